This is an optimization exercise on Yosys and OpenROAD, whose aim is small area, a short achievable clock period and few clock cycles, not a production implementation. At most, simulation tests tie the RTL to the original design; equivalence was not proved. The runs stand in the order in which they began. Some may have run side by side, so a run need not build on the results above it, and the first need not be the original design. Some runs may be left out. An edit can pass the tests and still lose a function that they never use. For runs 2 to 4 and 10, only the layout was checked, not whether the RTL still works. Power figures rest on the tool's default switching activity, not on a simulated workload.

## flow/design.v

```verilog
module half_addr(
    input a,
    input b,
    output sum,
    output carry  
);
assign sum = a ^ b;
assign carry = a & b;
endmodule
module full_addr(
    input a,
    input b,
    input cin,  
    output sum,
    output carry  
);
assign sum = a ^ b ^ cin;
assign carry = (a & b) | (cin & (a ^ b));
endmodule
module i4_addr(
    input  [3:0] a,           
    input  [3:0] b,           
    input        cin,         
    input        valid_in,    
    output [3:0] sum,         
    output       group_g,     
    output       group_p,     
    output       ready_out    
);
wire [3:0] g, p;
assign g = a & b;           
assign p = a | b;           
wire c1, c2, c3;
assign c1 = g[0] | (p[0] & cin);
assign c2 = g[1] | (p[1] & g[0]) | (p[1] & p[0] & cin);
assign c3 = g[2] | (p[2] & g[1]) | (p[2] & p[1] & g[0]) | (p[2] & p[1] & p[0] & cin);
assign group_g = g[3] | (p[3] & g[2]) | (p[3] & p[2] & g[1]) | (p[3] & p[2] & p[1] & g[0]);
assign group_p = p[3] & p[2] & p[1] & p[0];
assign sum[0] = a[0] ^ b[0] ^ cin;
assign sum[1] = a[1] ^ b[1] ^ c1;
assign sum[2] = a[2] ^ b[2] ^ c2;
assign sum[3] = a[3] ^ b[3] ^ c3;
reg ready_out_reg;
always @(*) begin
    if (valid_in) begin
        ready_out_reg = 1'b1;
    end else begin
        ready_out_reg = 1'b0;
    end
end
assign ready_out = ready_out_reg;
endmodule
module i8_addr(
    input  [7:0] a,           
    input  [7:0] b,           
    input        cin,         
    input        valid_in,    
    output [7:0] sum,         
    output       group_g,     
    output       group_p,     
    output       ready_out    
);
wire [3:0] a_low  = a[3:0];
wire [3:0] a_high = a[7:4];
wire [3:0] b_low  = b[3:0];
wire [3:0] b_high = b[7:4];
wire c4;                
wire g_low, p_low;      
wire g_high, p_high;    
wire ready_low, ready_high;
i4_addr cla_low(
    .a(a_low), .b(b_low), .cin(cin), .valid_in(valid_in),
    .sum(sum[3:0]), .group_g(g_low), .group_p(p_low), .ready_out(ready_low)
);
i4_addr cla_high(
    .a(a_high), .b(b_high), .cin(c4), .valid_in(valid_in),
    .sum(sum[7:4]), .group_g(g_high), .group_p(p_high), .ready_out(ready_high)
);
assign c4 = g_low | (p_low & cin);
assign group_g = g_high | (p_high & g_low);
assign group_p = p_high & p_low;
assign ready_out = ready_low & ready_high;
endmodule
module i16_add(
    input  [15:0] a,          
    input  [15:0] b,          
    input        valid_in,    
    output [15:0] sum,        
    output       carry_out,   
    output       ready_out    
);
wire [7:0] a_low  = a[7:0];   
wire [7:0] a_high = a[15:8];  
wire [7:0] b_low  = b[7:0];
wire [7:0] b_high = b[15:8];
wire c0, c8;                
wire g_low, p_low;          
wire g_high, p_high;        
wire ready_low, ready_high; 
assign c0 = 1'b0;           
i8_addr cla_low_8bit(
    .a(a_low), .b(b_low), .cin(c0), .valid_in(valid_in),
    .sum(sum[7:0]), .group_g(g_low), .group_p(p_low), .ready_out(ready_low)
);
i8_addr cla_high_8bit(
    .a(a_high), .b(b_high), .cin(c8), .valid_in(valid_in),
    .sum(sum[15:8]), .group_g(g_high), .group_p(p_high), .ready_out(ready_high)
);
assign c8 = g_low | (p_low & c0);                   
assign carry_out = g_high | (p_high & g_low) | (p_high & p_low & c0);  
assign ready_out = ready_low & ready_high;
endmodule
module i16_sub(
    input  [15:0] a,          
    input  [15:0] b,          
    input        valid_in,    
    output [15:0] diff,       
    output       borrow_out,  
    output       ready_out    
);
wire [15:0] b_neg = ~b;  
wire [7:0] a_low  = a[7:0];
wire [7:0] a_high = a[15:8];
wire [7:0] b_low  = b_neg[7:0];
wire [7:0] b_high = b_neg[15:8];
wire c0, c8;               
wire g_low, p_low;         
wire g_high, p_high;       
wire ready_low, ready_high;
wire carry_result;
assign c0 = 1'b1;           
i8_addr cla_low_8bit(
    .a(a_low), .b(b_low), .cin(c0), .valid_in(valid_in),
    .sum(diff[7:0]), .group_g(g_low), .group_p(p_low), .ready_out(ready_low)
);
i8_addr cla_high_8bit(
    .a(a_high), .b(b_high), .cin(c8), .valid_in(valid_in),
    .sum(diff[15:8]), .group_g(g_high), .group_p(p_high), .ready_out(ready_high)
);
assign c8 = g_low | (p_low & c0);
assign carry_result = g_high | (p_high & g_low) | (p_high & p_low & c0);
assign borrow_out = ~carry_result;
assign ready_out = ready_low & ready_high;
endmodule
module i16_mul(
    input signed [15:0] a,    
    input signed [15:0] b,    
    input        valid_in,
    output signed [15:0] prod,  
    output       ready_out
);
wire sign_a = a[15];
wire sign_b = b[15];
wire sign_res = sign_a ^ sign_b;
wire [15:0] abs_a = sign_a ? (~a + 1'b1) : a;
wire [15:0] abs_b = sign_b ? (~b + 1'b1) : b;
reg [15:0] abs_prod;
integer i;
always @(*) begin
    abs_prod = 16'd0;
    for(i = 0; i < 16; i = i + 1) begin
        if(abs_b[i]) begin
            abs_prod = abs_prod + (abs_a << i);
        end
    end
end
assign prod = sign_res ? (~abs_prod + 1'b1) : abs_prod;
assign ready_out = valid_in;
endmodule
module i16_div(
    input signed [15:0] a,    
    input signed [15:0] b,    
    input        valid_in,
    output signed [15:0] quot,  
    output       ready_out
);
wire sign_a = a[15];
wire sign_b = b[15];
wire sign_res = sign_a ^ sign_b;
wire [15:0] abs_a = sign_a ? (~a + 1'b1) : a;
wire [15:0] abs_b = sign_b ? (~b + 1'b1) : b;
reg [15:0] abs_quot;
reg [31:0] temp_r;  
integer i;
always @(*) begin
    temp_r = 32'd0;
    if (abs_b == 0) begin
        abs_quot = 16'hFFFF;  
    end else begin
        abs_quot = 16'd0;
        temp_r = 32'd0;
        for(i = 15; i >= 0; i = i - 1) begin
            temp_r = temp_r << 1;
            temp_r[0] = abs_a[i];  
            if(temp_r >= {16'd0, abs_b}) begin
                temp_r = temp_r - {16'd0, abs_b};
                abs_quot[i] = 1'b1;
            end
        end
    end
end
assign quot = sign_res ? (~abs_quot + 1'b1) : abs_quot;
assign ready_out = valid_in;
endmodule
module calc(
    input clk,  
    input rst_n,  
    input [7:0] num,
    input [2:0] op,
    input start,
    output reg [15:0] result,
    output reg [15:0] display_val,  
    output [2:0] led_op,  
    output reg stop
);
reg [15:0] local_result;
reg local_stop;
localparam ADD = 3'd6;
localparam SUB = 3'd5;
localparam MUL = 3'd4;
localparam DIV = 3'd1;
localparam ENT = 3'd2;
localparam CLR = 3'd3;
reg [15:0] a, b;
reg [2:0] local_op;
assign led_op = local_op;  
wire [15:0] res_add, res_sub, res_mul, res_div;
i16_add u_add(.a(a), .b(b), .valid_in(1'b1), .sum(res_add), .carry_out(), .ready_out());
i16_sub u_sub(.a(a), .b(b), .valid_in(1'b1), .diff(res_sub), .borrow_out(), .ready_out());
i16_mul u_mul(.a(a), .b(b), .valid_in(1'b1), .prod(res_mul), .ready_out());
i16_div u_div(.a(a), .b(b), .valid_in(1'b1), .quot(res_div), .ready_out());
localparam S_INPUT_A = 2'b00;
localparam S_INPUT_B = 2'b01;
reg [2:0] state;
always @(posedge clk) begin
	if (~rst_n) begin
    	local_stop <= 0;
        a <= 0;
        b <= 0;
        local_result <= 0;
        display_val <= 0;
        local_op <= 0;
        state <= S_INPUT_A;
    end else begin
        if (~start&local_stop) begin
        local_stop <= 0;
        end else if (start&~local_stop) begin
            case (state)
            S_INPUT_A: begin
                if (op == CLR) begin
                    a <= 0; b <= 0; display_val <= 0; local_result <= 0; local_op <= 0;
                end else if (op == ADD || op == SUB || op == MUL || op == DIV) begin
                    local_op <= op;
                    b <= 0;
                    state <= S_INPUT_B;
                end else if (op == 0) begin
                    a <= a * 16'd10 + {8'd0, num};
                    display_val <= a * 16'd10 + {8'd0, num};
                end
            end
            S_INPUT_B: begin
                if (op == CLR) begin
                    a <= 0; b <= 0; display_val <= 0; local_result <= 0; local_op <= 0;
                    state <= S_INPUT_A;
                end else if (op == ENT) begin
                    case (local_op)
                    ADD: begin local_result <= res_add; display_val <= res_add; end
                    SUB: begin local_result <= res_sub; display_val <= res_sub; end
                    DIV: begin local_result <= res_div; display_val <= res_div; end
                    MUL: begin local_result <= res_mul; display_val <= res_mul; end
                    endcase
                    a <= 0;
                    local_op <= 0;  
                    state <= S_INPUT_A;
                end else if (op == 0) begin
                    b <= b * 16'd10 + {8'd0, num};
                    display_val <= b * 16'd10 + {8'd0, num};
                end
            end
            endcase
            local_stop <= 1;
        end
    end
end
always @(posedge clk) begin
    result <= local_result;
    stop <= local_stop;
end
endmodule
```

## flow/constraint.sdc

```tcl
create_clock -name core_clock -period 55.0 [get_ports {clk}]
set_input_delay 11.0000 -clock core_clock [delete_from_list [all_inputs] [get_ports {clk}]]
set_output_delay 11.0000 -clock core_clock [all_outputs]
set_load 0.01 [all_outputs]
```

## flow/run.sh

```bash
#!/bin/bash
# synth_recipe.tcl (not shown) runs the flow's synth.tcl, then flattens the netlist and writes it again
# the make line also repeats each setting of config.mk as NAME=value (left out here)
make -C /OpenROAD-flow-scripts/flow DESIGN_CONFIG=/design/flow/config.mk WORK_HOME=/design/flow/orfs CLKGATE_MAP_FILE= SYNTH_SCRIPT=/design/flow/synth_recipe.tcl finish
```

## flow/config.mk

```make
export PLATFORM = sky130hd
export DESIGN_NAME = calc
export DESIGN_NICKNAME = calc
export VERILOG_FILES = /design/flow/design.v
export SDC_FILE = /design/flow/constraint.sdc
export NUM_CORES = 4
export LEC_CHECK = 0
export CAP_MARGIN = 20
export CORE_MARGIN = 2
export CORE_UTILIZATION = 40
export PLACE_DENSITY = 0.6
export SLEW_MARGIN = 20
```

==> impl_results.md, run 1 <==
* Layout Skew at 0.0119 ns
* Placer Congestion at 0.992
* # diodes at 0
* Post-synthesis register bit count at 86
* Post-route ant nets at 0
* Top cell type's share of synthesized area at 18.6%
* Cell variety after synth at 126
* Clock slew at reported path FFs at 0.07 ns
* Final hold slack at 0.341 ns
* Total GRT Usage at 27.1%
* Final min period at 52.22 ns
* Pre-antenna DRT Iters at 6
* Synth Net Count at 5115
* Die width at 290 um
* GRT overflow at 0
* Cells after synthesis at 4579
* Hold WC Path Type: flop to flop
* Register area share after synthesis at 5.28%
* Worst skew pair latency at 0.36 ns
* Port Buf Inserts at 49
* CP Data Required Time at 55.31 ns
* CP peak stage delay at 0.65 ns
* TritonCTS Buffers at 9
* 1st-iter DRT viols at 3076
* H-tree depth at 3
* Post-synth ARST share at 0%
* Area contributors post-synth: ha_1 19%, xnor2_1 7.8%, a21oi_1 6.6%
* Worst reg2reg path depth at 303
* Final period utilization at 94.9%
* Routed wire per std cell at 20.2 um
* CTS tree: yes
* R2r setup slk at 2.78 ns
* Setup CP Type: flop to flop
* CTS root buffer: clkbuf_16
* Chip Height at 290 um
* CP most frequent cell: a21o_1
* Top cells by count, synth: 484 x ha_1, 431 x a21oi_1, 408 x nor2_1, 371 x nand2_1, 293 x o21ai_0
* HPWL Detailed at 95300 um
* EDFF count, synth at 0
* Netlist Area Pre-Place at 32600 um2
* Final wirelength at 119000 um
* Setup crit end kind: flop
* CP arrival at 52.53 ns
* Final setup vio count at 0
* Hold_buf cts at 0
* Initial antenna violation count at 0
* Most common cell in the netlist: ha_1
* Synth area leader: ha_1
* Final Hold Fails at 0
* Max clock buf depth at 2
* Peak Freq at 19.1 MHz
* Worst-Margin Slew at 1.19 ns
* Std-Cell Rows at 104
* Final core utilization at 47.2%
* Synth-to-Final Area Change at 16.7%
* Fin nets at 5373
* Die area at 83800 um2
* Clock Sinks at 86
* Core Box Area at 80700 um2
* Slowest CP cell: or4b_4
* Slew Viols, Final at 0
* Predominant post-synthesis flop cell: dfxtp_1
* First-pass GRT wire length at 183000 um
* Initial cell density of the core at 40.4%
* Via count of the routed design at 35200
* Vias in the first global route at 32200
* MaxCap Viol Count at 0
* Slew HR at 20.5%
* Min-Delay Path Depth at 0
* Crit Path Max Fanout at 27
* I/O pins at 50
* Number of vias per cell at 5.97
* Synthesized area per cell at 7.12 um2
* Drt drc at 0
* Share of layout cells above drive strength 1 at 15.5%
* Largest net degree at the start of global routing at 64
* Status: no timing/DRC/antenna violations
* Yosys warns at 4
* CP Launch Type: flop
timing repair:
item	CTS	global route
buffers inserted	7	99
hold endpoints to repair	0	0
setup endpoints to repair	27	32
pin swaps	3	135
gates cloned	0	3
gates resized for setup	6	238
area by class of cell:
type | instances | area, um2
clock inverters | 7 | 73.8
multi-input cells | 4068 | 30500
flip-flops and latches | 86 | 1730
repair buffers | 386 | 3120
clock buffers | 9 | 225
inverters | 286 | 1070
fillers | 8156 | 42600
well taps | 1060 | 1330
critical path: cells and delay by family (launching register included):
kind	cells	cell delay (ns)
compound gates	158	25.20
xor+xnor	1	0.19
fa+ha+maj	17	4.85
mux	8	2.19
buf+inv	16	2.26
flops	1	0.32
simple gates	103	17.01
state kept, by name, indices dropped and copies added (netlist names):
register,count
stop,1
local_stop,1
local_result,16
b,16
a,16
result,16
state,1
local_op,3
display_val,16
placed cells by master, fill, tap and decap left out, types with 55 or more instances in the layout:
cell type  instances
o21bai_1          86
nor2b_1           70
ha_1             475
nor2_1           388
nand3_1          124
buf_4            322
nand4_1           65
dfxtp_1           85
o21ai_0          236
a21o_1           156
nand2_1          365
nand2b_1         109
o21ai_1           64
a21oi_1          392
inv_1            279
xor2_1           125
mux2_2            55
nor3_1            84
xnor2_1          281
kinds of logic (layout without fill, tap and decap cells):
logic type,count (synthesis),count (layout),synth area share (%)
and+or+nand+nor,1566,1567,24.8
AOI/OAI and AO/OA,1454,1454,29.2
adders and majority gates,522,522,20.9
buffers and inverters,426,688,5.11
xor gates and xnor gates,417,417,11.2
muxes,108,108,3.55
DFF,86,86,5.28
final timing paths:
kind,from,end
hold reg to reg,local_result[12],result[12]
hold / removal,local_result[12],result[12]
setup / recovery,b[1],display_val[4]
setup reg to reg,b[1],display_val[4]
layer usage:
metal | global-route usage [%] | part of all wire (%) | up-vias
met4 | 7.13 | 2.8 | 0
met3 | 2.17 | 6.0 | 163
li1 | - | - | 17200
met1 | 38.9 | 47 | 16600
met2 | 43.5 | 44 | 1223
met5 | 0 | 0 | -
stage by stage:
step	area (um2)	cells	TNS, ns	setup WS, ns
after floorplan	33000	4579	0	0.000771
after global placement	35900	5777	-0.760	-0.146
after detailed placement	35900	5777	-12.89	-1.11
after CTS	36300	5800	0	0.0138
after global routing	38100	5902	-4.37	-0.439
final	38100	5902	0	2.78
Testbench counts, summed over its fixed seeds: cycles 45,608.
Power of run 1 is not shown: default switching activity piles up to over one toggle a cycle in this logic, so the estimate is an artifact.
==> run 2: changes to the inputs <==
==> flow/design.v (replaced) <==
module calc(
    input clk,
    input rst_n,
    input [7:0] num,
    input [2:0] op,
    input start,
    output [15:0] result,
    output [15:0] display_val,
    output [2:0] led_op,
    output stop
);
localparam ADD = 3'd6;
localparam SUB = 3'd5;
localparam MUL = 3'd4;
localparam DIV = 3'd1;
localparam ENT = 3'd2;
localparam CLR = 3'd3;
reg [15:0] a, b, r;
reg [2:0]  o;           
reg        stp;         
reg        busy;        
reg        show_b, show_r;
reg [3:0]  cnt;         
reg        fin;         
reg        sg;          
wire ph = |o;
assign result = r;
assign display_val = show_b ? b : (show_r ? r : a);
assign led_op = o;
assign stop = stp;
wire is_mul = (o == MUL);
wire is_div = (o == DIV);
wire is_sub = (o == SUB);
reg [16:0] x, y;
reg        cin;
always @(*) begin
    x = 17'd0; y = 17'd0; cin = 1'b0;
    if (is_div) begin
        if (busy & ~fin) begin
            x = {r, a[15]};
            y = {~r[15], b ^ {16{~r[15] ^ b[15]}}};
            cin = ~r[15] ^ b[15];
        end else begin
            x = {1'b0, a ^ {16{busy ? sg : a[15]}}};
            cin = busy ? sg : a[15];
        end
    end else if (is_mul) begin
        x = busy ? {1'b0, r} : 17'd0;
        y = a[0] ? {1'b0, b} : 17'd0;
    end else begin
        x = {1'b0, a};
        y = {1'b0, b ^ {16{is_sub}}};
        cin = is_sub;
    end
end
wire [16:0] s;
rca #(17) u_add(.x(x), .y(y), .ci(cin), .s(s));
wire [15:0] cur = ph ? b : a;
wire [15:0] dg;
wire [15:0] t0 = {cur[12:0], 3'd0};
wire [15:0] t1 = {cur[14:0], 1'b0};
wire [15:0] t2 = {8'd0, num};
wire [15:0] cs_s = t0 ^ t1 ^ t2;
wire [15:0] cs_c = (t0 & t1) | (t0 & t2) | (t1 & t2);
rca #(16) u_dig(.x(cs_s), .y({cs_c[14:0], 1'b0}), .ci(1'b0), .s(dg));
wire req = start & ~stp & ~busy;
wire mul_last = (a[15:1] == 15'd0);
always @(posedge clk) begin
    if (~rst_n) begin
        a <= 0; b <= 0; r <= 0; o <= 0;
        stp <= 0; busy <= 0; show_b <= 0; show_r <= 0;
        cnt <= 0; fin <= 0; sg <= 0;
    end else if (busy) begin
        if (is_mul) begin
            r <= s[15:0];
            a <= {1'b0, a[15:1]};
            b <= {b[14:0], 1'b0};
            if (mul_last) begin
                busy <= 0; stp <= 1; o <= 0;
            end
        end else if (~fin) begin
            r <= s[15:0];
            a <= {a[14:0], ~s[16]};
            cnt <= cnt + 4'd1;
            if (cnt == 4'd15) fin <= 1;
        end else begin
            r <= s[15:0];
            a <= 0;
            busy <= 0; stp <= 1; o <= 0;
        end
    end else if (stp) begin
        if (~start) stp <= 0;
    end else if (start) begin
        stp <= 1;
        case (op)
        3'd0: begin
            if (ph) begin b <= dg; show_b <= 1; show_r <= 0; end
            else    begin a <= dg; show_b <= 0; show_r <= 0; end
        end
        ADD, SUB, MUL, DIV: begin
            if (~ph) begin o <= op; b <= 0; end
        end
        CLR: begin
            a <= 0; b <= 0; r <= 0; o <= 0; show_b <= 0; show_r <= 1;
        end
        ENT: begin
            if (ph) begin
                show_b <= 0; show_r <= 1;
                if (is_mul) begin
                    r <= s[15:0];
                    a <= {1'b0, a[15:1]};
                    b <= {b[14:0], 1'b0};
                    if (mul_last) o <= 0;
                    else begin busy <= 1; stp <= 0; end
                end else if (is_div) begin
                    a <= s[15:0];
                    r <= 0;
                    sg <= a[15] ^ b[15];
                    cnt <= 0; fin <= 0;
                    busy <= 1; stp <= 0;
                end else begin
                    r <= s[15:0];
                    a <= 0;
                    o <= 0;
                end
            end
        end
        default: ;
        endcase
    end
end
endmodule
module rca #(parameter W = 16) (
    input  [W-1:0] x,
    input  [W-1:0] y,
    input          ci,
    output [W-1:0] s
);
wire [W:0] c;
assign c[0] = ci;
genvar i;
generate
    for (i = 0; i < W; i = i + 1) begin : g
        assign s[i] = x[i] ^ y[i] ^ c[i];
        assign c[i+1] = (x[i] & y[i]) | (c[i] & (x[i] ^ y[i]));
    end
endgenerate
endmodule
==> impl_results.md, run 2 <==
* Port Buf Inserts at 49 (unchanged)
* Drt drc at 0 (unchanged)
* Cell variety after synth at 66 (-48%)
* Slew HR at 27.0% (+6.5 points)
* # resized after CTS at 0 (-6)
* Final hold slack at 0.492 ns (+0.150 ns)
* CTS root buffer: clkbuf_16
* Final wirelength at 19700 um (-84%)
* Final min period at 16.69 ns (-35.53 ns)
* Register area share after synthesis at 22.3% (+17 points)
* Layout fillers at 1307 (-84%)
* # diodes at 0 (unchanged)
* Min-delay src: cnt[0]
* Final Cell Area at 6320 um2 (-83%)
* Biggest registers after layout: a x16, b x16, r x16
* Final period utilization at 30.3% (-65 points)
* Clock Sinks at 61 (-29%)
* Top cell type's share of synthesized area at 22.3% (+3.8 points)
* Share of layout cells above drive strength 1 at 7.36% (-8.1 points)
* Area contributors post-synth: dfxtp_1 22%, fa_1 12%, nand2_1 6.4%
* Routed wire per std cell at 23.1 um (+14%)
* I/O pins at 50 (unchanged)
* Setup crit end kind: flop
* Pre-antenna DRT Iters at 6 (unchanged)
* RSZ-0062 raised after global routing: no
* Crit Path Max Fanout at 3 (-89%)
* Post-synthesis mux area share at 5.77% (+2.2 points)
* Max clock buf depth at 2 (unchanged)
* Post-synthesis register bit count at 61 (-29%)
* Slew Viols, Final at 0 (unchanged)
* CP delay by family, top: adder cells
* Commonest non-fill, non-tap cell in the layout: nand2_1
* Synth Area in XOR/XNOR at 4.00% (-7.2 points)
* GRT overflow at 0 (unchanged)
* TritonCTS Buffers at 9 (unchanged)
* Clock slew at reported path FFs at 0.05 ns (-0.02 ns)
* Chip Height at 121 um (-58%)
* Number of vias per cell at 6.58 (+10%)
* RR Startpoint: busy
* Via count of the routed design at 5623 (-84%)
* Total setup buffers inserted after CTS at 0 (-7)
* CP arrival at 16.94 ns (-35.59 ns)
* Leakage at 2.22 nW
* Total GRT Usage at 28.1% (+0.93 points)
* Std-Cell Rows at 42 (-60%)
* H-tree depth at 3 (unchanged)
* 1st-iter DRT viols at 827 (-73%)
* Synthesized area per cell at 8.11 um2 (+14%)
* Fin nets at 734 (-86%)
* First-pass GRT wire length at 31600 um (-83%)
* Most common cell in the netlist: nand2_1
* Layout Skew at 0.00728 ns (-0.00462 ns)
* Cells after synthesis at 674 (-85%)
* Synth Area in Simple Gates at 18.1% (-6.6 points)
* CP Launch Type: input port
* Hold EP: cnt[0]
* FF-to-FF End: a[0]
* EDFF count, synth at 0 (unchanged)
* Final setup vio count at 0 (unchanged)
* Placed cell areas at 6030 um2 (-83%)
* Core Box Area at 13300 um2 (-84%)
* Top cells by count, synth: 93 x nand2_1, 66 x clkbuf_1, 61 x dfxtp_1, 36 x o21ai_0, 35 x nor2_1
* CTS tree: yes
* Hold WC Path Type: flop to flop
* Most frequent cells in the layout: 93 x nand2_1, 59 x dfxtp_1, 49 x clkdlybuf4s50_1
* Worst skew pair latency at 0.34 ns (-0.02 ns)
* HPWL Detailed at 13500 um (-86%)
* Setup CP Type: input port to flop
* Placer Congestion at 0.883 (-11%)
* VDD IR max at 0.0168 mV
* Netlist Area Pre-Place at 5470 um2 (-83%)
* Die width at 121 um (-58%)
* Pwr/cell area at 22.2 nW/um2
* Crit path buf inv count at 2 (-14)
* Yosys warns at 1 (-3)
* Setup_tns at 0 ns (unchanged)
* Final Hold Fails at 0 (unchanged)
* Predominant post-synthesis flop cell: dfxtp_1
* Die area at 14600 um2 (-83%)
* CP most frequent cell: fa_1
* CP peak stage delay at 0.56 ns (-0.09 ns)
* Post-synth ARST share at 0% (unchanged)
* Hold_buf cts at 0 (unchanged)
* Largest family of logic cells by synthesized area: compound AO/OA/AOI/OAI gates
* MaxCap Viol Count at 0 (unchanged)
* Crit-path cells: clkdlybuf4s50_1 > fa_1 > fa_1 > fa_1 > fa_1 > fa_1 > fa_1 > fa_1 > inv_1 > fa_1 > fa_1 > fa_1 > fa_1 > fa_1 > fa_1 > xnor2_1 > and3_1 > mux2i_1 > a311oi_1
* Synth Net Count at 732 (-86%)
* Slowest CP cell: fa_1
* Min-Delay Path Depth at 1 (+1)
* Synth area leader: dfxtp_1
* Initial antenna violation count at 0 (unchanged)
* Initial cell density of the core at 41.1% (+0.71 points)
* Adder-cell share of the synthesized area at 14.6% (-6.3 points)
* Status: no timing/DRC/antenna violations
* Worst reg2reg path depth at 24 (-92%)
* Peak Freq at 59.9 MHz (+210%)
* Largest net degree at the start of global routing at 49 (-23%)
* Compound-Gate Fraction of Synth Area at 27.8% (-1.4 points)
* Worst-Margin Slew at 1.09 ns (-0.0948 ns)
* Vias in the first global route at 5515 (-83%)
* Synth-to-Final Area Change at 15.5%
* R2r setup slk at 44.88 ns (+42.10 ns)
* Post-route ant nets at 0 (unchanged)
* CP Data Required Time at 55.25 ns (-0.06 ns)
run 2: changes by cell type after synthesis, sizes merged, moves of 125 or more:
cell	before	now
a21oi	434	20
o21ai	319	36
nand2	373	93
nor2	415	35
a21o	157	2
xnor2	292	24
inv	285	27
ha	484	11
nand3	135	10
run 2: report_power, final:
| part | internal [W] | leakage [nW] | switching [W] | total [W] |
|---|---|---|---|---|
| registers | 0.0000453 | 0.494 | 0.00000313 | 0.0000484 |
| clock network | 0.0000357 | 0.139 | 0.0000210 | 0.0000567 |
| logic | 0.0000141 | 1.59 | 0.0000212 | 0.0000353 |
| total | 0.0000951 | 2.22 | 0.0000454 | 0.000140 |
run 2: layer usage:
metal	global-route usage (%)	vias to the layer above	routed length [um]
met5	0	-	0
met4	14.0	0	932
met3	5.50	69	1680
met2	43.1	343	8800
met1	37.6	2715	8310
li1	-	2496	-
run 2: area by class of cell:
type | count | area (um2) | share of cell area, %
sequential | 61 | 1220 | 19.4
tap | 176 | 220 | 3.49
inverter | 28 | 105 | 1.66
clock inverter | 2 | 35.0 | 0.555
multi-input combinational | 511 | 3880 | 61.4
timing repair buffer | 65 | 611 | 9.67
clock buffer | 12 | 246 | 3.90
run 2: metrics by stage:
| step | util [%] | total power (W) | setup WS (ns) | instances |
|---|---|---|---|---|
| detailed placement | 45.4 | 0.0000839 | 37.96 | 841 |
| global route | 47.5 | 0.000147 | 38.05 | 855 |
| global placement | 45.4 | 0.0000832 | 38.03 | 841 |
| floorplan | - | 0.0000715 | 38.77 | 674 |
| CTS | 47.5 | 0.000141 | 38.29 | 855 |
| finish | 47.5 | 0.000140 | 38.31 | 855 |
run 2: worst register-to-register path, cell delays in order (launching register included):
cell and delay (ns):
dfxtp_2 0.46, buf_4 0.53, mux2i_2 0.28, buf_4 0.33
nor2_1 0.08, o21a_1 0.20, fa_1 0.46, fa_1 0.46
fa_1 0.46, fa_1 0.47, fa_1 0.47, fa_1 0.47
fa_1 0.48, fa_1 0.48, fa_1 0.48, fa_1 0.47
fa_1 0.47, fa_1 0.47, fa_1 0.47, fa_1 0.46
fa_1 0.46, fa_1 0.49, xnor2_1 0.17, a222oi_1 0.27
a21oi_1 0.11
run 2: logic make-up (layout without fill, tap and decap cells):
logic type | after synthesis | after routing
buffers and inverters | 102 | 107
AND/OR/NAND/NOR | 206 | 206
adder cells (fa/ha/maj) | 44 | 44
AO/OA/AOI/OAI | 205 | 205
flip-flops | 61 | 61
multiplexers | 31 | 31
XOR/XNOR | 25 | 25
run 2: how the worst max path moves through the flow:
stage | slack, ns | from | cells past startpoint | to
floorplan | 38.77 | num[3] | 18 | a[15]
global placement | 38.03 | num[3] | 19 | a[15]
global route | 38.05 | num[3] | 19 | a[15]
CTS | 38.29 | num[3] | 19 | a[15]
finish | 38.31 | num[3] | 19 | a[15]
detailed placement | 37.96 | num[3] | 19 | a[15]
==> run 3: changes to the inputs <==
==> flow/design.v (replaced) <==
module calc(
    input clk,
    input rst_n,
    input [7:0] num,
    input [2:0] op,
    input start,
    output [15:0] result,
    output [15:0] display_val,
    output [2:0] led_op,
    output stop
);
localparam ADD = 3'd6;
localparam SUB = 3'd5;
localparam MUL = 3'd4;
localparam DIV = 3'd1;
localparam ENT = 3'd2;
localparam CLR = 3'd3;
reg [15:0] a, b, r;
reg [2:0]  o;           
reg        stp;         
reg        busy;        
reg        show_b, show_r;
reg [3:0]  cnt;         
reg        algn;        
reg        fix;         
reg        sg;          
reg        bneg;        
wire ph = |o;
assign result = r;
assign display_val = show_b ? b : (show_r ? r : a);
assign led_op = o;
assign stop = stp;
wire is_add = (o == ADD);
wire is_sub = (o == SUB);
wire is_mul = (o == MUL);
wire is_div = (o == DIV);
wire div_run = busy & is_div & ~fix;
wire sel_a = (~busy & (is_add | is_sub | is_div)) | div_run;
wire inv_a = ~busy & is_div & a[15];
wire sel_r = busy & (is_mul | fix);
wire y_en  = is_add | is_sub | (is_mul & a[0]) | div_run;
wire y_inv = (~busy & is_sub) | (div_run & ~bneg);
wire ci    = y_inv | inv_a | (busy & fix);
wire [15:0] x = sel_a ? (a ^ {16{inv_a}}) : (sel_r ? r : 16'd0);
wire [15:0] y = (b & {16{y_en}}) ^ {16{y_inv}};
wire [15:0] s;
wire        co;
rca #(16) u_add(.x(x), .y(y), .ci(ci), .s(s), .co(co));
wire [15:0] cur = ph ? b : a;
wire [15:0] c10;
rca #(13) u_x10(.x(cur[12:0]), .y(cur[14:2]), .ci(1'b0), .s(c10[15:3]), .co());
assign c10[2:0] = {cur[1:0], 1'b0};
wire [7:0] hi1 = c10[15:8] + 8'd1;
wire [7:0] lo;
wire       c8;
cla8 u_lo(.x(c10[7:0]), .y(num), .s(lo), .co(c8));
wire [15:0] dg = {c8 ? hi1 : c10[15:8], lo};
wire [15:0] pm;         
assign pm[15] = a[15];
genvar gi;
generate
    for (gi = 14; gi >= 0; gi = gi - 1) begin : g_pm
        assign pm[gi] = pm[gi+1] | a[gi];
    end
endgenerate
wire fits = y[15] & (y[14] | ~bneg) & ~|(~y[14:0] & ~pm[15:1]) & ~&cnt;
wire req    = start & ~stp & ~busy;
wire q_dig  = req & (op == 3'd0);
wire q_clr  = req & (op == CLR);
wire q_ent  = req & (op == ENT) & ph;
wire q_opk  = req & (op == ADD || op == SUB || op == MUL || op == DIV) & ~ph;
wire mul_last = ~|a[15:1];
wire b_mul   = busy & is_mul;
wire b_fix   = busy & is_div & fix;
wire b_shift = div_run & algn & fits;
wire b_step  = div_run & ~(algn & fits);
wire last    = b_step & (cnt == 4'd0);
wire done    = (b_mul & mul_last) | b_fix | (last & ~sg);
wire e_mul = q_ent & is_mul;
wire e_div = q_ent & is_div;
wire e_as  = q_ent & (is_add | is_sub);
wire a_dg  = q_dig & ~ph;
wire a_s   = e_div | (b_step & co & ~last);
wire a_sh  = e_mul | b_mul;
wire a_clr = q_clr | e_as | last;
wire a_hld = ~(a_dg | a_s | a_sh | a_clr);
wire b_dg  = q_dig & ph;
wire b_shl = e_mul | b_mul | b_shift;
wire b_shr = b_step;
wire b_clr = q_clr | q_opk;
wire b_hld = ~(b_dg | b_shl | b_shr | b_clr);
wire r_s   = e_as | e_mul | b_mul | b_fix;
wire r_sh  = b_step;
wire r_ini = e_div;
wire r_clr = q_clr;
wire r_hld = ~(r_s | r_sh | r_ini | r_clr);
wire sgn = a[15] ^ b[15];
always @(posedge clk) begin
    if (~rst_n) begin
        a <= 0; b <= 0; r <= 0;
    end else begin
        a <= ({16{a_dg}} & dg) | ({16{a_s}} & s) |
             ({16{a_sh}} & {1'b0, a[15:1]}) | ({16{a_hld}} & a);
        b <= ({16{b_dg}} & dg) | ({16{b_shl}} & {b[14:0], 1'b0}) |
             ({16{b_shr}} & {bneg, b[15:1]}) | ({16{b_hld}} & b);
        r <= ({16{r_s}} & s) | ({16{r_sh}} & {r[14:0], co ^ sg}) |
             {16{r_ini & sgn}} | ({16{r_hld}} & r);
    end
end
always @(posedge clk) begin
    if (~rst_n) begin
        o <= 0; stp <= 0; busy <= 0; show_b <= 0; show_r <= 0;
        cnt <= 0; algn <= 0; fix <= 0; sg <= 0; bneg <= 0;
    end else begin
        if (stp & ~start) stp <= 0;
        if (req | done) stp <= 1;
        if ((e_mul & ~mul_last) | e_div) begin busy <= 1; stp <= 0; end
        if (done) busy <= 0;
        if (q_opk) o <= op;
        if (q_clr | e_as | (e_mul & mul_last) | done) o <= 0;
        if (q_dig) begin show_b <= ph; show_r <= 0; end
        if (q_clr | q_ent) begin show_b <= 0; show_r <= 1; end
        if (e_div) begin
            sg <= sgn; bneg <= b[15];
            cnt <= 0; algn <= 1; fix <= 0;
        end
        if (b_shift) cnt <= cnt + 4'd1;
        if (b_step) begin
            algn <= 0;
            cnt <= cnt - 4'd1;
            if (cnt == 4'd0 && sg) fix <= 1;
        end
        if (b_fix) fix <= 0;
    end
end
endmodule
module rca #(parameter W = 16) (
    input  [W-1:0] x,
    input  [W-1:0] y,
    input          ci,
    output [W-1:0] s,
    output         co
);
wire [W:0] c;
assign c[0] = ci;
assign co = c[W];
genvar i;
generate
    for (i = 0; i < W; i = i + 1) begin : g
        assign s[i] = x[i] ^ y[i] ^ c[i];
        assign c[i+1] = (x[i] & y[i]) | (c[i] & (x[i] ^ y[i]));
    end
endgenerate
endmodule
module cla8 (
    input  [7:0] x,
    input  [7:0] y,
    output [7:0] s,
    output       co
);
wire [7:0] g0 = x & y;
wire [7:0] p0 = x ^ y;
wire [7:0] g1, p1, g2, p2, g3;
assign g1[0] = g0[0];                 assign p1[0] = p0[0];
genvar i;
generate
    for (i = 1; i < 8; i = i + 1) begin : l1
        assign g1[i] = g0[i] | (p0[i] & g0[i-1]);
        assign p1[i] = p0[i] & p0[i-1];
    end
    for (i = 0; i < 2; i = i + 1) begin : l2a
        assign g2[i] = g1[i]; assign p2[i] = p1[i];
    end
    for (i = 2; i < 8; i = i + 1) begin : l2
        assign g2[i] = g1[i] | (p1[i] & g1[i-2]);
        assign p2[i] = p1[i] & p1[i-2];
    end
    for (i = 0; i < 4; i = i + 1) begin : l3a
        assign g3[i] = g2[i];
    end
    for (i = 4; i < 8; i = i + 1) begin : l3
        assign g3[i] = g2[i] | (p2[i] & g2[i-4]);
    end
endgenerate
assign s = p0 ^ {g3[6:0], 1'b0};
assign co = g3[7];
endmodule
==> impl_results.md, run 3 <==
* Status: no timing/DRC/antenna violations
* CTS tree: yes
* Hold_buf cts at 0 (unchanged)
* Drt drc at 0 (unchanged)
* Commonest non-fill, non-tap cell in the layout: nand2_1
* Setup_tns at 0 ns (unchanged)
* Clock Sinks at 63 (+3.3%)
* Initial cell density of the core at 40.4% (-0.70 points)
* Fin worst setup slack at 41.48 ns (+3.18 ns)
* Layout Skew at 0.00785 ns (+0.000573 ns)
* Core Box Area at 14400 um2 (+8.1%)
* Fin nets at 789 (+7.5%)
* Hold WC Path Type: flop to flop
* EDFF count, synth at 0 (unchanged)
* Grt met1 use at 35.3% (-2.3 points)
* TritonCTS Buffers at 9 (unchanged)
* Post-route ant nets at 0 (unchanged)
* Final wirelength at 20800 um (+5.5%)
* Chip Height at 125 um (+3.0%)
* Netlist Area Pre-Place at 5810 um2 (+6.2%)
* CTS root buffer: clkbuf_16
* Number of vias per cell at 6.48 (-1.5%)
* RSZ-0062 raised after global routing: no
* Cells after synthesis at 727 (+7.9%)
* Crit Path Max Fanout at 18 (+15)
* Synth-to-Final Area Change at 15.1%
* HPWL Detailed at 14500 um (+8.0%)
* # diodes at 0 (unchanged)
* VDD IR max at 0.0126 mV (-25%)
* Synthesized area per cell at 7.99 um2 (-1.5%)
* Routing usage on met3 at 5.24% (-0.26 points)
* Placer Congestion at 0.897 (+1.7%)
* Slew HR at 21.2% (-5.8 points)
* Std-Cell Rows at 44 (+4.8%)
* Worst-Margin Slew at 1.18 ns (+0.0847 ns)
* Place WS at 40.86 ns (+2.91 ns)
* Peak Freq at 74.0 MHz (+23%)
* Largest net degree at the start of global routing at 46 (-6.1%)
* Via count of the routed design at 5981 (+6.4%)
* RR Startpoint: o[2]
* Layout fillers at 1426 (+9.1%)
* Port Buf Inserts at 49 (unchanged)
* Routed wire per std cell at 22.5 um (-2.2%)
* Pwr/cell area at 18.6 nW/um2 (-17%)
* Initial antenna violation count at 0 (unchanged)
* Slew Viols, Final at 0 (unchanged)
* H-tree depth at 3 (unchanged)
* Die width at 125 um (+3.0%)
* Tot Pwr at 0.000124 W (-12%)
* # resized after CTS at 0 (unchanged)
* Yosys warns at 1 (unchanged)
* Synth Net Count at 781 (+6.7%)
* Placed cell areas at 6340 um2 (+5.1%)
* CP peak stage delay at 0.69 ns (+0.13 ns)
* CP arrival at 13.72 ns (-3.22 ns)
* Biggest registers after layout: a x16, b x16, r x16
* Seq pwr share at 38.0% (+3.5 points)
* Met2 usage at 43.1% (about the same)
* First-pass GRT wire length at 32800 um (+3.9%)
* Crit path buf inv count at 2 (unchanged)
* Setup crit end kind: flop
* Top cell type's share of synthesized area at 21.7% (-0.62 points)
* I/O pins at 50 (unchanged)
* R2r setup slk at 43.10 ns (-1.78 ns)
* Top cells by count, synth: 82 x nand2_1, 65 x o21ai_0, 63 x dfxtp_1, 52 x a21oi_1, 44 x clkbuf_1
* Clock slew at reported path FFs at 0.06 ns (about the same)
* Combinational share of power at 9.5% (-16 points)
* Final Cell Area at 6690 um2 (+5.9%)
* Total setup buffers inserted after CTS at 0 (unchanged)
* P_int at 0.0000934 W (-1.8%)
* Area contributors post-synth: dfxtp_1 22%, fa_1 9.6%, o21ai_0 5.6%
* Final Hold Fails at 0 (unchanged)
* Min-delay src: r[3]
* Final period utilization at 24.6% (-5.8 points)
* CP Launch Type: input port
* CP Data Required Time at 55.20 ns (-0.05 ns)
* MaxCap Viol Count at 0 (unchanged)
* Predominant post-synthesis flop cell: dfxtp_1
* NetSw at 0.0000307 W (-32%)
* Setup CP Type: input port to flop
* Post-synth ARST share at 0% (unchanged)
* Clock network power share at 52.5% (+12 points)
* Finished Layout Cells at 923 (+8.0%)
* Most frequent cells in the layout: 82 x nand2_1, 65 x o21ai_0, 61 x dfxtp_1
* Total GRT Usage at 26.7% (-1.4 points)
* CP delay by family, top: compound AO/OA/AOI/OAI gates
* Crit-path cells: clkdlybuf4s50_1 > nor4b_1 > and2_1 > nand2_1 > a21boi_2 > nor4b_2 > buf_4 > a222oi_1 > a21oi_1
* 1st-iter DRT viols at 722 (-13%)
* Critical Path Start: start
* Slowest CP cell: a21boi_2
* Post-synthesis register bit count at 63 (+3.3%)
* GRT overflow at 0 (unchanged)
* Most common cell in the netlist: nand2_1
* Share of layout cells above drive strength 1 at 6.50% (-0.87 points)
* Worst skew pair latency at 0.35 ns (about the same)
* Max clock buf depth at 2 (unchanged)
* Final setup vio count at 0 (unchanged)
* Die area at 15500 um2 (+6.0%)
* Final min period at 13.52 ns (-3.18 ns)
* GRT Max-Usage Layer: met2
* Dpl cells at 907 (+7.8%)
* Leakage at 2.29 nW (+3.4%)
* Synth area leader: dfxtp_1
* Cell variety after synth at 74 (+12%)
* Pre-antenna DRT Iters at 7 (+1)
* Vias in the first global route at 5783 (+4.9%)
* Register area share after synthesis at 21.7% (-0.62 points)
* Sw frac at 24.7% (-7.6 points)
-- run 3: cell families (layout without fill, tap and decap cells) --
group                      count (synthesis)  in the layout  synth area share [%]
adders and majority gates                 40             40                  12.2
xor gates and xnor gates                  43             43                  6.48
buffers and inverters                     92            104                  6.70
muxes                                     31             31                  5.40
DFF                                       63             63                  21.7
and+or+nand+nor                          219            219                  18.4
AOI/OAI and AO/OA                        239            239                  29.1
-- run 3: cell type report --
cell class	instances	area (um2)	area share (%)
Clock buffer	12	267	3.98
Clock inverter	3	65.1	0.973
Inverter	28	105	1.57
Multi-Input combinational cell	572	4170	62.4
Sequential cell	63	1260	18.9
Tap cell	184	230	3.44
Timing Repair Buffer	61	584	8.74
-- run 3: routing by layer --
metal / routed length [um] / part of all wire, %
met5: 0 / 0
met4: 609 / 2.9
met2: 9810 / 47
met1: 8860 / 43
met3: 1530 / 7.4
-- run 3: path summary, 6_finish.rpt --
kind | to | cells after the start
max | b[6] | 9
min | r[3] | 2
max reg2reg | a[5] | 24
min reg2reg | r[3] | 2
-- run 3: power groups by stage --
stage           clock, W  combinational [W]  sequential (W)
2_1_floorplan          0         0.00000825       0.0000472
3_3_place_gp           0          0.0000113       0.0000481
3_5_place_dp           0          0.0000114       0.0000481
4_1_cts        0.0000656          0.0000115       0.0000471
5_1_grt        0.0000674          0.0000127       0.0000472
6_report       0.0000652          0.0000118       0.0000472
-- run 3: tightest hold or removal path: stages (launching register included) --
cell and delay, ns:
dfxtp_1 0.35, nand3_1 0.08, a21oi_1 0.06
-- run 3: through the flow --
stage                     hold slack, ns  util [%]
after floorplan                    0.478         -
after global placement             0.509      44.1
after detailed placement           0.512      44.1
after CTS                          0.522      46.4
after global routing               0.551      46.6
final                              0.526      46.6
==> run 4: changes to the inputs <==
==> flow/flow/run.sh (new file) <==
#!/bin/bash
# Layout flow: the standard flow, unchanged (keeps copies of the standard flow's scripts for reference).
cp standard.sh standard_sh.log
cp synth_recipe.tcl synth_recipe_tcl.log
cp config.mk config_mk.log
bash standard.sh > standard.log 2>&1
==> flow/standard.sh (new file) <==
#!/bin/bash
# synth_recipe.tcl (not shown) runs the flow's synth.tcl, then flattens the netlist and writes it again
# the make line also repeats each setting of config.mk as NAME=value (left out here)
make -C /OpenROAD-flow-scripts/flow DESIGN_CONFIG=/design/flow/config.mk WORK_HOME=/design/flow/orfs CLKGATE_MAP_FILE= SYNTH_SCRIPT=/design/flow/synth_recipe.tcl "${@:-finish}"
removed: flow/run.sh
==> impl_results.md, run 4 <==
* Port Buf Inserts at 49 (unchanged)
* Register area share after synthesis at 21.7% (unchanged)
* Max clock buf depth at 2 (unchanged)
* Biggest registers after layout: a x16, b x16, r x16
* Vias in the first global route at 5783 (unchanged)
* GRT overflow at 0 (unchanged)
* Clock slew at reported path FFs at 0.06 ns (about the same)
* Routed wire per std cell at 22.5 um (unchanged)
* Post-synth ARST share at 0% (unchanged)
* # diodes at 0 (unchanged)
* Most frequent cells in the layout: 82 x nand2_1, 65 x o21ai_0, 61 x dfxtp_1
* Total GRT Usage at 26.7% (unchanged)
* RSZ-0062 raised after global routing: no
* Most common cell in the netlist: nand2_1
* Pre-antenna DRT Iters at 7 (unchanged)
* Netlist Area Pre-Place at 5810 um2 (unchanged)
* Via count of the routed design at 5981 (unchanged)
* Clock Sinks at 63 (unchanged)
* First-pass GRT wire length at 32800 um (unchanged)
* # resized after CTS at 0 (unchanged)
* Setup CP Type: input port to flop
* Final min period at 13.52 ns (unchanged)
* Std-Cell Rows at 44 (unchanged)
* Grt met1 use at 35.3% (unchanged)
* EDFF count, synth at 0 (unchanged)
* Die width at 125 um (unchanged)
* Status: no timing/DRC/antenna violations
* Setup crit end kind: flop
* Worst-Margin Slew at 1.18 ns (unchanged)
* Yosys warns at 1 (unchanged)
* Synth area leader: dfxtp_1
* Finished Layout Cells at 923 (unchanged)
* Number of vias per cell at 6.48 (unchanged)
* Worst reg2reg path depth at 24 (unchanged)
* Placed cell areas at 6340 um2 (unchanged)
* Post-synthesis register bit count at 63 (unchanged)
* Initial antenna violation count at 0 (unchanged)
* HPWL Detailed at 14500 um (unchanged)
* Crit Path Max Fanout at 18 (unchanged)
* Leakage at 2.29 nW (unchanged)
* Slew Viols, Final at 0 (unchanged)
* Peak Freq at 74.0 MHz (unchanged)
* CP Data Required Time at 55.20 ns (about the same)
* VDD IR max at 0.0126 mV (unchanged)
* R2r setup slk at 43.10 ns (about the same)
* Post-route ant nets at 0 (unchanged)
* CTS root buffer: clkbuf_16
* Synth-to-Final Area Change at 15.1% (unchanged)
* Drt drc at 0 (unchanged)
* Initial cell density of the core at 40.4% (unchanged)
* CTS tree: yes
* Largest net degree at the start of global routing at 46 (unchanged)
* Final hold slack at 0.526 ns (unchanged)
* Final wirelength at 20800 um (unchanged)
* Pwr/cell area at 18.6 nW/um2 (unchanged)
* CP Launch Type: input port
* Commonest non-fill, non-tap cell in the layout: nand2_1
* Predominant post-synthesis flop cell: dfxtp_1
* I/O pins at 50 (unchanged)
* Met2 usage at 43.1% (unchanged)
* Setup_tns at 0 ns (unchanged)
* Final Hold Fails at 0 (unchanged)
* Synthesized area per cell at 7.99 um2 (unchanged)
* 1st-iter DRT viols at 722 (unchanged)
* Fin worst setup slack at 41.48 ns (unchanged)
* Fin nets at 789 (unchanged)
* Area contributors post-synth: dfxtp_1 22%, fa_1 9.6%, o21ai_0 5.6%
* Routing usage on met3 at 5.24% (unchanged)
* Share of layout cells above drive strength 1 at 6.50% (unchanged)
* Top cells by count, synth: 82 x nand2_1, 65 x o21ai_0, 63 x dfxtp_1, 52 x a21oi_1, 44 x clkbuf_1
* Cell variety after synth at 74 (unchanged)
* Final period utilization at 24.6% (unchanged)
* Place WS at 40.86 ns (unchanged)
* Cells after synthesis at 727 (unchanged)
* Placer Congestion at 0.897 (unchanged)
* Slew HR at 21.2% (unchanged)
* H-tree depth at 3 (unchanged)
* Chip Height at 125 um (unchanged)
* Hold_buf cts at 0 (unchanged)
* Dpl cells at 907 (unchanged)
* MaxCap Viol Count at 0 (unchanged)
* Core Box Area at 14400 um2 (unchanged)
* Hold WC Path Type: flop to flop
* Layout Skew at 0.00785 ns (unchanged)
* Final Cell Area at 6690 um2 (unchanged)
* Synth Net Count at 781 (unchanged)
* GRT Max-Usage Layer: met2
* Total setup buffers inserted after CTS at 0 (unchanged)
* Top cell type's share of synthesized area at 21.7% (unchanged)
* Final setup vio count at 0 (unchanged)
* Min-Delay Path Depth at 2 (unchanged)
* Worst skew pair latency at 0.35 ns (about the same)
* Die area at 15500 um2 (unchanged)
* CP arrival at 13.72 ns (about the same)
* TritonCTS Buffers at 9 (unchanged)
run 4: cell counts in the layout (fill, tap and decap cells not counted):
Identical to the previous run, type by type.
run 4: final cells by class:
cell class | count | area, um2
clock buffers | 12 | 267
clock inverters | 3 | 65.1
fillers | 1426 | 7680
inverters | 28 | 105
multi-input cells | 572 | 4170
flip-flops and latches | 63 | 1260
well taps | 184 | 230
repair buffers | 61 | 584
run 4: kinds of logic (layout without fill, tap and decap cells):
logic type,after synthesis,count (layout),synth area share [%]
AO/OA/AOI/OAI,239,239,29.1
multiplexers,31,31,5.40
flip-flops,63,63,21.7
AND/OR/NAND/NOR,219,219,18.4
adder cells (fa/ha/maj),40,40,12.2
buffers and inverters,92,104,6.70
XOR/XNOR,43,43,6.48
run 4: worst paths after layout:
kind          end  start
min          r[3]   r[3]
max          b[6]  start
min reg2reg  r[3]   r[3]
max reg2reg  a[5]   o[2]
run 4: critical path, stage by stage:
cell and delay, ns:
clkdlybuf4s50_1 0.49, nor4b_1 0.47, and2_1 0.24, nand2_1 0.13
a21boi_2 0.69, nor4b_2 0.10, buf_4 0.23, a222oi_1 0.25
a21oi_1 0.11
run 4: stage by stage:
stage | power (W) | util, %
finish | 0.000124 | 46.6
global route | 0.000127 | 46.6
CTS | 0.000124 | 46.4
detailed placement | 0.0000596 | 44.1
global placement | 0.0000594 | 44.1
floorplan | 0.0000555 | -
run 4: routing by layer:
layer | wire length, um | up-vias | share of wire, %
met5 | 0 | - | 0
met4 | 609 | 0 | 2.9
met3 | 1530 | 52 | 7.4
met2 | 9810 | 311 | 47
met1 | 8860 | 2910 | 43
li1 | - | 2708 | -
run 4: power breakdown:
group | internal, W | switching [W]
sequential | 0.0000460 | 0.00000123
combinational | 0.00000440 | 0.00000737
clock | 0.0000431 | 0.0000221
total | 0.0000934 | 0.0000307
==> run 5: changes to the inputs <==
--- a/flow/design.v
+++ b/flow/design.v
@@ -37,7 +37,7 @@
 wire div_run = busy & is_div & ~fix;
-wire sel_a = (~busy & (is_add | is_sub | is_div)) | div_run;
-wire inv_a = ~busy & is_div & a[15];
+wire sel_a = (~busy & (is_add | is_sub)) | div_run;
+wire inv_a = ~busy & is_sub;
 wire sel_r = busy & (is_mul | fix);
-wire y_en  = is_add | is_sub | (is_mul & a[0]) | div_run;
-wire y_inv = (~busy & is_sub) | (div_run & ~bneg);
+wire y_en  = is_add | is_sub | (is_mul & a[0]) | is_div & ~fix;
+wire y_inv = (~busy & is_div & b[15]) | (div_run & ~bneg);
 wire ci    = y_inv | inv_a | (busy & fix);
@@ -48,3 +48,3 @@
 rca #(16) u_add(.x(x), .y(y), .ci(ci), .s(s), .co(co));
-wire [15:0] cur = ph ? b : a;
+wire [15:0] cur = a;
 wire [15:0] c10;
@@ -81,12 +81,11 @@
 wire e_as  = q_ent & (is_add | is_sub);
-wire a_dg  = q_dig & ~ph;
+wire a_dg  = q_dig;
 wire a_s   = e_div | (b_step & co & ~last);
 wire a_sh  = e_mul | b_mul;
-wire a_clr = q_clr | e_as | last;
+wire a_clr = q_clr | q_opk | e_as | last;
 wire a_hld = ~(a_dg | a_s | a_sh | a_clr);
-wire b_dg  = q_dig & ph;
+wire b_a   = q_opk | e_div;
 wire b_shl = e_mul | b_mul | b_shift;
 wire b_shr = b_step;
-wire b_clr = q_clr | q_opk;
-wire b_hld = ~(b_dg | b_shl | b_shr | b_clr);
+wire b_hld = ~(b_a | b_shl | b_shr);
 wire r_s   = e_as | e_mul | b_mul | b_fix;
@@ -99,3 +98,3 @@
     if (~rst_n) begin
-        a <= 0; b <= 0; r <= 0;
+        a <= 0; r <= 0;
     end else begin
@@ -103,4 +102,2 @@
              ({16{a_sh}} & {1'b0, a[15:1]}) | ({16{a_hld}} & a);
-        b <= ({16{b_dg}} & dg) | ({16{b_shl}} & {b[14:0], 1'b0}) |
-             ({16{b_shr}} & {bneg, b[15:1]}) | ({16{b_hld}} & b);
         r <= ({16{r_s}} & s) | ({16{r_sh}} & {r[14:0], co ^ sg}) |
@@ -108,2 +105,6 @@
     end
+end
+always @(posedge clk) begin
+    b <= ({16{b_a}} & a) | ({16{b_shl}} & {b[14:0], 1'b0}) |
+         ({16{b_shr}} & {bneg, b[15:1]}) | ({16{b_hld}} & b);
 end
@@ -120,6 +121,7 @@
         if (q_clr | e_as | (e_mul & mul_last) | done) o <= 0;
-        if (q_dig) begin show_b <= ph; show_r <= 0; end
+        if (q_dig) begin show_b <= 0; show_r <= 0; end
+        if (q_opk & ~show_r) show_b <= 1;
         if (q_clr | q_ent) begin show_b <= 0; show_r <= 1; end
         if (e_div) begin
-            sg <= sgn; bneg <= b[15];
+            sg <= sgn; bneg <= a[15];
             cnt <= 0; algn <= 1; fix <= 0;
==> flow/run.sh (new file) <==
#!/bin/bash
# synth_recipe.tcl (not shown) runs the flow's synth.tcl, then flattens the netlist and writes it again
# the make line also repeats each setting of config.mk as NAME=value (left out here)
make -C /OpenROAD-flow-scripts/flow DESIGN_CONFIG=/design/flow/config.mk WORK_HOME=/design/flow/orfs CLKGATE_MAP_FILE= SYNTH_SCRIPT=/design/flow/synth_recipe.tcl finish
--- a/flow/config.mk
+++ b/flow/config.mk
@@ -9,4 +9,4 @@
 export CORE_MARGIN = 2
-export CORE_UTILIZATION = 40
-export PLACE_DENSITY = 0.6
+export CORE_UTILIZATION = 70
+export PLACE_DENSITY = 0.8
 export SLEW_MARGIN = 20
removed: flow/flow/run.sh
removed: flow/standard.sh
==> impl_results.md, run 5 <==
* Status: no timing/DRC/antenna violations
* Initial cell density of the core at 72.9% (+32 points)
* Placer Congestion at 0.983 (+9.5%)
* Cell variety after synth at 69 (-6.8%)
* Slew HR at 22.1% (+0.90 points)
* Clock slew at reported path FFs at 0.07 ns (about the same)
* Vias in the first global route at 4995 (-14%)
* Setup crit end kind: flop
* CTS tree: yes
* GRT overflow at 0 (unchanged)
* Peak Freq at 72.1 MHz (-2.6%)
* FF-to-FF End: a[5]
* Hold_buf cts at 0 (unchanged)
* Via count of the routed design at 5399 (-9.7%)
* Crit Path Max Fanout at 18 (unchanged)
* Chip Height at 91.1 um (-27%)
* R2r setup slk at 43.86 ns (+0.76 ns)
* Setup_tns at 0 ns (unchanged)
* HPWL Detailed at 11000 um (-24%)
* Max clock buf depth at 2 (unchanged)
* TritonCTS Buffers at 9 (unchanged)
* Total GRT Usage at 38.9% (+12 points)
* Fin nets at 699 (-11%)
* Area contributors post-synth: dfxtp_1 24%, fa_1 11%, xnor2_1 6.9%
* CP arrival at 14.09 ns (+0.37 ns)
* Synthesized area per cell at 8.42 um2 (+5.4%)
* Seq pwr share at 46.3% (+8.3 points)
* CP Data Required Time at 55.22 ns (+0.02 ns)
* Dpl cells at 733 (-19%)
* H-tree depth at 3 (unchanged)
* Final setup vio count at 0 (unchanged)
* Biggest registers after layout: a x16, b x16, r x16
* Worst skew pair latency at 0.35 ns (about the same)
* Die width at 91.1 um (-27%)
* Min-delay src: b[0]
* Largest net degree at the start of global routing at 41 (-11%)
* Register area share after synthesis at 23.7% (+2.0 points)
* Min-Delay Path Depth at 2 (unchanged)
* Clock network power share at 43.6% (-8.9 points)
* Final min period at 13.88 ns (+0.360 ns)
* Predominant post-synthesis flop cell: dfxtp_1
* Core Box Area at 7290 um2 (-49%)
* Slowest CP cell: a2111oi_0
* Finished Layout Cells at 748 (-19%)
* Number of vias per cell at 7.22 (+11%)
* Hold EP: b[1]
* Initial antenna violation count at 0 (unchanged)
* VDD IR max at 0.0136 mV (+8.1%)
* Worst reg2reg path depth at 24 (unchanged)
* Final wirelength at 16000 um (-23%)
* I/O pins at 50 (unchanged)
* Register Area at 1260 um2 (-0.20%)
* Setup CP Type: input port to flop
* Synth Net Count at 685 (-12%)
* Sw frac at 26.3% (+1.5 points)
* Final period utilization at 25.2% (+0.66 points)
* Std-Cell Rows at 31 (-30%)
* CP Launch Type: input port
* Layout Skew at 0.0115 ns (+0.00361 ns)
* Final Cell Area at 6000 um2 (-10%)
* Post-route ant nets at 0 (unchanged)
* Combinational share of power at 10.1% (+0.6 points)
* Pre-antenna DRT Iters at 11 (+4)
* # resized after CTS at 0 (unchanged)
* CTS root buffer: clkbuf_8
* CP peak stage delay at 0.87 ns (+0.18 ns)
* Share of layout cells above drive strength 1 at 6.32% (-0.18 points)
* Placed cell areas at 5790 um2 (-8.7%)
* Top cell type's share of synthesized area at 23.7% (+2.0 points)
* NetSw at 0.0000274 W (-11%)
* Netlist Area Pre-Place at 5310 um2 (-8.5%)
* Yosys warns at 1 (unchanged)
* Synth area leader: dfxtp_1
* Pwr/cell area at 17.4 nW/um2 (-6.4%)
* # diodes at 0 (unchanged)
* Post-synthesis register bit count at 63 (unchanged)
* CP delay by family, top: simple AND/OR/NAND/NOR gates
* Crit path buf inv count at 2 (unchanged)
* Area of the multi-input gates at 3730 um2 (-11%)
* 1st-iter DRT viols at 778 (+7.8%)
* EDFF count, synth at 0 (unchanged)
* MaxCap Viol Count at 0 (unchanged)
* Final Hold Fails at 0 (unchanged)
* Post-synth ARST share at 0% (unchanged)
* Leakage at 2.12 nW (-7.4%)
* Layout fillers at 477 (-67%)
* Clock Sinks at 63 (unchanged)
* Most common cell in the netlist: nand2_1
* Cells after synthesis at 631 (-13%)
* RR Startpoint: o[2]
* Die area at 8300 um2 (-46%)
* P_int at 0.0000769 W (-18%)
* Port Buf Inserts at 49 (unchanged)
* First-pass GRT wire length at 26000 um (-21%)
* Total setup buffers inserted after CTS at 0 (unchanged)
* Drt drc at 0 (unchanged)
* Routed wire per std cell at 21.4 um (-4.9%)
* Slew Viols, Final at 0 (unchanged)
* Commonest non-fill, non-tap cell in the layout: nand2_1
* Synth-to-Final Area Change at 13.0%
* Worst-Margin Slew at 1.16 ns (-0.0190 ns)
* Top cells by count, synth: 90 x nand2_1, 63 x dfxtp_1, 42 x o21ai_0, 42 x xnor2_1, 38 x clkbuf_1
* Most frequent cells in the layout: 90 x nand2_1, 63 x dfxtp_1, 49 x clkdlybuf4s50_1
* Crit-path cells: clkdlybuf4s50_1 > nor2_1 > a2111oi_0 > inv_1 > nand2_1 > nor4_1 > and2_1 > o2bb2ai_1
* RSZ-0062 raised after global routing: no
* Hold WC Path Type: flop to flop
[run 5: final cells by class]
| class | instances | area share [%] |
|---|---|---|
| inverters | 31 | 1.94 |
| clock inverters | 4 | 1.17 |
| flip-flops and latches | 63 | 21.0 |
| well taps | 99 | 2.06 |
| clock buffers | 11 | 2.35 |
| multi-input cells | 481 | 62.1 |
| repair buffers | 59 | 9.42 |
[run 5: power groups by stage]
stage / registers (W) / clock network (W) / logic [W]
final: 0.0000483 / 0.0000455 / 0.0000106
after global routing: 0.0000485 / 0.0000469 / 0.0000114
after CTS: 0.0000482 / 0.0000448 / 0.0000103
after detailed placement: 0.0000493 / 0 / 0.0000102
after global placement: 0.0000492 / 0 / 0.00000975
after floorplan: 0.0000478 / 0 / 0.00000782
[run 5: how the worst max path moves through the flow]
stage	from	endpoint	cells after the start
final	op[0]	a[10]	8
after global placement	op[0]	a[0]	8
after CTS	op[0]	a[10]	8
after detailed placement	op[0]	a[10]	8
after floorplan	num[2]	a[9]	10
after global routing	op[0]	a[11]	8
[run 5: per-layer routing]
| metal | global-route usage (%) | share of wire (%) | vias up |
|---|---|---|---|
| met5 | 0 | 0 | - |
| met4 | 16.2 | 4.1 | 0 |
| met3 | 8.55 | 11 | 83 |
| met2 | 61.2 | 45 | 413 |
| met1 | 52.0 | 40 | 2551 |
| li1 | - | - | 2352 |
[run 5: cells by family after synthesis]
logic type / Yosys count / share of synthesized area (%)
adder cells (fa/ha/maj): 40 / 13.4
AO/OA/AOI/OAI: 192 / 27.9
multiplexers: 21 / 4.00
flip-flops: 63 / 23.7
AND/OR/NAND/NOR: 177 / 16.0
buffers and inverters: 87 / 6.66
XOR/XNOR: 51 / 8.41
[run 5: metrics by stage]
step                hold slack, ns  power (W)  util [%]  setup WS, ns
global route                 0.541   0.000107      82.3         40.87
floorplan                    0.448  0.0000556         -         42.13
detailed placement           0.489  0.0000595      79.4         40.86
global placement             0.486  0.0000590      79.4         41.11
finish                       0.506   0.000104      82.3         41.12
CTS                          0.499   0.000103      82.3         41.20
[run 5: tightest hold or removal path: stages, from the launching register on]
cell	delay [ns]
dfxtp_1	0.35
nand2_1	0.07
nand2_1	0.04
Testbench counts for the RTL of run 5, summed over its fixed seeds: cycles 28,086.
==> run 6: changes to the inputs <==
==> flow/flow/run.sh (new file) <==
#!/bin/bash
# Layout flow: the standard flow with small port buffers and a clock
# tree of small buffers without dummy loads. Each tool's output is in standard.log.
bash standard.sh \
  "BUFFER_PORTS_ARGS=-buffer_cell sky130_fd_sc_hd__buf_2" \
  "CTS_ARGS=-sink_clustering_enable -repair_clock_nets -dont_use_dummy_load -buf_list sky130_fd_sc_hd__clkbuf_4" \
  finish > standard.log 2>&1
==> flow/standard.sh (new file) <==
#!/bin/bash
# synth_recipe.tcl (not shown) runs the flow's synth.tcl, then flattens the netlist and writes it again
# the make line also repeats each setting of config.mk as NAME=value (left out here)
make -C /OpenROAD-flow-scripts/flow DESIGN_CONFIG=/design/flow/config.mk WORK_HOME=/design/flow/orfs CLKGATE_MAP_FILE= SYNTH_SCRIPT=/design/flow/synth_recipe.tcl "${@:-finish}"
--- a/flow/config.mk
+++ b/flow/config.mk
@@ -11,2 +11,2 @@
 export PLACE_DENSITY = 0.8
-export SLEW_MARGIN = 20
+export SLEW_MARGIN = 80
removed: flow/run.sh
==> impl_results.md, run 6 <==
* Combinational share of power at 15.6% (+5.5 points)
* P_int at 0.0000589 W (-23%)
* Initial antenna violation count at 0 (unchanged)
* CP arrival at 15.14 ns (+1.05 ns)
* Seq pwr share at 56.8% (+10 points)
* Pwr/cell area at 13.6 nW/um2 (-22%)
* Via count of the routed design at 5612 (+3.9%)
* NetSw at 0.0000255 W (-7.1%)
* Layout fillers at 463 (-2.9%)
* Final hold slack at 0.529 ns (+0.0231 ns)
* Top cells by count, synth: 90 x nand2_1, 63 x dfxtp_1, 42 x o21ai_0, 42 x xnor2_1, 38 x clkbuf_1
* Largest net degree at the start of global routing at 38 (-7.3%)
* HPWL Detailed at 11900 um (+8.0%)
* Hold WC Path Type: flop to flop
* Pre-antenna DRT Iters at 10 (-1)
* Critical Path Start: op[0]
* Final wirelength at 17000 um (+6.2%)
* Slew HR at 77.0% (+55 points)
* Final period utilization at 27.0% (+1.7 points)
* Max clock buf depth at 2 (unchanged)
* Commonest non-fill, non-tap cell in the layout: nand2_1
* Clock slew at reported path FFs at 0.11 ns (+0.04 ns)
* Post-synth ARST share at 0% (unchanged)
* H-tree depth at 3 (unchanged)
* Synthesized area per cell at 8.42 um2 (unchanged)
* Crit path depth at 14 (+6)
* Setup CP Type: input port to flop
* I/O pins at 50 (unchanged)
* Crit path buf inv count at 8 (+6)
* R2r setup slk at 44.37 ns (+0.51 ns)
* 1st-iter DRT viols at 974 (+25%)
* Post-synthesis register bit count at 63 (unchanged)
* Die area at 8300 um2 (unchanged)
* Register area share after synthesis at 23.7% (unchanged)
* Yosys warns at 1 (unchanged)
* Total setup buffers inserted after CTS at 0 (unchanged)
* CP peak stage delay at 0.58 ns (-0.29 ns)
* Final setup vio count at 0 (unchanged)
* Port Buf Inserts at 49 (unchanged)
* Synth-to-Final Area Change at 16.5%
* Setup crit end: b[3]
* Clock Sinks at 63 (unchanged)
* Share of layout cells above drive strength 1 at 23.7% (+17 points)
* CTS tree: yes
* Number of vias per cell at 7.24 (+0.32%)
* CP Data Required Time at 55.30 ns (+0.08 ns)
* Synth area leader: dfxtp_1
* Peak Freq at 67.4 MHz (-6.5%)
* Setup_tns at 0 ns (unchanged)
* Worst reg2reg path depth at 26 (+8.3%)
* Top cell type's share of synthesized area at 23.7% (unchanged)
* Chip Height at 91.1 um (unchanged)
* Netlist Area Pre-Place at 5310 um2 (unchanged)
* Fin nets at 732 (+4.7%)
* Cells after synthesis at 631 (unchanged)
* Drt drc at 0 (unchanged)
* First-pass GRT wire length at 27700 um (+6.3%)
* Final core utilization at 84.9% (+2.6 points)
* Most common cell in the netlist: nand2_1
* RSZ-0062 raised after global routing: no
* Slowest CP cell: clkdlybuf4s50_1
* Std-Cell Rows at 31 (unchanged)
* Register Area at 1310 um2 (+3.6%)
* FF-to-FF End: a[11]
* Predominant post-synthesis flop cell: dfxtp_1
* Clock network power share at 27.5% (-16 points)
* Post-route ant nets at 0 (unchanged)
* Hold_buf cts at 0 (unchanged)
* Synth Net Count at 685 (unchanged)
* Crit-path cells: buf_2 > nor2_2 > a2111oi_4 > clkdlybuf4s50_1 > clkdlybuf4s50_1 > clkdlybuf4s50_1 > clkdlybuf4s50_1 > clkdlybuf4s50_1 > inv_1 > nand2_4 > nor3b_2 > buf_4 > a222oi_1 > nand2_1
* Crit Path Max Fanout at 18 (unchanged)
* Dpl cells at 762 (+4.0%)
* CTS root buffer: clkbuf_4
* Slew Viols, Final at 0 (unchanged)
* Initial cell density of the core at 72.9% (unchanged)
* Core Box Area at 7290 um2 (unchanged)
* Placer Congestion at 0.941 (-4.3%)
* Setup crit end kind: flop
* Status: no timing/DRC/antenna violations
* Worst skew pair latency at 0.43 ns (+0.08 ns)
* RR Startpoint: o[0]
* Biggest registers after layout: a x16, b x16, r x16
* VDD IR max at 0.0144 mV (+5.5%)
* Cell variety after synth at 69 (unchanged)
* Routed wire per std cell at 22.0 um (+2.5%)
* Area contributors post-synth: dfxtp_1 24%, fa_1 11%, xnor2_1 6.9%
* GRT overflow at 0 (unchanged)
* MaxCap Viol Count at 0 (unchanged)
* Sw frac at 30.2% (+3.9 points)
* # resized after CTS at 0 (unchanged)
* Tot Pwr at 0.0000844 W (-19%)
* TritonCTS Buffers at 9 (unchanged)
* CP most frequent cell: clkdlybuf4s50_1
* Die width at 91.1 um (unchanged)
* Total GRT Usage at 41.5% (+2.6 points)
* CP delay by family, top: buffers and inverters
* Most frequent cells in the layout: 86 x nand2_1, 56 x buf_2, 40 x xnor2_1
* Area of the multi-input gates at 4010 um2 (+7.7%)
* EDFF count, synth at 0 (unchanged)
* Vias in the first global route at 5456 (+9.2%)
* Leakage at 2.33 nW (+9.9%)
* Layout Skew at 0.0337 ns (+0.0223 ns)
* Final Hold Fails at 0 (unchanged)
* Worst-Margin Slew at 0.344 ns (-0.815 ns)
* Finished Layout Cells at 775 (+3.6%)
* Final min period at 14.84 ns (+0.961 ns)
* # diodes at 0 (unchanged)
* CP Launch Type: input port
run 6: cell types whose count changed in the layout (fill, tap and decap cells not counted), moves of 14 or more:
| cell | delta |
|---|---|
| dfxtp_1 | -26 |
| o21ai_1 | +14 |
| buf_2 | +56 |
| clkdlybuf4s50_1 | -39 |
| dfxtp_2 | +21 |
| o21ai_0 | -16 |
run 6: final cells by class:
type | count | area share [%]
multi-input cells | 481 | 64.8
flip-flops and latches | 63 | 21.1
repair buffers | 92 | 9.11
well taps | 99 | 2.00
inverters | 31 | 1.88
clock buffers | 9 | 1.09
run 6: kinds of logic (layout without fill, tap and decap cells):
kind of cell	after synthesis	in the layout	synth area share (%)
AOI/OAI and AO/OA	192	192	27.9
buffers and inverters	87	132	6.66
muxes	21	21	4.00
adders and majority gates	40	40	13.4
and+or+nand+nor	177	177	16.0
xor gates and xnor gates	51	51	8.41
DFF	63	63	23.7
run 6: how the worst min path moves through the flow:
stage                      from    end  slack (ns)  cells after the start
after detailed placement   b[0]   b[1]        0.49                      2
after floorplan            b[0]   b[1]        0.45                      2
after global placement     b[0]   b[1]        0.48                      2
after CTS                  b[0]   b[1]        0.51                      2
final                      b[0]   b[1]        0.53                      2
after global routing      r[10]  r[10]        0.54                      1
run 6: stage by stage:
step / area [um2] / setup slack [ns]
after floorplan: 5310 / 42.13
after global placement: 5530 / 41.56
after detailed placement: 5980 / 39.80
after CTS: 6040 / 40.19
after global routing: 6190 / 40.06
final: 6190 / 40.16
run 6: power by group through the flow:
stage          combinational (W)  sequential, W  clock [W]
6_report               0.0000132      0.0000480  0.0000232
5_1_grt                0.0000141      0.0000481  0.0000250
2_1_floorplan         0.00000782      0.0000478          0
3_5_place_dp           0.0000121      0.0000489          0
4_1_cts                0.0000122      0.0000479  0.0000228
3_3_place_gp          0.00000891      0.0000492          0
run 6: per-layer routing:
metal  global-route usage [%]  vias up  part of all wire [%]
li1                         -     2419                     -
met1                     56.9     2617                    38
met2                     64.8      489                    45
met3                     5.98       87                    13
met4                     19.7        0                   4.3
met5                        0        -                     0
run 6: worst reg2reg max path: cells and delay by family, from the launching register on:
family	cells	cell delay, ns
adders and majority gates	16	7.53
DFF	1	0.49
and+or+nand+nor	2	0.47
AOI/OAI and AO/OA	4	0.81
xor gates and xnor gates	1	0.18
buffers and inverters	3	1.05
==> run 7: changes to the inputs <==
--- a/flow/config.mk
+++ b/flow/config.mk
@@ -11,2 +11,2 @@
 export PLACE_DENSITY = 0.8
-export SLEW_MARGIN = 80
+export SLEW_MARGIN = 20
==> impl_results.md, run 7 <==
* Total GRT Usage at 38.4% (-3.1 points)
* Area of the multi-input gates at 3730 um2 (-7.1%)
* Finished Layout Cells at 741 (-4.4%)
* Area contributors post-synth: dfxtp_1 24%, fa_1 11%, xnor2_1 6.9%
* Synth Net Count at 685 (unchanged)
* Yosys warns at 1 (unchanged)
* Die width at 91.1 um (unchanged)
* Layout fillers at 575 (+24%)
* Worst-Margin Slew at 1.12 ns (+0.773 ns)
* Synth-to-Final Area Change at 5.58%
* Tot Pwr at 0.0000818 W (-3.1%)
* Number of vias per cell at 7.06 (-2.5%)
* Place WS at 41.31 ns (+1.51 ns)
* Pre-antenna DRT Iters at 6 (-4)
* Post-synth ARST share at 0% (unchanged)
* Largest net degree at the start of global routing at 38 (unchanged)
* Initial cell density of the core at 72.9% (unchanged)
* CP Launch Type: input port
* Status: no timing/DRC/antenna violations
* Port Buf Inserts at 49 (unchanged)
* First-pass GRT wire length at 25700 um (-7.1%)
* Top cells by count, synth: 90 x nand2_1, 63 x dfxtp_1, 42 x o21ai_0, 42 x xnor2_1, 38 x clkbuf_1
* Netlist Area Pre-Place at 5310 um2 (unchanged)
* Register area share after synthesis at 23.7% (unchanged)
* Final period utilization at 24.3% (-2.6 points)
* Leakage at 2.13 nW (-8.8%)
* CP Data Required Time at 55.29 ns (about the same)
* CTS root buffer: clkbuf_4
* 1st-iter DRT viols at 657 (-33%)
* Final wirelength at 15600 um (-8.5%)
* Min-Delay Path Depth at 2 (unchanged)
* Die area at 8300 um2 (unchanged)
* # resized after CTS at 0 (unchanged)
* Core Box Area at 7290 um2 (unchanged)
* Cells after synthesis at 631 (unchanged)
* CTS tree: yes
* Synth area leader: dfxtp_1
* FF-to-FF End: a[2]
* Predominant post-synthesis flop cell: dfxtp_1
* Layout Skew at 0.0285 ns (-0.00523 ns)
* Register Area at 1260 um2 (-3.3%)
* Dpl cells at 732 (-3.9%)
* CP arrival at 13.68 ns (-1.46 ns)
* Setup CP Type: input port to flop
* Synthesized area per cell at 8.42 um2 (unchanged)
* Commonest non-fill, non-tap cell in the layout: nand2_1
* Clock Sinks at 63 (unchanged)
* Fin worst setup slack at 41.61 ns (+1.45 ns)
* Worst skew pair latency at 0.42 ns (about the same)
* HPWL Detailed at 10900 um (-8.1%)
* Setup crit end kind: flop
* Worst reg2reg path depth at 24 (-7.7%)
* Final min period at 13.39 ns (-1.45 ns)
* Setup_tns at 0 ns (unchanged)
* Vias in the first global route at 5088 (-6.7%)
* Post-synthesis register bit count at 63 (unchanged)
* TritonCTS Buffers at 9 (unchanged)
* VDD IR max at 0.0119 mV (-17%)
* GRT overflow at 0 (unchanged)
* Clock slew at reported path FFs at 0.09 ns (-0.02 ns)
* MaxCap Viol Count at 0 (unchanged)
* # diodes at 0 (unchanged)
* Peak Freq at 74.7 MHz (+11%)
* Hold WC Path Type: flop to flop
* H-tree depth at 3 (unchanged)
* Final setup vio count at 0 (unchanged)
* Hold_buf cts at 0 (unchanged)
* RSZ-0062 raised after global routing: no
* Std-Cell Rows at 31 (unchanged)
* RR Startpoint: o[2]
* Fin nets at 698 (-4.6%)
* Chip Height at 91.1 um (unchanged)
* Crit Path Max Fanout at 18 (unchanged)
* Most frequent cells in the layout: 90 x nand2_1, 61 x dfxtp_1, 49 x buf_2
* Total setup buffers inserted after CTS at 0 (unchanged)
* Cell variety after synth at 69 (unchanged)
* R2r setup slk at 43.85 ns (-0.52 ns)
* Hold EP: b[1]
* Drt drc at 0 (unchanged)
* Slew Viols, Final at 0 (unchanged)
* Max clock buf depth at 2 (unchanged)
* Share of layout cells above drive strength 1 at 13.4% (-10 points)
* Via count of the routed design at 5231 (-6.8%)
* Placer Congestion at 0.941 (unchanged)
* Initial antenna violation count at 0 (unchanged)
* Post-route ant nets at 0 (unchanged)
* Slew HR at 25.0% (-52 points)
* Most common cell in the netlist: nand2_1
* EDFF count, synth at 0 (unchanged)
* Pwr/cell area at 14.6 nW/um2 (+6.9%)
* Routed wire per std cell at 21.0 um (-4.3%)
* I/O pins at 50 (unchanged)
* Final Hold Fails at 0 (unchanged)
* Top cell type's share of synthesized area at 23.7% (unchanged)
* Final core utilization at 76.9% (-8.0 points)
* Biggest registers after layout: a x16, b x16, r x16
* Min-delay src: b[0]
run 7: cell counts after synthesis:
Identical to the previous run, type by type.
run 7: worst max-delay path: stages:
cell	delay, ns
buf_2	0.16
nor2_1	0.07
a2111oi_0	0.88
inv_1	0.17
nand2_1	0.52
nor3b_1	0.26
buf_4	0.25
a222oi_1	0.27
nand2_1	0.08
run 7: worst max path at each step:
stage                     startpoint  endpoint  depth (start not counted)
after floorplan               num[2]      a[9]                         10
after global placement         op[0]      b[9]                          9
after detailed placement       op[0]      b[2]                          9
after CTS                      op[0]      b[2]                          9
after global routing           op[0]      b[2]                          9
final                          op[0]      b[2]                          9
run 7: cell type report:
cell class	count	area share, %
multi-input combinational	481	66.4
sequential	63	22.5
timing repair buffer	58	5.58
tap	99	2.21
inverter	31	2.07
clock buffer	9	1.20
run 7: kinds of logic (layout without fill, tap and decap cells):
kind of cell	Yosys count	count (layout)	synth area share, %
AOI/OAI and AO/OA	192	192	27.9
xor gates and xnor gates	51	51	8.41
adders and majority gates	40	40	13.4
buffers and inverters	87	98	6.66
DFF	63	63	23.7
muxes	21	21	4.00
and+or+nand+nor	177	177	16.0
run 7: power by group:
part | leakage, nW | total (W) | internal, W | switching [W]
registers | 0.509 | 0.0000484 | 0.0000462 | 0.00000219
clock network | 0.0414 | 0.0000238 | 0.00000761 | 0.0000162
logic | 1.58 | 0.00000961 | 0.00000358 | 0.00000602
run 7: layer usage:
layer | vias up | part of all wire (%) | GRT usage [%]
met4 | 0 | 3.4 | 17.6
met2 | 384 | 46 | 60.1
met1 | 2435 | 40 | 52.2
met5 | - | 0 | 0
met3 | 63 | 11 | 6.39
li1 | 2349 | - | -
run 7: through the flow:
stage          hold WS (ns)  instance area [um2]
2_1_floorplan         0.448                 5310
3_3_place_gp          0.483                 5530
3_5_place_dp          0.492                 5530
4_1_cts               0.503                 5600
5_1_grt               0.518                 5610
6_report              0.510                 5610
==> run 8: changes to the inputs <==
==> flow/flow/run.sh (replaced) <==
#!/bin/bash
# Layout flow: the standard flow with small port buffers, a clock tree of
# small buffers without dummy loads, and timing repair that aims for slack
# well above zero. Each tool's output is in standard.log.
bash standard.sh \
  "BUFFER_PORTS_ARGS=-buffer_cell sky130_fd_sc_hd__buf_2" \
  "CTS_ARGS=-sink_clustering_enable -repair_clock_nets -dont_use_dummy_load -buf_list sky130_fd_sc_hd__clkbuf_4" \
  "SETUP_SLACK_MARGIN=42.5" \
  finish > standard.log 2>&1
==> impl_results.md, run 8 <==
* Fin nets at 708 (+1.4%)
* Final Hold Fails at 0 (unchanged)
* # diodes at 0 (unchanged)
* VDD IR max at 0.0135 mV (+13%)
* Hold WC Path Type: flop to flop
* EDFF count, synth at 0 (unchanged)
* Cell variety after synth at 69 (unchanged)
* Netlist Area Pre-Place at 5310 um2 (unchanged)
* I/O pins at 50 (unchanged)
* CP arrival at 12.81 ns (-0.87 ns)
* Synthesized area per cell at 8.42 um2 (unchanged)
* Initial antenna violation count at 0 (unchanged)
* Die area at 8300 um2 (unchanged)
* Slew Viols, Final at 0 (unchanged)
* Worst skew pair latency at 0.44 ns (+0.02 ns)
* Commonest non-fill, non-tap cell in the layout: nand2_1
* Synth Net Count at 685 (unchanged)
* Share of layout cells above drive strength 1 at 20.1% (+6.7 points)
* Largest net degree at the start of global routing at 35 (-7.9%)
* Final period utilization at 22.8% (-1.6 points)
* Yosys warns at 1 (unchanged)
* Via count of the routed design at 5364 (+2.5%)
* Status: no timing/DRC/antenna violations
* Drt drc at 0 (unchanged)
* Worst-Margin Slew at 1.14 ns (+0.0261 ns)
* Biggest registers after layout: a x16, b x16, r x16
* Hold_buf cts at 0 (unchanged)
* Slowest CP cell: mux2_4
* Final setup vio count at 0 (unchanged)
* Placer Congestion at 1.02 (+8.3%)
* CP Launch Type: input port
* Clock Sinks at 63 (unchanged)
* Setup CP Type: input port to flop
* Slew HR at 23.5% (-1.5 points)
* Std-Cell Rows at 31 (unchanged)
* Synth-to-Final Area Change at 11.5%
* Post-synth ARST share at 0% (unchanged)
* CTS root buffer: clkbuf_4
* Most common cell in the netlist: nand2_1
* Total GRT Usage at 39.9% (+1.5 points)
* Routed wire per std cell at 22.0 um (+4.5%)
* Top cell type's share of synthesized area at 23.7% (unchanged)
* Final wirelength at 16500 um (+5.9%)
* Max clock buf depth at 2 (unchanged)
* Setup_tns at 0 ns (unchanged)
* Vias in the first global route at 5210 (+2.4%)
* Register area share after synthesis at 23.7% (unchanged)
* Initial cell density of the core at 72.9% (unchanged)
* MaxCap Viol Count at 0 (unchanged)
* Core Box Area at 7290 um2 (unchanged)
* HPWL Detailed at 11100 um (+1.8%)
* Pwr/cell area at 14.1 nW/um2 (-3.2%)
* GRT overflow at 0 (unchanged)
* Crit Path Max Fanout at 8 (-10)
* CP peak stage delay at 0.33 ns (-0.55 ns)
* Final min period at 12.52 ns (-0.870 ns)
* Layout Skew at 0.0361 ns (+0.00756 ns)
* Port Buf Inserts at 49 (unchanged)
* Synth area leader: dfxtp_1
* CP delay by family, top: compound AO/OA/AOI/OAI gates
* CTS tree: yes
* Chip Height at 91.1 um (unchanged)
* Peak Freq at 79.9 MHz (+6.9%)
* First-pass GRT wire length at 26600 um (+3.4%)
* TritonCTS Buffers at 9 (unchanged)
* Area of the multi-input gates at 3910 um2 (+5.0%)
* Crit path buf inv count at 1 (-2)
* CP Data Required Time at 55.29 ns (about the same)
* Cells after synthesis at 631 (unchanged)
* H-tree depth at 3 (unchanged)
* Die width at 91.1 um (unchanged)
* Post-synthesis register bit count at 63 (unchanged)
* Top cells by count, synth: 90 x nand2_1, 63 x dfxtp_1, 42 x o21ai_0, 42 x xnor2_1, 38 x clkbuf_1
* Area contributors post-synth: dfxtp_1 24%, fa_1 11%, xnor2_1 6.9%
* Placed cell areas at 5580 um2 (+0.90%)
* Leakage at 2.22 nW (+4.3%)
* Register Area at 1280 um2 (+1.7%)
* Final Cell Area at 5920 um2 (+5.6%)
* Pre-antenna DRT Iters at 7 (+1)
* Clock slew at reported path FFs at 0.08 ns (about the same)
* Layout fillers at 500 (-13%)
* Predominant post-synthesis flop cell: dfxtp_1
* R2r setup slk at 43.96 ns (+0.11 ns)
* Setup crit end kind: flop
* Crit-path cells: buf_8 > ha_4 > a21o_1 > a21oi_2 > nor2b_2 > o21ai_2 > a21oi_4 > mux2_4 > a22o_1 > a21oi_1 > o2bb2ai_1
* Most frequent cells in the layout: 88 x nand2_1, 48 x dfxtp_1, 48 x buf_2
* Number of vias per cell at 7.14 (+1.2%)
* RSZ-0062 raised after global routing: yes
* Post-route ant nets at 0 (unchanged)
* 1st-iter DRT viols at 895 (+36%)
[run 8: final timing paths]
| check | startpoint | to | depth (start not counted) |
|---|---|---|---|
| max | num[2] | a[9] | 11 |
| min reg2reg | b[0] | b[1] | 2 |
| min | b[0] | b[1] | 2 |
| max reg2reg | o[2] | a[1] | 24 |
[run 8: cells by family (layout without fill, tap and decap cells)]
logic type / after synthesis / after routing / share of synthesized area (%)
xor+xnor: 51 / 51 / 8.41
simple gates: 177 / 178 / 16.0
mux: 21 / 21 / 4.00
fa+ha+maj: 40 / 40 / 13.4
buf+inv: 87 / 107 / 6.66
flops: 63 / 63 / 23.7
compound gates: 192 / 192 / 27.9
[run 8: area by class of cell]
class / instances / share of cell area (%)
multi-input cells: 482 / 66.0
well taps: 99 / 2.09
clock buffers: 9 / 1.14
repair buffers: 67 / 7.07
inverters: 31 / 1.96
flip-flops and latches: 63 / 21.7
[run 8: per-layer routing]
layer  part of all wire (%)  wire, um  track usage [%]  vias up
met3                     10      1690             8.05       75
li1                       -         -                -     2363
met2                     46      7530             62.8      391
met1                     40      6580             53.1     2535
met5                      0         0                0        -
met4                    4.3       705             17.7        0
[run 8: worst reg2reg max path: stages, from the launching register on]
cell and delay, ns:
dfxtp_1 0.80, nor4b_1 0.17, nand2_1 0.41, and2_0 0.70
o21ai_0 0.27, fa_1 0.48, fa_1 0.47, fa_1 0.49
fa_1 0.47, fa_1 0.46, fa_1 0.46, fa_1 0.47
fa_1 0.48, fa_1 0.46, fa_1 0.46, fa_1 0.46
fa_1 0.46, fa_1 0.50, fa_1 0.48, fa_1 0.48
fa_1 0.53, nor2b_1 0.17, a21o_2 0.37, a222oi_1 0.32
o2bb2ai_1 0.13
[run 8: where the power goes]
| group | switching (W) | internal (W) | total, W |
|---|---|---|---|
| clock network | 0.0000157 | 0.00000759 | 0.0000233 |
| registers | 0.00000205 | 0.0000462 | 0.0000482 |
| logic | 0.00000739 | 0.00000478 | 0.0000122 |
| total | 0.0000251 | 0.0000585 | 0.0000836 |
[run 8: stage by stage]
step / utilization [%] / hold WS [ns] / std cells / worst slack [ns] / total power (W)
5_1_grt: 81.2 / 0.546 / 751 / 42.37 / 0.0000859
4_1_cts: 79.2 / 0.505 / 746 / 42.48 / 0.0000815
2_1_floorplan: - / 0.448 / 631 / 42.32 / 0.0000559
6_report: 81.2 / 0.526 / 751 / 42.48 / 0.0000836
3_3_place_gp: 76.6 / 0.486 / 730 / 41.87 / 0.0000585
3_5_place_dp: 76.6 / 0.494 / 730 / 41.71 / 0.0000590
[run 8: repair_timing]
action / in CTS / in global routing
gates cloned: 0 / 1
buffers inserted: 7 / 4
resized for setup: 18 / 31
setup endpoints to repair: 64 / 57
pin swaps: 12 / 10
==> run 9: changes to the inputs <==
==> flow/flow/run.sh (replaced) <==
#!/bin/bash
# Layout flow: the standard flow with small port buffers and a clock
# tree of small buffers without dummy loads. Each tool's output is in standard.log.
bash standard.sh \
  "BUFFER_PORTS_ARGS=-buffer_cell sky130_fd_sc_hd__buf_1" \
  "CTS_ARGS=-sink_clustering_enable -repair_clock_nets -dont_use_dummy_load -buf_list sky130_fd_sc_hd__clkbuf_4" \
  finish > standard.log 2>&1
--- a/flow/config.mk
+++ b/flow/config.mk
@@ -9,4 +9,4 @@
 export CORE_MARGIN = 2
-export CORE_UTILIZATION = 70
-export PLACE_DENSITY = 0.8
+export CORE_UTILIZATION = 80
+export PLACE_DENSITY = 0.88
 export SLEW_MARGIN = 20
==> impl_results.md, run 9 <==
* Status: no timing/DRC/antenna violations
* Setup CP Type: input port to flop
* Min-delay src: bneg
* Met3 wire len at 2350 um (+39%)
* Final hold slack at 0.531 ns (+0.00430 ns)
* Clock Sinks at 63 (unchanged)
* Top cell type's share of synthesized area at 23.7% (unchanged)
* Commonest non-fill, non-tap cell in the layout: nand2_1
* Synth-to-Final Area Change at 4.24%
* Vias in the first global route at 5210 (unchanged)
* EDFF count, synth at 0 (unchanged)
* Number of vias per cell at 7.60 (+6.4%)
* TritonCTS Buffers at 9 (unchanged)
* CP arrival at 13.88 ns (+1.07 ns)
* Synthesized area per cell at 8.42 um2 (unchanged)
* Clock slew at reported path FFs at 0.07 ns (about the same)
* Total GRT Usage at 44.6% (+4.8 points)
* CTS root buffer: clkbuf_4
* Final setup vio count at 0 (unchanged)
* MaxCap Viol Count at 0 (unchanged)
* Largest net degree at the start of global routing at 38 (+8.6%)
* Met2 Wirelength at 7110 um (-5.5%)
* Setup_tns at 0 ns (unchanged)
* Synth Net Count at 685 (unchanged)
* 1st-iter DRT viols at 1121 (+25%)
* CP Data Required Time at 55.28 ns (about the same)
* I/O pins at 50 (unchanged)
* Die width at 85.5 um (-6.2%)
* Final wirelength at 16100 um (-2.3%)
* Post-route ant nets at 0 (unchanged)
* Cell variety after synth at 69 (unchanged)
* Drt drc at 0 (unchanged)
* HPWL Detailed at 11200 um (+0.44%)
* Post-synth ARST share at 0% (unchanged)
* Seq pwr share at 59.3% (+1.7 points)
* Initial antenna violation count at 0 (unchanged)
* Biggest registers after layout: a x16, b x16, r x16
* Highest metal used: met4
* Yosys warns at 1 (unchanged)
* Post-synthesis register bit count at 63 (unchanged)
* Predominant post-synthesis flop cell: dfxtp_1
* Synth area leader: dfxtp_1
* P_int at 0.0000572 W (-2.3%)
* R2r setup slk at 43.88 ns (-0.08 ns)
* Worst-Margin Slew at 1.17 ns (+0.0229 ns)
* RR Startpoint: o[2]
* Peak Freq at 73.5 MHz (-8.0%)
* Placed cell areas at 5470 um2 (-2.1%)
* FF-to-FF End: a[6]
* Worst reg2reg path depth at 24 (unchanged)
* Total setup buffers inserted after CTS at 0 (-7)
* GRT overflow at 0 (unchanged)
* Via count of the routed design at 5486 (+2.3%)
* Std-Cell Rows at 29 (-6.5%)
* Hold_buf cts at 0 (unchanged)
* Initial cell density of the core at 83.2% (+10 points)
* VDD IR max at 0.0185 mV (+37%)
* Share of layout cells above drive strength 1 at 5.74% (-14 points)
* Hold EP: bneg
* Slew Viols, Final at 0 (unchanged)
* Setup crit end kind: flop
* Combinational share of power at 11.8% (-2.8 points)
* Hold WC Path Type: flop to flop
* Layout fillers at 363 (-27%)
* CTS tree: yes
* # resized after CTS at 0 (-18)
* Most common cell in the netlist: nand2_1
* Port Buf Inserts at 49 (unchanged)
* Routed wire per std cell at 22.3 um (+1.7%)
* Chip Height at 85.5 um (-6.2%)
* Top cells by count, synth: 90 x nand2_1, 63 x dfxtp_1, 42 x o21ai_0, 42 x xnor2_1, 38 x clkbuf_1
* Clock network power share at 28.8% (+1.0 points)
* Sw frac at 29.8% (-0.18 points)
* Final Cell Area at 5540 um2 (-6.5%)
* Netlist Area Pre-Place at 5310 um2 (unchanged)
* Worst skew pair latency at 0.43 ns (about the same)
* Pre-antenna DRT Iters at 12 (+5)
* Max clock buf depth at 2 (unchanged)
* Placer Congestion at 0.984 (-3.4%)
* Leakage at 1.95 nW (-12%)
* CP Launch Type: input port
* RSZ-0062 raised after global routing: no
* Slew HR at 21.7% (-1.8 points)
* Cells after synthesis at 631 (unchanged)
* Area contributors post-synth: dfxtp_1 24%, fa_1 11%, xnor2_1 6.9%
* Final period utilization at 24.7% (+2.0 points)
* First-pass GRT wire length at 25800 um (-2.9%)
* Pwr/cell area at 14.7 nW/um2 (+4.2%)
* Layout Skew at 0.0321 ns (-0.00401 ns)
* Routed metal-1 wirelength at 5730 um (-13%)
* # diodes at 0 (unchanged)
* Register area share after synthesis at 23.7% (unchanged)
* Fin nets at 701 (-0.99%)
* Final min period at 13.60 ns (+1.08 ns)
* H-tree depth at 3 (unchanged)
* Die area at 7310 um2 (-12%)
* Most frequent cells in the layout: 90 x nand2_1, 63 x dfxtp_1, 49 x buf_1
* NetSw at 0.0000243 W (-3.1%)
* Crit Path Max Fanout at 18 (+10)
* Core Box Area at 6390 um2 (-12%)
* Final Hold Fails at 0 (unchanged)
* Min-Delay Path Depth at 2 (unchanged)
## run 9: metrics by stage
step / setup WS [ns] / utilization (%) / std cells / total power (W)
5_1_grt: 41.26 / 86.7 / 722 / 0.0000834
3_3_place_gp: 41.47 / 85.6 / 713 / 0.0000578
3_5_place_dp: 41.18 / 85.6 / 713 / 0.0000584
2_1_floorplan: 42.13 / - / 631 / 0.0000556
6_report: 41.40 / 86.7 / 722 / 0.0000815
4_1_cts: 41.62 / 86.7 / 722 / 0.0000806
## run 9: worst max-delay path by stage
stage                start  slack (ns)     to
global placement     op[0]       41.47  b[14]
CTS                  op[0]       41.62  b[15]
floorplan           num[2]       42.13   a[9]
detailed placement   op[0]       41.18  b[14]
global route         op[0]       41.26   b[8]
finish               op[0]       41.40  b[15]
## run 9: cell type report
cell class / count / area [um2] / share of cell area (%)
Clock buffer: 9 / 67.6 / 1.22
Inverter: 31 / 116 / 2.10
Multi-Input combinational cell: 481 / 3720 / 67.2
Sequential cell: 63 / 1260 / 22.8
Tap cell: 77 / 96.3 / 1.74
Timing Repair Buffer: 61 / 274 / 4.95
## run 9: worst max-delay path, stage by stage
cell,delay (ns)
buf_1,0.24
nor2_1,0.11
a2111oi_0,0.94
inv_1,0.19
nand2_1,0.55
nor3b_1,0.27
buf_4,0.25
a222oi_1,0.24
nand2_1,0.09
## run 9: kinds of logic (layout without fill, tap and decap cells)
group / count (synthesis) / in the layout / synth area share (%)
buffers and inverters: 87 / 101 / 6.66
XOR/XNOR: 51 / 51 / 8.41
flip-flops: 63 / 63 / 23.7
AND/OR/NAND/NOR: 177 / 177 / 16.0
multiplexers: 21 / 21 / 4.00
AO/OA/AOI/OAI: 192 / 192 / 27.9
adder cells (fa/ha/maj): 40 / 40 / 13.4
## run 9: power groups by stage
| stage | sequential (W) | clock (W) | combinational [W] |
|---|---|---|---|
| after global placement | 0.0000492 | 0 | 0.00000860 |
| after detailed placement | 0.0000492 | 0 | 0.00000917 |
| after global routing | 0.0000484 | 0.0000247 | 0.0000102 |
| final | 0.0000484 | 0.0000235 | 0.00000963 |
| after CTS | 0.0000482 | 0.0000232 | 0.00000921 |
| after floorplan | 0.0000478 | 0 | 0.00000782 |
## run 9: per-layer routing
layer	up-vias	global-route usage, %
li1	2349	-
met1	2484	59.7
met2	544	69.9
met3	109	9.14
met4	0	20.9
met5	-	0
==> run 10: changes to the inputs <==
--- a/flow/design.v
+++ b/flow/design.v
@@ -21,3 +21,3 @@
 reg        busy;        
-reg        show_b, show_r;
+reg        fresh;       
 reg [3:0]  cnt;         
@@ -29,3 +29,3 @@
 assign result = r;
-assign display_val = show_b ? b : (show_r ? r : a);
+assign display_val = a;
 assign led_op = o;
@@ -36,10 +36,12 @@
 wire is_div = (o == DIV);
+wire [15:0] ae = a & {16{~fresh}};    
 wire div_run = busy & is_div & ~fix;
-wire sel_a = (~busy & (is_add | is_sub)) | div_run;
+wire b_fix   = busy & is_div & fix;
+wire sel_a = (~busy & (is_add | is_sub) & ~fresh) | div_run;
 wire inv_a = ~busy & is_sub;
-wire sel_r = busy & (is_mul | fix);
-wire y_en  = is_add | is_sub | (is_mul & a[0]) | is_div & ~fix;
+wire sel_r = (busy & is_mul) | b_fix;
+wire y_en  = is_add | is_sub | (is_mul & ae[0]) | (is_div & ~b_fix);
 wire y_inv = (~busy & is_div & b[15]) | (div_run & ~bneg);
-wire ci    = y_inv | inv_a | (busy & fix);
-wire [15:0] x = sel_a ? (a ^ {16{inv_a}}) : (sel_r ? r : 16'd0);
+wire ci    = y_inv | inv_a | (b_fix & sg);
+wire [15:0] x = sel_a ? (a ^ {16{inv_a}}) : (sel_r ? r : {16{inv_a}});
 wire [15:0] y = (b & {16{y_en}}) ^ {16{y_inv}};
@@ -48,3 +50,3 @@
 rca #(16) u_add(.x(x), .y(y), .ci(ci), .s(s), .co(co));
-wire [15:0] cur = a;
+wire [15:0] cur = ae;
 wire [15:0] c10;
@@ -71,5 +73,4 @@
 wire q_opk  = req & (op == ADD || op == SUB || op == MUL || op == DIV) & ~ph;
-wire mul_last = ~|a[15:1];
+wire mul_last = ~|ae[15:1];
 wire b_mul   = busy & is_mul;
-wire b_fix   = busy & is_div & fix;
 wire b_shift = div_run & algn & fits;
@@ -77,3 +78,3 @@
 wire last    = b_step & (cnt == 4'd0);
-wire done    = (b_mul & mul_last) | b_fix | (last & ~sg);
+wire done    = (b_mul & mul_last) | b_fix;
 wire e_mul = q_ent & is_mul;
@@ -82,10 +83,9 @@
 wire a_dg  = q_dig;
-wire a_s   = e_div | (b_step & co & ~last);
-wire a_sh  = e_mul | b_mul;
-wire a_clr = q_clr | q_opk | e_as | last;
-wire a_hld = ~(a_dg | a_s | a_sh | a_clr);
-wire b_a   = q_opk | e_div;
+wire a_s   = e_div | e_as | ((e_mul | b_mul) & mul_last) | (b_step & co & ~last) | b_fix;
+wire a_sh  = (e_mul | b_mul) & ~mul_last;
+wire a_hld = ~(a_dg | a_s | a_sh | q_clr | last);
+wire b_a   = (q_opk | e_div) & ~fresh;
 wire b_shl = e_mul | b_mul | b_shift;
 wire b_shr = b_step;
-wire b_hld = ~(b_a | b_shl | b_shr);
+wire b_hld = ~(q_opk | e_div | b_shl | b_shr);
 wire r_s   = e_as | e_mul | b_mul | b_fix;
@@ -93,5 +93,4 @@
 wire r_ini = e_div;
-wire r_clr = q_clr;
-wire r_hld = ~(r_s | r_sh | r_ini | r_clr);
-wire sgn = a[15] ^ b[15];
+wire r_hld = ~(r_s | r_sh | r_ini | q_clr);
+wire sgn = ae[15] ^ b[15];
 always @(posedge clk) begin
@@ -112,4 +111,3 @@
     if (~rst_n) begin
-        o <= 0; stp <= 0; busy <= 0; show_b <= 0; show_r <= 0;
-        cnt <= 0; algn <= 0; fix <= 0; sg <= 0; bneg <= 0;
+        o <= 0; stp <= 0; busy <= 0; fresh <= 0;
     end else begin
@@ -121,9 +119,11 @@
         if (q_clr | e_as | (e_mul & mul_last) | done) o <= 0;
-        if (q_dig) begin show_b <= 0; show_r <= 0; end
-        if (q_opk & ~show_r) show_b <= 1;
-        if (q_clr | q_ent) begin show_b <= 0; show_r <= 1; end
-        if (e_div) begin
-            sg <= sgn; bneg <= a[15];
-            cnt <= 0; algn <= 1; fix <= 0;
-        end
+        if (q_dig) fresh <= 0;
+        if (q_opk | e_as | (e_mul & mul_last) | done) fresh <= 1;
+    end
+end
+always @(posedge clk) begin
+    if (e_div) begin
+        sg <= sgn; bneg <= ae[15];
+        cnt <= 0; algn <= 1; fix <= 0;
+    end else begin
         if (b_shift) cnt <= cnt + 4'd1;
@@ -132,3 +132,3 @@
             cnt <= cnt - 4'd1;
-            if (cnt == 4'd0 && sg) fix <= 1;
+            if (cnt == 4'd0) fix <= 1;
         end
@@ -165,3 +165,4 @@
 wire [7:0] g1, p1, g2, p2, g3;
-assign g1[0] = g0[0];                 assign p1[0] = p0[0];
+assign g1[0] = g0[0];
+assign p1[0] = p0[0];
 genvar i;
@@ -173,3 +174,4 @@
     for (i = 0; i < 2; i = i + 1) begin : l2a
-        assign g2[i] = g1[i]; assign p2[i] = p1[i];
+        assign g2[i] = g1[i];
+        assign p2[i] = p1[i];
     end
--- a/flow/flow/run.sh
+++ b/flow/flow/run.sh
@@ -4,3 +4,3 @@
 bash standard.sh \
-  "BUFFER_PORTS_ARGS=-buffer_cell sky130_fd_sc_hd__buf_1" \
+  "BUFFER_PORTS_ARGS=-buffer_cell sky130_fd_sc_hd__buf_2" \
   "CTS_ARGS=-sink_clustering_enable -repair_clock_nets -dont_use_dummy_load -buf_list sky130_fd_sc_hd__clkbuf_4" \
--- a/flow/config.mk
+++ b/flow/config.mk
@@ -9,4 +9,4 @@
 export CORE_MARGIN = 2
-export CORE_UTILIZATION = 80
-export PLACE_DENSITY = 0.88
+export CORE_UTILIZATION = 70
+export PLACE_DENSITY = 0.8
 export SLEW_MARGIN = 20
==> impl_results.md, run 10 <==
* Peak Freq at 72.8 MHz (-0.93%)
* Final min period at 13.73 ns (+0.127 ns)
* Fin nets at 699 (-0.29%)
* Cells after synthesis at 627 (-0.63%)
* Pwr/cell area at 15.4 nW/um2 (+4.6%)
* Post-route ant nets at 0 (unchanged)
* Top cell type's share of synthesized area at 23.0% (-0.74 points)
* Crit-path cells: buf_2 > nor3b_1 > nand3_1 > a211oi_4 > and2_0 > nor3_1 > nand2_1 > a21oi_4 > a221o_1
* Most common cell in the netlist: nor2_1
* Combinational share of power at 15.7% (+3.9 points)
* Tot Pwr at 0.0000850 W (+4.3%)
* Register area share after synthesis at 24.1% (+0.41 points)
* Most frequent cells in the layout: 65 x nor2_1, 60 x dfxtp_1, 51 x nand2_1
* Post-synthesis register bit count at 62 (-1.6%)
* Slowest CP cell: and2_0
* Core Box Area at 7250 um2 (+14%)
* Status: no timing/DRC/antenna violations
* HPWL Detailed at 11000 um (-1.3%)
* Synthesized area per cell at 8.33 um2 (-1.1%)
* Number of vias per cell at 7.08 (-6.8%)
* Clock Sinks at 62 (-1.6%)
* Min-Delay Path Depth at 1 (-1)
* Predominant post-synthesis flop cell: dfxtp_1
* Setup crit end kind: flop
* Final setup vio count at 0 (unchanged)
* Hold EP: algn
* TritonCTS Buffers at 9 (unchanged)
* Largest net degree at the start of global routing at 35 (-7.9%)
* GRT overflow at 0 (unchanged)
* Drt drc at 0 (unchanged)
* Post-synth ARST share at 0% (unchanged)
* Worst-Margin Slew at 1.08 ns (-0.0864 ns)
* H-tree depth at 3 (unchanged)
* Setup_tns at 0 ns (unchanged)
* CP delay by family, top: simple AND/OR/NAND/NOR gates
* Die width at 90.4 um (+5.7%)
* Total GRT Usage at 38.4% (-6.2 points)
* Synth area leader: dfxtp_1
* Top cells by count, synth: 65 x nor2_1, 60 x dfxtp_1, 51 x nand2_1, 48 x o21ai_0, 39 x a21oi_1
* Vias in the first global route at 4896 (-6.0%)
* Final wirelength at 15400 um (-4.8%)
* RR Startpoint: busy
* Crit path buf inv count at 1 (-2)
* CP peak stage delay at 0.81 ns (-0.13 ns)
* # diodes at 0 (unchanged)
* Hold_buf cts at 0 (unchanged)
* Yosys warns at 1 (unchanged)
* Std-Cell Rows at 31 (+6.9%)
* MaxCap Viol Count at 0 (unchanged)
* I/O pins at 50 (unchanged)
* Pre-antenna DRT Iters at 9 (-3)
* Dpl cells at 733 (+2.8%)
* 1st-iter DRT viols at 678 (-40%)
* Synth-to-Final Area Change at 5.68%
* Die area at 8170 um2 (+12%)
* Worst reg2reg path depth at 28 (+17%)
* # resized after CTS at 0 (unchanged)
* Share of layout cells above drive strength 1 at 12.1% (+6.4 points)
* Leakage at 2.31 nW (+18%)
* Final Hold Fails at 0 (unchanged)
* RSZ-0062 raised after global routing: no
* CTS tree: yes
* Port Buf Inserts at 49 (unchanged)
* Clock slew at reported path FFs at 0.08 ns (about the same)
* R2r setup slk at 44.08 ns (+0.20 ns)
* Finished Layout Cells at 742 (+2.8%)
* Routed wire per std cell at 20.7 um (-7.4%)
* EDFF count, synth at 2 (+2)
* Slew HR at 27.8% (+6.2 points)
* Via count of the routed design at 5256 (-4.2%)
* Sw frac at 30.2% (+0.39 points)
* Worst skew pair latency at 0.43 ns (about the same)
* Clock network power share at 26.6% (-2.2 points)
* Layout Skew at 0.0526 ns (+0.0206 ns)
* Setup CP Type: input port to flop
* CTS root buffer: clkbuf_4
* Hold WC Path Type: flop to flop
* Area contributors post-synth: dfxtp_1 23%, fa_1 11%, a221o_1 6.1%
* Max clock buf depth at 2 (unchanged)
* CP Launch Type: input port
* Placer Congestion at 0.963 (-2.1%)
* Initial antenna violation count at 0 (unchanged)
* Crit Path Max Fanout at 17 (-1)
* Total setup buffers inserted after CTS at 0 (unchanged)
* FF-to-FF End: a[11]
* Seq pwr share at 57.7% (-1.6 points)
* Cell variety after synth at 62 (-10%)
* Synth Net Count at 681 (-0.58%)
* CP Data Required Time at 55.29 ns (about the same)
* Chip Height at 90.4 um (+5.7%)
* Final period utilization at 25.0% (+0.23 points)
* NetSw at 0.0000257 W (+5.6%)
* P_int at 0.0000593 W (+3.7%)
* Netlist Area Pre-Place at 5220 um2 (-1.7%)
* Slew Viols, Final at 0 (unchanged)
* First-pass GRT wire length at 25100 um (-2.8%)
* Initial cell density of the core at 72.0% (-11 points)
* Min-delay src: algn
* CP arrival at 14.02 ns (+0.14 ns)
* Commonest non-fill, non-tap cell in the layout: nor2_1
* Biggest registers after layout: a x16, b x16, r x16
* VDD IR max at 0.0166 mV (-11%)
## run 10: area by class of cell
class	count	area [um2]
multi-input cells	487	3660
fillers	565	1730
flip-flops and latches	62	1260
repair buffers	57	305
well taps	99	124
inverters	28	105
clock buffers	9	67.6
## run 10: worst reg2reg max path: cells and delay by family, from the launching register on
kind            cells  cell delay, ns
simple gates        6            1.20
flops               1            0.58
buf+inv             2            0.46
compound gates      4            0.98
fa+ha+maj          16            7.58
## run 10: cell families (layout without fill, tap and decap cells)
group	Yosys count	in the layout	share of synthesized area, %
DFF	62	62	24.1
and+or+nand+nor	184	184	16.3
adders and majority gates	40	40	13.7
buffers and inverters	78	94	6.61
xor gates and xnor gates	36	36	6.04
muxes	17	17	3.26
AOI/OAI and AO/OA	210	210	29.9
## run 10: stage by stage
step | util [%] | hold slack, ns | area, um2 | worst slack (ns)
detailed placement | 75.0 | 0.489 | 5440 | 40.79
global route | 76.1 | 0.513 | 5520 | 41.09
floorplan | - | 0.426 | 5220 | 41.71
global placement | 74.9 | 0.472 | 5430 | 40.96
CTS | 75.9 | 0.505 | 5500 | 41.20
finish | 76.1 | 0.495 | 5520 | 41.27
## run 10: worst max-delay path by stage
stage | end | cells past startpoint | startpoint | slack, ns
finish | a[11] | 9 | start | 41.27
global placement | a[5] | 9 | start | 40.96
detailed placement | a[4] | 9 | start | 40.79
global route | a[2] | 9 | start | 41.09
floorplan | a[13] | 9 | num[2] | 41.71
CTS | a[11] | 9 | start | 41.20
## run 10: power by group through the flow
stage / sequential, W / clock, W / combinational [W]
detailed placement: 0.0000499 / 0 / 0.0000130
global route: 0.0000492 / 0.0000246 / 0.0000147
global placement: 0.0000498 / 0 / 0.0000124
floorplan: 0.0000486 / 0 / 0.0000102
CTS: 0.0000488 / 0.0000227 / 0.0000131
finish: 0.0000490 / 0.0000226 / 0.0000134
## run 10: layer usage
layer	wire length (um)	share of wire (%)	global-route usage [%]	vias up
met2	7100	46	62.1	373
met5	0	0	0	-
li1	-	-	-	2360
met4	627	4.1	13.6	0
met1	5800	38	50.2	2451
met3	1820	12	9.52	72
==> run 11: changes to the inputs <==
--- a/flow/design.v
+++ b/flow/design.v
@@ -51,5 +51,3 @@
 wire [15:0] cur = ae;
-wire [15:0] c10;
-rca #(13) u_x10(.x(cur[12:0]), .y(cur[14:2]), .ci(1'b0), .s(c10[15:3]), .co());
-assign c10[2:0] = {cur[1:0], 1'b0};
+wire [15:0] c10 = {cur[12:0], 3'd0} + {cur[14:0], 1'b0};
 wire [7:0] hi1 = c10[15:8] + 8'd1;
==> flow/flow/run.sh (replaced) <==
#!/bin/bash
# Layout flow: the standard flow with small port buffers, a clock tree of
# small buffers without dummy loads, and timing repair that aims for slack
# well above zero. Each tool's output is in standard.log.
bash standard.sh \
  "BUFFER_PORTS_ARGS=-buffer_cell sky130_fd_sc_hd__buf_2" \
  "CTS_ARGS=-sink_clustering_enable -repair_clock_nets -dont_use_dummy_load -buf_list sky130_fd_sc_hd__clkbuf_8" \
  "SETUP_SLACK_MARGIN=42.5" \
  finish > standard.log 2>&1
==> impl_results.md, run 11 <==
* Via count of the routed design at 5732 (+9.1%)
* CP Launch Type: input port
* Pre-antenna DRT Iters at 8 (-1)
* Placer Congestion at 1.00 (+3.8%)
* Placed cell areas at 5570 um2 (+2.4%)
* Crit Path Max Fanout at 3 (-14)
* Slew HR at 31.0% (+3.1 points)
* Initial cell density of the core at 71.9% (-0.15 points)
* Synth area leader: dfxtp_1
* Sw frac at 29.1% (-1.2 points)
* Final Hold Fails at 0 (unchanged)
* Layout Skew at 0.0335 ns (-0.0191 ns)
* Std-Cell Rows at 31 (unchanged)
* Post-route ant nets at 0 (unchanged)
* Most frequent cells in the layout: 87 x nand2_1, 67 x a21oi_1, 60 x dfxtp_1
* Largest net degree at the start of global routing at 39 (+11%)
* Most common cell in the netlist: nand2_1
* Max clock buf depth at 2 (unchanged)
* Post-synthesis register bit count at 62 (unchanged)
* Combinational share of power at 15.8% (about the same)
* Top cell type's share of synthesized area at 23.2% (+0.17 points)
* # diodes at 0 (unchanged)
* RR Startpoint: o[0]
* Final core utilization at 82.0% (+5.9 points)
* Seq pwr share at 51.9% (-5.8 points)
* RSZ-0062 raised after global routing: yes
* Register area share after synthesis at 24.3% (+0.18 points)
* CP Data Required Time at 55.22 ns (-0.07 ns)
* EDFF count, synth at 2 (unchanged)
* Worst-Margin Slew at 1.03 ns (-0.0456 ns)
* Drt drc at 0 (unchanged)
* Clock Sinks at 62 (unchanged)
* Port Buf Inserts at 49 (unchanged)
* Number of vias per cell at 7.22 (+1.9%)
* Slew Viols, Final at 0 (unchanged)
* Final min period at 12.55 ns (-1.18 ns)
* NetSw at 0.0000274 W (+6.7%)
* Peak Freq at 79.7 MHz (+9.4%)
* Status: no timing/DRC/antenna violations
* I/O pins at 50 (unchanged)
* HPWL Detailed at 11700 um (+6.2%)
* TritonCTS Buffers at 9 (unchanged)
* CTS root buffer: clkbuf_8
* Commonest non-fill, non-tap cell in the layout: nand2_1
* Yosys warns at 1 (unchanged)
* 1st-iter DRT viols at 694 (+2.4%)
* Setup_tns at 0 ns (unchanged)
* Top cells by count, synth: 89 x nand2_1, 72 x a21oi_1, 60 x dfxtp_1, 56 x nor2_1, 34 x xnor2_1
* Fin nets at 752 (+7.6%)
* Synth-to-Final Area Change at 14.2%
* Hold_buf cts at 0 (unchanged)
* H-tree depth at 3 (unchanged)
* Fin worst setup slack at 42.45 ns (+1.18 ns)
* Layout fillers at 478 (-15%)
* Total GRT Usage at 40.5% (+2.1 points)
* MaxCap Viol Count at 0 (unchanged)
* Final wirelength at 16900 um (+9.8%)
* VDD IR max at 0.0148 mV (-11%)
* Final period utilization at 22.8% (-2.1 points)
* Vias in the first global route at 5482 (+12%)
* GRT overflow at 0 (unchanged)
* Netlist Area Pre-Place at 5180 um2 (-0.74%)
* Setup CP Type: input port to flop
* Synth Net Count at 720 (+5.7%)
* Place WS at 41.71 ns (+0.923 ns)
* Routed wire per std cell at 21.2 um (+2.6%)
* Synthesized area per cell at 7.80 um2 (-6.4%)
* Worst skew pair latency at 0.35 ns (-0.08 ns)
* Final setup vio count at 0 (unchanged)
* Area contributors post-synth: dfxtp_1 23%, fa_1 7.3%, a21oi_1 6.9%
* Worst reg2reg path depth at 27 (-3.6%)
* Pwr/cell area at 15.9 nW/um2 (+3.5%)
* Initial antenna violation count at 0 (unchanged)
* Die area at 8110 um2 (-0.71%)
* Chip Height at 90.1 um (-0.35%)
* Final Cell Area at 5920 um2 (+7.2%)
* Predominant post-synthesis flop cell: dfxtp_1
* Core Box Area at 7210 um2 (-0.53%)
* Clock slew at reported path FFs at 0.07 ns (about the same)
* FF-to-FF End: a[6]
* Hold WC Path Type: flop to flop
* CP arrival at 12.76 ns (-1.26 ns)
* First-pass GRT wire length at 26600 um (+5.9%)
* Share of layout cells above drive strength 1 at 17.0% (+4.8 points)
* P_int at 0.0000669 W (+13%)
* Post-synth ARST share at 0% (unchanged)
* Clock network power share at 32.4% (+5.8 points)
* CTS tree: yes
* Setup crit end: a[15]
* Die width at 90.1 um (-0.35%)
* Cell variety after synth at 60 (-3.2%)
* R2r setup slk at 43.69 ns (-0.39 ns)
* Leakage at 2.46 nW (+6.6%)
* Cells after synthesis at 665 (+6.1%)
* Biggest registers after layout: a x16, b x16, r x16
* Setup crit end kind: flop
* Critical Path Start: num[4]
==> run 11: cell types whose count changed after synthesis, sizes merged, moves of 10 or more <==
cell	before	now
nand2	51	90
ha	11	22
fa	29	19
a31oi	3	17
inv	27	12
mux2i	17	0
a221o	32	1
a21oi	40	73
o21ai	49	34
a222oi	16	29
nand3	9	24
==> run 11: how the worst min path moves through the flow <==
stage | from | endpoint | cells after the start
floorplan | b[0] | b[1] | 2
global placement | r[7] | r[8] | 2
detailed placement | r[7] | r[8] | 2
CTS | r[12] | r[13] | 2
global route | cnt[2] | cnt[2] | 2
finish | algn | algn | 2
==> run 11: stage by stage <==
step,instances,power (W),hold slack [ns]
finish,794,0.0000943,0.506
global route,794,0.0000969,0.534
CTS,787,0.0000929,0.503
detailed placement,773,0.0000629,0.491
global placement,773,0.0000622,0.486
floorplan,665,0.0000590,0.459
==> run 11: timing repair <==
| action | in CTS | in global routing |
|---|---|---|
| endpoints found under the setup margin | 48 | 42 |
| resized for setup | 11 | 8 |
| buffers inserted | 5 | 7 |
| pin swaps | 11 | 8 |
==> run 11: layout make-up <==
| cell class | count | area, um2 | share of cell area, % |
|---|---|---|---|
| repair buffers | 64 | 410 | 6.93 |
| flip-flops and latches | 62 | 1260 | 21.3 |
| multi-input cells | 547 | 3950 | 66.7 |
| clock buffers | 9 | 124 | 2.09 |
| well taps | 99 | 124 | 2.09 |
| inverters | 13 | 53.8 | 0.909 |
==> run 11: power groups by stage <==
stage / Sequential, W / Clock (W) / Combinational (W)
floorplan: 0.0000484 / 0 / 0.0000106
global placement: 0.0000495 / 0 / 0.0000127
detailed placement: 0.0000496 / 0 / 0.0000133
CTS: 0.0000487 / 0.0000304 / 0.0000138
global route: 0.0000490 / 0.0000318 / 0.0000160
finish: 0.0000489 / 0.0000305 / 0.0000149
==> run 11: worst max-delay path, stage by stage <==
cell      delay [ns]
buf_2           0.11
ha_4            0.28
nor2_2          0.05
nor2_2          0.14
o31ai_4         0.09
a21oi_2         0.15
nand4_1         0.17
nor4_2          0.20
xnor3_1         0.25
a222oi_1        0.25
nor2_1          0.06
==> run 11: per-layer routing <==
| metal | share of wire, % | vias to the layer above | track usage [%] |
|---|---|---|---|
| li1 | - | 2534 | - |
| met1 | 35 | 2655 | 47.9 |
| met2 | 46 | 426 | 66.9 |
| met3 | 12 | 117 | 9.14 |
| met4 | 6.6 | 0 | 25.0 |
| met5 | 0 | - | 0 |
==> run 11: cells by family after synthesis <==
family | count (synthesis) | share of synthesized area (%)
mux | 1 | 0.217
buf+inv | 56 | 4.61
flops | 62 | 24.3
fa+ha+maj | 41 | 12.6
xor+xnor | 41 | 7.19
simple gates | 247 | 22.6
compound gates | 217 | 28.4
Testbench counts for the RTL of run 11, summed over its fixed seeds: cycles 28,309.
==> run 12: changes to the inputs <==
==> flow/flow/run.sh (replaced) <==
#!/bin/bash
# Layout flow: the standard flow with small port buffers and a clock
# tree of small buffers without dummy loads. Each tool's output is in standard.log.
bash standard.sh \
  "BUFFER_PORTS_ARGS=-buffer_cell sky130_fd_sc_hd__buf_2" \
  "CTS_ARGS=-sink_clustering_enable -repair_clock_nets -dont_use_dummy_load -buf_list sky130_fd_sc_hd__clkbuf_8" \
  finish > standard.log 2>&1
==> impl_results.md, run 12 <==
* Max clock buf depth at 2 (unchanged)
* Synthesized area per cell at 7.80 um2 (unchanged)
* Final setup vio count at 0 (unchanged)
* Synth area leader: dfxtp_1
* CP Data Required Time at 55.19 ns (-0.03 ns)
* Sw frac at 28.9% (-0.19 points)
* RR Startpoint: o[0]
* Final Cell Area at 5540 um2 (-6.4%)
* Total GRT Usage at 39.3% (-1.2 points)
* Top cells by count, synth: 89 x nand2_1, 72 x a21oi_1, 60 x dfxtp_1, 56 x nor2_1, 34 x xnor2_1
* Number of vias per cell at 7.13 (-1.2%)
* Setup CP Type: input port to flop
* Chip Height at 90.1 um (unchanged)
* Crit Path Max Fanout at 5 (+2)
* Final period utilization at 23.9% (+1.1 points)
* Top cell type's share of synthesized area at 23.2% (unchanged)
* Hold_buf cts at 0 (unchanged)
* Final min period at 13.15 ns (+0.605 ns)
* Clock network power share at 33.7% (+1.3 points)
* HPWL Detailed at 11400 um (-3.0%)
* Clock Sinks at 62 (unchanged)
* Final Hold Fails at 0 (unchanged)
* Post-synth ARST share at 0% (unchanged)
* Hold WC Path Type: flop to flop
* EDFF count, synth at 2 (unchanged)
* Drt drc at 0 (unchanged)
* Area contributors post-synth: dfxtp_1 23%, fa_1 7.3%, a21oi_1 6.9%
* # diodes at 0 (unchanged)
* Share of layout cells above drive strength 1 at 11.0% (-6.0 points)
* Total setup buffers inserted after CTS at 0 (-5)
* Netlist Area Pre-Place at 5180 um2 (unchanged)
* MaxCap Viol Count at 0 (unchanged)
* Port Buf Inserts at 49 (unchanged)
* Worst-Margin Slew at 1.11 ns (+0.0739 ns)
* Most frequent cells in the layout: 89 x nand2_1, 72 x a21oi_1, 60 x dfxtp_1
* H-tree depth at 3 (unchanged)
* Largest net degree at the start of global routing at 39 (unchanged)
* Setup_tns at 0 ns (unchanged)
* Post-route ant nets at 0 (unchanged)
* Cell variety after synth at 60 (unchanged)
* GRT overflow at 0 (unchanged)
* Yosys warns at 1 (unchanged)
* Final wirelength at 15700 um (-6.9%)
* Final core utilization at 76.8% (-5.3 points)
* Die area at 8110 um2 (unchanged)
* Fin nets at 741 (-1.5%)
* I/O pins at 50 (unchanged)
* VDD IR max at 0.0136 mV (-7.6%)
* Vias in the first global route at 5297 (-3.4%)
* Commonest non-fill, non-tap cell in the layout: nand2_1
* Post-synthesis register bit count at 62 (unchanged)
* Die width at 90.1 um (unchanged)
* Predominant post-synthesis flop cell: dfxtp_1
* Layout Skew at 0.0261 ns (-0.00738 ns)
* Finished Layout Cells at 783 (-1.4%)
* Via count of the routed design at 5585 (-2.6%)
* Synth Net Count at 720 (unchanged)
* Cells after synthesis at 665 (unchanged)
* TritonCTS Buffers at 9 (unchanged)
* Setup crit end kind: flop
* Min-delay src: r[2]
* Biggest registers after layout: a x16, b x16, r x16
* RSZ-0062 raised after global routing: no
* Leakage at 2.37 nW (-3.7%)
* Initial cell density of the core at 71.9% (unchanged)
* Dpl cells at 774 (+0.13%)
* Status: no timing/DRC/antenna violations
* First-pass GRT wire length at 25800 um (-2.9%)
* Combinational share of power at 13.7% (-2.1 points)
* Routed wire per std cell at 20.0 um (-5.6%)
* P_int at 0.0000658 W (-1.7%)
* CP arrival at 13.34 ns (+0.58 ns)
* # resized after CTS at 0 (-11)
* Seq pwr share at 52.7% (+0.8 points)
* Placer Congestion at 1.01 (+1.2%)
* Worst skew pair latency at 0.36 ns (about the same)
* Slew Viols, Final at 0 (unchanged)
* Core Box Area at 7210 um2 (unchanged)
* CTS tree: yes
* CP Launch Type: input port
* Most common cell in the netlist: nand2_1
* Clock slew at reported path FFs at 0.07 ns (about the same)
* Pre-antenna DRT Iters at 7 (-1)
* CTS root buffer: clkbuf_8
* Critical Path Start: num[2]
* Slew HR at 25.6% (-5.3 points)
* Peak Freq at 76.0 MHz (-4.6%)
* Synth-to-Final Area Change at 6.80%
* Initial antenna violation count at 0 (unchanged)
* Pwr/cell area at 16.7 nW/um2 (+4.8%)
* 1st-iter DRT viols at 730 (+5.2%)
* Std-Cell Rows at 31 (unchanged)
* NetSw at 0.0000267 W (-2.6%)
* Placed cell areas at 5410 um2 (-2.9%)
* Register area share after synthesis at 24.3% (unchanged)
[run 12: cell type report]
| class | count | area (um2) |
|---|---|---|
| Sequential cell | 62 | 1260 |
| Multi-Input combinational cell | 547 | 3700 |
| Inverter | 13 | 53.8 |
| Clock buffer | 9 | 124 |
| Fill cell | 598 | 1680 |
| Tap cell | 99 | 124 |
| Timing Repair Buffer | 53 | 275 |
[run 12: per-stage QoR]
| step | setup slack (ns) | power [W] | hold WS (ns) |
|---|---|---|---|
| 2_1_floorplan | 41.95 | 0.0000579 | 0.459 |
| 3_3_place_gp | 41.61 | 0.0000613 | 0.484 |
| 3_5_place_dp | 41.51 | 0.0000618 | 0.497 |
| 4_1_cts | 41.86 | 0.0000914 | 0.500 |
| 5_1_grt | 41.64 | 0.0000951 | 0.523 |
| 6_report | 41.85 | 0.0000925 | 0.504 |
[run 12: worst paths after layout]
check,endpoint,slack (ns),cells past startpoint
setup / recovery,a[15],41.85,11
hold / removal,r[3],0.50,2
setup reg to reg,a[14],42.84,26
hold reg to reg,r[3],0.50,2
[run 12: kinds of logic (layout without fill, tap and decap cells)]
group / Yosys count / after routing / synth area share, %
AO/OA/AOI/OAI: 217 / 217 / 28.4
XOR/XNOR: 41 / 41 / 7.19
adder cells (fa/ha/maj): 41 / 41 / 12.6
buffers and inverters: 56 / 75 / 4.61
flip-flops: 62 / 62 / 24.3
multiplexers: 1 / 1 / 0.217
AND/OR/NAND/NOR: 247 / 247 / 22.6
[run 12: metal layers]
metal	part of all wire, %	up-vias	track usage, %
met1	36	2607	48.0
met5	0	-	0
li1	-	2512	-
met4	4.8	0	18.5
met2	47	388	66.5
met3	11	78	7.96
[run 12: power groups by stage]
stage	registers (W)	clock network, W	logic (W)
global route	0.0000489	0.0000324	0.0000139
finish	0.0000487	0.0000311	0.0000126
CTS	0.0000485	0.0000305	0.0000124
detailed placement	0.0000495	0	0.0000123
global placement	0.0000495	0	0.0000118
floorplan	0.0000484	0	0.00000956
[run 12: critical path, stage by stage]
cell,delay (ns)
buf_2,0.12
ha_1,0.28
a21oi_1,0.07
nor2b_1,0.16
o31ai_1,0.10
a21oi_1,0.41
nand4_1,0.24
nor4_1,0.30
xnor3_1,0.38
a222oi_1,0.22
nor2_1,0.07
==> run 13: changes to the inputs <==
--- a/flow/config.mk
+++ b/flow/config.mk
@@ -7,2 +7,3 @@
 export LEC_CHECK = 0
+export ABC_AREA = 1
 export CAP_MARGIN = 20
==> impl_results.md, run 13 <==
* Post-synthesis register bit count at 62 (unchanged)
* I/O pins at 50 (unchanged)
* # diodes at 0 (unchanged)
* H-tree depth at 3 (unchanged)
* Synth Net Count at 866 (+20%)
* Layout fillers at 581 (-2.8%)
* Hold WC Path Type: flop to flop
* Worst reg2reg path depth at 30 (+15%)
* Setup CP Type: input port to flop
* Fin nets at 901 (+22%)
* Setup crit end: r[1]
* Biggest registers after layout: a x16, b x16, r x16
* Pwr/cell area at 15.6 nW/um2 (-6.7%)
* Post-route ant nets at 0 (unchanged)
* Final setup vio count at 0 (unchanged)
* Hold_buf cts at 0 (unchanged)
* Synth-to-Final Area Change at 6.97%
* Post-synth ARST share at 0% (unchanged)
* Slowest CP cell: nor2_1
* Netlist Area Pre-Place at 5360 um2 (+3.5%)
* Core Box Area at 7330 um2 (+1.6%)
* Drt drc at 0 (unchanged)
* Cells after synthesis at 811 (+22%)
* Chip Height at 91.5 um (+1.6%)
* Setup_tns at 0 ns (unchanged)
* FF-to-FF End: a[1]
* Final period utilization at 23.9% (about the same)
* CP Launch Type: input port
* CP arrival at 13.41 ns (+0.07 ns)
* CTS root buffer: clkbuf_8
* Critical Path Start: op[2]
* Total setup buffers inserted after CTS at 0 (unchanged)
* HPWL Detailed at 12700 um (+12%)
* R2r setup slk at 43.61 ns (+0.77 ns)
* Register area share after synthesis at 23.5% (-0.81 points)
* CP peak stage delay at 0.87 ns (+0.46 ns)
* Die width at 91.5 um (+1.6%)
* Fin worst setup slack at 41.85 ns (+0.00530 ns)
* Register Area at 1260 um2 (unchanged)
* RSZ-0062 raised after global routing: no
* Initial cell density of the core at 73.2% (+1.3 points)
* Pre-antenna DRT Iters at 10 (+3)
* Share of layout cells above drive strength 1 at 10.3% (-0.66 points)
* RR Startpoint: o[0]
* CP most frequent cell: inv_1
* First-pass GRT wire length at 27200 um (+5.3%)
* Predominant post-synthesis flop cell: dfxtp_1
* Layout Skew at 0.0263 ns (+0.000175 ns)
* Number of vias per cell at 6.52 (-8.7%)
* Final core utilization at 78.3% (+1.5 points)
* Total GRT Usage at 40.7% (+1.4 points)
* Peak Freq at 76.1 MHz (about the same)
* Worst-Margin Slew at 1.10 ns (-0.00512 ns)
* Status: no timing/DRC/antenna violations
* Placed cell areas at 5610 um2 (+3.8%)
* Most frequent cells in the layout: 193 x nand2_1, 86 x nor2_1, 80 x inv_1
* Die area at 8380 um2 (+3.3%)
* Port Buf Inserts at 49 (unchanged)
* Synth area leader: dfxtp_1
* Final Cell Area at 5740 um2 (+3.6%)
* Area of the multi-input gates at 3630 um2 (-1.8%)
* Commonest non-fill, non-tap cell in the layout: nand2_1
* Place WS at 41.49 ns (-0.0291 ns)
* Crit Path Max Fanout at 16 (+11)
* Cell variety after synth at 47 (-22%)
* Most common cell in the netlist: nand2_1
* VDD IR max at 0.00939 mV (-31%)
* CP Data Required Time at 55.26 ns (+0.07 ns)
* Area contributors post-synth: dfxtp_1 22%, nand2_1 14%, fa_1 7.1%
* Crit-path cells: buf_2 > nor2_1 > inv_1 > nor3b_1 > inv_1 > nor2_2 > inv_1 > nor2_1 > a21oi_1 > a31oi_1
* Clock slew at reported path FFs at 0.07 ns (about the same)
* Yosys warns at 1 (unchanged)
* MaxCap Viol Count at 0 (unchanged)
* 1st-iter DRT viols at 984 (+35%)
* Slew Viols, Final at 0 (unchanged)
* TritonCTS Buffers at 9 (unchanged)
* Std-Cell Rows at 31 (unchanged)
* Top cells by count, synth: 193 x nand2_1, 86 x nor2_1, 80 x inv_1, 75 x a21oi_1, 63 x nand3_1
* Clock Sinks at 62 (unchanged)
* Placer Congestion at 1.03 (+1.7%)
* EDFF count, synth at 2 (unchanged)
* Via count of the routed design at 6144 (+10%)
* Setup crit end kind: flop
* # resized after CTS at 0 (unchanged)
* Worst skew pair latency at 0.36 ns (about the same)
* Synthesized area per cell at 6.61 um2 (-15%)
* Routed wire per std cell at 17.8 um (-11%)
* Initial antenna violation count at 0 (unchanged)
* CTS tree: yes
* Top cell type's share of synthesized area at 22.4% (-0.77 points)
* Vias in the first global route at 5662 (+6.9%)
* Leakage at 2.66 nW (+12%)
* Final min period at 13.15 ns (-0.00530 ns)
* Max clock buf depth at 2 (unchanged)
* Slew HR at 26.2% (+0.57 points)
* Final Hold Fails at 0 (unchanged)
* Final wirelength at 16800 um (+7.1%)
* Largest net degree at the start of global routing at 34 (-13%)
* GRT overflow at 0 (unchanged)
run 13: changes by cell type after synthesis, moves of 7 or more:
cell,delta
a222oi_1,-29
xor2_1,+23
clkbuf_1,-18
nand3_1,+40
nor2b_1,-21
or3_1,-7
nor2_1,+30
nand4_1,+16
o22ai_1,+15
xnor2_1,-31
a221oi_1,-18
inv_1,+69
nand2_1,+104
run 13: kinds of logic after synthesis:
| family | after synthesis | share of synthesized area (%) |
|---|---|---|
| compound gates | 165 | 17.5 |
| xor+xnor | 34 | 5.83 |
| fa+ha+maj | 41 | 12.2 |
| buf+inv | 114 | 8.79 |
| flops | 62 | 23.5 |
| simple gates | 395 | 32.2 |
run 13: power breakdown:
part / internal, W / switching, W
Combinational: 0.00000340 / 0.00000706
Clock: 0.0000145 / 0.0000167
Sequential: 0.0000460 / 0.00000171
run 13: layout make-up:
type                    instances  share of cell area (%)
inverters                      85                    5.56
well taps                      99                    2.16
flip-flops and latches         62                    22.0
clock buffers                   9                    2.16
multi-input cells             635                    63.3
repair buffers                 53                    4.80
run 13: metrics by stage:
stage               std cells  hold slack (ns)  total power [W]
finish                    943            0.490        0.0000894
global route              943            0.530        0.0000920
CTS                       943            0.492        0.0000884
detailed placement        934            0.480        0.0000586
global placement          934            0.474        0.0000582
floorplan                 811            0.451        0.0000556
run 13: worst min-delay path by stage:
stage                     startpoint   end  slack, ns  depth (start not counted)
final                           algn  algn       0.49                          2
after global routing            algn  algn       0.53                          2
after CTS                       algn  algn       0.49                          2
after detailed placement        algn  algn       0.48                          2
after global placement          algn  algn       0.47                          2
after floorplan                 algn  algn       0.45                          2
run 13: metal layers:
metal | vias to the layer above | GRT usage, % | wire (um)
met5 | - | 0 | 0
li1 | 2791 | - | -
met2 | 503 | 63.5 | 7460
met4 | 0 | 17.4 | 853
met3 | 95 | 11.3 | 2180
met1 | 2755 | 52.8 | 6330
run 13: worst max-delay path, delay by kind of cell:
family          cells  cell delay, ns
simple gates        4            1.55
buf+inv             4            0.50
compound gates      2            0.35
==> run 14: changes to the inputs <==
--- a/flow/config.mk
+++ b/flow/config.mk
@@ -7,7 +7,6 @@
 export LEC_CHECK = 0
-export ABC_AREA = 1
 export CAP_MARGIN = 20
 export CORE_MARGIN = 2
-export CORE_UTILIZATION = 70
-export PLACE_DENSITY = 0.8
+export CORE_UTILIZATION = 60
+export PLACE_DENSITY = 0.7
 export SLEW_MARGIN = 20
==> impl_results.md, run 14 <==
* Number of vias per cell at 6.91 (+6.1%)
* Fin nets at 741 (-18%)
* Commonest non-fill, non-tap cell in the layout: nand2_1
* Pre-antenna DRT Iters at 7 (-3)
* Hold EP: r[4]
* Post-synth ARST share at 0% (unchanged)
* Total setup buffers inserted after CTS at 0 (unchanged)
* Synth area leader: dfxtp_1
* Cell variety after synth at 60 (+28%)
* CTS root buffer: clkbuf_8
* Leakage at 2.37 nW (-11%)
* Largest net degree at the start of global routing at 39 (+15%)
* Chip Height at 97.0 um (+5.9%)
* Routed wire per std cell at 20.7 um (+16%)
* Biggest registers after layout: a x16, b x16, r x16
* Placed cell areas at 5420 um2 (-3.5%)
* Crit-path cells: buf_2 > ha_1 > a21oi_1 > nor2b_1 > o31ai_1 > a21oi_1 > nand4_1 > nor4_1 > xnor3_1 > a222oi_1 > nor2_1
* Post-synthesis mux area share at 0.217% (+0.22 points)
* Setup_tns at 0 ns (unchanged)
* Hold_buf cts at 0 (unchanged)
* Top cell type's share of synthesized area at 23.2% (+0.77 points)
* I/O pins at 50 (unchanged)
* Hold WC Path Type: flop to flop
* RR Startpoint: o[0]
* Clock slew at reported path FFs at 0.07 ns (about the same)
* Largest family of logic cells by synthesized area: compound AO/OA/AOI/OAI gates
* Final wirelength at 16300 um (-2.9%)
* Register area share after synthesis at 24.3% (+0.81 points)
* R2r setup slk at 42.56 ns (-1.05 ns)
* Netlist Area Pre-Place at 5180 um2 (-3.3%)
* Min-delay src: r[3]
* Top cells by count, synth: 89 x nand2_1, 72 x a21oi_1, 60 x dfxtp_1, 56 x nor2_1, 34 x xnor2_1
* Post-synthesis register bit count at 62 (unchanged)
* Place WS at 41.40 ns (-0.0852 ns)
* Predominant post-synthesis flop cell: dfxtp_1
* Finished Layout Cells at 789 (-16%)
* CTS tree: yes
* Slowest CP cell: a21oi_1
* CP peak stage delay at 0.45 ns (-0.42 ns)
* EDFF count, synth at 2 (unchanged)
* Initial cell density of the core at 62.5% (-11 points)
* Synth Area in Simple Gates at 22.6% (-9.5 points)
* # resized after CTS at 0 (unchanged)
* Synth-to-Final Area Change at 7.09%
* Drt drc at 0 (unchanged)
* Final Cell Area at 5550 um2 (-3.2%)
* Yosys warns at 1 (unchanged)
* First-pass GRT wire length at 26100 um (-4.0%)
* Worst reg2reg path depth at 25 (-17%)
* Clock Sinks at 62 (unchanged)
* Port Buf Inserts at 49 (unchanged)
* Min-Delay Path Depth at 2 (unchanged)
* # diodes at 0 (unchanged)
* TritonCTS Buffers at 9 (unchanged)
* Slew HR at 33.0% (+6.8 points)
* Layout Skew at 0.0343 ns (+0.00802 ns)
* CP Data Required Time at 55.19 ns (-0.07 ns)
* Adder-cell share of the synthesized area at 12.6% (+0.42 points)
* Most frequent cells in the layout: 89 x nand2_1, 71 x a21oi_1, 60 x dfxtp_1
* Final period utilization at 24.2% (+0.32 points)
* FF-to-FF End: a[14]
* Dpl cells at 780 (-16%)
* Worst-Margin Slew at 0.999 ns (-0.104 ns)
* Compound-Gate Fraction of Synth Area at 28.4% (+11 points)
* Fin worst setup slack at 41.68 ns (-0.174 ns)
* HPWL Detailed at 11700 um (-7.7%)
* Final setup vio count at 0 (unchanged)
* Area contributors post-synth: dfxtp_1 23%, fa_1 7.3%, a21oi_1 6.9%
* Die area at 9400 um2 (+12%)
* Synthesized area per cell at 7.80 um2 (+18%)
* Final min period at 13.32 ns (+0.174 ns)
* Slew Viols, Final at 0 (unchanged)
* Via count of the routed design at 5455 (-11%)
* Peak Freq at 75.1 MHz (-1.3%)
* Std-Cell Rows at 33 (+6.5%)
* VDD IR max at 0.0133 mV (+42%)
* Final Hold Fails at 0 (unchanged)
* Post-route ant nets at 0 (unchanged)
* Setup crit end kind: flop
* Initial antenna violation count at 0 (unchanged)
* Max clock buf depth at 2 (unchanged)
* Total GRT Usage at 34.1% (-6.6 points)
* Core Box Area at 8300 um2 (+13%)
* CP most frequent cell: a21oi_1
* Vias in the first global route at 5242 (-7.4%)
* CP arrival at 13.51 ns (+0.10 ns)
* 1st-iter DRT viols at 670 (-32%)
* Cells after synthesis at 665 (-18%)
* Most common cell in the netlist: nand2_1
* RSZ-0062 raised after global routing: no
* Synth Net Count at 720 (-17%)
* Pwr/cell area at 16.8 nW/um2 (+7.6%)
* Final hold slack at 0.503 ns (+0.0132 ns)
* Crit Path Max Fanout at 5 (-11)
* Synth Area in XOR/XNOR at 7.19% (+1.4 points)
* MaxCap Viol Count at 0 (unchanged)
* Share of layout cells above drive strength 1 at 11.3% (+0.95 points)
* H-tree depth at 3 (unchanged)
* Worst skew pair latency at 0.36 ns (about the same)
* Die width at 97.0 um (+5.9%)
* CP Launch Type: input port
* Placer Congestion at 0.952 (-7.4%)
* Setup CP Type: input port to flop
* GRT overflow at 0 (unchanged)
* Status: no timing/DRC/antenna violations
## run 14: worst max-delay path, delay by kind of cell
kind	cells	cell delay (ns)
compound gates	4	0.89
fa+ha+maj	1	0.28
xor+xnor	1	0.39
buf+inv	1	0.12
simple gates	4	0.82
## run 14: how the worst max path moves through the flow
stage / start / end / slack [ns] / cells past startpoint
after detailed placement: num[2] / a[15] / 41.40 / 11
after CTS: num[2] / a[15] / 41.71 / 11
final: num[2] / a[15] / 41.68 / 11
after floorplan: num[3] / a[15] / 41.95 / 9
after global placement: start / a[13] / 41.50 / 9
after global routing: num[2] / a[15] / 41.43 / 11
## run 14: final cells by class
cell class	count	area, um2
Clock buffer	9	124
Tap cell	105	131
Inverter	13	53.8
Timing Repair Buffer	53	275
Multi-Input combinational cell	547	3710
Sequential cell	62	1260
Fill cell	760	2750
## run 14: metrics by stage
stage | total power (W) | util [%]
floorplan | 0.0000579 | -
global placement | 0.0000616 | 65.2
detailed placement | 0.0000621 | 65.3
CTS | 0.0000928 | 66.8
global route | 0.0000961 | 66.9
finish | 0.0000931 | 66.9
## run 14: cell families (layout without fill, tap and decap cells)
group                    after synthesis  count (layout)
AND/OR/NAND/NOR                      247             247
flip-flops                            62              62
XOR/XNOR                              41              41
adder cells (fa/ha/maj)               41              41
multiplexers                           1               1
buffers and inverters                 56              75
AO/OA/AOI/OAI                        217             217
## run 14: metal layers
metal	vias up	global-route usage [%]	routed length, um	part of all wire (%)
met3	46	8.67	1790	11
met4	0	12.6	486	3.0
met1	2586	42.1	6160	38
met5	-	2.75	0	0
li1	2510	-	-	-
met2	313	57.4	7890	48
## run 14: report_power, final
| group | total [W] | switching (W) | internal, W |
|---|---|---|---|
| combinational | 0.0000132 | 0.00000817 | 0.00000504 |
| sequential | 0.0000483 | 0.00000204 | 0.0000462 |
| clock | 0.0000316 | 0.0000171 | 0.0000145 |
| total | 0.0000931 | 0.0000273 | 0.0000658 |
==> run 15: changes to the inputs <==
==> flow/flow/run.sh (replaced) <==
#!/bin/bash
# Layout flow: the standard flow with small port buffers and a clock
# tree without dummy loads: a clkbuf_8 root and clkbuf_4 leaves driving
# small clusters of flip-flops. Each tool's output is in standard.log.
bash standard.sh \
  "BUFFER_PORTS_ARGS=-buffer_cell sky130_fd_sc_hd__buf_2" \
  "CTS_ARGS=-sink_clustering_enable -sink_clustering_size 6 -repair_clock_nets -dont_use_dummy_load -root_buf sky130_fd_sc_hd__clkbuf_8 -buf_list sky130_fd_sc_hd__clkbuf_4" \
  finish > standard.log 2>&1
--- a/flow/config.mk
+++ b/flow/config.mk
@@ -9,4 +9,4 @@
 export CORE_MARGIN = 2
-export CORE_UTILIZATION = 60
-export PLACE_DENSITY = 0.7
+export CORE_UTILIZATION = 70
+export PLACE_DENSITY = 0.8
 export SLEW_MARGIN = 20
==> impl_results.md, run 15 <==
* Setup crit end kind: flop
* Worst-Margin Slew at 1.11 ns (+0.109 ns)
* Final wirelength at 15700 um (-3.9%)
* Pwr/cell area at 16.7 nW/um2 (-0.38%)
* Slew Viols, Final at 0 (unchanged)
* Hold_buf cts at 0 (unchanged)
* CP Data Required Time at 55.19 ns (about the same)
* Commonest non-fill, non-tap cell in the layout: nand2_1
* Seq pwr share at 52.7% (+0.8 points)
* Total GRT Usage at 39.3% (+5.2 points)
* Largest net degree at the start of global routing at 39 (unchanged)
* Clock Sinks at 62 (unchanged)
* Final Hold Fails at 0 (unchanged)
* Crit-path cells: buf_2 > ha_1 > a21oi_1 > nor2b_1 > o31ai_1 > a21oi_1 > nand4_1 > nor4_1 > xnor3_1 > a222oi_1 > nor2_1
* Post-synthesis register bit count at 62 (unchanged)
* MaxCap Viol Count at 0 (unchanged)
* Highest metal used: met4
* Netlist Area Pre-Place at 5180 um2 (unchanged)
* Post-route ant nets at 0 (unchanged)
* Fin worst setup slack at 41.85 ns (+0.168 ns)
* Vias in the first global route at 5297 (+1.0%)
* Slowest CP cell: a21oi_1
* CP most frequent cell: a21oi_1
* Routed metal-1 wirelength at 5710 um (-7.3%)
* Layout Skew at 0.0261 ns (-0.00820 ns)
* Slew HR at 25.6% (-7.3 points)
* Max clock buf depth at 2 (unchanged)
* First-pass GRT wire length at 25800 um (-1.1%)
* Setup CP Type: input port to flop
* Std-Cell Rows at 31 (-6.1%)
* Most frequent cells in the layout: 89 x nand2_1, 72 x a21oi_1, 60 x dfxtp_1
* Fin nets at 741 (unchanged)
* Total setup buffers inserted after CTS at 0 (unchanged)
* P_int at 0.0000658 W (about the same)
* Worst skew pair latency at 0.36 ns (about the same)
* Biggest registers after layout: a x16, b x16, r x16
* TritonCTS Buffers at 9 (unchanged)
* Chip Height at 90.1 um (-7.1%)
* Cells after synthesis at 665 (unchanged)
* # diodes at 0 (unchanged)
* Number of vias per cell at 7.13 (+3.2%)
* NetSw at 0.0000267 W (-2.1%)
* Synthesized area per cell at 7.80 um2 (unchanged)
* CTS tree: yes
* Die width at 90.1 um (-7.1%)
* Met3 wire len at 1810 um (+0.61%)
* Status: no timing/DRC/antenna violations
* Placer Congestion at 1.01 (+6.2%)
* Synth area leader: dfxtp_1
* Crit Path Max Fanout at 5 (unchanged)
* Synth-to-Final Area Change at 6.80%
* CP arrival at 13.34 ns (-0.17 ns)
* Met2 Wirelength at 7420 um (-6.0%)
* Yosys warns at 1 (unchanged)
* Sw frac at 28.9% (-0.42 points)
* I/O pins at 50 (unchanged)
* Drt drc at 0 (unchanged)
* Routed wire per std cell at 20.0 um (-3.2%)
* RSZ-0062 raised after global routing: no
* Combinational share of power at 13.7% (-0.5 points)
* Core Box Area at 7210 um2 (-13%)
* CP Launch Type: input port
* Peak Freq at 76.0 MHz (+1.3%)
* Top cell type's share of synthesized area at 23.2% (unchanged)
* Predominant post-synthesis flop cell: dfxtp_1
* Initial cell density of the core at 71.9% (+9.4 points)
* Place WS at 41.51 ns (+0.114 ns)
* Layout fillers at 598 (-21%)
* Register area share after synthesis at 24.3% (unchanged)
* Post-synth ARST share at 0% (unchanged)
* Final period utilization at 23.9% (-0.31 points)
* 1st-iter DRT viols at 730 (+9.0%)
* Most common cell in the netlist: nand2_1
* Pre-antenna DRT Iters at 7 (unchanged)
* Clock slew at reported path FFs at 0.07 ns (about the same)
* Leakage at 2.37 nW (-0.15%)
* CTS root buffer: clkbuf_8
* H-tree depth at 3 (unchanged)
* Share of layout cells above drive strength 1 at 11.0% (-0.29 points)
* Hold WC Path Type: flop to flop
* Final min period at 13.15 ns (-0.168 ns)
* Port Buf Inserts at 49 (unchanged)
* Final setup vio count at 0 (unchanged)
* Die area at 8110 um2 (-14%)
* Via count of the routed design at 5585 (+2.4%)
* VDD IR max at 0.0136 mV (+2.1%)
* # resized after CTS at 0 (unchanged)
* CP peak stage delay at 0.41 ns (-0.04 ns)
* Initial antenna violation count at 0 (unchanged)
* GRT overflow at 0 (unchanged)
* Top cells by count, synth: 89 x nand2_1, 72 x a21oi_1, 60 x dfxtp_1, 56 x nor2_1, 34 x xnor2_1
* Cell variety after synth at 60 (unchanged)
* Setup_tns at 0 ns (unchanged)
* HPWL Detailed at 11400 um (-3.1%)
* EDFF count, synth at 2 (unchanged)
* Area contributors post-synth: dfxtp_1 23%, fa_1 7.3%, a21oi_1 6.9%
* Synth Net Count at 720 (unchanged)
* Clock network power share at 33.7% (-0.2 points)
## run 15: per-stage QoR
stage	hold WS, ns	instances	area, um2	power [W]	utilization [%]
finish	0.504	783	5540	0.0000925	76.8
global placement	0.484	774	5410	0.0000613	74.9
CTS	0.500	783	5530	0.0000914	76.6
global route	0.523	783	5540	0.0000951	76.8
floorplan	0.459	665	5180	0.0000579	-
detailed placement	0.497	774	5410	0.0000618	74.9
## run 15: layout make-up
| type | count | area, um2 | area share [%] |
|---|---|---|---|
| clock buffers | 9 | 124 | 2.24 |
| inverters | 13 | 53.8 | 0.972 |
| multi-input cells | 547 | 3700 | 66.8 |
| flip-flops and latches | 62 | 1260 | 22.8 |
| well taps | 99 | 124 | 2.24 |
| repair buffers | 53 | 275 | 4.97 |
## run 15: path summary, 6_finish.rpt
kind / from / endpoint / slack [ns] / cells past startpoint
setup / recovery: num[2] / a[15] / 41.85 / 11
hold / removal: r[2] / r[3] / 0.50 / 2
setup reg to reg: o[0] / a[14] / 42.84 / 26
hold reg to reg: r[2] / r[3] / 0.50 / 2
## run 15: kinds of logic (layout without fill, tap and decap cells)
family	count (synthesis)	in the layout	share of synthesized area, %
fa+ha+maj	41	41	12.6
buf+inv	56	75	4.61
xor+xnor	41	41	7.19
flops	62	62	24.3
simple gates	247	247	22.6
mux	1	1	0.217
compound gates	217	217	28.4
## run 15: worst max-delay path: cells and delay by family
| family | cells | cell delay (ns) |
|---|---|---|
| AOI/OAI and AO/OA | 4 | 0.80 |
| xor gates and xnor gates | 1 | 0.38 |
| adders and majority gates | 1 | 0.28 |
| and+or+nand+nor | 4 | 0.77 |
| buffers and inverters | 1 | 0.12 |
## run 15: power by group through the flow
stage	sequential [W]	clock, W	combinational (W)
finish	0.0000487	0.0000311	0.0000126
global route	0.0000489	0.0000324	0.0000139
CTS	0.0000485	0.0000305	0.0000124
detailed placement	0.0000495	0	0.0000123
global placement	0.0000495	0	0.0000118
floorplan	0.0000484	0	0.00000956
## run 15: per-layer routing
metal	vias to the layer above	track usage [%]
li1	2512	-
met1	2607	48.0
met2	388	66.5
met3	78	7.96
met4	0	18.5
met5	-	0
==> run 16: changes to the inputs <==
==> flow/flow/run.sh (replaced) <==
#!/bin/bash
# Layout flow: the standard flow with small port buffers and a clock
# tree of small buffers without dummy loads. Each tool's output is in standard.log.
bash standard.sh \
  "BUFFER_PORTS_ARGS=-buffer_cell sky130_fd_sc_hd__buf_2" \
  "CTS_ARGS=-sink_clustering_enable -repair_clock_nets -dont_use_dummy_load -buf_list sky130_fd_sc_hd__clkbuf_8" \
  finish > standard.log 2>&1
--- a/flow/config.mk
+++ b/flow/config.mk
@@ -10,2 +10,3 @@
 export CORE_UTILIZATION = 70
+export GPL_TIMING_DRIVEN = 1
 export PLACE_DENSITY = 0.8
==> impl_results.md, run 16 <==
* Number of vias per cell at 7.13 (unchanged)
* Worst reg2reg path depth at 26 (unchanged)
* Largest net degree at the start of global routing at 39 (unchanged)
* Pre-antenna DRT Iters at 7 (unchanged)
* Layout Skew at 0.0261 ns (unchanged)
* Clock Sinks at 62 (unchanged)
* CP Data Required Time at 55.19 ns (about the same)
* CP Launch Type: input port
* Final wirelength at 15700 um (unchanged)
* HPWL Detailed at 11400 um (unchanged)
* Clock slew at reported path FFs at 0.07 ns (about the same)
* Drt drc at 0 (unchanged)
* Register Area at 1260 um2 (unchanged)
* Fin nets at 741 (unchanged)
* Sw frac at 28.9% (unchanged)
* Cell variety after synth at 60 (unchanged)
* VDD IR max at 0.0136 mV (unchanged)
* 1st-iter DRT viols at 730 (unchanged)
* GRT overflow at 0 (unchanged)
* EDFF count, synth at 2 (unchanged)
* Commonest non-fill, non-tap cell in the layout: nand2_1
* Finished Layout Cells at 783 (unchanged)
* Initial antenna violation count at 0 (unchanged)
* CTS tree: yes
* Max clock buf depth at 2 (unchanged)
* Synth area leader: dfxtp_1
* Die area at 8110 um2 (unchanged)
* Final Cell Area at 5540 um2 (unchanged)
* Combinational share of power at 13.7% (about the same)
* Leakage at 2.37 nW (unchanged)
* Synthesized area per cell at 7.80 um2 (unchanged)
* Initial cell density of the core at 71.9% (unchanged)
* Hold WC Path Type: flop to flop
* P_int at 0.0000658 W (unchanged)
* Via count of the routed design at 5585 (unchanged)
* Dpl cells at 774 (unchanged)
* Post-route ant nets at 0 (unchanged)
* TritonCTS Buffers at 9 (unchanged)
* Synth-to-Final Area Change at 6.80% (unchanged)
* RR Startpoint: o[0]
* Post-synth ARST share at 0% (unchanged)
* Setup CP Type: input port to flop
* Layout fillers at 598 (unchanged)
* Netlist Area Pre-Place at 5180 um2 (unchanged)
* Yosys warns at 1 (unchanged)
* Port Buf Inserts at 49 (unchanged)
* NetSw at 0.0000267 W (unchanged)
* Synth Net Count at 720 (unchanged)
* Routed wire per std cell at 20.0 um (unchanged)
* Die width at 90.1 um (unchanged)
* Slew Viols, Final at 0 (unchanged)
* Post-synthesis register bit count at 62 (unchanged)
* Most frequent cells in the layout: 89 x nand2_1, 72 x a21oi_1, 60 x dfxtp_1
* Predominant post-synthesis flop cell: dfxtp_1
* Share of layout cells above drive strength 1 at 11.0% (unchanged)
* Worst-Margin Slew at 1.11 ns (unchanged)
* Peak Freq at 76.0 MHz (unchanged)
* Vias in the first global route at 5297 (unchanged)
* Tot Pwr at 0.0000925 W (unchanged)
* Seq pwr share at 52.7% (about the same)
* Status: no timing/DRC/antenna violations
* Core Box Area at 7210 um2 (unchanged)
* Setup_tns at 0 ns (unchanged)
* FF-to-FF End: a[14]
* CP arrival at 13.34 ns (about the same)
* Area of the multi-input gates at 3700 um2 (unchanged)
* MaxCap Viol Count at 0 (unchanged)
* Area contributors post-synth: dfxtp_1 23%, fa_1 7.3%, a21oi_1 6.9%
* Total GRT Usage at 39.3% (unchanged)
* Register area share after synthesis at 24.3% (unchanged)
* I/O pins at 50 (unchanged)
* H-tree depth at 3 (unchanged)
* # resized after CTS at 0 (unchanged)
* Biggest registers after layout: a x16, b x16, r x16
* Placer Congestion at 1.01 (unchanged)
* CTS root buffer: clkbuf_8
* Final period utilization at 23.9% (unchanged)
* Chip Height at 90.1 um (unchanged)
* Cells after synthesis at 665 (unchanged)
* # diodes at 0 (unchanged)
* Setup crit end kind: flop
* Clock network power share at 33.7% (about the same)
* Placed cell areas at 5410 um2 (unchanged)
* Top cell type's share of synthesized area at 23.2% (unchanged)
* Slew HR at 25.6% (unchanged)
* Crit Path Max Fanout at 5 (unchanged)
* RSZ-0062 raised after global routing: no
* Final min period at 13.15 ns (unchanged)
* Worst skew pair latency at 0.36 ns (about the same)
* R2r setup slk at 42.84 ns (about the same)
* Std-Cell Rows at 31 (unchanged)
* Total setup buffers inserted after CTS at 0 (unchanged)
* Most common cell in the netlist: nand2_1
* Setup crit end: a[15]
* Final core utilization at 76.8% (unchanged)
* Critical Path Start: num[2]
* Hold_buf cts at 0 (unchanged)
* Pwr/cell area at 16.7 nW/um2 (unchanged)
* Top cells by count, synth: 89 x nand2_1, 72 x a21oi_1, 60 x dfxtp_1, 56 x nor2_1, 34 x xnor2_1
* Final setup vio count at 0 (unchanged)
* Final Hold Fails at 0 (unchanged)
* First-pass GRT wire length at 25800 um (unchanged)
run 16: cell type report:
class	count	share of cell area, %
flip-flops and latches	62	22.8
repair buffers	53	4.97
multi-input cells	547	66.8
well taps	99	2.24
clock buffers	9	2.24
inverters	13	0.972
run 16: power by group through the flow:
| stage | logic, W | clock network [W] | registers, W |
|---|---|---|---|
| finish | 0.0000126 | 0.0000311 | 0.0000487 |
| detailed placement | 0.0000123 | 0 | 0.0000495 |
| CTS | 0.0000124 | 0.0000305 | 0.0000485 |
| global placement | 0.0000118 | 0 | 0.0000495 |
| floorplan | 0.00000956 | 0 | 0.0000484 |
| global route | 0.0000139 | 0.0000324 | 0.0000489 |
run 16: how the worst min path moves through the flow:
stage | endpoint | from | depth (start not counted)
4_1_cts | r[10] | r[9] | 2
3_5_place_dp | r[9] | r[8] | 2
3_3_place_gp | r[7] | r[6] | 2
6_report | r[3] | r[2] | 2
5_1_grt | r[3] | r[2] | 2
2_1_floorplan | b[1] | b[0] | 2
run 16: per-layer routing:
metal	global-route usage [%]	share of wire [%]	vias up
li1	-	-	2512
met1	48.0	36	2607
met2	66.5	47	388
met3	7.96	11	78
met4	18.5	4.8	0
met5	0	0	-
run 16: metrics by stage:
step / setup slack (ns) / hold WS, ns
after floorplan: 41.95 / 0.459
after global placement: 41.61 / 0.484
after detailed placement: 41.51 / 0.497
after CTS: 41.86 / 0.500
after global routing: 41.64 / 0.523
final: 41.85 / 0.504
run 16: kinds of logic after synthesis:
| kind of cell | count (synthesis) | share of synthesized area, % |
|---|---|---|
| xor gates and xnor gates | 41 | 7.19 |
| adders and majority gates | 41 | 12.6 |
| and+or+nand+nor | 247 | 22.6 |
| buffers and inverters | 56 | 4.61 |
| muxes | 1 | 0.217 |
| DFF | 62 | 24.3 |
| AOI/OAI and AO/OA | 217 | 28.4 |
run 16: worst max-delay path, cell delays in order:
cell,delay (ns)
buf_2,0.12
ha_1,0.28
a21oi_1,0.07
nor2b_1,0.16
o31ai_1,0.10
a21oi_1,0.41
nand4_1,0.24
nor4_1,0.30
xnor3_1,0.38
a222oi_1,0.22
nor2_1,0.07
==> run 17: changes to the inputs <==
--- a/flow/config.mk
+++ b/flow/config.mk
@@ -10,4 +10,3 @@
 export CORE_UTILIZATION = 70
-export GPL_TIMING_DRIVEN = 1
 export PLACE_DENSITY = 0.8
-export SLEW_MARGIN = 20
+export SLEW_MARGIN = 45
==> impl_results.md, run 17 <==
* Min-Delay Path Depth at 2 (unchanged)
* TritonCTS Buffers at 9 (unchanged)
* Final min period at 13.22 ns (+0.0635 ns)
* Post-synth ARST share at 0% (unchanged)
* FF-to-FF End: a[13]
* First-pass GRT wire length at 26000 um (+0.75%)
* Initial antenna violation count at 0 (unchanged)
* Area of the multi-input gates at 3720 um2 (+0.54%)
* Netlist Area Pre-Place at 5180 um2 (unchanged)
* Total setup buffers inserted after CTS at 0 (unchanged)
* Synth-to-Final Area Change at 7.24%
* Std-Cell Rows at 31 (unchanged)
* Biggest registers after layout: a x16, b x16, r x16
* Number of vias per cell at 7.15 (+0.30%)
* Crit-path cells: buf_2 > ha_1 > a21oi_1 > nor2b_1 > o31ai_1 > a21oi_1 > nand4_1 > nor4_1 > xnor3_1 > a222oi_1 > nor2_1
* Synth Net Count at 720 (unchanged)
* Synthesized area per cell at 7.80 um2 (unchanged)
* Via count of the routed design at 5602 (+0.30%)
* Slowest CP cell: a21oi_1
* Max clock buf depth at 2 (unchanged)
* Crit Path Max Fanout at 5 (unchanged)
* Final wirelength at 16000 um (+1.7%)
* Most frequent cells in the layout: 89 x nand2_1, 72 x a21oi_1, 59 x dfxtp_1
* Share of layout cells above drive strength 1 at 12.0% (+1.0 points)
* Cells after synthesis at 665 (unchanged)
* Clock slew at reported path FFs at 0.07 ns (about the same)
* Slew HR at 50.2% (+25 points)
* CP arrival at 13.43 ns (+0.09 ns)
* GRT overflow at 0 (unchanged)
* Pwr/cell area at 16.6 nW/um2 (-0.32%)
* Layout fillers at 573 (-4.2%)
* Top cells by count, synth: 89 x nand2_1, 72 x a21oi_1, 60 x dfxtp_1, 56 x nor2_1, 34 x xnor2_1
* Cell variety after synth at 60 (unchanged)
* Min-delay src: r[2]
* CP Launch Type: input port
* RSZ-0062 raised after global routing: no
* Peak Freq at 75.7 MHz (-0.48%)
* Chip Height at 90.1 um (unchanged)
* Routed wire per std cell at 20.4 um (+1.7%)
* Vias in the first global route at 5258 (-0.74%)
* Top cell type's share of synthesized area at 23.2% (unchanged)
* Slew Viols, Final at 0 (unchanged)
* Final period utilization at 24.0% (+0.12 points)
* Synth area leader: dfxtp_1
* Pre-antenna DRT Iters at 9 (+2)
* Status: no timing/DRC/antenna violations
* Worst reg2reg path depth at 26 (unchanged)
* EDFF count, synth at 2 (unchanged)
* Worst skew pair latency at 0.36 ns (about the same)
* CTS root buffer: clkbuf_8
* # resized after CTS at 0 (unchanged)
* Leakage at 2.38 nW (+0.29%)
* Tot Pwr at 0.0000926 W (about the same)
* Hold EP: r[3]
* Register Area at 1260 um2 (about the same)
* CP peak stage delay at 0.44 ns (+0.03 ns)
* CP Data Required Time at 55.21 ns (+0.02 ns)
* Register area share after synthesis at 24.3% (unchanged)
* Setup crit end kind: flop
* Setup CP Type: input port to flop
* Predominant post-synthesis flop cell: dfxtp_1
* MaxCap Viol Count at 0 (unchanged)
* Drt drc at 0 (unchanged)
* Place WS at 41.55 ns (+0.0330 ns)
* Hold WC Path Type: flop to flop
* Placer Congestion at 1.01 (unchanged)
* Yosys warns at 1 (unchanged)
* Largest net degree at the start of global routing at 39 (unchanged)
* I/O pins at 50 (unchanged)
* Area contributors post-synth: dfxtp_1 23%, fa_1 7.3%, a21oi_1 6.9%
* Fin worst setup slack at 41.78 ns (-0.0635 ns)
* R2r setup slk at 43.70 ns (+0.86 ns)
* 1st-iter DRT viols at 833 (+14%)
* RR Startpoint: o[0]
* Core Box Area at 7210 um2 (unchanged)
* HPWL Detailed at 11400 um (+0.22%)
* Setup_tns at 0 ns (unchanged)
* Hold_buf cts at 0 (unchanged)
* CP most frequent cell: a21oi_1
* Total GRT Usage at 39.5% (+0.21 points)
* Layout Skew at 0.0186 ns (-0.00756 ns)
* Die width at 90.1 um (unchanged)
* Die area at 8110 um2 (unchanged)
* Port Buf Inserts at 49 (unchanged)
* CTS tree: yes
* Worst-Margin Slew at 0.745 ns (-0.363 ns)
* Post-synthesis register bit count at 62 (unchanged)
* Most common cell in the netlist: nand2_1
* VDD IR max at 0.0135 mV (-0.73%)
* Final Hold Fails at 0 (unchanged)
* H-tree depth at 3 (unchanged)
* Fin nets at 741 (unchanged)
* Final setup vio count at 0 (unchanged)
* Initial cell density of the core at 71.9% (unchanged)
* # diodes at 0 (unchanged)
* Commonest non-fill, non-tap cell in the layout: nand2_1
* Post-route ant nets at 0 (unchanged)
* Clock Sinks at 62 (unchanged)
[run 17: worst max-delay path, delay by kind of cell]
family	cells	cell delay, ns
buf+inv	1	0.12
simple gates	4	0.81
compound gates	4	0.85
fa+ha+maj	1	0.28
xor+xnor	1	0.38
[run 17: routing by layer]
layer | up-vias | global-route usage, % | wire length (um)
met3 | 73 | 6.12 | 1840
met5 | - | 0 | 0
met2 | 394 | 65.5 | 7520
li1 | 2521 | - | -
met4 | 0 | 19.2 | 682
met1 | 2614 | 50.5 | 5910
[run 17: stage by stage]
step / cells / util [%] / hold slack [ns] / area, um2
finish: 783 / 77.1 / 0.482 / 5560
global route: 783 / 77.1 / 0.491 / 5560
CTS: 783 / 77.1 / 0.483 / 5560
detailed placement: 774 / 75.3 / 0.494 / 5440
global placement: 774 / 74.9 / 0.484 / 5410
floorplan: 665 / - / 0.459 / 5180
[run 17: cell type report]
type,count,share of cell area [%]
timing repair buffer,53,4.95
clock buffer,9,2.23
inverter,13,0.990
multi-input combinational,547,66.9
sequential,62,22.7
tap,99,2.23
[run 17: worst max path at each step]
stage | startpoint | end | slack (ns) | cells after the start
final | num[2] | a[15] | 41.78 | 11
after global routing | num[2] | a[15] | 41.56 | 11
after CTS | num[2] | a[15] | 41.85 | 11
after detailed placement | num[2] | a[15] | 41.55 | 11
after global placement | num[2] | a[15] | 41.61 | 11
after floorplan | num[3] | a[15] | 41.95 | 9
[run 17: kinds of logic (layout without fill, tap and decap cells)]
logic type,after synthesis,count (layout),synth area share (%)
AND/OR/NAND/NOR,247,247,22.6
AO/OA/AOI/OAI,217,217,28.4
flip-flops,62,62,24.3
buffers and inverters,56,75,4.61
adder cells (fa/ha/maj),41,41,12.6
XOR/XNOR,41,41,7.19
multiplexers,1,1,0.217
[run 17: power breakdown]
group | total (W) | internal (W) | switching [W]
registers | 0.0000487 | 0.0000463 | 0.00000249
clock network | 0.0000311 | 0.0000146 | 0.0000166
logic | 0.0000127 | 0.00000500 | 0.00000770
total | 0.0000926 | 0.0000658 | 0.0000267
==> run 18: changes to the inputs <==
--- a/flow/config.mk
+++ b/flow/config.mk
@@ -7,3 +7,3 @@
 export LEC_CHECK = 0
-export CAP_MARGIN = 20
+export CAP_MARGIN = 50
 export CORE_MARGIN = 2
@@ -11,2 +11,2 @@
 export PLACE_DENSITY = 0.8
-export SLEW_MARGIN = 45
+export SLEW_MARGIN = 20
==> impl_results.md, run 18 <==
* Chip Height at 90.1 um (unchanged)
* Crit Path Max Fanout at 5 (unchanged)
* Critical Path Start: num[2]
* # diodes at 0 (unchanged)
* H-tree depth at 3 (unchanged)
* Pre-antenna DRT Iters at 13 (+4)
* RR Startpoint: o[0]
* Synthesized area per cell at 7.80 um2 (unchanged)
* Via count of the routed design at 5536 (-1.2%)
* Routed wire per std cell at 20.0 um (-1.7%)
* Synth-to-Final Area Change at 8.06%
* Predominant post-synthesis flop cell: dfxtp_1
* Final min period at 13.15 ns (-0.0727 ns)
* Netlist Area Pre-Place at 5180 um2 (unchanged)
* Initial antenna violation count at 0 (unchanged)
* EDFF count, synth at 2 (unchanged)
* R2r setup slk at 43.80 ns (+0.10 ns)
* CTS root buffer: clkbuf_8
* VDD IR max at 0.0125 mV (-7.8%)
* CP Launch Type: input port
* Max clock buf depth at 2 (unchanged)
* Setup CP Type: input port to flop
* Adder-cell share of the synthesized area at 12.6% (unchanged)
* Largest family of logic cells by synthesized area: compound AO/OA/AOI/OAI gates
* Area contributors post-synth: dfxtp_1 23%, fa_1 7.3%, a21oi_1 6.9%
* CTS tree: yes
* Placer Congestion at 1.01 (unchanged)
* Min-delay src: r[1]
* Most common cell in the netlist: nand2_1
* Post-synthesis register bit count at 62 (unchanged)
* Pwr/cell area at 16.5 nW/um2 (-1.1%)
* First-pass GRT wire length at 26300 um (+0.95%)
* Cell variety after synth at 60 (unchanged)
* Leakage at 2.42 nW (+1.7%)
* CP Data Required Time at 55.20 ns (about the same)
* Initial cell density of the core at 71.9% (unchanged)
* Commonest non-fill, non-tap cell in the layout: nand2_1
* Final period utilization at 23.9% (-0.13 points)
* Post-synthesis mux area share at 0.217% (unchanged)
* Slew HR at 53.8% (+3.7 points)
* Post-route ant nets at 0 (unchanged)
* MaxCap Viol Count at 0 (unchanged)
* 1st-iter DRT viols at 713 (-14%)
* Top cell type's share of synthesized area at 23.2% (unchanged)
* Die width at 90.1 um (unchanged)
* Layout fillers at 567 (-1.0%)
* # resized after CTS at 0 (unchanged)
* CP arrival at 13.35 ns (-0.08 ns)
* Compound-Gate Fraction of Synth Area at 28.4% (unchanged)
* Core Box Area at 7210 um2 (unchanged)
* Setup_tns at 0 ns (unchanged)
* Most frequent cells in the layout: 89 x nand2_1, 72 x a21oi_1, 60 x dfxtp_1
* Register area share after synthesis at 24.3% (unchanged)
* Number of vias per cell at 6.99 (-2.3%)
* Layout Skew at 0.0280 ns (+0.00944 ns)
* Synth area leader: dfxtp_1
* Clock slew at reported path FFs at 0.07 ns (about the same)
* Yosys warns at 1 (unchanged)
* Final core utilization at 77.7% (+0.59 points)
* Hold WC Path Type: flop to flop
* Drt drc at 0 (unchanged)
* GRT overflow at 0 (unchanged)
* Die area at 8110 um2 (unchanged)
* Slew Viols, Final at 0 (unchanged)
* Biggest registers after layout: a x16, b x16, r x16
* Setup crit end kind: flop
* Vias in the first global route at 5404 (+2.8%)
* Final hold slack at 0.498 ns (+0.0165 ns)
* Tot Pwr at 0.0000922 W (-0.39%)
* Synth Net Count at 720 (unchanged)
* Largest net degree at the start of global routing at 39 (unchanged)
* Hold_buf cts at 0 (unchanged)
* Total setup buffers inserted after CTS at 0 (unchanged)
* Worst skew pair latency at 0.36 ns (about the same)
* Worst-Margin Slew at 0.690 ns (-0.0547 ns)
* Final wirelength at 15900 um (-0.59%)
* Clock Sinks at 62 (unchanged)
* Peak Freq at 76.1 MHz (+0.55%)
* Final setup vio count at 0 (unchanged)
* Top cells by count, synth: 89 x nand2_1, 72 x a21oi_1, 60 x dfxtp_1, 56 x nor2_1, 34 x xnor2_1
* Fin nets at 750 (+1.2%)
* RSZ-0062 raised after global routing: no
* Share of layout cells above drive strength 1 at 11.7% (-0.30 points)
* TritonCTS Buffers at 9 (unchanged)
* Status: no timing/DRC/antenna violations
* I/O pins at 50 (unchanged)
* HPWL Detailed at 11500 um (+1.2%)
* Post-synth ARST share at 0% (unchanged)
* Port Buf Inserts at 49 (unchanged)
* Std-Cell Rows at 31 (unchanged)
* Final Hold Fails at 0 (unchanged)
* Synth Area in XOR/XNOR at 7.19% (unchanged)
* Synth Area in Simple Gates at 22.6% (unchanged)
* Total GRT Usage at 39.7% (+0.20 points)
* Cells after synthesis at 665 (unchanged)
run 18: cell count changes in the layout (fill, tap and decap cells not counted), sizes merged:
cell / delta
buf: +9
run 18: cell families after synthesis:
| group | count (synthesis) |
|---|---|
| xor gates and xnor gates | 41 |
| buffers and inverters | 56 |
| adders and majority gates | 41 |
| DFF | 62 |
| and+or+nand+nor | 247 |
| AOI/OAI and AO/OA | 217 |
| muxes | 1 |
run 18: layer usage:
| metal | vias to the layer above | share of wire (%) | global-route usage (%) |
|---|---|---|---|
| met5 | - | 0 | 1.28 |
| met4 | 0 | 4.7 | 19.1 |
| met3 | 90 | 11 | 9.05 |
| met2 | 366 | 48 | 66.6 |
| met1 | 2551 | 37 | 48.2 |
| li1 | 2529 | - | - |
run 18: worst max-delay path, cell delays in order:
cell	delay, ns
buf_2	0.12
ha_1	0.29
a21oi_1	0.07
nor2b_1	0.17
o31ai_1	0.11
a21oi_1	0.41
nand4_1	0.24
nor4_1	0.30
xnor3_1	0.38
a222oi_1	0.22
nor2_1	0.07
run 18: path summary, 6_finish.rpt:
check        endpoint  depth (start not counted)
min              r[2]                          2
max             a[15]                         11
max reg2reg     a[14]                         27
min reg2reg      r[2]                          2
run 18: power breakdown:
| part | leakage, nW | total, W | internal (W) | switching (W) |
|---|---|---|---|---|
| Clock | 0.0647 | 0.0000305 | 0.0000145 | 0.0000160 |
| Combinational | 1.85 | 0.0000134 | 0.00000534 | 0.00000808 |
| Sequential | 0.508 | 0.0000483 | 0.0000463 | 0.00000205 |
run 18: final cells by class:
| cell class | instances | area [um2] | share of cell area, % |
|---|---|---|---|
| multi-input combinational | 547 | 3690 | 65.9 |
| sequential | 62 | 1260 | 22.5 |
| timing repair buffer | 62 | 349 | 6.23 |
| clock buffer | 9 | 124 | 2.21 |
| tap | 99 | 124 | 2.21 |
| inverter | 13 | 53.8 | 0.960 |
run 18: metrics by stage:
stage	instance area (um2)	worst slack [ns]	cells
3_3_place_gp	5410	41.61	774
4_1_cts	5600	41.87	792
5_1_grt	5600	41.65	792
2_1_floorplan	5180	41.95	665
6_report	5600	41.85	792
3_5_place_dp	5480	41.53	783

## separate check: timing with driven ports
Ports are ideal in the flow. The routed layouts listed here were re-timed in OpenROAD.
Step 1: set_driving_cell puts a clkbuf_16 on clk and a buf_2 on each other input, an assumption about the parent block.
Step 2, shift: input delay + t, output delay - t, t = (earliest + latest rising clock arrival at the registers) / 2. This alone moves slack from input paths to output paths.
Slacks: no drivers / after step 1 / after step 2; pairs: no drivers / after step 1.
| run | t, ns | setup WS [ns] | slew at the worst register clock pin (ns) |
|---|---|---|---|
| run 1 | 0.403 | 2.779 / 2.779 / 2.779 | 0.07 / 0.07 |
| run 2 | 0.382 | 38.308 / 38.329 / 37.948 | 0.06 / 0.06 |
| run 3 | 0.378 | 41.484 / 41.492 / 41.114 | 0.06 / 0.06 |
| run 4 | 0.378 | 41.484 / 41.492 / 41.114 | 0.06 / 0.06 |
| run 5 | 0.379 | 41.123 / 41.125 / 40.746 | 0.08 / 0.08 |
| run 6 | 0.439 | 40.162 / 40.166 / 39.727 | 0.12 / 0.12 |
| run 7 | 0.438 | 41.612 / 41.618 / 41.180 | 0.12 / 0.12 |
| run 8 | 0.447 | 42.481 / 42.469 / 42.022 | 0.12 / 0.12 |
| run 9 | 0.441 | 41.396 / 41.403 / 40.962 | 0.11 / 0.11 |
| run 10 | 0.433 | 41.269 / 41.281 / 40.847 | 0.12 / 0.12 |
| run 11 | 0.371 | 42.451 / 42.460 / 42.089 | 0.07 / 0.07 |
| run 12 | 0.378 | 41.846 / 41.860 / 41.482 | 0.07 / 0.07 |
| run 13 | 0.378 | 41.851 / 41.862 / 41.484 | 0.08 / 0.08 |
| run 14 | 0.377 | 41.677 / 41.695 / 41.318 | 0.08 / 0.08 |
| run 15 | 0.378 | 41.846 / 41.860 / 41.482 | 0.07 / 0.07 |
| run 16 | 0.378 | 41.846 / 41.860 / 41.482 | 0.07 / 0.07 |
| run 17 | 0.381 | 41.782 / 41.796 / 41.416 | 0.07 / 0.07 |
| run 18 | 0.377 | 41.855 / 41.869 / 41.492 | 0.08 / 0.08 |
After both steps setup and hold are still met in every run listed. For run 8, which loses most, drivers alone change the setup slack by -0.012 ns; drivers and shift together by -0.459 ns.
